What follows belongs to an exercise in optimizing a design on an open flow for small area, a short achievable clock period and few clock cycles per item; a production flow would make more cautious choices. Where RTL was checked, it was by simulation tests only, not by an equivalence proof against the original. Order is by start time. A run may have started before the one above it ended, and the first run may already hold edits. Some runs may be left out. An edit can pass the tests and still lose a function that they never use. For run 2, only the layout was checked, not whether the RTL still works. The clock port is modelled as an ideal driver; clocking choices that lean on that would not hold on a real chip.

==> flow/design.v <==
module systolic_array #(
    parameter N_SIZE = 5 ,
    parameter DATAWIDTH = 16
) (
    input logic clk,rst_n,valid_in,  
    input wire [N_SIZE*DATAWIDTH-1:0] matrix_a_in,  
    input wire [N_SIZE*DATAWIDTH-1:0] matrix_b_in,  
    output logic valid_out,
    output logic [N_SIZE*2*DATAWIDTH-1:0] matrix_c_out
);
logic [DATAWIDTH-1:0] matrix_a_delayed [0:N_SIZE-1][0:N_SIZE-1];  
logic [DATAWIDTH-1:0] matrix_b_delayed [0:N_SIZE-1][0:N_SIZE-1];  
logic [DATAWIDTH-1:0] a_interconnects [0:N_SIZE-1][0:N_SIZE];  
logic [DATAWIDTH-1:0] b_interconnects [0:N_SIZE-1][0:N_SIZE];  
logic [N_SIZE-1:0] valid_out_array [N_SIZE-1:0];
logic signed [2*DATAWIDTH-1:0] row_c_out [0:N_SIZE-1][0:N_SIZE-1];
genvar row_h, col_h;
genvar row_v, col_v;
generate
    for (row_h = 0; row_h < N_SIZE; row_h++) begin : GEN_ROW_H
        for (col_h = 0; col_h <= row_h; col_h++) begin : GEN_COL_H_A
            if (col_h == 0) begin
                assign matrix_a_delayed[row_h][col_h] = matrix_a_in[row_h*DATAWIDTH +: DATAWIDTH];
            end else begin
                D_ff #(.DATAWIDTH(DATAWIDTH)) dff_a (
                    .clk(clk),
                    .rst_n(rst_n),
                    .d_in(matrix_a_delayed[row_h][col_h-1]),
                    .d_out(matrix_a_delayed[row_h][col_h])
                );
            end
        end
    end
endgenerate
generate
    for (col_v = 0; col_v<N_SIZE ; col_v++ ) begin : GEN_COL_v
        for (row_v =0; row_v<=col_v ;row_v++ ) begin : GEN_ROW_V_B
            if (row_v == 0) begin
                assign matrix_b_delayed[col_v][row_v] = matrix_b_in[col_v*DATAWIDTH +: DATAWIDTH];
            end else begin
                D_ff #(.DATAWIDTH(DATAWIDTH)) dff_b (
                    .clk(clk),
                    .rst_n(rst_n),
                    .d_in(matrix_b_delayed[col_v][row_v-1]),
                    .d_out(matrix_b_delayed[col_v][row_v]));
            end
        end
    end
endgenerate
generate
    for (genvar row = 0 ; row<N_SIZE ;row++ ) begin :GEN_ROW_ASSIGN
        assign a_interconnects[row][0] = matrix_a_delayed[row][row];
    end
    for (genvar col = 0 ; col<N_SIZE ;col++ ) begin :GEN_COL_ASSIGN
        assign b_interconnects[col][0] = matrix_b_delayed[col][col];
    end
endgenerate
genvar row_PE, col_PE;
generate
    for (row_PE = 0; row_PE<N_SIZE ; row_PE++ ) begin :GEN_PE_R
        for (col_PE = 0; col_PE<N_SIZE ; col_PE++ ) begin :GEN_PE_C
                PE #(
                .N_SIZE(N_SIZE),
                .DATAWIDTH(DATAWIDTH),
                .x_id(row_PE),
                .y_id(col_PE)
                ) pe_inst (
                .clk(clk),
                .rst_n(rst_n),
                .valid_in(valid_in),
                .a_in(a_interconnects[row_PE][col_PE]),
                .b_in(b_interconnects[col_PE][row_PE]),
                .valid_out(valid_out_array[row_PE][col_PE]),
                .a_out_right(a_interconnects[row_PE][col_PE+1]),
                .b_out_down(b_interconnects[col_PE][row_PE+1]),
                .c_out(row_c_out[row_PE][col_PE]));
       end
    end
endgenerate
always_comb begin
    valid_out = 0;
    for (int row = 0; row < N_SIZE; row++) begin
        if (valid_out_array[row][N_SIZE-1]) begin
            valid_out = 1;
        end
    end
end
always_comb begin
    matrix_c_out = '0;
    for (int row = 0; row < N_SIZE; row++) begin
        if (valid_out_array[row][N_SIZE-1]) begin
            for (int col = 0; col < N_SIZE; col++) begin
                matrix_c_out[col*2*DATAWIDTH +: 2*DATAWIDTH] = row_c_out[row][col];
            end
        end
    end
end
endmodule
module PE #(
    parameter N_SIZE = 5,
    parameter DATAWIDTH = 16,
    parameter x_id = 0 ,
    parameter y_id = 0 
) (
    input logic clk,rst_n,valid_in,
    input logic signed [DATAWIDTH-1:0] a_in,b_in,
    output logic valid_out,
    output logic signed [(DATAWIDTH)-1:0]b_out_down,
    output logic signed [(DATAWIDTH)-1:0]a_out_right,
    output logic signed [(2*DATAWIDTH)-1:0]c_out
);
logic [N_SIZE:0] internal_counter;
logic signed [(2*DATAWIDTH)-1:0] sum;
logic valid_in_flag_holder;
    always @(posedge clk , negedge rst_n)begin
       if (!rst_n) begin
            internal_counter <= 0;
            sum <= 0;
            valid_in_flag_holder <=0;
            c_out<=0;
            valid_out<=0;
            a_out_right<=0;
            b_out_down<=0;
       end 
       else begin
        valid_out<=0;
        if (valid_in || valid_in_flag_holder) begin
            valid_in_flag_holder<=1;
            if (internal_counter < N_SIZE + x_id + y_id) begin
                internal_counter <= internal_counter + 1; 
                if (internal_counter >= x_id +y_id) begin
                    if (internal_counter == N_SIZE + x_id + y_id - 1) begin
                        valid_out <= 1;
                        valid_in_flag_holder <= 0;
                        internal_counter <= 0;
                        c_out <= sum + (a_in*b_in);
                        sum <= 0;
                    end
                    else begin
                        sum <= sum + (a_in*b_in);
                    end
                    a_out_right <= a_in;
                    b_out_down <= b_in;
                end
            end
            else begin
            end
        end   
       end 
    end
endmodule
module D_ff #(
    parameter DATAWIDTH = 16 
) (
    input logic clk,rst_n,
    input logic [DATAWIDTH-1:0] d_in,
    output logic [DATAWIDTH-1:0] d_out
);
always @(posedge clk , negedge rst_n) begin
    if(!rst_n) d_out <= 0;
    else d_out <= d_in;
end
endmodule
==> flow/run.sh <==
#!/bin/bash
# synth_recipe.tcl (not shown) runs the flow's synth.tcl, then flattens the netlist and writes it again
# the make line also repeats each setting of config.mk as NAME=value (left out here)
make -C /OpenROAD-flow-scripts/flow DESIGN_CONFIG=/design/flow/config.mk WORK_HOME=/design/flow/orfs CLKGATE_MAP_FILE= SYNTH_SCRIPT=/design/flow/synth_recipe.tcl finish
==> flow/config.mk <==
export PLATFORM = sky130hd
export DESIGN_NAME = systolic_array
export DESIGN_NICKNAME = systolic_array
export VERILOG_FILES = /design/flow/design.v
export SDC_FILE = /design/flow/constraint.sdc
export NUM_CORES = 8
export LEC_CHECK = 0
export CAP_MARGIN = 20
export CORE_MARGIN = 2
export CORE_UTILIZATION = 40
export SLEW_MARGIN = 20
==> flow/constraint.sdc <==
create_clock -name core_clock -period 10.0 [get_ports {clk}]
set_input_delay 2.0000 -clock core_clock [delete_from_list [all_inputs] [get_ports {clk}]]
set_output_delay 2.0000 -clock core_clock [all_outputs]
set_load 0.01 [all_outputs]
==> flow_metrics.tcl, run 1 <==
set metrics [dict create \
    die_w_um 969 \
    vias 255957 \
    gp_congestion 0.911 \
    ant_nets 0 \
    wl_per_cell_um 20.9 \
    syn_to_final_growth_pct 7.81 \
    final_layout_size_suffix_gt1_frac 0.0499 \
    synth_edf_count 0 \
    crit_slowest_cell "clkdlybuf4s50_1" \
    cts-buffers-inserted 369 \
    final-setup-viol-count 0 \
    clkLatencyLatePin_ns 1.09 \
    htreeDepth 5 \
    endpoint_kind "flip-flop" \
    core_um2 928000 \
    critPathMaxStageDelay_ns 0.77 \
    cts_resized 0 \
    maxSlewViolCount 0 \
    finClkSkew_ns 0.121 \
    arrival_ns 9.08 \
    die_y_um 969 \
    setup_tns_ns 0 \
    grt_max_degree 164 \
    postSynthCellCount 38115 \
    row_count 354 \
    yosysSeqAreaShare 0.184 \
    min_period_ns 8.18 \
    syn_nets 48078 \
    outcome "complete, no violations" \
    ys_warn_count 37 \
    synth_area_um2 372000 \
    yosysUniqueCellTypes 99 \
    rsz0062_at_grt "false" \
    dr.pass1.iters 8 \
    syn_avg_cell_area_um2 9.77 \
    totalWireLength_um 1050000 \
    r2r_slack_ns 2.36 \
    overflow 0 \
    cts_buffer_depth 5 \
    path_cells "clkdlybuf4s50_1 -> and2_1 -> fa_1 -> inv_1 -> fa_1 -> fa_1 -> fa_1 -> inv_1 -> fa_1 -> inv_1 -> fa_1 -> inv_1 -> ha_1 -> a211o_1 -> nor3_1 -> o21a_1 -> nor3_1 -> a41o_1 -> a21oi_1 -> o21ai_0 -> o31a_1 -> a31oi_1 -> mux2_2 -> o21ai_0" \
    io_buffers 323 \
    nets 47658 \
    cp.required_ns 10.90 \
    dieArea_um2 938000 \
    antenna_found_initial 62 \
    async_reset_ff_frac 1.00 \
    tightest_slew_ns 1.29 \
    crit_type "primary input to flip-flop" \
    crit_path_max_fanout 8 \
    critPathLaunchType "primary input" \
    grt_pass1_wl_um 1680000 \
    hpwl_um 831000 \
    cts.root.buffer_cell "clkbuf_16" \
    hold_class "flip-flop to flip-flop" \
    ios 324 \
    ys_ff_latch 2740 \
    hold_viol 0 \
    fin_crit_sh 0.818 \
    grt_pass1_vias 287106 \
    yosys_most_used_dff "dfrtp_1" \
    viasPerCell 5.09 \
    fmax_mhz 122 \
    grt.total_usage 0.229 \
    drtIter0Drc 15400 \
    ctsHoldBuffers 0 \
    tritoncts "built" \
    initial_core_util 0.401 \
    cts_setup_buffers 0 \
    path_clk_slew_ns 0.06 \
    crit_path_frequent_cell "fa_1" \
    slew_headroom 0.134 \
    cap_violations 0 \
    clkSinkCount 2740 \
    drc 0 \
]
## cell usage after synthesis (8+ instances only)
library cell,count,share of area
and3_1,51,0.00086
o41ai_1,15,0.00035
a211oi_1,47,0.00095
xor2_1,259,0.0061
or2_2,23,0.00039
a22o_1,556,0.013
nand2_1,5373,0.054
a21oi_1,884,0.012
ha_1,2500,0.084
nand4_1,50,0.00084
clkbuf_1,1440,0.015
o21a_1,120,0.0024
nand2b_1,201,0.0034
buf_1,50,0.00050
nand4b_1,12,0.00028
mux2_2,771,0.023
a221o_1,9,0.00024
dfrtp_1,2740,0.18
nor2_1,1033,0.010
a31oi_1,56,0.00094
a41o_1,15,0.00040
or3_1,33,0.00055
nor3_1,108,0.0015
o31ai_1,107,0.0022
a31o_2,13,0.00031
a41oi_1,9,0.00021
inv_1,8503,0.086
xnor2_1,779,0.018
a22oi_1,161,0.0032
o211ai_1,40,0.00081
o21ai_1,32,0.00043
a211o_1,19,0.00045
nand3b_1,8,0.00016
nand3_1,114,0.0015
fa_1,7300,0.39
o31a_1,11,0.00026
a21boi_0,22,0.00044
a21o_1,311,0.0063
o21bai_1,74,0.0015
and2_1,3069,0.052
nor2b_1,116,0.0019
o21ai_0,894,0.012
nor4_1,17,0.00029
## final timing paths
kind	startpoint	endpoint	cells after the start
max in group asynchronous	rst_n	GEN_COL_v[2].GEN_ROW_V_B[1].genblk1.dff_b.d_out[4]	3
max	matrix_b_in[4]	GEN_PE_R[0].GEN_PE_C[0].pe_inst.c_out[30]	24
max reg2reg	GEN_PE_R[3].GEN_PE_C[0].pe_inst.a_out_right[6]	GEN_PE_R[3].GEN_PE_C[1].pe_inst.c_out[28]	22
min reg2reg	GEN_COL_v[4].GEN_ROW_V_B[2].genblk1.dff_b.d_out[1]	GEN_COL_v[4].GEN_ROW_V_B[3].genblk1.dff_b.d_out[1]	0
min in group asynchronous	rst_n	GEN_PE_R[4].GEN_PE_C[0].pe_inst.c_out[12]	1
min	GEN_COL_v[4].GEN_ROW_V_B[2].genblk1.dff_b.d_out[1]	GEN_COL_v[4].GEN_ROW_V_B[3].genblk1.dff_b.d_out[1]	0
## cells by family (layout without fill, tap and decap cells)
kind of cell             Yosys count  after routing  share of synthesized area
AND/OR/NAND/NOR                10239          10239                      0.129
adder cells (fa/ha/maj)         9800           9800                      0.477
flip-flops                      2740           2740                      0.184
buffers and inverters          10002           9864                      0.101
other                              0             24                          0
AO/OA/AOI/OAI                   3519           3519                     0.0618
XOR/XNOR                        1038           1038                     0.0244
multiplexers                     777            777                     0.0235
## per-layer routing
layer	vias up	wire, µm	track usage
met3	1584	59800	0.0338
met5	-	143	0
li1	113159	-	-
met4	20	38800	0.0741
met1	134441	452000	0.309
met2	6753	502000	0.380
## sequential cells by signal (all words and copies together) (netlist names)
| register | count |
|---|---|
| GEN_PE_R.GEN_PE_C.pe_inst.valid_in_flag_holder | 25 |
| GEN_PE_R.GEN_PE_C.pe_inst.sum | 800 |
| GEN_PE_R.GEN_PE_C.pe_inst.valid_out | 5 |
| GEN_PE_R.GEN_PE_C.pe_inst.c_out | 800 |
| GEN_PE_R.GEN_PE_C.pe_inst.b_out_down | 320 |
| GEN_PE_R.GEN_PE_C.pe_inst.a_out_right | 320 |
| GEN_PE_R.GEN_PE_C.pe_inst.internal_counter | 150 |
| GEN_ROW_H.GEN_COL_H_A.genblk1.dff_a.d_out | 160 |
| GEN_COL_v.GEN_ROW_V_B.genblk1.dff_b.d_out | 160 |
## critical path, delay by kind of cell
kind	cells	cell delay [ns]
adders and majority gates	7	3.38
AOI/OAI and AO/OA	8	1.81
buffers and inverters	5	0.96
and+or+nand+nor	3	0.56
muxes	1	0.34
## layout make-up
cell class	count	area, µm²
multi-input cells	25373	266000
well taps	12282	15400
inverters	8508	31900
repair buffers	703	6390
diodes	24	60.1
clock inverters	175	2210
clock buffers	478	10200
fillers	89296	527000
flip-flops and latches	2740	68600
## metrics by stage
| stage | utilization | hold WS, ns | std cells | area [µm²] | setup WS, ns |
|---|---|---|---|---|---|
| final | 0.432 | 0.308 | 50283 | 401000 | 1.82 |
| after global routing | 0.432 | 0.333 | 50260 | 401000 | 1.38 |
| after CTS | 0.432 | 0.308 | 50257 | 401000 | 1.82 |
| after detailed placement | 0.419 | 0.335 | 49604 | 389000 | 0.764 |
| after global placement | 0.419 | 0.332 | 49603 | 389000 | 0.610 |
| after floorplan | - | 0.331 | 38115 | 372000 | 2.08 |
## layout by cell type, fill, tap and decap left out, drive strengths merged, types with 19 or more instances in the layout
cell / Yosys / layout
and3: 51 / 51
clkinv: 3 / 84
fa: 7300 / 7300
o211ai: 40 / 40
a21boi: 27 / 27
nor2b: 116 / 116
xnor2: 779 / 779
a211oi: 49 / 49
o41ai: 20 / 20
a22o: 556 / 556
clkdlybuf4s50: 0 / 321
a21oi: 888 / 888
bufinv: 0 / 41
a31oi: 57 / 57
or2: 24 / 24
nand4: 50 / 50
clkbuf: 1440 / 480
nor2: 1033 / 1033
inv: 8505 / 8528
a21o: 311 / 311
dfrtp: 2740 / 2740
a22oi: 161 / 161
mux2: 772 / 772
ha: 2500 / 2500
a211o: 19 / 19
clkinvlp: 0 / 30
o21a: 120 / 120
and2: 3072 / 3072
o21bai: 74 / 74
o31ai: 110 / 110
diode: 0 / 24
nor3: 108 / 108
xor2: 259 / 259
or3: 33 / 33
nand2: 5373 / 5373
buf: 54 / 380
nand2b: 201 / 201
nand3: 114 / 114
o21ai: 927 / 927
Testbench counts, summed over its fixed seeds: cycles 3,328, matrices 256.
Power of run 1 is not shown: default switching activity piles up to over one toggle a cycle in this logic, so the estimate is an artifact.
==> run 2: changes to the inputs <==
==> flow/design.v (replaced) <==
module systolic_array #(
    parameter N_SIZE = 5 ,
    parameter DATAWIDTH = 16
) (
    input logic clk,rst_n,valid_in,
    input wire [N_SIZE*DATAWIDTH-1:0] matrix_a_in,
    input wire [N_SIZE*DATAWIDTH-1:0] matrix_b_in,
    output logic valid_out,
    output logic [N_SIZE*2*DATAWIDTH-1:0] matrix_c_out
);
  logic [4:0] cnt, cnt_nx;
  logic hold;       
  logic first;      
  logic vo;
  always_comb begin
    if (valid_in) cnt_nx = 5'd1;
    else if (cnt == 5'd31) cnt_nx = 5'd31;
    else cnt_nx = cnt + 5'd1;
  end
  always_ff @(posedge clk or negedge rst_n) begin
    if (!rst_n) begin
      cnt   <= 5'd31;
      hold  <= 1'b0;
      first <= 1'b0;
      vo    <= 1'b0;
    end else begin
      cnt   <= cnt_nx;
      hold  <= (cnt_nx >= 5'd5) && (cnt_nx <= 5'd24);
      first <= (cnt_nx == 5'd1) || (cnt_nx == 5'd6) || (cnt_nx == 5'd11) ||
               (cnt_nx == 5'd16) || (cnt_nx == 5'd21);
      vo    <= (cnt_nx == 5'd7) || (cnt_nx == 5'd12) || (cnt_nx == 5'd17) ||
               (cnt_nx == 5'd22) || (cnt_nx == 5'd27);
    end
  end
  assign valid_out = vo;
  logic [63:0] aq [0:4];
  logic [79:0] bq [0:4];
  always_ff @(posedge clk) begin
    aq[0][47:0]  <= hold ? aq[4][63:16] : matrix_a_in[63:16];
    aq[0][63:48] <= matrix_a_in[79:64];
    bq[0] <= hold ? bq[4] : matrix_b_in;
    for (int n = 1; n < 5; n++) begin
      aq[n] <= aq[n-1];
      bq[n] <= bq[n-1];
    end
  end
  logic [15:0] aop;
  assign aop = hold ? aq[4][15:0] : matrix_a_in[15:0];
  logic [7:0] e_one, e_two, e_neg;
  always_ff @(posedge clk) begin
    for (int i = 0; i < 8; i++) begin
      e_neg[i] <= aop[2*i+1];
      e_one[i] <= aop[2*i] ^ (i > 0 ? aop[2*i-1] : 1'b0);
      e_two[i] <= (aop[2*i+1] & ~aop[2*i] & ~(i > 0 ? aop[2*i-1] : 1'b0)) |
                  (~aop[2*i+1] & aop[2*i] & (i > 0 ? aop[2*i-1] : 1'b0));
    end
  end
  localparam logic [31:0] K5 = 32'h55570000;
  genvar j;
  generate
    for (j = 0; j < 5; j++) begin : GEN_MAC
      logic [31:0] acc_s, acc_c, ns, nc, res;
      mac_tree u_tree (
        .one(e_one), .two(e_two), .neg(e_neg),
        .b(bq[0][16*j +: 16]),
        .as(first ? K5 : acc_s), .ac(first ? 32'd0 : acc_c),
        .os(ns), .oc(nc)
      );
      always_ff @(posedge clk) begin
        acc_s <= ns;
        acc_c <= nc;
        res   <= acc_s + acc_c;
      end
      assign matrix_c_out[32*j +: 32] = res;
    end
  endgenerate
endmodule
module mac_tree (
    input  logic [7:0]  one, two, neg,
    input  logic [15:0] b,
    input  logic [31:0] as, ac,
    output logic [31:0] os, oc
);
  logic [16:0] bx;
  assign bx = {b[15], b};
  logic [16:0] pp0, pp1, pp2, pp3, pp4, pp5, pp6, pp7;
  assign pp0[0] = ((one[0] & bx[0]) | 1'b0) ^ neg[0];
  assign pp0[1] = ((one[0] & bx[1]) | (two[0] & bx[0])) ^ neg[0];
  assign pp0[2] = ((one[0] & bx[2]) | (two[0] & bx[1])) ^ neg[0];
  assign pp0[3] = ((one[0] & bx[3]) | (two[0] & bx[2])) ^ neg[0];
  assign pp0[4] = ((one[0] & bx[4]) | (two[0] & bx[3])) ^ neg[0];
  assign pp0[5] = ((one[0] & bx[5]) | (two[0] & bx[4])) ^ neg[0];
  assign pp0[6] = ((one[0] & bx[6]) | (two[0] & bx[5])) ^ neg[0];
  assign pp0[7] = ((one[0] & bx[7]) | (two[0] & bx[6])) ^ neg[0];
  assign pp0[8] = ((one[0] & bx[8]) | (two[0] & bx[7])) ^ neg[0];
  assign pp0[9] = ((one[0] & bx[9]) | (two[0] & bx[8])) ^ neg[0];
  assign pp0[10] = ((one[0] & bx[10]) | (two[0] & bx[9])) ^ neg[0];
  assign pp0[11] = ((one[0] & bx[11]) | (two[0] & bx[10])) ^ neg[0];
  assign pp0[12] = ((one[0] & bx[12]) | (two[0] & bx[11])) ^ neg[0];
  assign pp0[13] = ((one[0] & bx[13]) | (two[0] & bx[12])) ^ neg[0];
  assign pp0[14] = ((one[0] & bx[14]) | (two[0] & bx[13])) ^ neg[0];
  assign pp0[15] = ((one[0] & bx[15]) | (two[0] & bx[14])) ^ neg[0];
  assign pp0[16] = ((one[0] & bx[16]) | (two[0] & bx[15])) ^ neg[0];
  assign pp1[0] = ((one[1] & bx[0]) | 1'b0) ^ neg[1];
  assign pp1[1] = ((one[1] & bx[1]) | (two[1] & bx[0])) ^ neg[1];
  assign pp1[2] = ((one[1] & bx[2]) | (two[1] & bx[1])) ^ neg[1];
  assign pp1[3] = ((one[1] & bx[3]) | (two[1] & bx[2])) ^ neg[1];
  assign pp1[4] = ((one[1] & bx[4]) | (two[1] & bx[3])) ^ neg[1];
  assign pp1[5] = ((one[1] & bx[5]) | (two[1] & bx[4])) ^ neg[1];
  assign pp1[6] = ((one[1] & bx[6]) | (two[1] & bx[5])) ^ neg[1];
  assign pp1[7] = ((one[1] & bx[7]) | (two[1] & bx[6])) ^ neg[1];
  assign pp1[8] = ((one[1] & bx[8]) | (two[1] & bx[7])) ^ neg[1];
  assign pp1[9] = ((one[1] & bx[9]) | (two[1] & bx[8])) ^ neg[1];
  assign pp1[10] = ((one[1] & bx[10]) | (two[1] & bx[9])) ^ neg[1];
  assign pp1[11] = ((one[1] & bx[11]) | (two[1] & bx[10])) ^ neg[1];
  assign pp1[12] = ((one[1] & bx[12]) | (two[1] & bx[11])) ^ neg[1];
  assign pp1[13] = ((one[1] & bx[13]) | (two[1] & bx[12])) ^ neg[1];
  assign pp1[14] = ((one[1] & bx[14]) | (two[1] & bx[13])) ^ neg[1];
  assign pp1[15] = ((one[1] & bx[15]) | (two[1] & bx[14])) ^ neg[1];
  assign pp1[16] = ((one[1] & bx[16]) | (two[1] & bx[15])) ^ neg[1];
  assign pp2[0] = ((one[2] & bx[0]) | 1'b0) ^ neg[2];
  assign pp2[1] = ((one[2] & bx[1]) | (two[2] & bx[0])) ^ neg[2];
  assign pp2[2] = ((one[2] & bx[2]) | (two[2] & bx[1])) ^ neg[2];
  assign pp2[3] = ((one[2] & bx[3]) | (two[2] & bx[2])) ^ neg[2];
  assign pp2[4] = ((one[2] & bx[4]) | (two[2] & bx[3])) ^ neg[2];
  assign pp2[5] = ((one[2] & bx[5]) | (two[2] & bx[4])) ^ neg[2];
  assign pp2[6] = ((one[2] & bx[6]) | (two[2] & bx[5])) ^ neg[2];
  assign pp2[7] = ((one[2] & bx[7]) | (two[2] & bx[6])) ^ neg[2];
  assign pp2[8] = ((one[2] & bx[8]) | (two[2] & bx[7])) ^ neg[2];
  assign pp2[9] = ((one[2] & bx[9]) | (two[2] & bx[8])) ^ neg[2];
  assign pp2[10] = ((one[2] & bx[10]) | (two[2] & bx[9])) ^ neg[2];
  assign pp2[11] = ((one[2] & bx[11]) | (two[2] & bx[10])) ^ neg[2];
  assign pp2[12] = ((one[2] & bx[12]) | (two[2] & bx[11])) ^ neg[2];
  assign pp2[13] = ((one[2] & bx[13]) | (two[2] & bx[12])) ^ neg[2];
  assign pp2[14] = ((one[2] & bx[14]) | (two[2] & bx[13])) ^ neg[2];
  assign pp2[15] = ((one[2] & bx[15]) | (two[2] & bx[14])) ^ neg[2];
  assign pp2[16] = ((one[2] & bx[16]) | (two[2] & bx[15])) ^ neg[2];
  assign pp3[0] = ((one[3] & bx[0]) | 1'b0) ^ neg[3];
  assign pp3[1] = ((one[3] & bx[1]) | (two[3] & bx[0])) ^ neg[3];
  assign pp3[2] = ((one[3] & bx[2]) | (two[3] & bx[1])) ^ neg[3];
  assign pp3[3] = ((one[3] & bx[3]) | (two[3] & bx[2])) ^ neg[3];
  assign pp3[4] = ((one[3] & bx[4]) | (two[3] & bx[3])) ^ neg[3];
  assign pp3[5] = ((one[3] & bx[5]) | (two[3] & bx[4])) ^ neg[3];
  assign pp3[6] = ((one[3] & bx[6]) | (two[3] & bx[5])) ^ neg[3];
  assign pp3[7] = ((one[3] & bx[7]) | (two[3] & bx[6])) ^ neg[3];
  assign pp3[8] = ((one[3] & bx[8]) | (two[3] & bx[7])) ^ neg[3];
  assign pp3[9] = ((one[3] & bx[9]) | (two[3] & bx[8])) ^ neg[3];
  assign pp3[10] = ((one[3] & bx[10]) | (two[3] & bx[9])) ^ neg[3];
  assign pp3[11] = ((one[3] & bx[11]) | (two[3] & bx[10])) ^ neg[3];
  assign pp3[12] = ((one[3] & bx[12]) | (two[3] & bx[11])) ^ neg[3];
  assign pp3[13] = ((one[3] & bx[13]) | (two[3] & bx[12])) ^ neg[3];
  assign pp3[14] = ((one[3] & bx[14]) | (two[3] & bx[13])) ^ neg[3];
  assign pp3[15] = ((one[3] & bx[15]) | (two[3] & bx[14])) ^ neg[3];
  assign pp3[16] = ((one[3] & bx[16]) | (two[3] & bx[15])) ^ neg[3];
  assign pp4[0] = ((one[4] & bx[0]) | 1'b0) ^ neg[4];
  assign pp4[1] = ((one[4] & bx[1]) | (two[4] & bx[0])) ^ neg[4];
  assign pp4[2] = ((one[4] & bx[2]) | (two[4] & bx[1])) ^ neg[4];
  assign pp4[3] = ((one[4] & bx[3]) | (two[4] & bx[2])) ^ neg[4];
  assign pp4[4] = ((one[4] & bx[4]) | (two[4] & bx[3])) ^ neg[4];
  assign pp4[5] = ((one[4] & bx[5]) | (two[4] & bx[4])) ^ neg[4];
  assign pp4[6] = ((one[4] & bx[6]) | (two[4] & bx[5])) ^ neg[4];
  assign pp4[7] = ((one[4] & bx[7]) | (two[4] & bx[6])) ^ neg[4];
  assign pp4[8] = ((one[4] & bx[8]) | (two[4] & bx[7])) ^ neg[4];
  assign pp4[9] = ((one[4] & bx[9]) | (two[4] & bx[8])) ^ neg[4];
  assign pp4[10] = ((one[4] & bx[10]) | (two[4] & bx[9])) ^ neg[4];
  assign pp4[11] = ((one[4] & bx[11]) | (two[4] & bx[10])) ^ neg[4];
  assign pp4[12] = ((one[4] & bx[12]) | (two[4] & bx[11])) ^ neg[4];
  assign pp4[13] = ((one[4] & bx[13]) | (two[4] & bx[12])) ^ neg[4];
  assign pp4[14] = ((one[4] & bx[14]) | (two[4] & bx[13])) ^ neg[4];
  assign pp4[15] = ((one[4] & bx[15]) | (two[4] & bx[14])) ^ neg[4];
  assign pp4[16] = ((one[4] & bx[16]) | (two[4] & bx[15])) ^ neg[4];
  assign pp5[0] = ((one[5] & bx[0]) | 1'b0) ^ neg[5];
  assign pp5[1] = ((one[5] & bx[1]) | (two[5] & bx[0])) ^ neg[5];
  assign pp5[2] = ((one[5] & bx[2]) | (two[5] & bx[1])) ^ neg[5];
  assign pp5[3] = ((one[5] & bx[3]) | (two[5] & bx[2])) ^ neg[5];
  assign pp5[4] = ((one[5] & bx[4]) | (two[5] & bx[3])) ^ neg[5];
  assign pp5[5] = ((one[5] & bx[5]) | (two[5] & bx[4])) ^ neg[5];
  assign pp5[6] = ((one[5] & bx[6]) | (two[5] & bx[5])) ^ neg[5];
  assign pp5[7] = ((one[5] & bx[7]) | (two[5] & bx[6])) ^ neg[5];
  assign pp5[8] = ((one[5] & bx[8]) | (two[5] & bx[7])) ^ neg[5];
  assign pp5[9] = ((one[5] & bx[9]) | (two[5] & bx[8])) ^ neg[5];
  assign pp5[10] = ((one[5] & bx[10]) | (two[5] & bx[9])) ^ neg[5];
  assign pp5[11] = ((one[5] & bx[11]) | (two[5] & bx[10])) ^ neg[5];
  assign pp5[12] = ((one[5] & bx[12]) | (two[5] & bx[11])) ^ neg[5];
  assign pp5[13] = ((one[5] & bx[13]) | (two[5] & bx[12])) ^ neg[5];
  assign pp5[14] = ((one[5] & bx[14]) | (two[5] & bx[13])) ^ neg[5];
  assign pp5[15] = ((one[5] & bx[15]) | (two[5] & bx[14])) ^ neg[5];
  assign pp5[16] = ((one[5] & bx[16]) | (two[5] & bx[15])) ^ neg[5];
  assign pp6[0] = ((one[6] & bx[0]) | 1'b0) ^ neg[6];
  assign pp6[1] = ((one[6] & bx[1]) | (two[6] & bx[0])) ^ neg[6];
  assign pp6[2] = ((one[6] & bx[2]) | (two[6] & bx[1])) ^ neg[6];
  assign pp6[3] = ((one[6] & bx[3]) | (two[6] & bx[2])) ^ neg[6];
  assign pp6[4] = ((one[6] & bx[4]) | (two[6] & bx[3])) ^ neg[6];
  assign pp6[5] = ((one[6] & bx[5]) | (two[6] & bx[4])) ^ neg[6];
  assign pp6[6] = ((one[6] & bx[6]) | (two[6] & bx[5])) ^ neg[6];
  assign pp6[7] = ((one[6] & bx[7]) | (two[6] & bx[6])) ^ neg[6];
  assign pp6[8] = ((one[6] & bx[8]) | (two[6] & bx[7])) ^ neg[6];
  assign pp6[9] = ((one[6] & bx[9]) | (two[6] & bx[8])) ^ neg[6];
  assign pp6[10] = ((one[6] & bx[10]) | (two[6] & bx[9])) ^ neg[6];
  assign pp6[11] = ((one[6] & bx[11]) | (two[6] & bx[10])) ^ neg[6];
  assign pp6[12] = ((one[6] & bx[12]) | (two[6] & bx[11])) ^ neg[6];
  assign pp6[13] = ((one[6] & bx[13]) | (two[6] & bx[12])) ^ neg[6];
  assign pp6[14] = ((one[6] & bx[14]) | (two[6] & bx[13])) ^ neg[6];
  assign pp6[15] = ((one[6] & bx[15]) | (two[6] & bx[14])) ^ neg[6];
  assign pp6[16] = ((one[6] & bx[16]) | (two[6] & bx[15])) ^ neg[6];
  assign pp7[0] = ((one[7] & bx[0]) | 1'b0) ^ neg[7];
  assign pp7[1] = ((one[7] & bx[1]) | (two[7] & bx[0])) ^ neg[7];
  assign pp7[2] = ((one[7] & bx[2]) | (two[7] & bx[1])) ^ neg[7];
  assign pp7[3] = ((one[7] & bx[3]) | (two[7] & bx[2])) ^ neg[7];
  assign pp7[4] = ((one[7] & bx[4]) | (two[7] & bx[3])) ^ neg[7];
  assign pp7[5] = ((one[7] & bx[5]) | (two[7] & bx[4])) ^ neg[7];
  assign pp7[6] = ((one[7] & bx[6]) | (two[7] & bx[5])) ^ neg[7];
  assign pp7[7] = ((one[7] & bx[7]) | (two[7] & bx[6])) ^ neg[7];
  assign pp7[8] = ((one[7] & bx[8]) | (two[7] & bx[7])) ^ neg[7];
  assign pp7[9] = ((one[7] & bx[9]) | (two[7] & bx[8])) ^ neg[7];
  assign pp7[10] = ((one[7] & bx[10]) | (two[7] & bx[9])) ^ neg[7];
  assign pp7[11] = ((one[7] & bx[11]) | (two[7] & bx[10])) ^ neg[7];
  assign pp7[12] = ((one[7] & bx[12]) | (two[7] & bx[11])) ^ neg[7];
  assign pp7[13] = ((one[7] & bx[13]) | (two[7] & bx[12])) ^ neg[7];
  assign pp7[14] = ((one[7] & bx[14]) | (two[7] & bx[13])) ^ neg[7];
  assign pp7[15] = ((one[7] & bx[15]) | (two[7] & bx[14])) ^ neg[7];
  assign pp7[16] = ((one[7] & bx[16]) | (two[7] & bx[15])) ^ neg[7];
  wire s0 = as[0] ^ ac[0] ^ neg[0];
  wire k0 = (as[0] & ac[0]) | (as[0] & neg[0]) | (ac[0] & neg[0]);
  wire s1 = as[1] ^ ac[1] ^ pp0[1];
  wire k1 = (as[1] & ac[1]) | (as[1] & pp0[1]) | (ac[1] & pp0[1]);
  wire s2 = as[2] ^ ac[2] ^ neg[1];
  wire k2 = (as[2] & ac[2]) | (as[2] & neg[1]) | (ac[2] & neg[1]);
  wire s3 = pp0[2] ^ pp1[0] ^ s2;
  wire k3 = (pp0[2] & pp1[0]) | (pp0[2] & s2) | (pp1[0] & s2);
  wire s4 = as[3] ^ ac[3] ^ pp0[3];
  wire k4 = (as[3] & ac[3]) | (as[3] & pp0[3]) | (ac[3] & pp0[3]);
  wire s5 = pp1[1] ^ k2 ^ s4;
  wire k5 = (pp1[1] & k2) | (pp1[1] & s4) | (k2 & s4);
  wire s6 = as[4] ^ ac[4] ^ neg[2];
  wire k6 = (as[4] & ac[4]) | (as[4] & neg[2]) | (ac[4] & neg[2]);
  wire s7 = pp0[4] ^ pp1[2] ^ pp2[0];
  wire k7 = (pp0[4] & pp1[2]) | (pp0[4] & pp2[0]) | (pp1[2] & pp2[0]);
  wire s8 = s6 ^ k4 ^ s7;
  wire k8 = (s6 & k4) | (s6 & s7) | (k4 & s7);
  wire s9 = as[5] ^ ac[5] ^ pp0[5];
  wire k9 = (as[5] & ac[5]) | (as[5] & pp0[5]) | (ac[5] & pp0[5]);
  wire s10 = pp1[3] ^ pp2[1] ^ k6;
  wire k10 = (pp1[3] & pp2[1]) | (pp1[3] & k6) | (pp2[1] & k6);
  wire s11 = k7 ^ s9 ^ s10;
  wire k11 = (k7 & s9) | (k7 & s10) | (s9 & s10);
  wire s12 = as[6] ^ ac[6] ^ neg[3];
  wire k12 = (as[6] & ac[6]) | (as[6] & neg[3]) | (ac[6] & neg[3]);
  wire s13 = pp0[6] ^ pp1[4] ^ pp2[2];
  wire k13 = (pp0[6] & pp1[4]) | (pp0[6] & pp2[2]) | (pp1[4] & pp2[2]);
  wire s14 = pp3[0] ^ s12 ^ k9;
  wire k14 = (pp3[0] & s12) | (pp3[0] & k9) | (s12 & k9);
  wire s15 = k10 ^ s13 ^ s14;
  wire k15 = (k10 & s13) | (k10 & s14) | (s13 & s14);
  wire s16 = as[7] ^ ac[7] ^ pp0[7];
  wire k16 = (as[7] & ac[7]) | (as[7] & pp0[7]) | (ac[7] & pp0[7]);
  wire s17 = pp1[5] ^ pp2[3] ^ pp3[1];
  wire k17 = (pp1[5] & pp2[3]) | (pp1[5] & pp3[1]) | (pp2[3] & pp3[1]);
  wire s18 = k12 ^ k13 ^ s16;
  wire k18 = (k12 & k13) | (k12 & s16) | (k13 & s16);
  wire s19 = s17 ^ k14 ^ s18;
  wire k19 = (s17 & k14) | (s17 & s18) | (k14 & s18);
  wire s20 = as[8] ^ ac[8] ^ neg[4];
  wire k20 = (as[8] & ac[8]) | (as[8] & neg[4]) | (ac[8] & neg[4]);
  wire s21 = pp0[8] ^ pp1[6] ^ pp2[4];
  wire k21 = (pp0[8] & pp1[6]) | (pp0[8] & pp2[4]) | (pp1[6] & pp2[4]);
  wire s22 = pp3[2] ^ pp4[0] ^ s20;
  wire k22 = (pp3[2] & pp4[0]) | (pp3[2] & s20) | (pp4[0] & s20);
  wire s23 = k16 ^ k17 ^ s21;
  wire k23 = (k16 & k17) | (k16 & s21) | (k17 & s21);
  wire s24 = s22 ^ k18 ^ s23;
  wire k24 = (s22 & k18) | (s22 & s23) | (k18 & s23);
  wire s25 = as[9] ^ ac[9] ^ pp0[9];
  wire k25 = (as[9] & ac[9]) | (as[9] & pp0[9]) | (ac[9] & pp0[9]);
  wire s26 = pp1[7] ^ pp2[5] ^ pp3[3];
  wire k26 = (pp1[7] & pp2[5]) | (pp1[7] & pp3[3]) | (pp2[5] & pp3[3]);
  wire s27 = pp4[1] ^ k20 ^ k21;
  wire k27 = (pp4[1] & k20) | (pp4[1] & k21) | (k20 & k21);
  wire s28 = s25 ^ s26 ^ k22;
  wire k28 = (s25 & s26) | (s25 & k22) | (s26 & k22);
  wire s29 = s27 ^ k23 ^ s28;
  wire k29 = (s27 & k23) | (s27 & s28) | (k23 & s28);
  wire s30 = as[10] ^ ac[10] ^ neg[5];
  wire k30 = (as[10] & ac[10]) | (as[10] & neg[5]) | (ac[10] & neg[5]);
  wire s31 = pp0[10] ^ pp1[8] ^ pp2[6];
  wire k31 = (pp0[10] & pp1[8]) | (pp0[10] & pp2[6]) | (pp1[8] & pp2[6]);
  wire s32 = pp3[4] ^ pp4[2] ^ pp5[0];
  wire k32 = (pp3[4] & pp4[2]) | (pp3[4] & pp5[0]) | (pp4[2] & pp5[0]);
  wire s33 = s30 ^ k25 ^ k26;
  wire k33 = (s30 & k25) | (s30 & k26) | (k25 & k26);
  wire s34 = s31 ^ s32 ^ k27;
  wire k34 = (s31 & s32) | (s31 & k27) | (s32 & k27);
  wire s35 = s33 ^ k28 ^ s34;
  wire k35 = (s33 & k28) | (s33 & s34) | (k28 & s34);
  wire s36 = as[11] ^ ac[11] ^ pp0[11];
  wire k36 = (as[11] & ac[11]) | (as[11] & pp0[11]) | (ac[11] & pp0[11]);
  wire s37 = pp1[9] ^ pp2[7] ^ pp3[5];
  wire k37 = (pp1[9] & pp2[7]) | (pp1[9] & pp3[5]) | (pp2[7] & pp3[5]);
  wire s38 = pp4[3] ^ pp5[1] ^ k30;
  wire k38 = (pp4[3] & pp5[1]) | (pp4[3] & k30) | (pp5[1] & k30);
  wire s39 = k31 ^ k32 ^ s36;
  wire k39 = (k31 & k32) | (k31 & s36) | (k32 & s36);
  wire s40 = s37 ^ s38 ^ k33;
  wire k40 = (s37 & s38) | (s37 & k33) | (s38 & k33);
  wire s41 = s39 ^ k34 ^ s40;
  wire k41 = (s39 & k34) | (s39 & s40) | (k34 & s40);
  wire s42 = as[12] ^ ac[12] ^ neg[6];
  wire k42 = (as[12] & ac[12]) | (as[12] & neg[6]) | (ac[12] & neg[6]);
  wire s43 = pp0[12] ^ pp1[10] ^ pp2[8];
  wire k43 = (pp0[12] & pp1[10]) | (pp0[12] & pp2[8]) | (pp1[10] & pp2[8]);
  wire s44 = pp3[6] ^ pp4[4] ^ pp5[2];
  wire k44 = (pp3[6] & pp4[4]) | (pp3[6] & pp5[2]) | (pp4[4] & pp5[2]);
  wire s45 = pp6[0] ^ s42 ^ k36;
  wire k45 = (pp6[0] & s42) | (pp6[0] & k36) | (s42 & k36);
  wire s46 = k37 ^ k38 ^ s43;
  wire k46 = (k37 & k38) | (k37 & s43) | (k38 & s43);
  wire s47 = s44 ^ s45 ^ k39;
  wire k47 = (s44 & s45) | (s44 & k39) | (s45 & k39);
  wire s48 = s46 ^ k40 ^ s47;
  wire k48 = (s46 & k40) | (s46 & s47) | (k40 & s47);
  wire s49 = as[13] ^ ac[13] ^ pp0[13];
  wire k49 = (as[13] & ac[13]) | (as[13] & pp0[13]) | (ac[13] & pp0[13]);
  wire s50 = pp1[11] ^ pp2[9] ^ pp3[7];
  wire k50 = (pp1[11] & pp2[9]) | (pp1[11] & pp3[7]) | (pp2[9] & pp3[7]);
  wire s51 = pp4[5] ^ pp5[3] ^ pp6[1];
  wire k51 = (pp4[5] & pp5[3]) | (pp4[5] & pp6[1]) | (pp5[3] & pp6[1]);
  wire s52 = k42 ^ k43 ^ k44;
  wire k52 = (k42 & k43) | (k42 & k44) | (k43 & k44);
  wire s53 = s49 ^ s50 ^ s51;
  wire k53 = (s49 & s50) | (s49 & s51) | (s50 & s51);
  wire s54 = k45 ^ s52 ^ k46;
  wire k54 = (k45 & s52) | (k45 & k46) | (s52 & k46);
  wire s55 = s53 ^ k47 ^ s54;
  wire k55 = (s53 & k47) | (s53 & s54) | (k47 & s54);
  wire s56 = as[14] ^ ac[14] ^ neg[7];
  wire k56 = (as[14] & ac[14]) | (as[14] & neg[7]) | (ac[14] & neg[7]);
  wire s57 = pp0[14] ^ pp1[12] ^ pp2[10];
  wire k57 = (pp0[14] & pp1[12]) | (pp0[14] & pp2[10]) | (pp1[12] & pp2[10]);
  wire s58 = pp3[8] ^ pp4[6] ^ pp5[4];
  wire k58 = (pp3[8] & pp4[6]) | (pp3[8] & pp5[4]) | (pp4[6] & pp5[4]);
  wire s59 = pp6[2] ^ pp7[0] ^ s56;
  wire k59 = (pp6[2] & pp7[0]) | (pp6[2] & s56) | (pp7[0] & s56);
  wire s60 = k49 ^ k50 ^ k51;
  wire k60 = (k49 & k50) | (k49 & k51) | (k50 & k51);
  wire s61 = s57 ^ s58 ^ s59;
  wire k61 = (s57 & s58) | (s57 & s59) | (s58 & s59);
  wire s62 = k52 ^ s60 ^ k53;
  wire k62 = (k52 & s60) | (k52 & k53) | (s60 & k53);
  wire s63 = s61 ^ k54 ^ s62;
  wire k63 = (s61 & k54) | (s61 & s62) | (k54 & s62);
  wire s64 = as[15] ^ ac[15] ^ pp0[15];
  wire k64 = (as[15] & ac[15]) | (as[15] & pp0[15]) | (ac[15] & pp0[15]);
  wire s65 = pp1[13] ^ pp2[11] ^ pp3[9];
  wire k65 = (pp1[13] & pp2[11]) | (pp1[13] & pp3[9]) | (pp2[11] & pp3[9]);
  wire s66 = pp4[7] ^ pp5[5] ^ pp6[3];
  wire k66 = (pp4[7] & pp5[5]) | (pp4[7] & pp6[3]) | (pp5[5] & pp6[3]);
  wire s67 = pp7[1] ^ k56 ^ k57;
  wire k67 = (pp7[1] & k56) | (pp7[1] & k57) | (k56 & k57);
  wire s68 = k58 ^ s64 ^ s65;
  wire k68 = (k58 & s64) | (k58 & s65) | (s64 & s65);
  wire s69 = s66 ^ k59 ^ k60;
  wire k69 = (s66 & k59) | (s66 & k60) | (k59 & k60);
  wire s70 = s67 ^ k61 ^ s68;
  wire k70 = (s67 & k61) | (s67 & s68) | (k61 & s68);
  wire s71 = k62 ^ s69 ^ s70;
  wire k71 = (k62 & s69) | (k62 & s70) | (s69 & s70);
  wire s72 = as[16] ^ ac[16] ^ ~pp0[16];
  wire k72 = (as[16] & ac[16]) | (as[16] & ~pp0[16]) | (ac[16] & ~pp0[16]);
  wire s73 = pp1[14] ^ pp2[12] ^ pp3[10];
  wire k73 = (pp1[14] & pp2[12]) | (pp1[14] & pp3[10]) | (pp2[12] & pp3[10]);
  wire s74 = pp4[8] ^ pp5[6] ^ pp6[4];
  wire k74 = (pp4[8] & pp5[6]) | (pp4[8] & pp6[4]) | (pp5[6] & pp6[4]);
  wire s75 = pp7[2] ^ k64 ^ k65;
  wire k75 = (pp7[2] & k64) | (pp7[2] & k65) | (k64 & k65);
  wire s76 = k66 ^ s72 ^ s73;
  wire k76 = (k66 & s72) | (k66 & s73) | (s72 & s73);
  wire s77 = s74 ^ k67 ^ s75;
  wire k77 = (s74 & k67) | (s74 & s75) | (k67 & s75);
  wire s78 = k68 ^ s76 ^ k69;
  wire k78 = (k68 & s76) | (k68 & k69) | (s76 & k69);
  wire s79 = k70 ^ s77 ^ s78;
  wire k79 = (k70 & s77) | (k70 & s78) | (s77 & s78);
  wire s80 = as[17] ^ ac[17] ^ pp1[15];
  wire k80 = (as[17] & ac[17]) | (as[17] & pp1[15]) | (ac[17] & pp1[15]);
  wire s81 = pp2[13] ^ pp3[11] ^ pp4[9];
  wire k81 = (pp2[13] & pp3[11]) | (pp2[13] & pp4[9]) | (pp3[11] & pp4[9]);
  wire s82 = pp5[7] ^ pp6[5] ^ pp7[3];
  wire k82 = (pp5[7] & pp6[5]) | (pp5[7] & pp7[3]) | (pp6[5] & pp7[3]);
  wire s83 = k72 ^ k73 ^ k74;
  wire k83 = (k72 & k73) | (k72 & k74) | (k73 & k74);
  wire s84 = s80 ^ s81 ^ s82;
  wire k84 = (s80 & s81) | (s80 & s82) | (s81 & s82);
  wire s85 = k75 ^ s83 ^ k76;
  wire k85 = (k75 & s83) | (k75 & k76) | (s83 & k76);
  wire s86 = s84 ^ k77 ^ s85;
  wire k86 = (s84 & k77) | (s84 & s85) | (k77 & s85);
  wire s87 = k78 ^ s86;
  wire k87 = k78 & s86;
  wire s88 = as[18] ^ ac[18] ^ ~pp1[16];
  wire k88 = (as[18] & ac[18]) | (as[18] & ~pp1[16]) | (ac[18] & ~pp1[16]);
  wire s89 = pp2[14] ^ pp3[12] ^ pp4[10];
  wire k89 = (pp2[14] & pp3[12]) | (pp2[14] & pp4[10]) | (pp3[12] & pp4[10]);
  wire s90 = pp5[8] ^ pp6[6] ^ pp7[4];
  wire k90 = (pp5[8] & pp6[6]) | (pp5[8] & pp7[4]) | (pp6[6] & pp7[4]);
  wire s91 = k80 ^ k81 ^ k82;
  wire k91 = (k80 & k81) | (k80 & k82) | (k81 & k82);
  wire s92 = s88 ^ s89 ^ s90;
  wire k92 = (s88 & s89) | (s88 & s90) | (s89 & s90);
  wire s93 = k83 ^ s91 ^ k84;
  wire k93 = (k83 & s91) | (k83 & k84) | (s91 & k84);
  wire s94 = s92 ^ k85 ^ s93;
  wire k94 = (s92 & k85) | (s92 & s93) | (k85 & s93);
  wire s95 = k86 ^ s94;
  wire k95 = k86 & s94;
  wire s96 = as[19] ^ ac[19] ^ pp2[15];
  wire k96 = (as[19] & ac[19]) | (as[19] & pp2[15]) | (ac[19] & pp2[15]);
  wire s97 = pp3[13] ^ pp4[11] ^ pp5[9];
  wire k97 = (pp3[13] & pp4[11]) | (pp3[13] & pp5[9]) | (pp4[11] & pp5[9]);
  wire s98 = pp6[7] ^ pp7[5] ^ k88;
  wire k98 = (pp6[7] & pp7[5]) | (pp6[7] & k88) | (pp7[5] & k88);
  wire s99 = k89 ^ k90 ^ s96;
  wire k99 = (k89 & k90) | (k89 & s96) | (k90 & s96);
  wire s100 = s97 ^ k91 ^ s98;
  wire k100 = (s97 & k91) | (s97 & s98) | (k91 & s98);
  wire s101 = k92 ^ s99 ^ k93;
  wire k101 = (k92 & s99) | (k92 & k93) | (s99 & k93);
  wire s102 = s100 ^ k94 ^ s101;
  wire k102 = (s100 & k94) | (s100 & s101) | (k94 & s101);
  wire s103 = as[20] ^ ac[20] ^ ~pp2[16];
  wire k103 = (as[20] & ac[20]) | (as[20] & ~pp2[16]) | (ac[20] & ~pp2[16]);
  wire s104 = pp3[14] ^ pp4[12] ^ pp5[10];
  wire k104 = (pp3[14] & pp4[12]) | (pp3[14] & pp5[10]) | (pp4[12] & pp5[10]);
  wire s105 = pp6[8] ^ pp7[6] ^ k96;
  wire k105 = (pp6[8] & pp7[6]) | (pp6[8] & k96) | (pp7[6] & k96);
  wire s106 = k97 ^ s103 ^ s104;
  wire k106 = (k97 & s103) | (k97 & s104) | (s103 & s104);
  wire s107 = k98 ^ s105 ^ k99;
  wire k107 = (k98 & s105) | (k98 & k99) | (s105 & k99);
  wire s108 = s106 ^ k100 ^ s107;
  wire k108 = (s106 & k100) | (s106 & s107) | (k100 & s107);
  wire s109 = k101 ^ s108;
  wire k109 = k101 & s108;
  wire s110 = as[21] ^ ac[21] ^ pp3[15];
  wire k110 = (as[21] & ac[21]) | (as[21] & pp3[15]) | (ac[21] & pp3[15]);
  wire s111 = pp4[13] ^ pp5[11] ^ pp6[9];
  wire k111 = (pp4[13] & pp5[11]) | (pp4[13] & pp6[9]) | (pp5[11] & pp6[9]);
  wire s112 = pp7[7] ^ k103 ^ k104;
  wire k112 = (pp7[7] & k103) | (pp7[7] & k104) | (k103 & k104);
  wire s113 = s110 ^ s111 ^ k105;
  wire k113 = (s110 & s111) | (s110 & k105) | (s111 & k105);
  wire s114 = s112 ^ k106 ^ k107;
  wire k114 = (s112 & k106) | (s112 & k107) | (k106 & k107);
  wire s115 = s113 ^ k108 ^ s114;
  wire k115 = (s113 & k108) | (s113 & s114) | (k108 & s114);
  wire s116 = as[22] ^ ac[22] ^ ~pp3[16];
  wire k116 = (as[22] & ac[22]) | (as[22] & ~pp3[16]) | (ac[22] & ~pp3[16]);
  wire s117 = pp4[14] ^ pp5[12] ^ pp6[10];
  wire k117 = (pp4[14] & pp5[12]) | (pp4[14] & pp6[10]) | (pp5[12] & pp6[10]);
  wire s118 = pp7[8] ^ k110 ^ k111;
  wire k118 = (pp7[8] & k110) | (pp7[8] & k111) | (k110 & k111);
  wire s119 = s116 ^ s117 ^ k112;
  wire k119 = (s116 & s117) | (s116 & k112) | (s117 & k112);
  wire s120 = s118 ^ k113 ^ s119;
  wire k120 = (s118 & k113) | (s118 & s119) | (k113 & s119);
  wire s121 = k114 ^ s120;
  wire k121 = k114 & s120;
  wire s122 = as[23] ^ ac[23] ^ pp4[15];
  wire k122 = (as[23] & ac[23]) | (as[23] & pp4[15]) | (ac[23] & pp4[15]);
  wire s123 = pp5[13] ^ pp6[11] ^ pp7[9];
  wire k123 = (pp5[13] & pp6[11]) | (pp5[13] & pp7[9]) | (pp6[11] & pp7[9]);
  wire s124 = k116 ^ k117 ^ s122;
  wire k124 = (k116 & k117) | (k116 & s122) | (k117 & s122);
  wire s125 = s123 ^ k118 ^ s124;
  wire k125 = (s123 & k118) | (s123 & s124) | (k118 & s124);
  wire s126 = k119 ^ s125 ^ k120;
  wire k126 = (k119 & s125) | (k119 & k120) | (s125 & k120);
  wire s127 = as[24] ^ ac[24] ^ ~pp4[16];
  wire k127 = (as[24] & ac[24]) | (as[24] & ~pp4[16]) | (ac[24] & ~pp4[16]);
  wire s128 = pp5[14] ^ pp6[12] ^ pp7[10];
  wire k128 = (pp5[14] & pp6[12]) | (pp5[14] & pp7[10]) | (pp6[12] & pp7[10]);
  wire s129 = k122 ^ k123 ^ s127;
  wire k129 = (k122 & k123) | (k122 & s127) | (k123 & s127);
  wire s130 = s128 ^ k124 ^ s129;
  wire k130 = (s128 & k124) | (s128 & s129) | (k124 & s129);
  wire s131 = k125 ^ s130;
  wire k131 = k125 & s130;
  wire s132 = as[25] ^ ac[25] ^ pp5[15];
  wire k132 = (as[25] & ac[25]) | (as[25] & pp5[15]) | (ac[25] & pp5[15]);
  wire s133 = pp6[13] ^ pp7[11] ^ k127;
  wire k133 = (pp6[13] & pp7[11]) | (pp6[13] & k127) | (pp7[11] & k127);
  wire s134 = k128 ^ s132 ^ s133;
  wire k134 = (k128 & s132) | (k128 & s133) | (s132 & s133);
  wire s135 = k129 ^ k130 ^ s134;
  wire k135 = (k129 & k130) | (k129 & s134) | (k130 & s134);
  wire s136 = as[26] ^ ac[26] ^ ~pp5[16];
  wire k136 = (as[26] & ac[26]) | (as[26] & ~pp5[16]) | (ac[26] & ~pp5[16]);
  wire s137 = pp6[14] ^ pp7[12] ^ k132;
  wire k137 = (pp6[14] & pp7[12]) | (pp6[14] & k132) | (pp7[12] & k132);
  wire s138 = s136 ^ k133 ^ s137;
  wire k138 = (s136 & k133) | (s136 & s137) | (k133 & s137);
  wire s139 = k134 ^ s138;
  wire k139 = k134 & s138;
  wire s140 = as[27] ^ ac[27] ^ pp6[15];
  wire k140 = (as[27] & ac[27]) | (as[27] & pp6[15]) | (ac[27] & pp6[15]);
  wire s141 = pp7[13] ^ k136 ^ s140;
  wire k141 = (pp7[13] & k136) | (pp7[13] & s140) | (k136 & s140);
  wire s142 = k137 ^ s141 ^ k138;
  wire k142 = (k137 & s141) | (k137 & k138) | (s141 & k138);
  wire s143 = as[28] ^ ac[28] ^ ~pp6[16];
  wire k143 = (as[28] & ac[28]) | (as[28] & ~pp6[16]) | (ac[28] & ~pp6[16]);
  wire s144 = pp7[14] ^ k140 ^ s143;
  wire k144 = (pp7[14] & k140) | (pp7[14] & s143) | (k140 & s143);
  wire s145 = k141 ^ s144;
  wire k145 = k141 & s144;
  wire s146 = as[29] ^ ac[29] ^ pp7[15];
  wire k146 = (as[29] & ac[29]) | (as[29] & pp7[15]) | (ac[29] & pp7[15]);
  wire s147 = k143 ^ s146 ^ k144;
  wire k147 = (k143 & s146) | (k143 & k144) | (s146 & k144);
  wire s148 = as[30] ^ ac[30] ^ ~pp7[16];
  wire k148 = (as[30] & ac[30]) | (as[30] & ~pp7[16]) | (ac[30] & ~pp7[16]);
  wire s149 = k146 ^ s148;
  wire k149 = k146 & s148;
  wire s150 = as[31] ^ ac[31] ^ k148;
  wire k150 = (as[31] & ac[31]) | (as[31] & k148) | (ac[31] & k148);
  assign os[0] = pp0[0];
  assign oc[0] = s0;
  assign os[1] = k0;
  assign oc[1] = s1;
  assign os[2] = k1;
  assign oc[2] = s3;
  assign os[3] = k3;
  assign oc[3] = s5;
  assign os[4] = k5;
  assign oc[4] = s8;
  assign os[5] = k8;
  assign oc[5] = s11;
  assign os[6] = k11;
  assign oc[6] = s15;
  assign os[7] = k15;
  assign oc[7] = s19;
  assign os[8] = k19;
  assign oc[8] = s24;
  assign os[9] = k24;
  assign oc[9] = s29;
  assign os[10] = k29;
  assign oc[10] = s35;
  assign os[11] = k35;
  assign oc[11] = s41;
  assign os[12] = k41;
  assign oc[12] = s48;
  assign os[13] = k48;
  assign oc[13] = s55;
  assign os[14] = k55;
  assign oc[14] = s63;
  assign os[15] = k63;
  assign oc[15] = s71;
  assign os[16] = k71;
  assign oc[16] = s79;
  assign os[17] = k79;
  assign oc[17] = s87;
  assign os[18] = k87;
  assign oc[18] = s95;
  assign os[19] = k95;
  assign oc[19] = s102;
  assign os[20] = k102;
  assign oc[20] = s109;
  assign os[21] = k109;
  assign oc[21] = s115;
  assign os[22] = k115;
  assign oc[22] = s121;
  assign os[23] = k121;
  assign oc[23] = s126;
  assign os[24] = k126;
  assign oc[24] = s131;
  assign os[25] = k131;
  assign oc[25] = s135;
  assign os[26] = k135;
  assign oc[26] = s139;
  assign os[27] = k139;
  assign oc[27] = s142;
  assign os[28] = k142;
  assign oc[28] = s145;
  assign os[29] = k145;
  assign oc[29] = s147;
  assign os[30] = k147;
  assign oc[30] = s149;
  assign os[31] = k149;
  assign oc[31] = s150;
endmodule
==> run 2 against run 1 <==
Largest cell class unchanged. Sequential cell count fell by 1508. Routed wire length down 83%. Synthesized area is 82% lower. Die area is 82% lower. Via count down 83%. Cell count shrank 83%. Cell area decreased by 81%. Highest routed layer unchanged. Synthesized cell count down 84%. Critical path type is now flip-flop to flip-flop.
==> flow_metrics.tcl, run 2 <==
set metrics [dict create \
    layout_commonest_cell "dfxtp_1" \
    grt-busiest-layer "met2" \
    r2r_end "GEN_MAC[3].acc_c[21]" \
    hold_ws_ns 0.311 \
    endpoint_kind "flip-flop" \
    finClkSkew_ns 0.0447 \
    die_w_um 409 \
    hold_class "flip-flop to flip-flop" \
    path_cells "buf_4 -> buf_4 -> xor2_1 -> fa_1 -> inv_1 -> fa_1 -> inv_1 -> fa_1 -> fa_1 -> inv_1 -> fa_1" \
    fmax_mhz 204 \
    arrival_ns 5.54 \
    tightest_slew_ns 1.15 \
    cp.buffers_inverters 5 \
    clkSinkCount 1232 \
    setup_slack_ns 5.10 \
    largest_reg_flops 400 \
    gp_congestion 0.865 \
    ios 324 \
    crit_path_frequent_cell "fa_1" \
    rsz0062_at_grt "false" \
    hp-start "bq[1][39]" \
    synth_top_cell_area_share 0.373 \
    grt_pass1_wl_um 273000 \
    registers.top_by_ff_count "bq" \
    overflow 0 \
    fillCellCount 15044 \
    postSynthCellCount 5997 \
    yosysUniqueCellTypes 81 \
    final_layout_size_suffix_gt1_frac 0.0880 \
    drc 0 \
    clkLatencyLatePin_ns 0.80 \
    io_buffers 323 \
    yosys_most_used_dff "dfxtp_1" \
    use_met2 0.360 \
    antenna_found_initial 13 \
    ys_ff_latch 1232 \
    outcome "complete, no violations" \
    async_reset_ff_frac 0.00649 \
    hold_viol 0 \
    final-setup-viol-count 0 \
    cts.root.buffer_cell "clkbuf_16" \
    nets 7192 \
    synth_edf_count 0 \
    drtIter0Drc 3012 \
    crit_slowest_cell "buf_4" \
    crit_type "flip-flop to flip-flop" \
    cts-buffers-inserted 137 \
    syn_to_final_growth_pct 15.2 \
    reg_top3 "bq x400, aq x320" \
    fin_crit_sh 0.490 \
    core_um2 163000 \
    synth_top_area_cell "dfxtp_1" \
    vias 42814 \
    yosysMostFrequentCell "dfxtp_1" \
    cts_buffer_depth 3 \
    seqCellArea_um2 24800 \
    grt_pass1_vias 46253 \
    hpwl_um 119000 \
    grt.total_usage 0.210 \
    dr.pass1.iters 5 \
    cp_top_family "adder cells" \
    tritoncts "built" \
    synth_common_cells "dfxtp_1 (1224), inv_1 (738), fa_1 (715)" \
    ys_warn_count 5 \
    synth_area_um2 65800 \
    htreeDepth 4 \
    grtUsageMet1 0.258 \
    grt_max_degree 105 \
    setup_tns_ns 0 \
    reg2reg_from "e_neg[2]" \
    cp.required_ns 10.65 \
    wl_per_cell_um 20.7 \
    dieArea_um2 168000 \
    ctsHoldBuffers 0 \
    ant_nets 0 \
    syn_nets 7071 \
    min_period_ns 4.90 \
    path_clk_slew_ns 0.06 \
    die_y_um 409 \
    viasPerCell 5.10 \
    holdPathStages 0 \
    totalWireLength_um 174000 \
    place_ws_ns 5.16 \
    cts_resized 0 \
    cap_violations 0 \
    maxSlewViolCount 0 \
    slew_headroom 0.231 \
    synth_top_cells_by_area "dfxtp_1 (37%), fa_1 (22%), a22oi_1 (6.9%)" \
    critPathMaxStageDelay_ns 0.74 \
    yosysSeqAreaShare 0.376 \
    initial_core_util 0.404 \
    r2r_slack_ns 5.10 \
    syn_avg_cell_area_um2 11.0 \
    crit_path_max_fanout 37 \
    multi_input_area_um2 36600 \
    min_to "bq[2][39]" \
    worstSetupPathDepth 11 \
    grt_use_met3 0.0445 \
    row_count 148 \
    critPathLaunchType "flip-flop" \
    cts_setup_buffers 0 \
    layout_common_cells "dfxtp_1 (1200), inv_1 (738), fa_1 (715)" \
    rr_worst_depth 11 \
]
## run 2: changes by cell type after synthesis, sizes merged, moves of 1079 or more
cell | previous run | this run
inv | 8505 | 739
fa | 7300 | 715
nand2 | 5373 | 122
and2 | 3072 | 8
dfrtp | 2740 | 3
ha | 2500 | 196
dfxtp | 0 | 1224
clkbuf | 1440 | 361
## run 2: logic make-up (layout without fill, tap and decap cells)
family | count (synthesis) | count (layout) | synth area share
AOI/OAI and AO/OA | 1055 | 1055 | 0.114
xor gates and xnor gates | 839 | 839 | 0.112
adders and majority gates | 911 | 911 | 0.255
buffers and inverters | 1181 | 1410 | 0.0674
DFF | 1232 | 1232 | 0.376
muxes | 146 | 146 | 0.0247
other | 0 | 2 | 0
and+or+nand+nor | 633 | 633 | 0.0516
## run 2: routing by layer
| metal | part of all wire | wire [µm] |
|---|---|---|
| met3 | 0.070 | 12100 |
| met4 | 0.037 | 6380 |
| met2 | 0.49 | 85600 |
| met5 | 0.00036 | 63 |
| met1 | 0.40 | 69800 |
## run 2: final cells by class
cell class                      count  area share
Clock buffer                      186      0.0526
Timing Repair Buffer              424      0.0527
Antenna cell                        2   0.0000660
Sequential cell                  1232       0.327
Clock inverter                     61      0.0114
Tap cell                         2175      0.0359
Inverter                          739      0.0366
Multi-Input combinational cell   3584       0.483
## run 2: per-stage QoR
step	util	std cells	instance area, µm²
3_3_place_gp	0.435	8154	70900
4_1_cts	0.465	8401	75800
2_1_floorplan	-	5997	65800
3_5_place_dp	0.435	8154	70900
5_1_grt	0.465	8401	75800
6_report	0.465	8403	75800
## run 2: worst max path at each step
stage,startpoint,endpoint,slack (ns)
finish,e_neg[2],GEN_MAC[3].acc_c[21],5.10
global route,e_neg[2],GEN_MAC[3].acc_c[21],4.92
CTS,e_neg[2],GEN_MAC[3].acc_c[21],5.14
detailed placement,e_neg[2],GEN_MAC[2].acc_c[21],5.16
global placement,e_neg[2],GEN_MAC[3].acc_c[21],5.23
floorplan,e_neg[2],GEN_MAC[0].acc_c[21],5.83
Power of run 2 is not shown: the default activity estimate is doubtful for this run.
==> run 3: changes to the inputs <==
==> flow/design.v (replaced) <==
module systolic_array #(
    parameter N_SIZE = 5 ,
    parameter DATAWIDTH = 16
) (
    input logic clk,rst_n,valid_in,
    input wire [N_SIZE*DATAWIDTH-1:0] matrix_a_in,
    input wire [N_SIZE*DATAWIDTH-1:0] matrix_b_in,
    output logic valid_out,
    output logic [N_SIZE*2*DATAWIDTH-1:0] matrix_c_out
);
  logic [4:0] cnt, cnt_nx;
  logic hold;       
  logic first;      
  logic first_n;    
  logic vo;
  always_comb begin
    if (valid_in) cnt_nx = 5'd1;
    else if (cnt == 5'd31) cnt_nx = 5'd31;
    else cnt_nx = cnt + 5'd1;
  end
  always_ff @(posedge clk or negedge rst_n) begin
    if (!rst_n) begin
      cnt   <= 5'd31;
      hold  <= 1'b0;
      first <= 1'b0;
      first_n <= 1'b1;
      vo    <= 1'b0;
    end else begin
      cnt   <= cnt_nx;
      hold  <= (cnt_nx >= 5'd5) && (cnt_nx <= 5'd24);
      first <= (cnt_nx == 5'd1) || (cnt_nx == 5'd6) || (cnt_nx == 5'd11) ||
               (cnt_nx == 5'd16) || (cnt_nx == 5'd21);
      first_n <= ~((cnt_nx == 5'd1) || (cnt_nx == 5'd6) || (cnt_nx == 5'd11) ||
                   (cnt_nx == 5'd16) || (cnt_nx == 5'd21));
      vo    <= (cnt_nx == 5'd7) || (cnt_nx == 5'd12) || (cnt_nx == 5'd17) ||
               (cnt_nx == 5'd22) || (cnt_nx == 5'd27);
    end
  end
  assign valid_out = vo;
  logic [63:0] aq [0:4];
  logic [79:0] bq [0:4];
  always_ff @(posedge clk) begin
    aq[0][47:0]  <= hold ? aq[4][63:16] : matrix_a_in[63:16];
    aq[0][63:48] <= matrix_a_in[79:64];
    bq[0] <= hold ? bq[4] : matrix_b_in;
    for (int n = 1; n < 5; n++) begin
      aq[n] <= aq[n-1];
      bq[n] <= bq[n-1];
    end
  end
  logic [15:0] aop;
  assign aop = hold ? aq[4][15:0] : matrix_a_in[15:0];
  logic [7:0] e_one, e_onen, e_two, e_twon, e_nz, e_nzn, e_neg, e_negn, e_negz, e_negzn;
  always_ff @(posedge clk) begin
    for (int i = 0; i < 8; i++) begin
      logic a2, a1, a0, one, two;
      a2 = aop[2*i+1];
      a1 = aop[2*i];
      a0 = (i > 0) ? aop[2*i-1] : 1'b0;
      one = a1 ^ a0;
      two = (a2 & ~a1 & ~a0) | (~a2 & a1 & a0);
      e_one[i]   <= one;
      e_onen[i]  <= ~one;
      e_two[i]   <= two;
      e_twon[i]  <= ~two;
      e_nz[i]    <= one | two;
      e_nzn[i]   <= ~(one | two);
      e_neg[i]   <= a2;
      e_negn[i]  <= ~a2;
      e_negz[i]  <= a2 & (one | two);
      e_negzn[i] <= ~(a2 & (one | two));
    end
  end
  localparam logic [31:0] K5 = 32'h55570000;
  genvar j;
  generate
    for (j = 0; j < 5; j++) begin : GEN_MAC
      logic [31:0] acc_s, acc_c, ns, nc, res, sum;
      cpa32 u_cpa (.a(acc_s), .b(acc_c), .y(sum));
      logic [16:0] bx;
      logic [16:0] pp [0:7];
      logic [7:0] ng;
      assign bx = {bq[0][16*j+15], bq[0][16*j +: 16]};
      always_comb begin
        for (int i = 0; i < 8; i++) begin
          for (int x = 0; x < 17; x++) begin
            logic b1, sel;
            b1 = (x > 0) ? bx[x-1] : 1'b0;
            case (j)
              0: sel = (e_one[i] & bx[x]) | (e_two[i] & b1);
              1: sel = (~e_onen[i] & bx[x]) | (~e_twon[i] & b1);
              2: sel = e_one[i] ? bx[x] : (e_nz[i] & b1);
              3: sel = ~e_onen[i] ? bx[x] : (~e_nzn[i] & b1);
              default: sel = ~e_nzn[i] & (~e_twon[i] ? b1 : bx[x]);
            endcase
            case (j)
              0, 4: pp[i][x] = sel ^ e_neg[i];
              1: pp[i][x] = sel ^ ~e_negn[i];
              2: pp[i][x] = sel ^ e_negz[i];
              default: pp[i][x] = sel ^ ~e_negzn[i];
            endcase
          end
          case (j)
            0, 4: ng[i] = e_neg[i];
            1: ng[i] = ~e_negn[i];
            2: ng[i] = e_negz[i];
            default: ng[i] = ~e_negzn[i];
          endcase
        end
      end
      mac_tree u_tree (
        .pp0(pp[0][15:0]), .pp1(pp[1][15:0]), .pp2(pp[2][15:0]), .pp3(pp[3][15:0]),
        .pp4(pp[4][15:0]), .pp5(pp[5][15:0]), .pp6(pp[6][15:0]), .pp7(pp[7][15:0]),
        .npp0(~pp[0][16]), .npp1(~pp[1][16]), .npp2(~pp[2][16]), .npp3(~pp[3][16]),
        .npp4(~pp[4][16]), .npp5(~pp[5][16]), .npp6(~pp[6][16]), .npp7(~pp[7][16]),
        .neg(ng),
        .as(first ? K5 : acc_s), .ac(first_n ? acc_c : 32'd0),
        .os(ns), .oc(nc)
      );
      always_ff @(posedge clk) begin
        acc_s <= ns;
        acc_c <= nc;
        res   <= sum;
      end
      assign matrix_c_out[32*j +: 32] = res;
    end
  endgenerate
endmodule
module mac_tree (
    input  logic [15:0] pp0, pp1, pp2, pp3, pp4, pp5, pp6, pp7,
    input  logic        npp0, npp1, npp2, npp3, npp4, npp5, npp6, npp7,
    input  logic [7:0]  neg,
    input  logic [31:0] as, ac,
    output logic [31:0] os, oc
);
  wire s0, k0;
  fa_cell u0 (.a(neg[0]), .b(pp0[0]), .c(as[0]), .s(s0), .co(k0));
  wire s1, k1;
  fa_cell u1 (.a(pp0[1]), .b(as[1]), .c(ac[1]), .s(s1), .co(k1));
  wire s2, k2;
  fa_cell u2 (.a(neg[1]), .b(pp0[2]), .c(pp1[0]), .s(s2), .co(k2));
  wire s3, k3;
  fa_cell u3 (.a(as[2]), .b(ac[2]), .c(s2), .s(s3), .co(k3));
  wire s4, k4;
  fa_cell u4 (.a(pp0[3]), .b(pp1[1]), .c(as[3]), .s(s4), .co(k4));
  wire s5, k5;
  fa_cell u5 (.a(ac[3]), .b(k2), .c(s4), .s(s5), .co(k5));
  wire s6, k6;
  fa_cell u6 (.a(neg[2]), .b(pp0[4]), .c(pp1[2]), .s(s6), .co(k6));
  wire s7, k7;
  fa_cell u7 (.a(pp2[0]), .b(as[4]), .c(ac[4]), .s(s7), .co(k7));
  wire s8, k8;
  fa_cell u8 (.a(s6), .b(k4), .c(s7), .s(s8), .co(k8));
  wire s9, k9;
  fa_cell u9 (.a(pp0[5]), .b(pp1[3]), .c(pp2[1]), .s(s9), .co(k9));
  wire s10, k10;
  fa_cell u10 (.a(as[5]), .b(ac[5]), .c(k6), .s(s10), .co(k10));
  wire s11, k11;
  fa_cell u11 (.a(s9), .b(k7), .c(s10), .s(s11), .co(k11));
  wire s12, k12;
  fa_cell u12 (.a(neg[3]), .b(pp0[6]), .c(pp1[4]), .s(s12), .co(k12));
  wire s13, k13;
  fa_cell u13 (.a(pp2[2]), .b(pp3[0]), .c(as[6]), .s(s13), .co(k13));
  wire s14, k14;
  fa_cell u14 (.a(ac[6]), .b(k9), .c(s12), .s(s14), .co(k14));
  wire s15, k15;
  fa_cell u15 (.a(s13), .b(k10), .c(s14), .s(s15), .co(k15));
  wire s16, k16;
  fa_cell u16 (.a(pp0[7]), .b(pp1[5]), .c(pp2[3]), .s(s16), .co(k16));
  wire s17, k17;
  fa_cell u17 (.a(pp3[1]), .b(as[7]), .c(ac[7]), .s(s17), .co(k17));
  wire s18, k18;
  fa_cell u18 (.a(k12), .b(s16), .c(k13), .s(s18), .co(k18));
  wire s19, k19;
  fa_cell u19 (.a(s17), .b(k14), .c(s18), .s(s19), .co(k19));
  wire s20, k20;
  fa_cell u20 (.a(neg[4]), .b(pp0[8]), .c(pp1[6]), .s(s20), .co(k20));
  wire s21, k21;
  fa_cell u21 (.a(pp2[4]), .b(pp3[2]), .c(pp4[0]), .s(s21), .co(k21));
  wire s22, k22;
  fa_cell u22 (.a(as[8]), .b(ac[8]), .c(k16), .s(s22), .co(k22));
  wire s23, k23;
  fa_cell u23 (.a(s20), .b(s21), .c(k17), .s(s23), .co(k23));
  wire s24, k24;
  fa_cell u24 (.a(s22), .b(k18), .c(s23), .s(s24), .co(k24));
  wire s25, k25;
  fa_cell u25 (.a(pp0[9]), .b(pp1[7]), .c(pp2[5]), .s(s25), .co(k25));
  wire s26, k26;
  fa_cell u26 (.a(pp3[3]), .b(pp4[1]), .c(as[9]), .s(s26), .co(k26));
  wire s27, k27;
  fa_cell u27 (.a(ac[9]), .b(k20), .c(k21), .s(s27), .co(k27));
  wire s28, k28;
  fa_cell u28 (.a(s25), .b(s26), .c(k22), .s(s28), .co(k28));
  wire s29, k29;
  fa_cell u29 (.a(s27), .b(k23), .c(s28), .s(s29), .co(k29));
  wire s30, k30;
  fa_cell u30 (.a(neg[5]), .b(pp0[10]), .c(pp1[8]), .s(s30), .co(k30));
  wire s31, k31;
  fa_cell u31 (.a(pp2[6]), .b(pp3[4]), .c(pp4[2]), .s(s31), .co(k31));
  wire s32, k32;
  fa_cell u32 (.a(pp5[0]), .b(as[10]), .c(ac[10]), .s(s32), .co(k32));
  wire s33, k33;
  fa_cell u33 (.a(k25), .b(s30), .c(s31), .s(s33), .co(k33));
  wire s34, k34;
  fa_cell u34 (.a(k26), .b(s32), .c(k27), .s(s34), .co(k34));
  wire s35, k35;
  fa_cell u35 (.a(s33), .b(k28), .c(s34), .s(s35), .co(k35));
  wire s36, k36;
  fa_cell u36 (.a(pp0[11]), .b(pp1[9]), .c(pp2[7]), .s(s36), .co(k36));
  wire s37, k37;
  fa_cell u37 (.a(pp3[5]), .b(pp4[3]), .c(pp5[1]), .s(s37), .co(k37));
  wire s38, k38;
  fa_cell u38 (.a(as[11]), .b(ac[11]), .c(k30), .s(s38), .co(k38));
  wire s39, k39;
  fa_cell u39 (.a(k31), .b(s36), .c(s37), .s(s39), .co(k39));
  wire s40, k40;
  fa_cell u40 (.a(k32), .b(s38), .c(k33), .s(s40), .co(k40));
  wire s41, k41;
  fa_cell u41 (.a(s39), .b(k34), .c(s40), .s(s41), .co(k41));
  wire s42, k42;
  fa_cell u42 (.a(neg[6]), .b(pp0[12]), .c(pp1[10]), .s(s42), .co(k42));
  wire s43, k43;
  fa_cell u43 (.a(pp2[8]), .b(pp3[6]), .c(pp4[4]), .s(s43), .co(k43));
  wire s44, k44;
  fa_cell u44 (.a(pp5[2]), .b(pp6[0]), .c(as[12]), .s(s44), .co(k44));
  wire s45, k45;
  fa_cell u45 (.a(ac[12]), .b(k36), .c(k37), .s(s45), .co(k45));
  wire s46, k46;
  fa_cell u46 (.a(s42), .b(s43), .c(s44), .s(s46), .co(k46));
  wire s47, k47;
  fa_cell u47 (.a(k38), .b(s45), .c(k39), .s(s47), .co(k47));
  wire s48, k48;
  fa_cell u48 (.a(s46), .b(k40), .c(s47), .s(s48), .co(k48));
  wire s49, k49;
  fa_cell u49 (.a(pp0[13]), .b(pp1[11]), .c(pp2[9]), .s(s49), .co(k49));
  wire s50, k50;
  fa_cell u50 (.a(pp3[7]), .b(pp4[5]), .c(pp5[3]), .s(s50), .co(k50));
  wire s51, k51;
  fa_cell u51 (.a(pp6[1]), .b(as[13]), .c(ac[13]), .s(s51), .co(k51));
  wire s52, k52;
  fa_cell u52 (.a(k42), .b(k43), .c(s49), .s(s52), .co(k52));
  wire s53, k53;
  fa_cell u53 (.a(s50), .b(k44), .c(s51), .s(s53), .co(k53));
  wire s54, k54;
  fa_cell u54 (.a(k45), .b(s52), .c(k46), .s(s54), .co(k54));
  wire s55, k55;
  fa_cell u55 (.a(s53), .b(k47), .c(s54), .s(s55), .co(k55));
  wire s56, k56;
  fa_cell u56 (.a(neg[7]), .b(pp0[14]), .c(pp1[12]), .s(s56), .co(k56));
  wire s57, k57;
  fa_cell u57 (.a(pp2[10]), .b(pp3[8]), .c(pp4[6]), .s(s57), .co(k57));
  wire s58, k58;
  fa_cell u58 (.a(pp5[4]), .b(pp6[2]), .c(pp7[0]), .s(s58), .co(k58));
  wire s59, k59;
  fa_cell u59 (.a(as[14]), .b(ac[14]), .c(k49), .s(s59), .co(k59));
  wire s60, k60;
  fa_cell u60 (.a(k50), .b(s56), .c(s57), .s(s60), .co(k60));
  wire s61, k61;
  fa_cell u61 (.a(s58), .b(k51), .c(s59), .s(s61), .co(k61));
  wire s62, k62;
  fa_cell u62 (.a(k52), .b(s60), .c(k53), .s(s62), .co(k62));
  wire s63, k63;
  fa_cell u63 (.a(s61), .b(k54), .c(s62), .s(s63), .co(k63));
  wire s64, k64;
  fa_cell u64 (.a(pp0[15]), .b(pp1[13]), .c(pp2[11]), .s(s64), .co(k64));
  wire s65, k65;
  fa_cell u65 (.a(pp3[9]), .b(pp4[7]), .c(pp5[5]), .s(s65), .co(k65));
  wire s66, k66;
  fa_cell u66 (.a(pp6[3]), .b(pp7[1]), .c(as[15]), .s(s66), .co(k66));
  wire s67, k67;
  fa_cell u67 (.a(ac[15]), .b(k56), .c(k57), .s(s67), .co(k67));
  wire s68, k68;
  fa_cell u68 (.a(k58), .b(s64), .c(s65), .s(s68), .co(k68));
  wire s69, k69;
  fa_cell u69 (.a(s66), .b(k59), .c(s67), .s(s69), .co(k69));
  wire s70, k70;
  fa_cell u70 (.a(k60), .b(s68), .c(k61), .s(s70), .co(k70));
  wire s71, k71;
  fa_cell u71 (.a(s69), .b(k62), .c(s70), .s(s71), .co(k71));
  wire s72, k72;
  fa_cell u72 (.a(npp0), .b(pp1[14]), .c(pp2[12]), .s(s72), .co(k72));
  wire s73, k73;
  fa_cell u73 (.a(pp3[10]), .b(pp4[8]), .c(pp5[6]), .s(s73), .co(k73));
  wire s74, k74;
  fa_cell u74 (.a(pp6[4]), .b(pp7[2]), .c(as[16]), .s(s74), .co(k74));
  wire s75, k75;
  fa_cell u75 (.a(ac[16]), .b(k64), .c(k65), .s(s75), .co(k75));
  wire s76, k76;
  fa_cell u76 (.a(s72), .b(s73), .c(k66), .s(s76), .co(k76));
  wire s77, k77;
  fa_cell u77 (.a(s74), .b(k67), .c(s75), .s(s77), .co(k77));
  wire s78, k78;
  fa_cell u78 (.a(k68), .b(s76), .c(k69), .s(s78), .co(k78));
  wire s79, k79;
  fa_cell u79 (.a(s77), .b(k70), .c(s78), .s(s79), .co(k79));
  wire s80, k80;
  fa_cell u80 (.a(pp1[15]), .b(pp2[13]), .c(pp3[11]), .s(s80), .co(k80));
  wire s81, k81;
  fa_cell u81 (.a(pp4[9]), .b(pp5[7]), .c(pp6[5]), .s(s81), .co(k81));
  wire s82, k82;
  fa_cell u82 (.a(pp7[3]), .b(as[17]), .c(ac[17]), .s(s82), .co(k82));
  wire s83, k83;
  fa_cell u83 (.a(k72), .b(k73), .c(s80), .s(s83), .co(k83));
  wire s84, k84;
  fa_cell u84 (.a(s81), .b(k74), .c(s82), .s(s84), .co(k84));
  wire s85, k85;
  fa_cell u85 (.a(k75), .b(k76), .c(s83), .s(s85), .co(k85));
  wire s86, k86;
  fa_cell u86 (.a(s84), .b(k77), .c(s85), .s(s86), .co(k86));
  wire s87, k87;
  ha_cell u87 (.a(k78), .b(s86), .s(s87), .c(k87));
  wire s88, k88;
  fa_cell u88 (.a(npp1), .b(pp2[14]), .c(pp3[12]), .s(s88), .co(k88));
  wire s89, k89;
  fa_cell u89 (.a(pp4[10]), .b(pp5[8]), .c(pp6[6]), .s(s89), .co(k89));
  wire s90, k90;
  fa_cell u90 (.a(pp7[4]), .b(as[18]), .c(ac[18]), .s(s90), .co(k90));
  wire s91, k91;
  fa_cell u91 (.a(k80), .b(k81), .c(s88), .s(s91), .co(k91));
  wire s92, k92;
  fa_cell u92 (.a(s89), .b(k82), .c(s90), .s(s92), .co(k92));
  wire s93, k93;
  fa_cell u93 (.a(k83), .b(s91), .c(k84), .s(s93), .co(k93));
  wire s94, k94;
  fa_cell u94 (.a(s92), .b(k85), .c(s93), .s(s94), .co(k94));
  wire s95, k95;
  ha_cell u95 (.a(k86), .b(s94), .s(s95), .c(k95));
  wire s96, k96;
  fa_cell u96 (.a(pp2[15]), .b(pp3[13]), .c(pp4[11]), .s(s96), .co(k96));
  wire s97, k97;
  fa_cell u97 (.a(pp5[9]), .b(pp6[7]), .c(pp7[5]), .s(s97), .co(k97));
  wire s98, k98;
  fa_cell u98 (.a(as[19]), .b(ac[19]), .c(k88), .s(s98), .co(k98));
  wire s99, k99;
  fa_cell u99 (.a(k89), .b(s96), .c(s97), .s(s99), .co(k99));
  wire s100, k100;
  fa_cell u100 (.a(k90), .b(s98), .c(k91), .s(s100), .co(k100));
  wire s101, k101;
  fa_cell u101 (.a(s99), .b(k92), .c(s100), .s(s101), .co(k101));
  wire s102, k102;
  fa_cell u102 (.a(k93), .b(s101), .c(k94), .s(s102), .co(k102));
  wire s103, k103;
  fa_cell u103 (.a(npp2), .b(pp3[14]), .c(pp4[12]), .s(s103), .co(k103));
  wire s104, k104;
  fa_cell u104 (.a(pp5[10]), .b(pp6[8]), .c(pp7[6]), .s(s104), .co(k104));
  wire s105, k105;
  fa_cell u105 (.a(as[20]), .b(ac[20]), .c(k96), .s(s105), .co(k105));
  wire s106, k106;
  fa_cell u106 (.a(k97), .b(s103), .c(s104), .s(s106), .co(k106));
  wire s107, k107;
  fa_cell u107 (.a(k98), .b(s105), .c(k99), .s(s107), .co(k107));
  wire s108, k108;
  fa_cell u108 (.a(s106), .b(k100), .c(s107), .s(s108), .co(k108));
  wire s109, k109;
  ha_cell u109 (.a(k101), .b(s108), .s(s109), .c(k109));
  wire s110, k110;
  fa_cell u110 (.a(pp3[15]), .b(pp4[13]), .c(pp5[11]), .s(s110), .co(k110));
  wire s111, k111;
  fa_cell u111 (.a(pp6[9]), .b(pp7[7]), .c(as[21]), .s(s111), .co(k111));
  wire s112, k112;
  fa_cell u112 (.a(ac[21]), .b(k103), .c(k104), .s(s112), .co(k112));
  wire s113, k113;
  fa_cell u113 (.a(s110), .b(s111), .c(k105), .s(s113), .co(k113));
  wire s114, k114;
  fa_cell u114 (.a(s112), .b(k106), .c(k107), .s(s114), .co(k114));
  wire s115, k115;
  fa_cell u115 (.a(s113), .b(k108), .c(s114), .s(s115), .co(k115));
  wire s116, k116;
  fa_cell u116 (.a(npp3), .b(pp4[14]), .c(pp5[12]), .s(s116), .co(k116));
  wire s117, k117;
  fa_cell u117 (.a(pp6[10]), .b(pp7[8]), .c(as[22]), .s(s117), .co(k117));
  wire s118, k118;
  fa_cell u118 (.a(ac[22]), .b(k110), .c(s116), .s(s118), .co(k118));
  wire s119, k119;
  fa_cell u119 (.a(k111), .b(s117), .c(k112), .s(s119), .co(k119));
  wire s120, k120;
  fa_cell u120 (.a(s118), .b(k113), .c(s119), .s(s120), .co(k120));
  wire s121, k121;
  ha_cell u121 (.a(k114), .b(s120), .s(s121), .c(k121));
  wire s122, k122;
  fa_cell u122 (.a(pp4[15]), .b(pp5[13]), .c(pp6[11]), .s(s122), .co(k122));
  wire s123, k123;
  fa_cell u123 (.a(pp7[9]), .b(as[23]), .c(ac[23]), .s(s123), .co(k123));
  wire s124, k124;
  fa_cell u124 (.a(k116), .b(s122), .c(k117), .s(s124), .co(k124));
  wire s125, k125;
  fa_cell u125 (.a(s123), .b(k118), .c(s124), .s(s125), .co(k125));
  wire s126, k126;
  fa_cell u126 (.a(k119), .b(s125), .c(k120), .s(s126), .co(k126));
  wire s127, k127;
  fa_cell u127 (.a(npp4), .b(pp5[14]), .c(pp6[12]), .s(s127), .co(k127));
  wire s128, k128;
  fa_cell u128 (.a(pp7[10]), .b(as[24]), .c(ac[24]), .s(s128), .co(k128));
  wire s129, k129;
  fa_cell u129 (.a(k122), .b(s127), .c(k123), .s(s129), .co(k129));
  wire s130, k130;
  fa_cell u130 (.a(s128), .b(k124), .c(s129), .s(s130), .co(k130));
  wire s131, k131;
  ha_cell u131 (.a(k125), .b(s130), .s(s131), .c(k131));
  wire s132, k132;
  fa_cell u132 (.a(pp5[15]), .b(pp6[13]), .c(pp7[11]), .s(s132), .co(k132));
  wire s133, k133;
  fa_cell u133 (.a(as[25]), .b(ac[25]), .c(k127), .s(s133), .co(k133));
  wire s134, k134;
  fa_cell u134 (.a(s132), .b(k128), .c(s133), .s(s134), .co(k134));
  wire s135, k135;
  fa_cell u135 (.a(k129), .b(s134), .c(k130), .s(s135), .co(k135));
  wire s136, k136;
  fa_cell u136 (.a(npp5), .b(pp6[14]), .c(pp7[12]), .s(s136), .co(k136));
  wire s137, k137;
  fa_cell u137 (.a(as[26]), .b(ac[26]), .c(k132), .s(s137), .co(k137));
  wire s138, k138;
  fa_cell u138 (.a(s136), .b(k133), .c(s137), .s(s138), .co(k138));
  wire s139, k139;
  ha_cell u139 (.a(k134), .b(s138), .s(s139), .c(k139));
  wire s140, k140;
  fa_cell u140 (.a(pp6[15]), .b(pp7[13]), .c(as[27]), .s(s140), .co(k140));
  wire s141, k141;
  fa_cell u141 (.a(ac[27]), .b(k136), .c(s140), .s(s141), .co(k141));
  wire s142, k142;
  fa_cell u142 (.a(k137), .b(s141), .c(k138), .s(s142), .co(k142));
  wire s143, k143;
  fa_cell u143 (.a(npp6), .b(pp7[14]), .c(as[28]), .s(s143), .co(k143));
  wire s144, k144;
  fa_cell u144 (.a(ac[28]), .b(k140), .c(s143), .s(s144), .co(k144));
  wire s145, k145;
  ha_cell u145 (.a(k141), .b(s144), .s(s145), .c(k145));
  wire s146, k146;
  fa_cell u146 (.a(pp7[15]), .b(as[29]), .c(ac[29]), .s(s146), .co(k146));
  wire s147, k147;
  fa_cell u147 (.a(k143), .b(s146), .c(k144), .s(s147), .co(k147));
  wire s148, k148;
  fa_cell u148 (.a(npp7), .b(as[30]), .c(ac[30]), .s(s148), .co(k148));
  wire s149, k149;
  ha_cell u149 (.a(k146), .b(s148), .s(s149), .c(k149));
  wire s150, k150;
  fa_cell u150 (.a(as[31]), .b(ac[31]), .c(k148), .s(s150), .co(k150));
  assign os[0] = ac[0];
  assign oc[0] = s0;
  assign os[1] = k0;
  assign oc[1] = s1;
  assign os[2] = k1;
  assign oc[2] = s3;
  assign os[3] = k3;
  assign oc[3] = s5;
  assign os[4] = k5;
  assign oc[4] = s8;
  assign os[5] = k8;
  assign oc[5] = s11;
  assign os[6] = k11;
  assign oc[6] = s15;
  assign os[7] = k15;
  assign oc[7] = s19;
  assign os[8] = k19;
  assign oc[8] = s24;
  assign os[9] = k24;
  assign oc[9] = s29;
  assign os[10] = k29;
  assign oc[10] = s35;
  assign os[11] = k35;
  assign oc[11] = s41;
  assign os[12] = k41;
  assign oc[12] = s48;
  assign os[13] = k48;
  assign oc[13] = s55;
  assign os[14] = k55;
  assign oc[14] = s63;
  assign os[15] = k63;
  assign oc[15] = s71;
  assign os[16] = k71;
  assign oc[16] = s79;
  assign os[17] = k79;
  assign oc[17] = s87;
  assign os[18] = k87;
  assign oc[18] = s95;
  assign os[19] = k95;
  assign oc[19] = s102;
  assign os[20] = k102;
  assign oc[20] = s109;
  assign os[21] = k109;
  assign oc[21] = s115;
  assign os[22] = k115;
  assign oc[22] = s121;
  assign os[23] = k121;
  assign oc[23] = s126;
  assign os[24] = k126;
  assign oc[24] = s131;
  assign os[25] = k131;
  assign oc[25] = s135;
  assign os[26] = k135;
  assign oc[26] = s139;
  assign os[27] = k139;
  assign oc[27] = s142;
  assign os[28] = k142;
  assign oc[28] = s145;
  assign os[29] = k145;
  assign oc[29] = s147;
  assign os[30] = k147;
  assign oc[30] = s149;
  assign os[31] = k149;
  assign oc[31] = s150;
endmodule
module cpa32 (input logic [31:0] a, b, output logic [31:0] y);
  logic [31:0] g, p;
  assign g = a & b;
  assign p = a ^ b;
  wire G0 = g[1] | (p[1] & g[0]);
  wire G1 = g[3] | (p[3] & g[2]);
  wire P1 = p[3] & p[2];
  wire G2 = g[5] | (p[5] & g[4]);
  wire P2 = p[5] & p[4];
  wire G3 = g[7] | (p[7] & g[6]);
  wire P3 = p[7] & p[6];
  wire G4 = g[9] | (p[9] & g[8]);
  wire P4 = p[9] & p[8];
  wire G5 = g[11] | (p[11] & g[10]);
  wire P5 = p[11] & p[10];
  wire G6 = g[13] | (p[13] & g[12]);
  wire P6 = p[13] & p[12];
  wire G7 = g[15] | (p[15] & g[14]);
  wire P7 = p[15] & p[14];
  wire G8 = g[17] | (p[17] & g[16]);
  wire P8 = p[17] & p[16];
  wire G9 = g[19] | (p[19] & g[18]);
  wire P9 = p[19] & p[18];
  wire G10 = g[21] | (p[21] & g[20]);
  wire P10 = p[21] & p[20];
  wire G11 = g[23] | (p[23] & g[22]);
  wire P11 = p[23] & p[22];
  wire G12 = g[25] | (p[25] & g[24]);
  wire P12 = p[25] & p[24];
  wire G13 = g[27] | (p[27] & g[26]);
  wire P13 = p[27] & p[26];
  wire G14 = g[29] | (p[29] & g[28]);
  wire P14 = p[29] & p[28];
  wire G15 = g[31] | (p[31] & g[30]);
  wire P15 = p[31] & p[30];
  wire G16 = G1 | (P1 & G0);
  wire G17 = G3 | (P3 & G2);
  wire P17 = P3 & P2;
  wire G18 = G5 | (P5 & G4);
  wire P18 = P5 & P4;
  wire G19 = G7 | (P7 & G6);
  wire P19 = P7 & P6;
  wire G20 = G9 | (P9 & G8);
  wire P20 = P9 & P8;
  wire G21 = G11 | (P11 & G10);
  wire P21 = P11 & P10;
  wire G22 = G13 | (P13 & G12);
  wire P22 = P13 & P12;
  wire G23 = G15 | (P15 & G14);
  wire P23 = P15 & P14;
  wire G24 = G17 | (P17 & G16);
  wire G25 = G19 | (P19 & G18);
  wire P25 = P19 & P18;
  wire G26 = G21 | (P21 & G20);
  wire P26 = P21 & P20;
  wire G27 = G23 | (P23 & G22);
  wire P27 = P23 & P22;
  wire G28 = G25 | (P25 & G24);
  wire G29 = G27 | (P27 & G26);
  wire P29 = P27 & P26;
  wire G30 = G29 | (P29 & G28);
  wire G31 = G26 | (P26 & G28);
  wire G32 = G18 | (P18 & G24);
  wire G33 = G20 | (P20 & G28);
  wire G34 = G22 | (P22 & G31);
  wire G35 = G2 | (P2 & G16);
  wire G36 = G4 | (P4 & G24);
  wire G37 = G6 | (P6 & G32);
  wire G38 = G8 | (P8 & G28);
  wire G39 = G10 | (P10 & G33);
  wire G40 = G12 | (P12 & G31);
  wire G41 = G14 | (P14 & G34);
  wire G42 = g[2] | (p[2] & G0);
  wire G43 = g[4] | (p[4] & G16);
  wire G44 = g[6] | (p[6] & G35);
  wire G45 = g[8] | (p[8] & G24);
  wire G46 = g[10] | (p[10] & G36);
  wire G47 = g[12] | (p[12] & G32);
  wire G48 = g[14] | (p[14] & G37);
  wire G49 = g[16] | (p[16] & G28);
  wire G50 = g[18] | (p[18] & G38);
  wire G51 = g[20] | (p[20] & G33);
  wire G52 = g[22] | (p[22] & G39);
  wire G53 = g[24] | (p[24] & G31);
  wire G54 = g[26] | (p[26] & G40);
  wire G55 = g[28] | (p[28] & G34);
  wire G56 = g[30] | (p[30] & G41);
  assign y[0] = p[0];
  assign y[1] = p[1] ^ g[0];
  assign y[2] = p[2] ^ G0;
  assign y[3] = p[3] ^ G42;
  assign y[4] = p[4] ^ G16;
  assign y[5] = p[5] ^ G43;
  assign y[6] = p[6] ^ G35;
  assign y[7] = p[7] ^ G44;
  assign y[8] = p[8] ^ G24;
  assign y[9] = p[9] ^ G45;
  assign y[10] = p[10] ^ G36;
  assign y[11] = p[11] ^ G46;
  assign y[12] = p[12] ^ G32;
  assign y[13] = p[13] ^ G47;
  assign y[14] = p[14] ^ G37;
  assign y[15] = p[15] ^ G48;
  assign y[16] = p[16] ^ G28;
  assign y[17] = p[17] ^ G49;
  assign y[18] = p[18] ^ G38;
  assign y[19] = p[19] ^ G50;
  assign y[20] = p[20] ^ G33;
  assign y[21] = p[21] ^ G51;
  assign y[22] = p[22] ^ G39;
  assign y[23] = p[23] ^ G52;
  assign y[24] = p[24] ^ G31;
  assign y[25] = p[25] ^ G53;
  assign y[26] = p[26] ^ G40;
  assign y[27] = p[27] ^ G54;
  assign y[28] = p[28] ^ G34;
  assign y[29] = p[29] ^ G55;
  assign y[30] = p[30] ^ G41;
  assign y[31] = p[31] ^ G56;
endmodule
module fa_cell (input logic a, b, c, output logic s, co);
  assign s  = a ^ b ^ c;
  assign co = (a & b) | (a & c) | (b & c);
endmodule
module ha_cell (input logic a, b, output logic s, c);
  assign s = a ^ b;
  assign c = a & b;
endmodule
==> flow/flow/run.sh (new file) <==
#!/bin/bash
# Layout flow: the standard ORFS flow (standard.sh, unchanged synthesis and
# steps), with the timing repair asked to keep more setup slack than the clock
# period needs, so that it also works on paths that already meet 10 ns.
set -euo pipefail
MARGIN=${REPAIR_MARGIN:-6.5}
bash standard.sh SETUP_SLACK_MARGIN=$MARGIN finish > flow_make.log 2>&1
==> flow/standard.sh (new file) <==
#!/bin/bash
# synth_recipe.tcl (not shown) runs the flow's synth.tcl, then flattens the netlist and writes it again
# the make line also repeats each setting of config.mk as NAME=value (left out here)
make -C /OpenROAD-flow-scripts/flow DESIGN_CONFIG=/design/flow/config.mk WORK_HOME=/design/flow/orfs CLKGATE_MAP_FILE= SYNTH_SCRIPT=/design/flow/synth_recipe.tcl "${@:-finish}"
--- a/flow/config.mk
+++ b/flow/config.mk
@@ -9,3 +9,5 @@
 export CORE_MARGIN = 2
 export CORE_UTILIZATION = 40
 export SLEW_MARGIN = 20
+export SYNTH_HIERARCHICAL = 1
+export SYNTH_MINIMUM_KEEP_SIZE = 0
removed: flow/run.sh
==> run 3 against run 2 <==
Still clean. Cell count is 3.8% lower. Cell area is 4.1% higher. Critical path depth down 4. Sequential cell count grew 57. Register-to-register slack better by 1.4 ns. Utilization is 0.25 points higher.
==> flow_metrics.tcl, run 3 <==
set metrics [dict create \
    hold_viol 0 \
    grt_pass1_vias 43359 \
    crit_type "flip-flop to flip-flop" \
    initial_core_util 0.401 \
    ios 324 \
    grt_use_met3 0.0430 \
    crit_path_max_fanout 11 \
    synth_top_cell_area_share 0.378 \
    yosysSeqAreaShare 0.382 \
    yosysMostFrequentCell "dfxtp_1" \
    synth_top_area_cell "dfxtp_1" \
    synth_edf_count 0 \
    nets 6890 \
    synth_top_cells_by_area "dfxtp_1 (38%), fa_1 (24%), xnor2_1 (7.6%)" \
    viasPerCell 5.01 \
    grtUsageMet1 0.263 \
    min_period_ns 3.51 \
    use_met2 0.323 \
    synth_common_cells "dfxtp_1 (1280), fa_1 (795), xnor2_1 (587)" \
    dr.pass1.iters 6 \
    overflow 0 \
    syn_avg_cell_area_um2 11.9 \
    outcome "complete, no violations" \
    yosysUniqueCellTypes 60 \
    grt_pass1_wl_um 267000 \
    syn_to_final_growth_pct 16.5 \
    holdPathStages 0 \
    tightest_slew_ns 0.935 \
    syn_nets 6822 \
    wl_per_cell_um 21.9 \
    finClkSkew_ns 0.0648 \
    largest_reg_flops 400 \
    cts.root.buffer_cell "clkbuf_16" \
    vias 40465 \
    hold_class "flip-flop to flip-flop" \
    fillCellCount 15081 \
    slew_headroom 0.376 \
    grt-busiest-layer "met2" \
    grt_max_degree 112 \
    place_inst 7610 \
    cap_violations 0 \
    antenna_found_initial 18 \
    synth_area_um2 67700 \
    grt.total_usage 0.203 \
    clkSinkCount 1289 \
    htreeDepth 4 \
    postSynthCellCount 5678 \
    arrival_ns 4.18 \
    final-setup-viol-count 0 \
    ant_nets 0 \
    async_reset_ff_frac 0.00698 \
    final_util 0.468 \
    reg_top3 "bq x400, aq x320" \
    die_w_um 415 \
    endpoint_kind "flip-flop" \
    dieArea_um2 173000 \
    tritoncts "built" \
    cp.required_ns 10.66 \
    cts-buffers-inserted 141 \
    drc 0 \
    io_buffers 323 \
    fin_crit_sh 0.351 \
    layout_common_cells "dfxtp_1 (1166), fa_1 (756), xnor2_1 (584)" \
    setup_tns_ns 0 \
    maxSlewViolCount 0 \
    ys_warn_count 21 \
    gp_congestion 0.862 \
    rsz0062_at_grt "true" \
    yosys_most_used_dff "dfxtp_1" \
    layout_commonest_cell "dfxtp_1" \
    clkLatencyLatePin_ns 0.82 \
    fin_cells 8082 \
    rr_worst_depth 7 \
    registers.top_by_ff_count "bq" \
    final_layout_size_suffix_gt1_frac 0.173 \
    core_um2 169000 \
    ctsHoldBuffers 0 \
    die_y_um 415 \
    path_clk_slew_ns 0.06 \
    row_count 151 \
    ys_ff_latch 1289 \
    fmax_mhz 285 \
    hpwl_um 118000 \
    cts_buffer_depth 3 \
    totalWireLength_um 177000 \
    critPathLaunchType "flip-flop" \
    drtIter0Drc 3214 \
]
run 3: per-module statistics from Yosys, one instance, submodules excluded:
module | cells inside | times used | flops+latches | cell area (µm²)
systolic_array | 3898 | 1 | 1289 | 43900
cpa32 | 141 | 5 | 0 | 1310
mac_tree | 64 | 5 | 0 | 480
fa_cell | 1 | 715 | 0 | 20.0
ha_cell | 1 | 40 | 0 | 12.5
run 3: cell families after synthesis:
group                    Yosys count  synth area share
buffers and inverters            849            0.0672
adder cells (fa/ha/maj)          981             0.269
multiplexers                     268            0.0437
flip-flops                      1289             0.382
AND/OR/NAND/NOR                  818            0.0669
AO/OA/AOI/OAI                    703            0.0713
XOR/XNOR                         770            0.0997
run 3: path summary, 6_finish.rpt:
path | startpoint | to | slack, ns
hold reg to reg | bq[2][72] | bq[3][72] | 0.27
setup / recovery | first | GEN_MAC[3].acc_c[19] | 6.49
setup reg to reg | first | GEN_MAC[3].acc_c[19] | 6.49
max in group asynchronous | rst_n | cnt[4] | 8.20
hold / removal | bq[2][72] | bq[3][72] | 0.27
min in group asynchronous | rst_n | first | 1.47
run 3: critical path, cell delays in order, from the launching register on:
cell	delay [ns]
dfrtp_4	0.60
buf_16	0.21
or2_2	0.34
fa_1	0.51
fa_1	0.39
fa_1	0.45
fa_1	0.39
fa_1	0.44
run 3: stage by stage:
| step | hold slack, ns | area (µm²) | setup WS (ns) |
|---|---|---|---|
| after floorplan | 0.310 | 67900 | 6.47 |
| after global placement | 0.310 | 70400 | 5.50 |
| after detailed placement | 0.312 | 70400 | 5.48 |
| after CTS | 0.270 | 77600 | 6.42 |
| after global routing | 0.279 | 78900 | 6.43 |
| final | 0.274 | 78900 | 6.49 |
run 3: final cells by class:
| cell class | instances | area [µm²] | share of cell area |
|---|---|---|---|
| flip-flops and latches | 1289 | 26100 | 0.331 |
| well taps | 2218 | 2780 | 0.0352 |
| inverters | 168 | 683 | 0.00866 |
| diodes | 3 | 7.51 | 0.0000952 |
| multi-input cells | 3541 | 37600 | 0.477 |
| clock inverters | 74 | 1190 | 0.0151 |
| clock buffers | 184 | 3950 | 0.0501 |
| repair buffers | 601 | 6460 | 0.0819 |
| repair inverters | 4 | 30.0 | 0.000381 |
run 3: timing repair:
item	in CTS	in global routing
resized for setup	463	139
buffers inserted	107	72
cloned	21	11
pin swaps	7	39
endpoints found under the setup margin	313	61
run 3: metal layers:
layer | share of wire | vias to the layer above
met1 | 0.42 | 20354
li1 | - | 18218
met5 | 0.00084 | -
met2 | 0.46 | 1469
met4 | 0.051 | 24
met3 | 0.065 | 400
Testbench counts for the RTL of run 3, summed over its fixed seeds: cycles 6,912, matrices 256.
Power of run 3 is not shown: the default activity estimate is doubtful for this run.
==> run 4: changes to the inputs <==
--- a/flow/design.v
+++ b/flow/design.v
@@ -72,6 +72,7 @@
     end
   end
   localparam logic [31:0] K5 = 32'h55570000;
+  localparam int NVAR = 1;
   genvar j;
   generate
     for (j = 0; j < 5; j++) begin : GEN_MAC
@@ -80,27 +81,28 @@
       logic [16:0] bx;
       logic [16:0] pp [0:7];
       logic [7:0] ng;
+      localparam int VSEL = (NVAR == 1) ? 0 : j;
       assign bx = {bq[0][16*j+15], bq[0][16*j +: 16]};
       always_comb begin
         for (int i = 0; i < 8; i++) begin
           for (int x = 0; x < 17; x++) begin
             logic b1, sel;
             b1 = (x > 0) ? bx[x-1] : 1'b0;
-            case (j)
+            case (VSEL)
               0: sel = (e_one[i] & bx[x]) | (e_two[i] & b1);
               1: sel = (~e_onen[i] & bx[x]) | (~e_twon[i] & b1);
               2: sel = e_one[i] ? bx[x] : (e_nz[i] & b1);
               3: sel = ~e_onen[i] ? bx[x] : (~e_nzn[i] & b1);
               default: sel = ~e_nzn[i] & (~e_twon[i] ? b1 : bx[x]);
             endcase
-            case (j)
+            case (VSEL)
               0, 4: pp[i][x] = sel ^ e_neg[i];
               1: pp[i][x] = sel ^ ~e_negn[i];
               2: pp[i][x] = sel ^ e_negz[i];
               default: pp[i][x] = sel ^ ~e_negzn[i];
             endcase
           end
-          case (j)
+          case (VSEL)
             0, 4: ng[i] = e_neg[i];
             1: ng[i] = ~e_negn[i];
             2: ng[i] = e_negz[i];
==> flow/flow/run.sh (replaced) <==
#!/bin/bash
# Layout flow: the standard ORFS flow (standard.sh: unchanged synthesis and
# steps) with two changes in how the layout is made:
#  - the timing repair is asked to keep more setup slack than the 10 ns clock
#    needs, so that it also shortens paths that already meet it;
#  - the port buffers that the flow inserts on every input and output are
#    buf_2 cells instead of the flow's default delay-buffer cells.
set -euo pipefail
MARGIN=${REPAIR_MARGIN:-6.5}
bash standard.sh SETUP_SLACK_MARGIN=$MARGIN \
  "BUFFER_PORTS_ARGS=-buffer_cell sky130_fd_sc_hd__buf_2" finish > flow_make.log 2>&1
--- a/flow/config.mk
+++ b/flow/config.mk
@@ -7,7 +7,9 @@
 export LEC_CHECK = 0
 export CAP_MARGIN = 20
 export CORE_MARGIN = 2
-export CORE_UTILIZATION = 40
+export CORE_UTILIZATION = 60
+export CTS_CLUSTER_DIAMETER = 60
+export CTS_CLUSTER_SIZE = 30
 export SLEW_MARGIN = 20
 export SYNTH_HIERARCHICAL = 1
 export SYNTH_MINIMUM_KEEP_SIZE = 0
==> run 4 against run 3 <==
Clock skew down 0.027 ns. Via count down 4.3%. Count of clock-buffer cells in the layout down 81. Global-route usage up 9.5 points. Synthesized cell count down 5.6%. Routed wire length down 6.2%. First-iteration DRC count up 7.6%. Sequential share of layout area up 2.1 points. Synthesized area down 3.9%. Register-to-register slack better by 0.03 ns. Cell area down 10%. Highest routed layer unchanged.
==> flow_metrics.tcl, run 4 <==
set metrics [dict create \
    final_layout_size_suffix_gt1_frac 0.185 \
    synth_common_cells "dfxtp_1 (1224), fa_1 (795), xnor2_1 (683)" \
    clkSinkCount 1233 \
    htreeDepth 3 \
    totalWireLength_um 166000 \
    vias 38722 \
    yosys_most_used_dff "dfxtp_1" \
    registers.top_by_ff_count "bq" \
    hp-start "bq[1][32]" \
    ys_ff_latch 1233 \
    holdPathStages 0 \
    path_cells "buf_16 -> a22oi_1 -> xnor2_1 -> fa_1 -> fa_1 -> fa_1 -> fa_1 -> fa_1" \
    setup_slack_ns 6.52 \
    synth_area_um2 65000 \
    synth_top_area_cell "dfxtp_1" \
    ys_warn_count 21 \
    gp_congestion 0.836 \
    cp.buffers_inverters 1 \
    overflow 0 \
    fin_cells 6672 \
    grt.total_usage 0.298 \
    largest_reg_flops 400 \
    synth_top_cells_by_area "dfxtp_1 (38%), fa_1 (24%), xnor2_1 (9.2%)" \
    place_ws_ns 5.46 \
    crit_type "flip-flop to flip-flop" \
    grt_pass1_vias 41274 \
    setup_tns_ns 0 \
    cap_violations 0 \
    die_y_um 333 \
    nets 6329 \
    syn_avg_cell_area_um2 12.1 \
    layout_common_cells "dfxtp_1 (1134), fa_1 (791), xnor2_1 (683)" \
    hold_class "flip-flop to flip-flop" \
    hpwl_um 100000 \
    dieArea_um2 111000 \
    r2r_slack_ns 6.52 \
    grt_max_degree 60 \
    reg_top3 "bq x400, aq x320" \
    clkLatencyLatePin_ns 0.71 \
    io_buffers 323 \
    synth_top_cell_area_share 0.377 \
    async_reset_ff_frac 0.00730 \
    grt_pass1_wl_um 251000 \
    final-setup-viol-count 0 \
    multi_input_area_um2 35800 \
    cts-buffers-inserted 93 \
    syn_nets 6504 \
    postSynthCellCount 5360 \
    cts.root.buffer_cell "clkbuf_16" \
    row_count 120 \
    rr_worst_depth 8 \
    fmax_mhz 287 \
    crit_path_max_fanout 48 \
    finClkSkew_ns 0.0378 \
    critPathLaunchType "flip-flop" \
    arrival_ns 4.05 \
    yosysSeqAreaShare 0.380 \
    reg2reg_from "e_two[5]" \
    layout_commonest_cell "dfxtp_1" \
    drtIter0Drc 3458 \
    min_to "bq[2][32]" \
    hold_viol 0 \
    viasPerCell 5.80 \
    outcome "complete, no violations" \
    core_um2 107000 \
    antenna_found_initial 25 \
    slew_headroom 0.516 \
    crit_slowest_cell "fa_1" \
    tightest_slew_ns 0.705 \
    synth_edf_count 0 \
    endpoint_kind "flip-flop" \
    ant_nets 0 \
    cts_buffer_depth 3 \
    place_inst 6382 \
    cp.required_ns 10.57 \
    dr.pass1.iters 6 \
    drc 0 \
    min_period_ns 3.48 \
    r2r_end "GEN_MAC[1].acc_c[19]" \
    crit_path_frequent_cell "fa_1" \
    yosysUniqueCellTypes 46 \
    die_w_um 333 \
    critPathMaxStageDelay_ns 0.49 \
    cp_top_family "adder cells" \
    initial_core_util 0.606 \
    maxSlewViolCount 0 \
    path_clk_slew_ns 0.09 \
    wl_per_cell_um 24.9 \
    seqCellArea_um2 25000 \
    fillCellCount 8111 \
    tritoncts "built" \
    syn_to_final_growth_pct 9.19 \
    ios 324 \
    rsz0062_at_grt "true" \
    yosysMostFrequentCell "dfxtp_1" \
    fin_crit_sh 0.348 \
]
==> run 4: changes by cell type in the layout (fill, tap and decap cells not counted), moves of 110 or more <==
cell,before,now
a22oi_1,236,595
buf_2,1,323
clkdlybuf4s50_1,162,0
nor2b_1,252,117
nor2_1,154,25
buf_4,185,60
o22ai_1,118,0
dlygate4sd2_1,117,0
mux2i_1,125,15
==> run 4: final cells by class <==
class	count	area share
multi-input cells	3261	0.504
flip-flops and latches	1233	0.352
repair buffers	482	0.0605
clock buffers	103	0.0352
well taps	1403	0.0247
clock inverters	72	0.0172
inverters	114	0.00603
diodes	4	0.000141
==> run 4: worst max-delay path by stage <==
stage,depth (start not counted),startpoint,end
global route,8,e_two[5],GEN_MAC[1].acc_c[19]
global placement,7,e_neg[2],GEN_MAC[1].acc_c[19]
finish,8,e_two[5],GEN_MAC[1].acc_c[19]
detailed placement,7,e_neg[2],GEN_MAC[1].acc_c[19]
floorplan,10,e_neg[4],GEN_MAC[0].acc_c[19]
CTS,7,bq[0][49],GEN_MAC[3].acc_c[19]
==> run 4: layer usage <==
layer,vias up,part of all wire,GRT usage
met5,-,0.0014,0
met4,38,0.038,0.110
met3,363,0.097,0.0812
met1,19673,0.43,0.414
met2,1700,0.44,0.447
li1,16948,-,-
==> run 4: per-stage QoR <==
step / instance area [µm²] / util / hold WS, ns
2_1_floorplan: 65400 / - / 0.310
3_5_place_dp: 64800 / 0.604 / 0.312
3_3_place_gp: 64800 / 0.604 / 0.309
4_1_cts: 70500 / 0.657 / 0.315
6_report: 71000 / 0.662 / 0.315
5_1_grt: 71000 / 0.662 / 0.320
==> run 4: Yosys stat by module (local to each module, per instance) <==
module          cells  copies in the design  area, µm²
ha_cell             1                    40       12.5
fa_cell             1                   715       20.0
mac_tree           64                     5        480
systolic_array   3560                     1      41300
cpa32             145                     5       1300
==> run 4: what timing repair did <==
action                     4_1_cts  5_1_grt
hold buffers                     0        0
pin swaps                        0        8
gates resized for setup        162       75
gates cloned                    10        8
setup endpoints to repair      197       36
setup buffers                   86        7
==> run 4: kinds of logic (layout without fill, tap and decap cells) <==
kind of cell,count (synthesis),after routing,share of synthesized area
DFF,1233,1233,0.380
AOI/OAI and AO/OA,846,846,0.0971
buffers and inverters,866,771,0.0697
and+or+nand+nor,519,519,0.0439
adders and majority gates,981,981,0.280
xor gates and xnor gates,770,770,0.104
other,0,4,0
muxes,145,145,0.0248
Testbench counts for the RTL of run 4, summed over its fixed seeds: cycles 6,912, matrices 256.
Power of run 4 is not shown: the default activity estimate is doubtful for this run.
==> run 5: changes to the inputs <==
--- a/flow/design.v
+++ b/flow/design.v
@@ -77,7 +77,10 @@
   generate
     for (j = 0; j < 5; j++) begin : GEN_MAC
       logic [31:0] acc_s, acc_c, ns, nc, res, sum;
-      cpa32 u_cpa (.a(acc_s), .b(acc_c), .y(sum));
+      logic [31:5] acc_ch;    
+      assign acc_c = {acc_ch, 5'd0};
+      cpa32 u_cpa (.a(acc_s[31:5]), .b(acc_ch), .y(sum[31:5]));
+      assign sum[5-1:0] = acc_s[5-1:0];
       logic [16:0] bx;
       logic [16:0] pp [0:7];
       logic [7:0] ng;
@@ -121,7 +124,7 @@
       );
       always_ff @(posedge clk) begin
         acc_s <= ns;
-        acc_c <= nc;
+        acc_ch <= nc[31:5];
         res   <= sum;
       end
       assign matrix_c_out[32*j +: 32] = res;
@@ -138,27 +141,27 @@
   wire s0, k0;
   fa_cell u0 (.a(neg[0]), .b(pp0[0]), .c(as[0]), .s(s0), .co(k0));
   wire s1, k1;
-  fa_cell u1 (.a(pp0[1]), .b(as[1]), .c(ac[1]), .s(s1), .co(k1));
+  fa_cell u1 (.a(pp0[1]), .b(as[1]), .c(k0), .s(s1), .co(k1));
   wire s2, k2;
   fa_cell u2 (.a(neg[1]), .b(pp0[2]), .c(pp1[0]), .s(s2), .co(k2));
   wire s3, k3;
-  fa_cell u3 (.a(as[2]), .b(ac[2]), .c(s2), .s(s3), .co(k3));
+  fa_cell u3 (.a(as[2]), .b(s2), .c(k1), .s(s3), .co(k3));
   wire s4, k4;
   fa_cell u4 (.a(pp0[3]), .b(pp1[1]), .c(as[3]), .s(s4), .co(k4));
   wire s5, k5;
-  fa_cell u5 (.a(ac[3]), .b(k2), .c(s4), .s(s5), .co(k5));
+  fa_cell u5 (.a(k2), .b(s4), .c(k3), .s(s5), .co(k5));
   wire s6, k6;
   fa_cell u6 (.a(neg[2]), .b(pp0[4]), .c(pp1[2]), .s(s6), .co(k6));
   wire s7, k7;
-  fa_cell u7 (.a(pp2[0]), .b(as[4]), .c(ac[4]), .s(s7), .co(k7));
+  fa_cell u7 (.a(pp2[0]), .b(as[4]), .c(s6), .s(s7), .co(k7));
   wire s8, k8;
-  fa_cell u8 (.a(s6), .b(k4), .c(s7), .s(s8), .co(k8));
+  fa_cell u8 (.a(k4), .b(s7), .c(k5), .s(s8), .co(k8));
   wire s9, k9;
   fa_cell u9 (.a(pp0[5]), .b(pp1[3]), .c(pp2[1]), .s(s9), .co(k9));
   wire s10, k10;
   fa_cell u10 (.a(as[5]), .b(ac[5]), .c(k6), .s(s10), .co(k10));
   wire s11, k11;
-  fa_cell u11 (.a(s9), .b(k7), .c(s10), .s(s11), .co(k11));
+  fa_cell u11 (.a(s9), .b(s10), .c(k7), .s(s11), .co(k11));
   wire s12, k12;
   fa_cell u12 (.a(neg[3]), .b(pp0[6]), .c(pp1[4]), .s(s12), .co(k12));
   wire s13, k13;
@@ -437,16 +440,16 @@
   ha_cell u149 (.a(k146), .b(s148), .s(s149), .c(k149));
   wire s150, k150;
   fa_cell u150 (.a(as[31]), .b(ac[31]), .c(k148), .s(s150), .co(k150));
-  assign os[0] = ac[0];
-  assign oc[0] = s0;
-  assign os[1] = k0;
-  assign oc[1] = s1;
-  assign os[2] = k1;
-  assign oc[2] = s3;
-  assign os[3] = k3;
-  assign oc[3] = s5;
-  assign os[4] = k5;
-  assign oc[4] = s8;
+  assign os[0] = s0;
+  assign oc[0] = 1'b0;
+  assign os[1] = s1;
+  assign oc[1] = 1'b0;
+  assign os[2] = s3;
+  assign oc[2] = 1'b0;
+  assign os[3] = s5;
+  assign oc[3] = 1'b0;
+  assign os[4] = s8;
+  assign oc[4] = 1'b0;
   assign os[5] = k8;
   assign oc[5] = s11;
   assign os[6] = k11;
@@ -502,8 +505,8 @@
   assign os[31] = k149;
   assign oc[31] = s150;
 endmodule
-module cpa32 (input logic [31:0] a, b, output logic [31:0] y);
-  logic [31:0] g, p;
+module cpa32 (input logic [26:0] a, b, output logic [26:0] y);
+  logic [26:0] g, p;
   assign g = a & b;
   assign p = a ^ b;
   wire G0 = g[1] | (p[1] & g[0]);
@@ -531,96 +534,72 @@
   wire P11 = p[23] & p[22];
   wire G12 = g[25] | (p[25] & g[24]);
   wire P12 = p[25] & p[24];
-  wire G13 = g[27] | (p[27] & g[26]);
-  wire P13 = p[27] & p[26];
-  wire G14 = g[29] | (p[29] & g[28]);
-  wire P14 = p[29] & p[28];
-  wire G15 = g[31] | (p[31] & g[30]);
-  wire P15 = p[31] & p[30];
-  wire G16 = G1 | (P1 & G0);
-  wire G17 = G3 | (P3 & G2);
-  wire P17 = P3 & P2;
-  wire G18 = G5 | (P5 & G4);
-  wire P18 = P5 & P4;
-  wire G19 = G7 | (P7 & G6);
-  wire P19 = P7 & P6;
-  wire G20 = G9 | (P9 & G8);
-  wire P20 = P9 & P8;
-  wire G21 = G11 | (P11 & G10);
-  wire P21 = P11 & P10;
-  wire G22 = G13 | (P13 & G12);
-  wire P22 = P13 & P12;
-  wire G23 = G15 | (P15 & G14);
-  wire P23 = P15 & P14;
-  wire G24 = G17 | (P17 & G16);
-  wire G25 = G19 | (P19 & G18);
-  wire P25 = P19 & P18;
-  wire G26 = G21 | (P21 & G20);
-  wire P26 = P21 & P20;
-  wire G27 = G23 | (P23 & G22);
-  wire P27 = P23 & P22;
-  wire G28 = G25 | (P25 & G24);
-  wire G29 = G27 | (P27 & G26);
-  wire P29 = P27 & P26;
-  wire G30 = G29 | (P29 & G28);
-  wire G31 = G26 | (P26 & G28);
-  wire G32 = G18 | (P18 & G24);
-  wire G33 = G20 | (P20 & G28);
-  wire G34 = G22 | (P22 & G31);
-  wire G35 = G2 | (P2 & G16);
-  wire G36 = G4 | (P4 & G24);
-  wire G37 = G6 | (P6 & G32);
-  wire G38 = G8 | (P8 & G28);
-  wire G39 = G10 | (P10 & G33);
-  wire G40 = G12 | (P12 & G31);
-  wire G41 = G14 | (P14 & G34);
-  wire G42 = g[2] | (p[2] & G0);
-  wire G43 = g[4] | (p[4] & G16);
-  wire G44 = g[6] | (p[6] & G35);
-  wire G45 = g[8] | (p[8] & G24);
-  wire G46 = g[10] | (p[10] & G36);
-  wire G47 = g[12] | (p[12] & G32);
-  wire G48 = g[14] | (p[14] & G37);
-  wire G49 = g[16] | (p[16] & G28);
-  wire G50 = g[18] | (p[18] & G38);
-  wire G51 = g[20] | (p[20] & G33);
-  wire G52 = g[22] | (p[22] & G39);
-  wire G53 = g[24] | (p[24] & G31);
-  wire G54 = g[26] | (p[26] & G40);
-  wire G55 = g[28] | (p[28] & G34);
-  wire G56 = g[30] | (p[30] & G41);
+  wire G13 = G1 | (P1 & G0);
+  wire G14 = G3 | (P3 & G2);
+  wire P14 = P3 & P2;
+  wire G15 = G5 | (P5 & G4);
+  wire P15 = P5 & P4;
+  wire G16 = G7 | (P7 & G6);
+  wire P16 = P7 & P6;
+  wire G17 = G9 | (P9 & G8);
+  wire P17 = P9 & P8;
+  wire G18 = G11 | (P11 & G10);
+  wire P18 = P11 & P10;
+  wire G19 = G14 | (P14 & G13);
+  wire G20 = G16 | (P16 & G15);
+  wire P20 = P16 & P15;
+  wire G21 = G18 | (P18 & G17);
+  wire P21 = P18 & P17;
+  wire G22 = G20 | (P20 & G19);
+  wire G23 = G21 | (P21 & G22);
+  wire G24 = G15 | (P15 & G19);
+  wire G25 = G17 | (P17 & G22);
+  wire G26 = G2 | (P2 & G13);
+  wire G27 = G4 | (P4 & G19);
+  wire G28 = G6 | (P6 & G24);
+  wire G29 = G8 | (P8 & G22);
+  wire G30 = G10 | (P10 & G25);
+  wire G31 = G12 | (P12 & G23);
+  wire G32 = g[2] | (p[2] & G0);
+  wire G33 = g[4] | (p[4] & G13);
+  wire G34 = g[6] | (p[6] & G26);
+  wire G35 = g[8] | (p[8] & G19);
+  wire G36 = g[10] | (p[10] & G27);
+  wire G37 = g[12] | (p[12] & G24);
+  wire G38 = g[14] | (p[14] & G28);
+  wire G39 = g[16] | (p[16] & G22);
+  wire G40 = g[18] | (p[18] & G29);
+  wire G41 = g[20] | (p[20] & G25);
+  wire G42 = g[22] | (p[22] & G30);
+  wire G43 = g[24] | (p[24] & G23);
+  wire G44 = g[26] | (p[26] & G31);
   assign y[0] = p[0];
   assign y[1] = p[1] ^ g[0];
   assign y[2] = p[2] ^ G0;
-  assign y[3] = p[3] ^ G42;
-  assign y[4] = p[4] ^ G16;
-  assign y[5] = p[5] ^ G43;
-  assign y[6] = p[6] ^ G35;
-  assign y[7] = p[7] ^ G44;
-  assign y[8] = p[8] ^ G24;
-  assign y[9] = p[9] ^ G45;
-  assign y[10] = p[10] ^ G36;
-  assign y[11] = p[11] ^ G46;
-  assign y[12] = p[12] ^ G32;
-  assign y[13] = p[13] ^ G47;
-  assign y[14] = p[14] ^ G37;
-  assign y[15] = p[15] ^ G48;
-  assign y[16] = p[16] ^ G28;
-  assign y[17] = p[17] ^ G49;
-  assign y[18] = p[18] ^ G38;
-  assign y[19] = p[19] ^ G50;
-  assign y[20] = p[20] ^ G33;
-  assign y[21] = p[21] ^ G51;
-  assign y[22] = p[22] ^ G39;
-  assign y[23] = p[23] ^ G52;
-  assign y[24] = p[24] ^ G31;
-  assign y[25] = p[25] ^ G53;
-  assign y[26] = p[26] ^ G40;
-  assign y[27] = p[27] ^ G54;
-  assign y[28] = p[28] ^ G34;
-  assign y[29] = p[29] ^ G55;
-  assign y[30] = p[30] ^ G41;
-  assign y[31] = p[31] ^ G56;
+  assign y[3] = p[3] ^ G32;
+  assign y[4] = p[4] ^ G13;
+  assign y[5] = p[5] ^ G33;
+  assign y[6] = p[6] ^ G26;
+  assign y[7] = p[7] ^ G34;
+  assign y[8] = p[8] ^ G19;
+  assign y[9] = p[9] ^ G35;
+  assign y[10] = p[10] ^ G27;
+  assign y[11] = p[11] ^ G36;
+  assign y[12] = p[12] ^ G24;
+  assign y[13] = p[13] ^ G37;
+  assign y[14] = p[14] ^ G28;
+  assign y[15] = p[15] ^ G38;
+  assign y[16] = p[16] ^ G22;
+  assign y[17] = p[17] ^ G39;
+  assign y[18] = p[18] ^ G29;
+  assign y[19] = p[19] ^ G40;
+  assign y[20] = p[20] ^ G25;
+  assign y[21] = p[21] ^ G41;
+  assign y[22] = p[22] ^ G30;
+  assign y[23] = p[23] ^ G42;
+  assign y[24] = p[24] ^ G23;
+  assign y[25] = p[25] ^ G43;
+  assign y[26] = p[26] ^ G31;
 endmodule
 module fa_cell (input logic a, b, c, output logic s, co);
   assign s  = a ^ b ^ c;
==> run 5 against run 4 <==
Non-clock buffer count grew 25. Sequential cell count is 25 lower. Cell area fell by 2.2%. Still clean. Routed wire length is 2.0% lower. Utilization increased by 0.65 points. Synthesized area decreased by 2.9%. Critical endpoint is now GEN_MAC[1].acc_ch[19].
==> flow_metrics.tcl, run 5 <==
set metrics [dict create \
    outcome "complete, no violations" \
    wl_per_cell_um 24.9 \
    cap_violations 0 \
    dieArea_um2 108000 \
    registers.top_by_ff_count "bq" \
    min_to "aq[4][16]" \
    synth_area_um2 63100 \
    maxSlewViolCount 0 \
    row_count 118 \
    slew_headroom 0.532 \
    antenna_found_initial 25 \
    viasPerCell 5.81 \
    drtIter0Drc 3527 \
    grt_pass1_wl_um 244000 \
    crit_type "flip-flop to flip-flop" \
    htreeDepth 3 \
    nets 6169 \
    endpoint_kind "flip-flop" \
    min_period_ns 3.50 \
    io_buffers 323 \
    grt_pass1_vias 39925 \
    critPathLaunchType "flip-flop" \
    dr.pass1.iters 7 \
    ys_warn_count 21 \
    final_layout_size_suffix_gt1_frac 0.194 \
    tritoncts "built" \
    grt.total_usage 0.299 \
    cts.root.buffer_cell "clkbuf_16" \
    tightest_slew_ns 0.682 \
    largest_reg_flops 400 \
    cp.required_ns 10.59 \
    fmax_mhz 286 \
    cts_buffer_depth 3 \
    reg_top3 "bq x400, aq x320" \
    arrival_ns 4.09 \
    final-setup-viol-count 0 \
    finClkSkew_ns 0.0585 \
    syn_nets 6297 \
    layout_common_cells "dfxtp_1 (1114), fa_1 (772), xnor2_1 (675)" \
    layout_commonest_cell "dfxtp_1" \
    clkSinkCount 1208 \
    initial_core_util 0.607 \
    syn_avg_cell_area_um2 12.2 \
    die_w_um 328 \
    r2r_end "GEN_MAC[1].acc_ch[19]" \
    postSynthCellCount 5188 \
    rr_worst_depth 8 \
    reg2reg_from "e_two[5]" \
    hpwl_um 97600 \
    syn_to_final_growth_pct 10.0 \
    grt_max_degree 56 \
    gp_congestion 0.830 \
    drc 0 \
    hold_class "flip-flop to flip-flop" \
    r2r_slack_ns 6.50 \
    hold_viol 0 \
    ant_nets 0 \
    fin_crit_sh 0.350 \
    ios 324 \
    path_clk_slew_ns 0.10 \
    overflow 0 \
    core_um2 104000 \
    cts-buffers-inserted 87 \
    rsz0062_at_grt "true" \
    totalWireLength_um 163000 \
    clkLatencyLatePin_ns 0.74 \
    crit_path_max_fanout 24 \
    vias 37873 \
    hp-start "aq[3][16]" \
    die_y_um 328 \
    setup_tns_ns 0 \
    holdPathStages 0 \
]
-- run 5: how the worst max path moves through the flow --
stage                  start               endpoint  slack [ns]  depth (start not counted)
floorplan           bq[0][7]  GEN_MAC[0].acc_ch[19]        6.49                         10
global placement    e_neg[2]  GEN_MAC[0].acc_ch[19]        5.47                          7
detailed placement  e_neg[2]  GEN_MAC[0].acc_ch[21]        5.39                          7
CTS                    first  GEN_MAC[1].acc_ch[19]        6.46                          7
global route        e_two[5]  GEN_MAC[1].acc_ch[19]        6.43                          8
finish              e_two[5]  GEN_MAC[1].acc_ch[19]        6.50                          8
-- run 5: worst max-delay path, stage by stage (launching register included) --
cell	delay, ns
dfxtp_4	0.47
buf_16	0.23
a22oi_1	0.13
xnor2_1	0.24
fa_1	0.50
fa_1	0.44
fa_1	0.45
fa_1	0.43
fa_1	0.44
-- run 5: timing repair --
| item | in CTS | in global routing |
|---|---|---|
| endpoints found under the setup margin | 234 | 40 |
| pin swaps | 1 | 7 |
| hold buffers | 0 | 0 |
| gates resized for setup | 186 | 86 |
| setup buffers | 92 | 13 |
| cloned | 9 | 14 |
-- run 5: layout make-up --
class | count | area [µm²]
multi-input combinational | 3148 | 34700
fill | 7828 | 34500
sequential | 1208 | 24500
timing repair buffer | 507 | 4620
clock buffer | 92 | 2220
tap | 1380 | 1730
clock inverter | 70 | 1230
inverter | 108 | 405
antenna | 5 | 12.5
-- run 5: layer usage --
layer  up-vias  GRT usage  part of all wire
li1      16481          -                 -
met1     19101      0.421              0.41
met2      1862      0.455              0.44
met3       391     0.0726              0.10
met4        38     0.0971             0.037
met5         -          0            0.0014
-- run 5: metrics by stage --
stage	instance area, µm²	worst slack [ns]	hold WS [ns]	util	instances
floorplan	63500	6.49	0.310	-	5188
global placement	63100	5.47	0.310	0.607	6223
detailed placement	63100	5.39	0.312	0.607	6223
CTS	68700	6.46	0.317	0.661	6486
global route	69400	6.43	0.322	0.668	6516
finish	69400	6.50	0.314	0.668	6518
Testbench counts for the RTL of run 5, summed over its fixed seeds: cycles 6,912, matrices 256.
Power of run 5 is not shown: the default activity estimate is doubtful for this run.
==> run 6: changes to the inputs <==
--- a/flow/design.v
+++ b/flow/design.v
@@ -21,21 +21,20 @@
   always_ff @(posedge clk or negedge rst_n) begin
     if (!rst_n) begin
       cnt   <= 5'd31;
-      hold  <= 1'b0;
-      first <= 1'b0;
-      first_n <= 1'b1;
       vo    <= 1'b0;
     end else begin
       cnt   <= cnt_nx;
-      hold  <= (cnt_nx >= 5'd5) && (cnt_nx <= 5'd24);
-      first <= (cnt_nx == 5'd1) || (cnt_nx == 5'd6) || (cnt_nx == 5'd11) ||
-               (cnt_nx == 5'd16) || (cnt_nx == 5'd21);
-      first_n <= ~((cnt_nx == 5'd1) || (cnt_nx == 5'd6) || (cnt_nx == 5'd11) ||
-                   (cnt_nx == 5'd16) || (cnt_nx == 5'd21));
       vo    <= (cnt_nx == 5'd7) || (cnt_nx == 5'd12) || (cnt_nx == 5'd17) ||
                (cnt_nx == 5'd22) || (cnt_nx == 5'd27);
     end
   end
+  always_ff @(posedge clk) begin
+    hold  <= (cnt_nx >= 5'd5) && (cnt_nx <= 5'd24);
+    first <= (cnt_nx == 5'd1) || (cnt_nx == 5'd6) || (cnt_nx == 5'd11) ||
+             (cnt_nx == 5'd16) || (cnt_nx == 5'd21);
+    first_n <= ~((cnt_nx == 5'd1) || (cnt_nx == 5'd6) || (cnt_nx == 5'd11) ||
+                 (cnt_nx == 5'd16) || (cnt_nx == 5'd21));
+  end
   assign valid_out = vo;
   logic [63:0] aq [0:4];
   logic [79:0] bq [0:4];
==> flow/flow/run.sh (replaced) <==
#!/bin/bash
# Layout flow: the standard ORFS flow (standard.sh: unchanged synthesis and
# steps) with three changes in how the layout is made:
#  - the timing repair is asked to keep more setup slack than the 10 ns clock
#    needs, so that it also shortens paths that already meet it;
#  - the port buffers that the flow inserts on every input and output are
#    buf_2 cells instead of the flow's default delay-buffer cells;
#  - clock tree synthesis runs without dummy loads (same clustering as
#    CTS_CLUSTER_SIZE / CTS_CLUSTER_DIAMETER in config.mk).
set -euo pipefail
MARGIN=${REPAIR_MARGIN:-6.5}
bash standard.sh SETUP_SLACK_MARGIN=$MARGIN \
  "BUFFER_PORTS_ARGS=-buffer_cell sky130_fd_sc_hd__buf_2" \
  "CTS_ARGS=-sink_clustering_enable -repair_clock_nets -sink_clustering_size 30 -sink_clustering_max_diameter 60 -dont_use_dummy_load" \
  finish > flow_make.log 2>&1
==> run 6 against run 5 <==
Still clean on timing, DRC and antenna. Routed wire length up 3.7%. Critical path depth unchanged. Fmax down 0.82%. Non-clock buffer count up 5. Clock skew up 0.013 ns. Via count up 0.81%. Cell count down 0.87%. Worst setup slack worse by 0.029 ns. Utilization down 1.2 points. Die area about the same. Count of clock-buffer cells in the layout down 2. Critical endpoint unchanged. Highest routed layer unchanged.
==> flow_metrics.tcl, run 6 <==
set metrics [dict create \
    viasPerCell 5.91 \
    layout_commonest_cell "dfxtp_1" \
    r2r_slack_ns 6.47 \
    hpwl_um 98100 \
    grt_pass1_vias 39579 \
    final_layout_size_suffix_gt1_frac 0.158 \
    critPathLaunchType "flip-flop" \
    synth_area_um2 63200 \
    setup_tns_ns 0 \
    maxSlewViolCount 0 \
    nets 6177 \
    fmax_mhz 283 \
    hp-start "bq[1][45]" \
    ant_nets 0 \
    vias 38179 \
    syn_avg_cell_area_um2 12.2 \
    ctsHoldBuffers 0 \
    cts.root.buffer_cell "clkbuf_16" \
    syn_nets 6296 \
    endpoint_kind "flip-flop" \
    finClkSkew_ns 0.0720 \
    drtIter0Drc 3713 \
    arrival_ns 4.07 \
    postSynthCellCount 5187 \
    dieArea_um2 108000 \
    reg_top3 "bq x400, aq x320" \
    ios 324 \
    hold_class "flip-flop to flip-flop" \
    rsz0062_at_grt "true" \
    tightest_slew_ns 0.840 \
    rr_worst_depth 8 \
    r2r_end "GEN_MAC[1].acc_ch[19]" \
    drc 0 \
    cp.required_ns 10.54 \
    clkSinkCount 1208 \
    syn_to_final_growth_pct 8.86 \
    wl_per_cell_um 26.1 \
    initial_core_util 0.603 \
    largest_reg_flops 400 \
    io_buffers 323 \
    core_um2 105000 \
    cts-buffers-inserted 90 \
    setup_slack_ns 6.47 \
    slew_headroom 0.440 \
    cts_buffer_depth 3 \
    registers.top_by_ff_count "bq" \
    min_period_ns 3.53 \
    clkLatencyLatePin_ns 0.72 \
    grt_pass1_wl_um 248000 \
    grt.total_usage 0.306 \
    die_w_um 328 \
    post_dp_cell_area_um2 63100 \
    die_y_um 328 \
    layout_common_cells "dfxtp_1 (1112), fa_1 (753), xnor2_1 (674)" \
    path_clk_slew_ns 0.09 \
    ys_warn_count 21 \
    grt_max_degree 52 \
    gp_congestion 0.854 \
    final-setup-viol-count 0 \
    place_ws_ns 5.42 \
    holdPathStages 0 \
    hold_viol 0 \
    fillCellCount 7937 \
    crit_type "flip-flop to flip-flop" \
    antenna_found_initial 26 \
    cap_violations 0 \
    overflow 0 \
    reg2reg_from "e_two[6]" \
    outcome "complete, no violations" \
    fin_crit_sh 0.353 \
    htreeDepth 3 \
    final_area_um2 68800 \
    tritoncts "built" \
    totalWireLength_um 169000 \
    row_count 119 \
    dr.pass1.iters 6 \
    crit_path_max_fanout 24 \
    min_to "bq[2][45]" \
]
-- run 6: what timing repair did --
action | CTS | global route
endpoints found under the setup margin | 227 | 43
endpoints found under the hold margin | 0 | 0
buffers inserted | 77 | 20
pin swaps | 1 | 36
gates resized for setup | 181 | 121
gates cloned | 20 | 20
-- run 6: worst max path at each step --
stage | depth (start not counted) | end | from
2_1_floorplan | 10 | GEN_MAC[1].acc_ch[16] | e_neg[0]
3_3_place_gp | 8 | GEN_MAC[1].acc_ch[19] | e_neg[3]
3_5_place_dp | 7 | GEN_MAC[1].acc_ch[19] | e_neg[4]
4_1_cts | 7 | GEN_MAC[1].acc_ch[19] | e_neg[1]
5_1_grt | 8 | GEN_MAC[1].acc_ch[19] | e_two[6]
6_report | 8 | GEN_MAC[1].acc_ch[19] | e_two[6]
-- run 6: layer usage --
layer / GRT usage / routed length [µm]
met1: 0.437 / 71000
met4: 0.0997 / 6800
met2: 0.457 / 72600
met5: 0 / 207
met3: 0.0772 / 18000
-- run 6: final cells by class --
cell class	count	area, µm²	share of cell area
Tap cell	1391	1740	0.0253
Inverter	108	405	0.00590
Sequential cell	1208	24500	0.356
Antenna cell	4	10.0	0.000146
Multi-Input combinational cell	3148	34900	0.507
Timing Repair Buffer	512	4990	0.0726
Clock buffer	90	2250	0.0328
-- run 6: through the flow --
step,hold slack (ns),utilization,instances
after global placement,0.310,0.602,6230
after detailed placement,0.312,0.602,6230
final,0.290,0.656,6461
after global routing,0.288,0.656,6459
after floorplan,0.310,-,5187
after CTS,0.291,0.645,6417
-- run 6: critical path, stage by stage (launching register included) --
cell,delay [ns]
dfxtp_4,0.48
buf_16,0.23
a22oi_1,0.14
xnor2_1,0.17
fa_1,0.42
fa_1,0.44
fa_1,0.47
fa_1,0.57
fa_1,0.42
Testbench counts for the RTL of run 6, summed over its fixed seeds: cycles 6,912, matrices 256.
Power of run 6 is not shown: the default activity estimate is doubtful for this run.
==> run 7: changes to the inputs <==
==> flow/flow/run.sh (replaced) <==
#!/bin/bash
# Layout flow: the standard ORFS flow (standard.sh: unchanged synthesis and
# steps) with these changes in how the layout is made:
#  - the timing repair is asked to keep more setup slack than the 10 ns clock
#    needs, so that it also shortens paths that already meet it;
#  - the port buffers that the flow inserts on every input and output are
#    buf_2 cells instead of the flow's default delay-buffer cells;
#  - clock tree synthesis runs without dummy loads (same clustering as
#    CTS_CLUSTER_SIZE / CTS_CLUSTER_DIAMETER in config.mk);
#  - after clock tree synthesis, the accumulator registers (internal only:
#    fed by the Booth/operand registers, feeding themselves and the result
#    registers) get their clock through two more buffers (useful skew for the
#    multiply-accumulate paths). No port-facing register is touched.
set -euo pipefail
MARGIN=${REPAIR_MARGIN:-6.5}
KNOBS=(SETUP_SLACK_MARGIN=$MARGIN
  "BUFFER_PORTS_ARGS=-buffer_cell sky130_fd_sc_hd__buf_2"
  "CTS_ARGS=-sink_clustering_enable -repair_clock_nets -sink_clustering_size 30 -sink_clustering_max_diameter 60 -dont_use_dummy_load")
bash standard.sh "${KNOBS[@]}" cts > flow_make_cts.log 2>&1
PLATFORM_DIR=$FLOW_HOME/platforms/$FLOW_PLATFORM \
ECO_DB=orfs/results/$FLOW_PLATFORM/systolic_array/base/4_cts.odb \
SKEW_TCL=flow/skew.tcl \
SKEW_CELL="sky130_fd_sc_hd__clkbuf_2 sky130_fd_sc_hd__clkbuf_8" \
SKEW_PATTERN='GEN_MAC.*acc_' \
  openroad -no_init -exit flow/eco.tcl > flow_skew.log 2>&1
bash standard.sh "${KNOBS[@]}" finish > flow_make.log 2>&1
==> flow/flow/eco.tcl (new file) <==
# Loads the post-CTS database, applies skew.tcl, writes it back.
set plat $::env(PLATFORM_DIR)
read_lef $plat/lef/sky130_fd_sc_hd.tlef
read_lef $plat/lef/sky130_fd_sc_hd_merged.lef
read_liberty $plat/lib/sky130_fd_sc_hd__tt_025C_1v80.lib
read_db $::env(ECO_DB)
source $::env(SKEW_TCL)
write_db $::env(ECO_DB)
==> flow/flow/skew.tcl (new file) <==
# Useful skew for the accumulator registers: the clock pins of the registers
# whose names match SKEW_PATTERN are moved behind a chain of clock buffers
# (SKEW_CELL) per leaf clock net, so they capture later than the Booth and
# operand registers that feed them. Accumulators drive no port and no port drives them.
set db [ord::get_db]
set block [ord::get_db_block]
set cell $::env(SKEW_CELL)
set pattern $::env(SKEW_PATTERN)
set chain {}
foreach c $cell { lappend chain [$db findMaster $c] }
set maxg [expr {[info exists ::env(SKEW_MAXG)] ? $::env(SKEW_MAXG) : 1000}]
set groups [dict create]
foreach inst [$block getInsts] {
  set name [$inst getName]
  if {![regexp $pattern $name]} continue
  set it [$inst findITerm CLK]
  if {$it eq "NULL" || $it eq ""} continue
  set net [$it getNet]
  set key [$net getName]
  set j 0
  while {[dict exists $groups "$key/$j"] && [llength [dict get $groups "$key/$j"]] >= $maxg} { incr j }
  dict lappend groups "$key/$j" $it
}
set n 0
dict for {netname iterms} $groups {
  set leaf [$block findNet [lindex [split $netname /] 0]]
  set src $leaf
  set insts {}
  set m 0
  foreach master $chain {
    set inst [odb::dbInst_create $block $master "skewbuf_${n}_$m"]
    set newnet [odb::dbNet_create $block "skewnet_${n}_$m"]
    $newnet setSigType CLOCK
    [$inst findITerm A] connect $src
    [$inst findITerm X] connect $newnet
    set src $newnet
    lappend insts $inst
    incr m
  }
  set sx 0; set sy 0
  foreach it $iterms {
    $it disconnect
    $it connect $newnet
    set loc [[$it getInst] getLocation]
    set sx [expr {$sx + [lindex $loc 0]}]; set sy [expr {$sy + [lindex $loc 1]}]
  }
  set k [llength $iterms]
  foreach inst $insts {
    $inst setLocation [expr {int($sx / $k)}] [expr {int($sy / $k)}]
    $inst setPlacementStatus PLACED
  }
  incr n
}
puts "skew: inserted $n $cell buffers"
global_connect
detailed_placement
check_placement
==> run 7 against run 6 <==
Global-route usage up 0.27 points. Sequential cell count stayed put. Utilization is 0.067 points lower. Register-to-register slack improved by 0.23 ns. Die area stayed put. Largest cell class unchanged. First-iteration DRC count fell by 8.6%. Routed wire length shrank 3.8%. Critical path type unchanged. Worst setup slack gained 0.23 ns. Critical path depth is 1 higher. Fmax increased by 7.1%. Non-clock buffer count increased by 72.
==> flow_metrics.tcl, run 7 <==
set metrics [dict create \
    crit_end "GEN_MAC[3].acc_ch[16]" \
    reg2reg_from "e_two[2]" \
    rsz0062_at_grt "false" \
    clkSinkCount 1208 \
    crit_path_start "e_two[2]" \
    overflow 0 \
    crit_path_max_fanout 10 \
    cts_buffer_depth 3 \
    layout_commonest_cell "dfxtp_1" \
    row_count 119 \
    totalWireLength_um 162000 \
    viasPerCell 5.81 \
    die_y_um 328 \
    die_w_um 328 \
    dieArea_um2 108000 \
    min_period_ns 3.30 \
    tightest_slew_ns 0.844 \
    grt_pass1_vias 40676 \
    tritoncts "built" \
    grt_max_degree 52 \
    cts.root.buffer_cell "clkbuf_16" \
    final-setup-viol-count 0 \
    drc 0 \
    outcome "complete, no violations" \
    clkLatencyLatePin_ns 0.95 \
    vias 37945 \
    postSynthCellCount 5187 \
    grt.total_usage 0.308 \
    final_layout_size_suffix_gt1_frac 0.159 \
    ctsHoldBuffers 0 \
    hold_class "flip-flop to flip-flop" \
    critPathLaunchType "flip-flop" \
    cp.required_ns 10.75 \
    htreeDepth 3 \
    wl_per_cell_um 24.8 \
    fin_crit_sh 0.330 \
    r2r_slack_ns 6.70 \
    synth_area_um2 63200 \
    antenna_found_initial 25 \
    path_clk_slew_ns 0.09 \
    largest_reg_flops 400 \
    syn_to_final_growth_pct 8.75 \
    ys_warn_count 21 \
    io_buffers 323 \
    fmax_mhz 303 \
    maxSlewViolCount 0 \
    reg_top3 "bq x400, aq x320" \
    registers.top_by_ff_count "bq" \
    layout_common_cells "dfxtp_1 (1113), fa_1 (780), xnor2_1 (680)" \
    core_um2 105000 \
    grt_pass1_wl_um 250000 \
    drtIter0Drc 3392 \
    crit_type "flip-flop to flip-flop" \
    syn_avg_cell_area_um2 12.2 \
    arrival_ns 4.05 \
    nets 6249 \
    cts-buffers-inserted 90 \
    hold_viol 0 \
    dr.pass1.iters 8 \
    endpoint_kind "flip-flop" \
    gp_congestion 0.854 \
    syn_nets 6296 \
    hpwl_um 98100 \
    ant_nets 0 \
    setup_tns_ns 0 \
    finClkSkew_ns 0.297 \
    initial_core_util 0.603 \
    ios 324 \
    slew_headroom 0.437 \
    r2r_end "GEN_MAC[3].acc_ch[16]" \
    rr_worst_depth 9 \
    cap_violations 0 \
]
## run 7: cell count changes in the layout (fill, tap and decap cells not counted), moves of 8 or more
cell	delta
clkbuf_2	+56
a22oi_1	+23
fa_1	+27
dfxtp_4	-27
dfxtp_2	+26
fa_2	-27
clkbuf_16	-19
buf_4	-8
clkbuf_8	+56
a22oi_2	-23
## run 7: area by class of cell
class                      count  area (µm²)
antenna                        4        10.0
buffer                       112        1050
clock buffer                  90        2250
fill                        8004       36100
inverter                     108         405
multi-input combinational   3148       34600
sequential                  1208       24400
tap                         1391        1740
timing repair buffer         472        4180
## run 7: worst min path at each step
stage	from	to	slack, ns	depth (start not counted)
6_report	bq[1][73]	bq[2][73]	0.26	0
5_1_grt	bq[1][73]	bq[2][73]	0.25	0
4_1_cts	bq[1][45]	bq[2][45]	0.29	0
3_5_place_dp	aq[3][60]	aq[4][60]	0.31	0
3_3_place_gp	bq[2][50]	bq[3][50]	0.31	0
2_1_floorplan	aq[0][0]	aq[1][0]	0.31	0
## run 7: worst max-delay path: stages (launching register included)
cell and delay [ns]:
dfxtp_4 0.43, buf_4 0.16, buf_6 0.20, a22oi_1 0.13
xnor2_1 0.18, fa_1 0.48, fa_1 0.46, fa_1 0.39
fa_1 0.51, fa_1 0.41
## run 7: per-stage QoR
stage / instance area (µm²) / hold WS (ns) / instances / util / setup WS (ns)
detailed placement: 63100 / 0.312 / 6230 / 0.602 / 5.42
global route: 68700 / 0.252 / 6531 / 0.655 / 6.57
global placement: 63100 / 0.310 / 6230 / 0.602 / 5.48
finish: 68700 / 0.259 / 6533 / 0.655 / 6.70
CTS: 67600 / 0.291 / 6417 / 0.645 / 6.49
floorplan: 63500 / 0.310 / 5187 / - / 6.48
## run 7: layer usage
layer,GRT usage,part of all wire,vias to the layer above
met4,0.108,0.033,36
met2,0.461,0.44,1655
met1,0.437,0.43,19325
li1,-,-,16579
met5,0,0.0013,-
met3,0.0782,0.092,350
## run 7: repair_timing
| item | in CTS | in global routing |
|---|---|---|
| endpoints found under the setup margin | 227 | 0 |
| setup buffers | 77 | 0 |
| gates resized for setup | 181 | 0 |
Power of run 7 is not shown: the default activity estimate is doubtful for this run.
==> run 8: changes to the inputs <==
==> flow/flow/run.sh (replaced) <==
#!/bin/bash
# Layout flow: the standard ORFS flow (standard.sh: unchanged synthesis and
# steps) with these changes in how the layout is made:
#  - the timing repair is asked to keep more setup slack than the 10 ns clock
#    needs (6.0 ns up to clock tree synthesis, 6.8 ns after it), so that it
#    also shortens paths that already meet 10 ns;
#  - the port buffers that the flow inserts on every input and output are
#    buf_2 cells instead of the flow's default delay-buffer cells;
#  - clock tree synthesis runs without dummy loads (same clustering as
#    CTS_CLUSTER_SIZE / CTS_CLUSTER_DIAMETER in config.mk);
#  - after clock tree synthesis, the accumulator registers (internal only:
#    fed by the Booth/operand registers, feeding themselves and the result
#    registers) get their clock through a short chain of extra clock buffers
#    (useful skew for the multiply-accumulate paths). No register that a port
#    feeds or that feeds a port is touched.
set -euo pipefail
COMMON=("BUFFER_PORTS_ARGS=-buffer_cell sky130_fd_sc_hd__buf_2"
  "CTS_ARGS=-sink_clustering_enable -repair_clock_nets -sink_clustering_size 30 -sink_clustering_max_diameter 60 -dont_use_dummy_load")
bash standard.sh SETUP_SLACK_MARGIN=6.0 "${COMMON[@]}" cts > flow_make_cts.log 2>&1
B=sky130_fd_sc_hd__clkbuf_2
PLATFORM_DIR=$FLOW_HOME/platforms/$FLOW_PLATFORM \
ECO_DB=orfs/results/$FLOW_PLATFORM/systolic_array/base/4_cts.odb \
SKEW_TCL=flow/skew.tcl \
SKEW_CELL="$B $B $B sky130_fd_sc_hd__clkbuf_8" \
SKEW_PATTERN='GEN_MAC.*acc_' \
  openroad -no_init -exit flow/eco.tcl > flow_skew.log 2>&1
bash standard.sh SETUP_SLACK_MARGIN=6.8 "${COMMON[@]}" finish > flow_make.log 2>&1
--- a/flow/flow/skew.tcl
+++ b/flow/flow/skew.tcl
@@ -52,6 +52,18 @@
   incr n
 }
 puts "skew: inserted $n $cell buffers"
+# Optional resizing: SKEW_SWAPS = "regex=cell;regex=cell" (same function, other drive strength)
+if {[info exists ::env(SKEW_SWAPS)] && $::env(SKEW_SWAPS) ne ""} {
+  foreach item [split $::env(SKEW_SWAPS) ";"] {
+    lassign [split $item "="] re cname
+    set m [$db findMaster $cname]
+    set k 0
+    foreach inst [$block getInsts] {
+      if {[regexp $re [$inst getName]]} { $inst swapMaster $m; incr k }
+    }
+    puts "skew: $k instances matching $re are now $cname"
+  }
+}
 global_connect
 detailed_placement
 check_placement
==> run 8 against run 7 <==
Worst hold slack improved by 0.018 ns. Synthesized area unchanged. Clock skew is 0.20 ns higher. Sequential cell count unchanged. Worst setup slack better by 0.11 ns. Cell area rose by 0.99%. Fmax is 3.6% higher. Die area did not move. Synthesized cell count is the same. Largest cell class unchanged. Via count rose by 1.5%. Highest routed layer unchanged. Count of clock-buffer cells in the layout increased by 2.
==> flow_metrics.tcl, run 8 <==
set metrics [dict create \
    nets 6369 \
    critPathMaxStageDelay_ns 0.40 \
    clkSinkCount 1208 \
    syn_to_final_growth_pct 9.83 \
    antenna_found_initial 24 \
    layout_commonest_cell "dfxtp_1" \
    slew_headroom 0.459 \
    cap_violations 0 \
    endpoint_kind "output port" \
    fmax_mhz 314 \
    outcome "complete, no violations" \
    dr.pass1.iters 6 \
    core_um2 105000 \
    overflow 0 \
    drtIter0Drc 3346 \
    hold_class "flip-flop to flip-flop" \
    totalWireLength_um 162000 \
    io_buffers 323 \
    tritoncts "built" \
    setup_tns_ns 0 \
    ys_warn_count 21 \
    initial_core_util 0.603 \
    cts-buffers-inserted 92 \
    ios 324 \
    vias 38525 \
    die_y_um 328 \
    postSynthCellCount 5187 \
    die_w_um 328 \
    layout_common_cells "dfxtp_1 (1095), fa_1 (777), xnor2_1 (679)" \
    grt_pass1_wl_um 234000 \
    seqCellArea_um2 24400 \
    tightest_slew_ns 0.812 \
    cp.required_ns 8.00 \
    largest_reg_flops 400 \
    htreeDepth 3 \
    drc 0 \
    reg_top3 "bq x400, aq x320" \
    rsz0062_at_grt "true" \
    final-setup-viol-count 0 \
    hpwl_um 96400 \
    cts.root.buffer_cell "clkbuf_16" \
    multi_input_area_um2 34800 \
    cp_top_family "flip-flops" \
    min_period_ns 3.18 \
    cp.buffers_inverters 1 \
    grt.total_usage 0.282 \
    arrival_ns 1.18 \
    ant_nets 0 \
    row_count 119 \
    maxSlewViolCount 0 \
    path_clk_slew_ns 0.08 \
    path_cells "buf_2" \
    hold_viol 0 \
    viasPerCell 5.79 \
    dieArea_um2 108000 \
    syn_avg_cell_area_um2 12.2 \
    synth_area_um2 63200 \
    crit_path_max_fanout 1 \
    registers.top_by_ff_count "bq" \
    cts_buffer_depth 3 \
    grt_pass1_vias 40900 \
    ctsHoldBuffers 0 \
    fin_crit_sh 0.318 \
    fillCellCount 7979 \
    finClkSkew_ns 0.496 \
    gp_congestion 0.848 \
    wl_per_cell_um 24.4 \
    syn_nets 6296 \
    clkLatencyLatePin_ns 1.12 \
    grt_max_degree 112 \
    crit_type "flip-flop to output port" \
    critPathLaunchType "flip-flop" \
    crit_slowest_cell "dfxtp_1" \
    final_layout_size_suffix_gt1_frac 0.183 \
]
-- run 8: stage by stage --
step | util | hold slack (ns) | std cells | area (µm²) | setup WS, ns
2_1_floorplan | - | 0.310 | 5187 | 63200 | 6.06
3_3_place_gp | 0.602 | 0.309 | 6230 | 63100 | 5.50
3_5_place_dp | 0.602 | 0.312 | 6230 | 63100 | 5.44
4_1_cts | 0.627 | 0.274 | 6330 | 65700 | 5.99
5_1_grt | 0.662 | 0.269 | 6652 | 69400 | 6.76
6_report | 0.662 | 0.277 | 6654 | 69400 | 6.82
-- run 8: path summary, 6_finish.rpt --
| path | start | endpoint | slack (ns) | cells after the start |
|---|---|---|---|---|
| hold reg to reg | bq[1][29] | bq[2][29] | 0.28 | 0 |
| setup reg to reg | e_neg[3] | GEN_MAC[0].acc_ch[21] | 6.84 | 7 |
| max in group asynchronous | rst_n | cnt[1] | 8.64 | 1 |
| setup / recovery | GEN_MAC[4].res[8] | matrix_c_out[136] | 6.82 | 1 |
| hold / removal | bq[1][29] | bq[2][29] | 0.28 | 0 |
| min in group asynchronous | rst_n | vo | 1.13 | 1 |
-- run 8: cell type report --
| class | count | share of cell area |
|---|---|---|
| Inverter | 108 | 0.00584 |
| Timing Repair Buffer | 470 | 0.0584 |
| Antenna cell | 5 | 0.000180 |
| Buffer | 232 | 0.0241 |
| Tap cell | 1391 | 0.0251 |
| Sequential cell | 1208 | 0.352 |
| Clock buffer | 92 | 0.0332 |
| Multi-Input combinational cell | 3148 | 0.501 |
-- run 8: repair_timing --
action / CTS / global route
resized for setup: 37 / 206
pin swaps: 0 / 4
setup buffers: 8 / 72
cloned: 0 / 15
hold endpoints to repair: 0 / 0
endpoints found under the setup margin: 135 / 187
-- run 8: per-layer routing --
metal  part of all wire  global-route usage
met5             0.0017                   0
met3              0.097              0.0691
met1               0.42               0.390
met4              0.035               0.101
met2               0.45               0.434
Power of run 8 is not shown: the default activity estimate is doubtful for this run.
==> run 9: changes to the inputs <==
--- a/flow/flow/run.sh
+++ b/flow/flow/run.sh
@@ -10,8 +10,9 @@
 #    CTS_CLUSTER_SIZE / CTS_CLUSTER_DIAMETER in config.mk);
 #  - after clock tree synthesis, the accumulator registers (internal only:
 #    fed by the Booth/operand registers, feeding themselves and the result
-#    registers) get their clock through a short chain of extra clock buffers
-#    (useful skew for the multiply-accumulate paths). No register that a port
+#    registers) get their clock through short chains of extra clock buffers, one per
+#    group of nearby accumulators (useful skew for the multiply-accumulate
+#    paths). No register that a port
 #    feeds or that feeds a port is touched.
 set -euo pipefail
 COMMON=("BUFFER_PORTS_ARGS=-buffer_cell sky130_fd_sc_hd__buf_2"
@@ -22,6 +23,6 @@
 ECO_DB=orfs/results/$FLOW_PLATFORM/systolic_array/base/4_cts.odb \
 SKEW_TCL=flow/skew.tcl \
 SKEW_CELL="$B $B $B sky130_fd_sc_hd__clkbuf_8" \
-SKEW_PATTERN='GEN_MAC.*acc_' \
+SKEW_PATTERN='GEN_MAC.*acc_' SKEW_GRID=50 SKEW_MAXG=16 \
   openroad -no_init -exit flow/eco.tcl > flow_skew.log 2>&1
 bash standard.sh SETUP_SLACK_MARGIN=6.8 "${COMMON[@]}" finish > flow_make.log 2>&1
--- a/flow/flow/skew.tcl
+++ b/flow/flow/skew.tcl
@@ -1,7 +1,9 @@
 # Useful skew for the accumulator registers: the clock pins of the registers
 # whose names match SKEW_PATTERN are moved behind a chain of clock buffers
-# (SKEW_CELL) per leaf clock net, so they capture later than the Booth and
-# operand registers that feed them. Accumulators drive no port and no port drives them.
+# (SKEW_CELL), one chain per group of nearby such registers (SKEW_GRID um
+# squares, at most SKEW_MAXG registers each), fed from the clock net of a
+# register in the group. They then capture later than the Booth and operand
+# registers that feed them. Accumulators drive no port and no port drives them.
 set db [ord::get_db]
 set block [ord::get_db_block]
 set cell $::env(SKEW_CELL)
@@ -10,6 +12,7 @@
 foreach c $cell { lappend chain [$db findMaster $c] }
 set maxg [expr {[info exists ::env(SKEW_MAXG)] ? $::env(SKEW_MAXG) : 1000}]
 set groups [dict create]
+set gridsrc [dict create]
 foreach inst [$block getInsts] {
   set name [$inst getName]
   if {![regexp $pattern $name]} continue
@@ -17,13 +20,20 @@
   if {$it eq "NULL" || $it eq ""} continue
   set net [$it getNet]
   set key [$net getName]
+  if {[info exists ::env(SKEW_GRID)]} {
+    set loc [$inst getLocation]
+    set g [expr {int($::env(SKEW_GRID) * 1000)}]
+    set key "grid_[expr {[lindex $loc 0] / $g}]_[expr {[lindex $loc 1] / $g}]"
+    dict set gridsrc $key $net
+  }
   set j 0
   while {[dict exists $groups "$key/$j"] && [llength [dict get $groups "$key/$j"]] >= $maxg} { incr j }
   dict lappend groups "$key/$j" $it
 }
 set n 0
 dict for {netname iterms} $groups {
-  set leaf [$block findNet [lindex [split $netname /] 0]]
+  set key [lindex [split $netname /] 0]
+  if {[dict exists $gridsrc $key]} { set leaf [dict get $gridsrc $key] } else { set leaf [$block findNet $key] }
   set src $leaf
   set insts {}
   set m 0
==> run 9 against run 8 <==
Critical path type unchanged. Register-to-register slack got worse by 0.02 ns. Sequential cell count is the same. Critical path depth did not move. Cell count decreased by 1.1%. Die area did not move. Cell area shrank 0.74%. Count of clock-buffer cells in the layout did not move. Critical endpoint unchanged. First-iteration DRC count up 3.1%. Still clean on timing, DRC and antenna. Global-route usage is 0.14 points lower. Worst setup slack worse by 0.0060 ns.
==> flow_metrics.tcl, run 9 <==
set metrics [dict create \
    outcome "complete, no violations" \
    grt_use_met3 0.0707 \
    min_period_ns 3.19 \
    wl_per_cell_um 24.6 \
    vias 38198 \
    layout_common_cells "dfxtp_1 (1094), fa_1 (777), xnor2_1 (679)" \
    ant_nets 0 \
    cts_buffer_depth 3 \
    dieArea_um2 108000 \
    cp_top_family "flip-flops" \
    antenna_found_initial 28 \
    clkSinkCount 1208 \
    grt_max_degree 112 \
    ys_warn_count 21 \
    gp_congestion 0.848 \
    finClkSkew_ns 0.535 \
    die_w_um 328 \
    crit_path_max_fanout 1 \
    cp.buffers_inverters 1 \
    rsz0062_at_grt "true" \
    slew_headroom 0.450 \
    grt_pass1_vias 40287 \
    clkLatencyLatePin_ns 1.14 \
    cts.root.buffer_cell "clkbuf_16" \
    core_um2 105000 \
    critPathLaunchType "flip-flop" \
    reg2reg_from "e_neg[7]" \
    crit_slowest_cell "dfxtp_1" \
    htreeDepth 3 \
    path_clk_slew_ns 0.09 \
    cp.required_ns 8.00 \
    postSynthCellCount 5187 \
    registers.top_by_ff_count "bq" \
    dr.pass1.iters 6 \
    grt_pass1_wl_um 233000 \
    syn_nets 6296 \
    row_count 119 \
    hold_ws_ns 0.270 \
    syn_avg_cell_area_um2 12.2 \
    viasPerCell 5.80 \
    setup_tns_ns 0 \
    overflow 0 \
    tritoncts "built" \
    initial_core_util 0.603 \
    reg_top3 "bq x400, aq x320" \
    hpwl_um 96400 \
    tightest_slew_ns 0.825 \
    final_layout_size_suffix_gt1_frac 0.173 \
    synth_area_um2 63200 \
    nets 6296 \
    die_y_um 328 \
    crit_path_start "GEN_MAC[4].res[8]" \
    totalWireLength_um 162000 \
    largest_reg_flops 400 \
    crit_type "flip-flop to output port" \
    arrival_ns 1.19 \
    cts-buffers-inserted 92 \
    grt-busiest-layer "met2" \
    final-setup-viol-count 0 \
    use_met2 0.432 \
    maxSlewViolCount 0 \
    layout_commonest_cell "dfxtp_1" \
    ios 324 \
    endpoint_kind "output port" \
    io_buffers 323 \
    grt.total_usage 0.281 \
    fmax_mhz 313 \
    path_cells "buf_2" \
    hold_viol 0 \
    fin_crit_sh 0.319 \
    hp-start "bq[1][10]" \
    syn_to_final_growth_pct 9.02 \
    drtIter0Drc 3449 \
    fillCellCount 8015 \
    cap_violations 0 \
    drc 0 \
    ctsHoldBuffers 0 \
    critPathMaxStageDelay_ns 0.40 \
    hold_class "flip-flop to flip-flop" \
    grtUsageMet1 0.388 \
]
-- run 9: final timing paths --
path	cells after the start	slack, ns	end
max in group asynchronous	1	8.64	cnt[0]
hold / removal	0	0.27	bq[2][10]
hold reg to reg	0	0.27	bq[2][10]
min in group asynchronous	1	1.12	vo
setup reg to reg	7	6.82	GEN_MAC[0].acc_ch[21]
setup / recovery	1	6.81	matrix_c_out[136]
-- run 9: timing repair --
item | in CTS | in global routing
pin swaps | 0 | 11
endpoints found under the setup margin | 135 | 187
resized for setup | 37 | 209
buffers inserted | 8 | 82
gates cloned | 0 | 16
-- run 9: per-stage QoR --
stage / setup slack [ns] / utilization / std cells / area, µm²
final: 6.81 / 0.657 / 6582 / 68900
after global routing: 6.76 / 0.657 / 6580 / 68800
after CTS: 5.99 / 0.627 / 6330 / 65700
after detailed placement: 5.44 / 0.602 / 6230 / 63100
after global placement: 5.50 / 0.602 / 6230 / 63100
after floorplan: 6.06 / - / 5187 / 63200
-- run 9: final cells by class --
type                    instances  area (µm²)  share of cell area
clock buffers                  92        2300              0.0334
inverters                     108         405             0.00589
plain buffers                 148        1060              0.0155
diodes                          6        15.0            0.000218
well taps                    1391        1740              0.0253
multi-input cells            3148       34800               0.505
repair buffers                481        4130              0.0600
flip-flops and latches       1208       24400               0.355
-- run 9: routing by layer --
metal	up-vias	wire length, µm
met5	-	197
li1	16632	-
met4	34	5160
met1	19430	67700
met3	358	15900
met2	1744	72900
Power of run 9 is not shown: the default activity estimate is doubtful for this run.

[separate check: timing with driven ports]
How much do the figures lean on ideal ports? The routed layouts below were timed once more, with nothing changed but the port constraints.
Step 1, drivers: a clkbuf_16 drives clk and a buf_2 each remaining input, both assumed.
Step 2, shift: input delay + t, output delay - t, t = (earliest + latest rising clock arrival at the registers) / 2. This alone moves slack from input paths to output paths.
a / b / c = no drivers / after step 1 / after step 2; a / b = the first two.
run	t (ns)	setup slack, ns	worst setup path at the end	latest minus earliest clock arrival (ns)	worst slew at a driven data input, ns	pins driven straight from the clock port
run 1	1.196	1.823 / 1.884 / 0.745	input to register	0.124 / 0.123	0.14	1
run 2	0.863	5.104 / 5.104 / 5.104	register to register	0.051 / 0.051	0.12	1
run 3	0.875	6.486 / 6.483 / 6.089	input to register	0.077 / 0.077	0.10	1
run 4	0.770	6.521 / 6.521 / 6.521	register to register	0.041 / 0.041	0.11	1
run 5	0.787	6.498 / 6.498 / 6.498	register to register	0.062 / 0.062	0.09	1
run 6	0.766	6.469 / 6.469 / 6.469	register to register	0.081 / 0.082	0.11	1
run 7	0.875	6.701 / 6.682 / 6.701	register to register	0.308 / 0.307	0.11	1
run 8	0.943	6.815 / 6.737 / 6.766	input to register	0.514 / 0.515	0.10	1
run 9	0.944	6.809 / 6.735 / 6.749	input to register	0.535 / 0.536	0.09	1
Clock arrivals are far apart in run 7, run 8 and run 9, so t is only a midpoint there and step 2 fits no single register. For run 1, which loses most, drivers alone change the setup slack by +0.061 ns; drivers and shift together by -1.078 ns.
